From an optimization exercise on the open Yosys and OpenROAD flow, aimed at small area; shortcuts taken in it are not production practice.
The RTL was checked by simulation tests, not by an equivalence proof against the original design.
Order is by start time. A run may have started before the one above it ended, and the first run may already hold edits.
Not every run is shown, and edits may drop behaviour that the tests do not exercise.
Power figures rest on the tool's default switching activity, not on a simulated workload.

[flow/run.sh]
#!/bin/bash
# synth_recipe.tcl (not shown) runs the flow's synth.tcl, then flattens the netlist and writes it again
# the make line also repeats each setting of config.mk as NAME=value (left out here)
make -C /OpenROAD-flow-scripts/flow DESIGN_CONFIG=/design/flow/config.mk WORK_HOME=/design/flow/orfs CLKGATE_MAP_FILE= SYNTH_SCRIPT=/design/flow/synth_recipe.tcl finish
[flow/config.mk]
export PLATFORM = sky130hd
export DESIGN_NAME = dct_top
export DESIGN_NICKNAME = dct_top
export VERILOG_FILES = /design/flow/design.v
export SDC_FILE = /design/flow/constraint.sdc
export NUM_CORES = 4
export LEC_CHECK = 0
export CAP_MARGIN = 20
export CORE_MARGIN = 2
export CORE_UTILIZATION = 40
export SLEW_MARGIN = 20
[flow/constraint.sdc]
create_clock -name core_clock -period 12.0 [get_ports {clk}]
set_input_delay 2.4000 -clock core_clock [delete_from_list [all_inputs] [get_ports {clk}]]
set_output_delay 2.4000 -clock core_clock [all_outputs]
set_load 0.01 [all_outputs]
[flow/design.v]
module dct_1d
#(  parameter BWo = 10,
    parameter BWi = 8)
(
    output [BWo-1:0] dct_out,
    output tp_mem_enb,
    input  [BWi-1:0] dct_in,  
    input  clk, rst, enb
);
reg signed [BWi-1:0] data_8bx8 [0:7];
reg signed [BWo-1:0] data_outs [0:7];
reg [2:0] cnt_data, cnt_data_out;
reg tp_enb, tp_enb_delayed;
wire signed [8:0] v0, v1, v2, v3, v4, v5, v6, v7;
wire signed [9:0] v8, v9, v10, v11, v12, vv13, v14;
wire signed [10:0] v15, v16, vv17, vv18;
wire signed [11:0] v13;
wire signed [11:0] v17, v18, v19, v20, v21, v22, v23, v24;
wire signed [11:0] v25, v26, v27, v28;
wire signed [11:0] out1, out2, out3, out4, out5, out6, out7;
assign v0 = (|cnt_data) ?  9'b0 : ({data_8bx8[0][BWi-1], data_8bx8[0]} + {data_8bx8[7][BWi-1], data_8bx8[7]});  
assign v1 = (|cnt_data) ?  9'b0 : ({data_8bx8[1][BWi-1], data_8bx8[1]} + {data_8bx8[6][BWi-1], data_8bx8[6]});  
assign v2 = (|cnt_data) ?  9'b0 : ({data_8bx8[2][BWi-1], data_8bx8[2]} + {data_8bx8[5][BWi-1], data_8bx8[5]});  
assign v3 = (|cnt_data) ?  9'b0 : ({data_8bx8[3][BWi-1], data_8bx8[3]} + {data_8bx8[4][BWi-1], data_8bx8[4]});  
assign v4 = (|cnt_data) ?  9'b0 : ({data_8bx8[3][BWi-1], data_8bx8[3]} - {data_8bx8[4][BWi-1], data_8bx8[4]});  
assign v5 = (|cnt_data) ?  9'b0 : ({data_8bx8[2][BWi-1], data_8bx8[2]} - {data_8bx8[5][BWi-1], data_8bx8[5]});  
assign v6 = (|cnt_data) ?  9'b0 : ({data_8bx8[1][BWi-1], data_8bx8[1]} - {data_8bx8[6][BWi-1], data_8bx8[6]});  
assign v7 = (|cnt_data) ?  9'b0 : ({data_8bx8[0][BWi-1], data_8bx8[0]} - {data_8bx8[7][BWi-1], data_8bx8[7]});  
assign v8 = v0 + v3;
assign v9 = v1 + v2;
assign v10 = v1 - v2;
assign v11 = v0 - v3;
assign v12 = -v4 - v5;
assign vv13 = v5 + v6;
assign v13 = ((vv13 <<< 1) + vv13) >>> 2;
assign v14 = v6 + v7;
assign v15 = v8 + v9;
assign v16 = v8 - v9;
assign vv17 = v10 + v11;
assign vv18 = v12 + v14;
assign v17 = ((vv17 <<< 1) + vv17) >>> 2;
assign v18 = ((vv18 <<< 1) + vv18) >>> 3;
assign v19 = ((-v12) >>> 1) - v18;
assign v20 = (((v14 <<< 2) + v14) - (v18 <<< 2)) >>> 2;
assign v21 = v17 + v11;
assign v22 = v11 - v17;
assign v23 = v13 + v7; 
assign v24 = v7 - v13; 
assign v25 = v19 + v24;
assign v26 = v23 + v20;
assign v27 = v23 - v20;
assign v28 = v24 - v19;
assign out1 = v26 >>> 1;
assign out2 = v21 >>> 1;
assign out3 = ((v28 <<< 2) + v28) >>> 3;
assign out4 = ((v16 <<< 1) + v16) >>> 2;
assign out5 = ((v25 <<< 3) - v25) >>> 3;
assign out6 = (v22 + (v22 <<< 2)) >>> 2;
assign out7 = ((v27 <<< 2) + v27) >>> 1;
assign dct_out = data_outs[cnt_data_out];
assign tp_mem_enb = tp_enb_delayed;
always @ (posedge clk) begin
    if (rst) begin
        data_8bx8[0] <= 8'b0;
        data_8bx8[1] <= 8'b0;
        data_8bx8[2] <= 8'b0;
        data_8bx8[3] <= 8'b0;
        data_8bx8[4] <= 8'b0;
        data_8bx8[5] <= 8'b0;
        data_8bx8[6] <= 8'b0;
        data_8bx8[7] <= 8'b0;
        data_outs[0] <= 8'b0;
        data_outs[1] <= 8'b0;
        data_outs[2] <= 8'b0;
        data_outs[3] <= 8'b0;
        data_outs[4] <= 8'b0;
        data_outs[5] <= 8'b0;
        data_outs[6] <= 8'b0;
        data_outs[7] <= 8'b0;
        cnt_data <= 3'b0;
        cnt_data_out <= 3'b0;
        tp_enb <= 1'b0;
        tp_enb_delayed <= 1'b0;
    end
    else if (enb) begin
        if (cnt_data == 3'd7) begin
            cnt_data <= 3'b0;
            tp_enb <= 1'b1;
        end
        else if (cnt_data == 3'b0) begin
            data_outs[0] <=  v15[10 -: BWo];
            data_outs[1] <= {out1[11], out1[0 +: BWo - 1]};
            data_outs[2] <= {out2[11], out2[0 +: BWo - 1]};
            data_outs[3] <= {out3[11], out3[0 +: BWo - 1]};
            data_outs[4] <= {out4[11], out4[0 +: BWo - 1]};
            data_outs[5] <= {out5[11], out5[0 +: BWo - 1]};
            data_outs[6] <= {out6[11], out6[0 +: BWo - 1]};
            data_outs[7] <= {out7[11], out7[0 +: BWo - 1]};
            cnt_data <= cnt_data + 3'b1;
        end
        else begin
            cnt_data <= cnt_data + 3'b1;
        end
        cnt_data_out <= cnt_data;
        tp_enb_delayed <= tp_enb;
        data_8bx8[cnt_data] <= dct_in;
    end
end
endmodule
module dct_2d
#(  parameter BWo = 12,
    parameter BWi = 10)
(
    output [BWo-1:0] dct_out,
    output tp_mem_enb,
    input  [BWi-1:0] dct_in,  
    input  clk, rst, enb
);
reg signed [BWi-1:0] data_10bx8 [0:7];
reg signed [BWo-1:0] data_outs [0:7];
reg [2:0] cnt_data, cnt_data_out;
reg tp_enb, tp_enb_delayed;
wire signed [BWi:0] v0, v1, v2, v3, v4, v5, v6, v7;
wire signed [BWi+1:0] v8, v9, v10, v11, v12, vv13, v14;
wire signed [BWi+2:0] v15, v16, vv17, vv18;
wire signed [BWi+3:0] v13;
wire signed [BWi+3:0] v17, v18, v19, v20, v21, v22, v23, v24;
wire signed [BWi+3:0] v25, v26, v27, v28;
wire signed [BWi+3:0] out1, out2, out3, out4, out5, out6, out7;
assign v0 = (|cnt_data) ?  10'b0 : ({data_10bx8[0][BWi-1], data_10bx8[0]} + {data_10bx8[7][BWi-1], data_10bx8[7]});  
assign v1 = (|cnt_data) ?  10'b0 : ({data_10bx8[1][BWi-1], data_10bx8[1]} + {data_10bx8[6][BWi-1], data_10bx8[6]});  
assign v2 = (|cnt_data) ?  10'b0 : ({data_10bx8[2][BWi-1], data_10bx8[2]} + {data_10bx8[5][BWi-1], data_10bx8[5]});  
assign v3 = (|cnt_data) ?  10'b0 : ({data_10bx8[3][BWi-1], data_10bx8[3]} + {data_10bx8[4][BWi-1], data_10bx8[4]});  
assign v4 = (|cnt_data) ?  10'b0 : ({data_10bx8[3][BWi-1], data_10bx8[3]} - {data_10bx8[4][BWi-1], data_10bx8[4]});  
assign v5 = (|cnt_data) ?  10'b0 : ({data_10bx8[2][BWi-1], data_10bx8[2]} - {data_10bx8[5][BWi-1], data_10bx8[5]});  
assign v6 = (|cnt_data) ?  10'b0 : ({data_10bx8[1][BWi-1], data_10bx8[1]} - {data_10bx8[6][BWi-1], data_10bx8[6]});  
assign v7 = (|cnt_data) ?  10'b0 : ({data_10bx8[0][BWi-1], data_10bx8[0]} - {data_10bx8[7][BWi-1], data_10bx8[7]});  
assign v8 = v0 + v3;
assign v9 = v1 + v2;
assign v10 = v1 - v2;
assign v11 = v0 - v3;
assign v12 = -v4 - v5;
assign vv13 = v5 + v6;
assign v13 = ((vv13 <<< 1) + vv13) >>> 2;
assign v14 = v6 + v7;
assign v15 = v8 + v9;
assign v16 = v8 - v9;
assign vv17 = v10 + v11;
assign vv18 = v12 + v14;
assign v17 = ((vv17 <<< 1) + vv17) >>> 2;
assign v18 = ((vv18 <<< 1) + vv18) >>> 3;
assign v19 = ((-v12) >>> 1) - v18;
assign v20 = (((v14 <<< 2) + v14) - (v18 <<< 2)) >>> 2;
assign v21 = v17 + v11;
assign v22 = v11 - v17;
assign v23 = v13 + v7; 
assign v24 = v7 - v13; 
assign v25 = v19 + v24;
assign v26 = v23 + v20;
assign v27 = v23 - v20;
assign v28 = v24 - v19;
assign out1 = v26 >>> 1;
assign out2 = v21 >>> 1;
assign out3 = ((v28 <<< 2) + v28) >>> 3;
assign out4 = ((v16 <<< 1) + v16) >>> 2;
assign out5 = ((v25 <<< 3) - v25) >>> 3;
assign out6 = (v22 + (v22 <<< 2)) >>> 2;
assign out7 = ((v27 <<< 2) + v27) >>> 1;
assign dct_out = data_outs[cnt_data_out];
assign tp_mem_enb = tp_enb_delayed;
always @ (posedge clk) begin
    if (rst) begin
        data_10bx8[0] <= 10'b0;
        data_10bx8[1] <= 10'b0;
        data_10bx8[2] <= 10'b0;
        data_10bx8[3] <= 10'b0;
        data_10bx8[4] <= 10'b0;
        data_10bx8[5] <= 10'b0;
        data_10bx8[6] <= 10'b0;
        data_10bx8[7] <= 10'b0;
        data_outs[0] <= 12'b0;
        data_outs[1] <= 12'b0;
        data_outs[2] <= 12'b0;
        data_outs[3] <= 12'b0;
        data_outs[4] <= 12'b0;
        data_outs[5] <= 12'b0;
        data_outs[6] <= 12'b0;
        data_outs[7] <= 12'b0;
        cnt_data <= 3'b0;
        cnt_data_out <= 3'b0;
        tp_enb <= 1'b0;
        tp_enb_delayed <= 1'b0;
    end
    else if (enb) begin
        if (cnt_data == 3'd7) begin
            cnt_data <= 3'b0;
            tp_enb <= 1'b1;
        end
        else if (cnt_data == 3'b0) begin
            data_outs[0] <=  v15[BWi+2 -: BWo];
            data_outs[1] <= {out1[BWi+3], out1[0 +: BWo - 1]};
            data_outs[2] <= {out2[BWi+3], out2[0 +: BWo - 1]};
            data_outs[3] <= {out3[BWi+3], out3[0 +: BWo - 1]};
            data_outs[4] <= {out4[BWi+3], out4[0 +: BWo - 1]};
            data_outs[5] <= {out5[BWi+3], out5[0 +: BWo - 1]};
            data_outs[6] <= {out6[BWi+3], out6[0 +: BWo - 1]};
            data_outs[7] <= {out7[BWi+3], out7[0 +: BWo - 1]};
            cnt_data <= cnt_data + 3'b1;
        end
        else begin
            cnt_data <= cnt_data + 3'b1;
        end
        cnt_data_out <= cnt_data;
        tp_enb_delayed <= tp_enb;
        data_10bx8[cnt_data] <= dct_in;
    end
end
endmodule
module tp_mem
#(parameter BW = 8)
(
    output [BW-1:0] mem_out,
    output reg enb_out,
    input  [BW-1:0] mem_in,
    input  clk, rst, enb
);
reg [BW-1:0] data [0:7][0:7];
reg odd;
reg [2:0] cnt_row, cnt_col;
assign mem_out = odd ? data[cnt_row][cnt_col] : data[cnt_col][cnt_row];
always @ (posedge clk) begin
    if (rst) begin
        odd        <= 1'b0;
        cnt_row    <= 3'b0;
        cnt_col    <= 3'b0;
        enb_out    <= 1'b0;
    end
    else if (enb) begin
        if (cnt_col == 3'd7) begin
            cnt_col <= 3'b0;
            if (cnt_row == 3'd7) begin
                cnt_row <= 3'b0;
                enb_out <= 1'b1;
                odd <= ~odd;
            end
            else begin
                cnt_row <= cnt_row + 3'b1;
            end
        end
        else begin
            cnt_col <= cnt_col + 3'b1;
        end
    end
end
integer i, j;    
always @ (posedge clk) begin
    if (rst) begin
        for (i=0;i<8;i=i+1) begin
            for (j=0;j<8;j=j+1) begin
                data[j][i] <= 0;
            end
        end
    end
    else if (odd) begin
        data[cnt_row][cnt_col] <= mem_in;
    end
    else begin
        data[cnt_col][cnt_row] <= mem_in;
    end
end
endmodule
module dct_top(
    output [11:0] dct_data_out,
    input  [7:0]  dct_data_in,
    input  clk, rst, enb
);
parameter BWo1d = 10;
parameter BWo2d = 12;
reg [7:0] dct_data_in_reg;
wire [BWo1d-1:0] dct_1d_out, tp_1d_out;
wire [BWo2d-1:0] dct_2d_out, tp_2d_out;
wire tp_1d_enb, tp_2d_enb;
wire dct_2d_enb, dct_fin_enb;
dct_1d DCT1D(dct_1d_out, tp_1d_enb, dct_data_in_reg, clk, rst, enb);
tp_mem #(.BW(10)) TP1D(tp_1d_out, dct_2d_enb, dct_1d_out, clk, rst, tp_1d_enb);
dct_2d DCT2D(dct_2d_out, tp_2d_enb, tp_1d_out, clk, rst, dct_2d_enb);
tp_mem #(.BW(12)) TP2D(tp_2d_out, dct_fin_enb, dct_2d_out, clk, rst, tp_2d_enb);
assign dct_data_out = tp_2d_out;
always @ (posedge clk) begin
    if (rst) begin
        dct_data_in_reg <= 8'b0;
    end
    else begin
        dct_data_in_reg <= dct_data_in;
    end
end
endmodule
==> reports/metrics.csv, run 1 <==
stage,metric,value,unit
run_status,status,no timing/DRC/antenna violations,
clock_network,H-tree Lvls,4,
grt,antenna violations before repair,25,
clock_network,Num CTS Buffers,200,
routing,metal2 WL,165000,microns
sta,minimum clock period after layout,9800,ps
worst_setup_path,Reg2Reg Depth,36,
synth,Synth Flop Type,edfxtp_1,
synth,cell taking the most area after synthesis,edfxtp_1,
floorplanning,Die Y,546,microns
hold_path,Hold Path Class,flip-flop to flip-flop,
placed_design,Detail Placement HPWL,245000,microns
clock_network,clock root cell,clkbuf_16,
placed_design,number of port buffers,22,
clock_network,worst-skew pair later-pin latency,960,ps
grt,total gr overflow,0,
routing,Iteration-0 DRC Markers,8805,
worst_setup_path,delay of the slowest critical-path stage,740,ps
sta,measured slew at the worst slew-check pin,1280,ps
cells_and_area,max FFs per register,768,
floorplanning,total core area,291000,sq um
floorplanning,Die W,546,microns
synth,Yosys Warn Count,7,
routing,DR WL/cell,24.9,microns
routing,post-DR vias/cell,5.84,
sta,final clock period utilization by the worst path,81.6,%
clock_network,clock transition at the registers of the reported paths,60,ps
sta,final setup vio count,0,
clock_network,postcts setup bufs,0,
routing,Routed Antenna Nets,0,
placed_design,Cell Count Post-Placement,13600,
worst_setup_path,CP arrival,10540,ps
worst_setup_path,Crit. End Element,flip-flop,
clock_network,CTS tree,built,
floorplanning,row count,198,
synth,Synth cell types,85,
cells_and_area,Largest regs,"TP2D.data x768, TP1D.data x640, DCT2D.data_outs x94",
sta,setup ws final,2200,ps
worst_setup_path,crit path kind,flip-flop to flip-flop,
floorplanning,Starting Density,40.3,%
hold_path,hold path cells,2,
clock_network,cts hold-fix bufs,0,
floorplanning,# IOs,23,
synth,asr flop ratio synth,0,%
sta,Max Freq,0.102,GHz
grt,first-pass GRT wire length,521000,microns
routing,Initial DRT Pass Iterations,8,
routing,DR top layer,met5,
synth,Syn Inst Count,10300,
worst_setup_path,Setup crit start kind,flip-flop,
synth,synth top area cells,"edfxtp_1 40%, mux4_2 18%, ha_1 8.2%, nor2_1 6.2%, dfxtp_1 3.6%",
cells_and_area,share of cells above drive strength 1,14.3,%
routing,drc violations,0,
synth,post-synthesis sequential area ratio,43.3,%
grt,largest net degree at the start of global routing,154,
cells_and_area,Final Non-Filler Cells,14000,
cells_and_area,Layout area overhead,8.45,%
sta,Slew HR,14.9,%
routing,DRT Wirelength,349000,microns
grt,total track usage,22.9,%
run,max_cap viols,0,
clock_network,post-CTS sizing,0,
cells_and_area,Largest Register,TP2D.data,
sta,Fin Setup TNS,0,ps
clock_network,Max Buffers Root-to-Sink,4,
synth,top cell type's share of synthesized area,39.7,%
worst_setup_path,critical path data required time,12750,ps
sta,WHS,448,ps
routing,vias post-DR,81700,
synth,"flops & latches, synth",1763,
clock_network,CTS sink cnt,1763,
worst_setup_path,Reg2Reg Setup Slack,2200,ps
placed_design,Setup WS pre-CTS,2300,ps
grt,vias in the first global route,80800,
routing,met1 WL,139000,microns
worst_setup_path,critical-path maximum fanout,22,
synth,Post-synth EDFFs,1552,
cells_and_area,layout net count,10800,
synth,Mapped Area,117000,sq um
placed_design,routability cong.,0.910,
sta,Max Slew Vio Count,0,
worst_setup_path,"Slowest-stage cell, CP",a2111oi_0,
routing,routed wl met3,30200,microns
synth,syn nets,11200,
worst_setup_path,CP dominant cell by count,ha_1,
sta,RSZ-0062 raised after global routing,no,
synth,Mapped Avg Cell Area,11.4,sq um
sta,Fin. Hold Viols,0,
floorplanning,DIE AREA,298000,sq um
sta,Worst Skew,148,ps
==> synthesized netlist by cell type (38+ instances only) <==
cell         n
o21bai_1   151
fa_1       106
a31oi_1     50
nor2b_1    102
clkbuf_1   518
a21oi_1    545
dfxtp_1    211
nand3_1     82
nand2b_1   117
or3_1       42
inv_1      674
nor3_1     137
xnor2_1    385
xor2_1     128
and2_1      97
edfxtp_1  1552
a21boi_0    38
nand2_1    646
a21o_1      96
mux4_2     929
buf_2       84
mux2i_1     52
nor2_1    1938
o21ai_0    269
ha_1       770
buf_1       50
==> worst paths after layout <==
path                         start               endpoint
min          DCT2D.data_outs[7][6]  DCT2D.data_outs[7][6]
min reg2reg  DCT2D.data_outs[7][6]  DCT2D.data_outs[7][6]
max reg2reg      DCT1D.cnt_data[0]  DCT1D.data_outs[3][8]
max              DCT1D.cnt_data[0]  DCT1D.data_outs[3][8]
==> metrics by stage <==
| stage | instance area [sq um] | util, % |
|---|---|---|
| 2_1_floorplan | 117000 | - |
| 3_3_place_gp | 121000 | 41.5 |
| 3_5_place_dp | 121000 | 41.5 |
| 4_1_cts | 127000 | 43.7 |
| 5_1_grt | 127000 | 43.7 |
| 6_report | 127000 | 43.7 |
==> area by class of cell <==
type	instances	area (sq um)
fill	26800	164000
antenna	10	25.0
multi-input combinational	7164	61700
sequential	1763	50900
tap	3900	4880
timing repair buffer	108	955
inverter	675	2540
clock inverter	124	1150
clock buffer	242	5210
==> cell families (layout without fill, tap and decap cells) <==
| kind of cell | after synthesis | in the layout | synth area share [%] |
|---|---|---|---|
| AND/OR/NAND/NOR | 3333 | 3333 | 12.1 |
| flip-flops | 1763 | 1763 | 43.3 |
| AO/OA/AOI/OAI | 1420 | 1420 | 7.47 |
| buffers and inverters | 1343 | 1149 | 4.45 |
| multiplexers | 1019 | 1019 | 18.7 |
| adder cells (fa/ha/maj) | 876 | 876 | 10.0 |
| XOR/XNOR | 516 | 516 | 3.89 |
| other | 0 | 10 | 0 |
==> layer usage <==
metal / GRT usage, % / vias up
li1: - / 36400
met1: 30.9 / 41200
met2: 37.5 / 3471
met3: 3.71 / 627
met4: 8.06 / 10
met5: 0.192 / -
==> placed cells by master (no fill, tap or decap), types with 38 or more instances in the layout <==
| master | instances |
|---|---|
| nor2b_1 | 100 |
| a31oi_1 | 50 |
| dfxtp_1 | 198 |
| clkbuf_1 | 38 |
| nand3_1 | 82 |
| nor2_1 | 1932 |
| a21o_1 | 96 |
| ha_1 | 770 |
| edfxtp_1 | 1552 |
| xnor2_1 | 385 |
| a21boi_0 | 38 |
| nor3_1 | 135 |
| xor2_1 | 128 |
| o21ai_0 | 268 |
| buf_4 | 78 |
| fa_1 | 106 |
| a21oi_1 | 544 |
| or3_1 | 41 |
| and2_1 | 97 |
| inv_1 | 673 |
| mux4_2 | 929 |
| clkinv_2 | 40 |
| clkinv_1 | 49 |
| clkbuf_16 | 201 |
| nand2_1 | 645 |
| o21bai_1 | 151 |
| nand2b_1 | 116 |
| mux2i_1 | 52 |
==> worst max-delay path: cells and delay by family (launching register included) <==
| family | cells | cell delay (ps) |
|---|---|---|
| DFF | 1 | 410 |
| adders and majority gates | 8 | 2660 |
| AOI/OAI and AO/OA | 13 | 3430 |
| buffers and inverters | 3 | 620 |
| xor gates and xnor gates | 4 | 680 |
| and+or+nand+nor | 8 | 1910 |
Power of run 1 is not shown: default switching activity piles up to over one toggle a cycle in this logic, so the estimate is an artifact.
==> run 2, diff against run 1 <==
==> flow/design.v (replaced) <==
module dct_1d
#(  parameter BWi = 8,
    parameter BWo = BWi + 2)
(
    input  [BWi-1:0] x0, x1, x2, x3, x4, x5, x6, x7,
    output [BWo-1:0] y0, y1, y2, y3, y4, y5, y6, y7
);
wire signed [BWi-1:0] d0 = x0, d1 = x1, d2 = x2, d3 = x3, d4 = x4, d5 = x5, d6 = x6, d7 = x7;
wire signed [BWi:0] v0, v1, v2, v3, v4, v5, v6, v7;
wire signed [BWi+1:0] v8, v9, v10, v11, v12, vv13, v14;
wire signed [BWi+2:0] v15, v16, vv17, vv18;
wire signed [BWi+3:0] v13;
wire signed [BWi+3:0] v17, v18, v19, v20, v21, v22, v23, v24;
wire signed [BWi+3:0] v25, v26, v27, v28;
wire signed [BWi+3:0] out1, out2, out3, out4, out5, out6, out7;
assign v0 = {d0[BWi-1], d0} + {d7[BWi-1], d7};
assign v1 = {d1[BWi-1], d1} + {d6[BWi-1], d6};
assign v2 = {d2[BWi-1], d2} + {d5[BWi-1], d5};
assign v3 = {d3[BWi-1], d3} + {d4[BWi-1], d4};
assign v4 = {d3[BWi-1], d3} - {d4[BWi-1], d4};
assign v5 = {d2[BWi-1], d2} - {d5[BWi-1], d5};
assign v6 = {d1[BWi-1], d1} - {d6[BWi-1], d6};
assign v7 = {d0[BWi-1], d0} - {d7[BWi-1], d7};
assign v8 = v0 + v3;
assign v9 = v1 + v2;
assign v10 = v1 - v2;
assign v11 = v0 - v3;
assign v12 = -v4 - v5;
assign vv13 = v5 + v6;
assign v13 = ((vv13 <<< 1) + vv13) >>> 2;
assign v14 = v6 + v7;
assign v15 = v8 + v9;
assign v16 = v8 - v9;
assign vv17 = v10 + v11;
assign vv18 = v12 + v14;
assign v17 = ((vv17 <<< 1) + vv17) >>> 2;
assign v18 = ((vv18 <<< 1) + vv18) >>> 3;
assign v19 = ((-v12) >>> 1) - v18;
assign v20 = (((v14 <<< 2) + v14) - (v18 <<< 2)) >>> 2;
assign v21 = v17 + v11;
assign v22 = v11 - v17;
assign v23 = v13 + v7;
assign v24 = v7 - v13;
assign v25 = v19 + v24;
assign v26 = v23 + v20;
assign v27 = v23 - v20;
assign v28 = v24 - v19;
assign out1 = v26 >>> 1;
assign out2 = v21 >>> 1;
assign out3 = ((v28 <<< 2) + v28) >>> 3;
assign out4 = ((v16 <<< 1) + v16) >>> 2;
assign out5 = ((v25 <<< 3) - v25) >>> 3;
assign out6 = (v22 + (v22 <<< 2)) >>> 2;
assign out7 = ((v27 <<< 2) + v27) >>> 1;
assign y0 = v15[BWi+2 -: BWo];
assign y1 = {out1[BWi+3], out1[0 +: BWo - 1]};
assign y2 = {out2[BWi+3], out2[0 +: BWo - 1]};
assign y3 = {out3[BWi+3], out3[0 +: BWo - 1]};
assign y4 = {out4[BWi+3], out4[0 +: BWo - 1]};
assign y5 = {out5[BWi+3], out5[0 +: BWo - 1]};
assign y6 = {out6[BWi+3], out6[0 +: BWo - 1]};
assign y7 = {out7[BWi+3], out7[0 +: BWo - 1]};
endmodule
module dct_top(
    output [11:0] dct_data_out,
    input  [7:0]  dct_data_in,
    input  clk, rst, enb
);
localparam NP = 90;             
reg  [7:0]  P [0:NP-1];
reg  [11:0] B [0:55];           
reg  [9:0]  T [56:63];          
reg  [5:0]  ph;                 
wire row_ins = (ph[2:0] == 3'd1);           
wire conv    = (ph >= 6'd18) && (ph <= 6'd25);   
wire [9:0] r0, r1, r2, r3, r4, r5, r6, r7;
wire [11:0] c0, c1, c2, c3, c4, c5, c6, c7;
dct_1d #(.BWi(8)) ROW (
    .x0(P[89]), .x1(P[88]), .x2(P[87]), .x3(P[86]),
    .x4(P[85]), .x5(P[84]), .x6(P[83]), .x7(P[82]),
    .y0(r0), .y1(r1), .y2(r2), .y3(r3), .y4(r4), .y5(r5), .y6(r6), .y7(r7));
dct_1d #(.BWi(10)) COL (
    .x0(B[0][9:0]),  .x1(B[8][9:0]),  .x2(B[16][9:0]), .x3(B[24][9:0]),
    .x4(B[32][9:0]), .x5(B[40][9:0]), .x6(B[48][9:0]), .x7(T[56]),
    .y0(c0), .y1(c1), .y2(c2), .y3(c3), .y4(c4), .y5(c5), .y6(c6), .y7(c7));
assign dct_data_out = conv ? c0 : B[0];
integer i;
always @(posedge clk) begin
    if (rst) ph <= 6'd0;
    else if (enb) ph <= ph + 6'd1;
    if (rst) P[0] <= 8'd0;
    else P[0] <= dct_data_in;
    for (i = 1; i < NP; i = i + 1) P[i] <= P[i-1];
    for (i = 0; i < 55; i = i + 1) B[i] <= B[i+1];
    B[55] <= {2'b00, T[56]};
    for (i = 56; i < 63; i = i + 1) T[i] <= T[i+1];
    if (conv) begin
        B[7]  <= c1;
        B[15] <= c2;
        B[23] <= c3;
        B[31] <= c4;
        B[39] <= c5;
        B[47] <= c6;
        B[55] <= c7;
    end
    if (row_ins) begin
        T[56] <= r0; T[57] <= r1; T[58] <= r2; T[59] <= r3;
        T[60] <= r4; T[61] <= r5; T[62] <= r6;
    end
    T[63] <= r7;
end
endmodule
==> run 2 against run 1 <==
Still clean on timing, DRC and antenna; register-to-register slack got worse by 640 ps; first-iteration DRC count down 80%; worst setup slack worse by 640 ps; via count is 56% lower; sequential share of layout area rose by 3.7 points; non-clock buffer count is 83 lower; die area decreased by 48%; critical endpoint is now B[39][10].
==> reports/metrics.csv, run 2 <==
stage,metric,value,unit
synth,top cell type's share of synthesized area,49.1,%
synth,Yosys Warn Count,7,
grt,antenna violations before repair,8,
cells_and_area,ant diodes,0,
cells_and_area,Layout area overhead,12.6,%
sta,Max Freq,0.0958,GHz
synth,Mapped Area,60200,sq um
cells_and_area,"leading cell types in the layout, fill and taps excluded","1478 x dfxtp_1, 730 x ha_1, 665 x inv_1",
cells_and_area,Largest regs,"P x720, B x672, T x80",
placed_design,Detail Placement HPWL,94800,microns
worst_setup_path,delay of the slowest critical-path stage,610,ps
cells_and_area,fillcell total,14000,
grt,first-pass GRT wire length,191000,microns
routing,Initial DRT Pass Iterations,5,
clock_network,CTS tree,built,
clock_network,CTS sink cnt,1478,
run,max_cap viols,0,
clock_network,post-CTS sizing,0,
cells_and_area,"commonest non-fill, non-tap cell in the layout",dfxtp_1,
sta,Slew HR,36.2,%
floorplanning,total core area,150000,sq um
synth,synth top area cells,"dfxtp_1 49%, ha_1 15%, xnor2_1 6.2%, inv_1 4.1%, fa_1 4.0%",
grt,vias in the first global route,34700,
sta,RSZ-0062 raised after global routing,no,
placed_design,routability cong.,0.885,
synth,Syn Inst Count,5608,
sta,Fin. Hold Viols,0,
sta,Max Slew Vio Count,0,
routing,vias post-DR,35700,
placed_design,Setup WS pre-CTS,1530,ps
routing,drc violations,0,
clock_network,cts hold-fix bufs,0,
floorplanning,# IOs,23,
synth,cell taking the most area after synthesis,dfxtp_1,
routing,Iteration-0 DRC Markers,1768,
routing,post-DR vias/cell,4.55,
worst_setup_path,crit path kind,flip-flop to flip-flop,
worst_setup_path,critical-path maximum fanout,9,
floorplanning,Starting Density,40.3,%
floorplanning,Die Y,392,microns
sta,Fin Setup TNS,0,ps
floorplanning,Die W,392,microns
worst_setup_path,critical path data required time,12640,ps
synth,Synth Flop Type,dfxtp_1,
synth,Post-synth EDFFs,0,
routing,DRT Wirelength,121000,microns
cells_and_area,Largest Register,P,
cells_and_area,Seq. cell area,29600,sq um
sta,minimum clock period after layout,10440,ps
clock_network,Num CTS Buffers,145,
synth,"flops & latches, synth",1478,
synth,Synth cell types,80,
synth,Mapped Avg Cell Area,10.7,sq um
synth,most frequent cell after synthesis,dfxtp_1,
worst_setup_path,Crit. End Element,flip-flop,
worst_setup_path,CP dominant cell by count,ha_1,
cells_and_area,share of cells above drive strength 1,5.19,%
clock_network,worst-skew pair later-pin latency,780,ps
run_status,status,no timing/DRC/antenna violations,
synth,asr flop ratio synth,0,%
grt,largest net degree at the start of global routing,174,
clock_network,Max Buffers Root-to-Sink,3,
sta,measured slew at the worst slew-check pin,933,ps
hold_path,Hold Path Class,flip-flop to flip-flop,
synth,post-synthesis sequential area ratio,49.1,%
synth,Post-synth top cells,"1478 x dfxtp_1, 730 x ha_1, 665 x inv_1",
sta,Worst Skew,34.6,ps
clock_network,postcts setup bufs,0,
floorplanning,row count,142,
cells_and_area,max FFs per register,720,
worst_setup_path,Setup crit start kind,flip-flop,
clock_network,clock root cell,clkbuf_16,
floorplanning,DIE AREA,154000,sq um
sta,final clock period utilization by the worst path,87.0,%
sta,setup ws final,1560,ps
placed_design,number of port buffers,22,
clock_network,clock transition at the registers of the reported paths,70,ps
cells_and_area,layout net count,6566,
worst_setup_path,CP arrival,11080,ps
clock_network,H-tree Lvls,4,
routing,DR WL/cell,15.4,microns
grt,total track usage,15.9,%
routing,Routed Antenna Nets,0,
grt,total gr overflow,0,
sta,final setup vio count,0,
worst_setup_path,"Slowest-stage cell, CP",a211oi_1,
synth,syn nets,6469,
cells_and_area,multi-input combinational cell area,27800,sq um
-- run 2: changes by cell type after synthesis, moves of 56 or more --
cell,previous run,this run
a21oi_1,545,430
and2_1,97,8
buf_2,84,3
clkbuf_1,518,64
dfxtp_1,211,1478
edfxtp_1,1552,0
mux4_2,929,0
nand2_1,646,232
nand2b_1,117,39
nand3_1,82,13
nor2_1,1938,251
nor3_1,137,52
o21bai_1,151,233
xor2_1,128,184
-- run 2: logic make-up (layout without fill, tap and decap cells) --
kind of cell	Yosys count	after routing	synth area share, %
AO/OA/AOI/OAI	1185	1185	12.1
XOR/XNOR	616	616	9.13
adder cells (fa/ha/maj)	853	853	19.2
buffers and inverters	740	952	4.67
flip-flops	1478	1478	49.1
multiplexers	18	18	0.322
AND/OR/NAND/NOR	718	718	5.48
-- run 2: final timing paths --
check,cells past startpoint,slack (ps),endpoint,startpoint
setup / recovery,46,1560,B[39][10],B[16][0]
hold / removal,0,300,P[19][0],P[18][0]
setup reg to reg,46,1560,B[39][10],B[16][0]
hold reg to reg,0,300,P[19][0],P[18][0]
-- run 2: final cells by class --
| type | count | area share, % |
|---|---|---|
| sequential | 1478 | 43.6 |
| multi-input combinational | 3390 | 41.1 |
| clock buffer | 183 | 5.93 |
| tap | 2016 | 3.72 |
| inverter | 665 | 3.68 |
| clock inverter | 79 | 1.60 |
| timing repair buffer | 25 | 0.376 |
-- run 2: stage by stage --
step	hold slack, ps	utilization [%]	area (sq um)	std cells
final	300	45.3	67800	7836
after global routing	306	45.3	67800	7836
after CTS	297	45.3	67800	7836
after detailed placement	312	41.9	62700	7574
after global placement	310	41.9	62700	7574
after floorplan	310	-	60200	5608
-- run 2: worst max-delay path: cells and delay by family, from the launching register on --
| kind | cells | cell delay, ps |
|---|---|---|
| buffers and inverters | 4 | 260 |
| and+or+nand+nor | 3 | 210 |
| adders and majority gates | 9 | 3100 |
| AOI/OAI and AO/OA | 22 | 4420 |
| xor gates and xnor gates | 8 | 1940 |
| DFF | 1 | 330 |
-- run 2: layer usage --
layer  share of wire [%]  wire (microns)  GRT usage (%)  vias to the layer above
met5               0.022              27              0                        -
met4                 2.5            3070           5.11                        4
met3                 3.8            4640           2.79                      167
li1                    -               -              -                    18600
met2                  43           51500           24.2                      494
met1                  51           61700           22.9                    16400
Power of run 2 is left out for the same reason.
==> run 3, diff against run 2 <==
==> flow/design.v (replaced) <==
module rca #(parameter W = 8) (
    input  [W-1:0] a, b,
    input          ci,
    output [W-1:0] s
);
wire [W:0] c;
assign c[0] = ci;
genvar i;
generate for (i = 0; i < W; i = i + 1) begin : g
    assign s[i]   = a[i] ^ b[i] ^ c[i];
    assign c[i+1] = (a[i] & b[i]) | (c[i] & (a[i] ^ b[i]));
end endgenerate
endmodule
module dct_1d
#(  parameter BWi = 8,
    parameter BWo = BWi + 2)
(
    input  [BWi-1:0] x0, x1, x2, x3, x4, x5, x6, x7,
    output [BWo-1:0] y0, y1, y2, y3, y4, y5, y6, y7
);
localparam N = BWi;
localparam W = BWi + 4;
wire [N:0] v0, v1, v2, v3, v4, v5, v6, v7;
rca #(N+1) a0 ({x0[N-1], x0}, { x7[N-1],  x7}, 1'b0, v0);
rca #(N+1) a1 ({x1[N-1], x1}, { x6[N-1],  x6}, 1'b0, v1);
rca #(N+1) a2 ({x2[N-1], x2}, { x5[N-1],  x5}, 1'b0, v2);
rca #(N+1) a3 ({x3[N-1], x3}, { x4[N-1],  x4}, 1'b0, v3);
rca #(N+1) a4 ({x3[N-1], x3}, ~{x4[N-1], x4}, 1'b1, v4);
rca #(N+1) a5 ({x2[N-1], x2}, ~{x5[N-1], x5}, 1'b1, v5);
rca #(N+1) a6 ({x1[N-1], x1}, ~{x6[N-1], x6}, 1'b1, v6);
rca #(N+1) a7 ({x0[N-1], x0}, ~{x7[N-1], x7}, 1'b1, v7);
wire [N+1:0] v8, v9, v10, v11, t, vv13, v14;
rca #(N+2) b8  ({v0[N], v0}, { v3[N], v3}, 1'b0, v8);
rca #(N+2) b9  ({v1[N], v1}, { v2[N], v2}, 1'b0, v9);
rca #(N+2) b10 ({v1[N], v1}, ~{v2[N], v2}, 1'b1, v10);
rca #(N+2) b11 ({v0[N], v0}, ~{v3[N], v3}, 1'b1, v11);
rca #(N+2) b12 ({v4[N], v4}, { v5[N], v5}, 1'b0, t);
rca #(N+2) b13 ({v5[N], v5}, { v6[N], v6}, 1'b0, vv13);
rca #(N+2) b14 ({v6[N], v6}, { v7[N], v7}, 1'b0, v14);
wire [N+2:0] v15, v16, vv17, vv18;
rca #(N+3) c15 ({v8[N+1],  v8},  { v9[N+1], v9},  1'b0, v15);
rca #(N+3) c16 ({v8[N+1],  v8},  ~{v9[N+1], v9},  1'b1, v16);
rca #(N+3) c17 ({v10[N+1], v10}, { v11[N+1], v11}, 1'b0, vv17);
rca #(N+3) c18 ({v14[N+1], v14}, ~{t[N+1], t},    1'b1, vv18);
wire [N+2:0] s13;
rca #(N+3) d13 ({vv13[N+1], vv13}, {{2{vv13[N+1]}}, vv13[N+1:1]}, 1'b0, s13);
wire [W-1:0] v13 = {{2{s13[N+2]}}, s13[N+2:1]};
wire [W-1:0] e17 = {vv17[N+2], vv17};
wire [W-1:0] m17;
rca #(W-1) d17 (e17[W-1:1], e17[W-2:0], 1'b0, m17[W-1:1]);
assign m17[0] = e17[0];
wire [W-1:0] v17 = {{2{m17[W-1]}}, m17[W-1:2]};
wire [W-1:0] e18 = {vv18[N+2], vv18};
wire [W-1:0] m18;
rca #(W-1) d18 (e18[W-1:1], e18[W-2:0], 1'b0, m18[W-1:1]);
assign m18[0] = e18[0];
wire [W-1:0] v18 = {{3{m18[W-1]}}, m18[W-1:3]};
wire [W-1:0] th = {{3{t[N+1]}}, t[N+1:1]};
wire [W-1:0] v19;
rca #(W) d19 (th, ~v18, 1'b1, v19);
wire [W-1:0] e14 = {{2{v14[N+1]}}, v14};
wire [W-3:0] p20, q20;
rca #(W-2) d20a (e14[W-3:0], ~v18[W-3:0], 1'b1, p20);
rca #(W-2) d20b (p20, e14[W-1:2], 1'b0, q20);
wire [W-1:0] v20 = {{2{q20[W-3]}}, q20};
wire [W-1:0] e11 = {{2{v11[N+1]}}, v11};
wire [W-1:0] e7  = {{3{v7[N]}}, v7};
wire [W-1:0] v21, v22, v23, v24;
rca #(W) f21 (v17, e11, 1'b0, v21);
rca #(W) f22 (e11, ~v17, 1'b1, v22);
rca #(W) f23 (v13, e7, 1'b0, v23);
rca #(W) f24 (e7, ~v13, 1'b1, v24);
wire [W-1:0] v25, v26, v27, v28;
rca #(W) g25 (v19, v24, 1'b0, v25);
rca #(W) g26 (v23, v20, 1'b0, v26);
rca #(W) g27 (v23, ~v20, 1'b1, v27);
rca #(W) g28 (v24, ~v19, 1'b1, v28);
assign y1 = {v26[W-1], v26[BWo-1:1]};
assign y2 = {v21[W-1], v21[BWo-1:1]};
wire [W-1:0] m3;
rca #(W-2) h3 (v28[W-1:2], v28[W-3:0], 1'b0, m3[W-1:2]);
assign m3[1:0] = v28[1:0];
assign y3 = {m3[W-1], m3[BWo+1:3]};
wire [W-1:0] e16 = {v16[N+2], v16};
wire [W-1:0] m4;
rca #(W-1) h4 (e16[W-1:1], e16[W-2:0], 1'b0, m4[W-1:1]);
assign m4[0] = e16[0];
assign y4 = {m4[W-1], m4[BWo:2]};
wire [W-1:0] m5;
rca #(W) h5 ({v25[W-4:0], 3'b000}, ~v25, 1'b1, m5);
assign y5 = {m5[W-1], m5[BWo+1:3]};
wire [W-1:0] m6;
rca #(W-2) h6 (v22[W-1:2], v22[W-3:0], 1'b0, m6[W-1:2]);
assign m6[1:0] = v22[1:0];
assign y6 = {m6[W-1], m6[BWo:2]};
wire [W-1:0] m7;
rca #(W-2) h7 (v27[W-1:2], v27[W-3:0], 1'b0, m7[W-1:2]);
assign m7[1:0] = v27[1:0];
assign y7 = {m7[W-1], m7[BWo-1:1]};
assign y0 = v15[N+2:1];
endmodule
module dct_top(
    output [11:0] dct_data_out,
    input  [7:0]  dct_data_in,
    input  clk, rst, enb
);
localparam NP = 90;             
reg  [7:0]  P [0:NP-1];
reg  [11:0] B [0:55];           
reg  [9:0]  T [56:63];          
reg  [5:0]  ph;                 
wire row_ins = (ph[2:0] == 3'd1);           
wire conv    = (ph >= 6'd18) && (ph <= 6'd25);   
wire [9:0] r0, r1, r2, r3, r4, r5, r6, r7;
wire [11:0] c0, c1, c2, c3, c4, c5, c6, c7;
dct_1d #(.BWi(8)) ROW (
    .x0(P[89]), .x1(P[88]), .x2(P[87]), .x3(P[86]),
    .x4(P[85]), .x5(P[84]), .x6(P[83]), .x7(P[82]),
    .y0(r0), .y1(r1), .y2(r2), .y3(r3), .y4(r4), .y5(r5), .y6(r6), .y7(r7));
dct_1d #(.BWi(10)) COL (
    .x0(B[0][9:0]),  .x1(B[8][9:0]),  .x2(B[16][9:0]), .x3(B[24][9:0]),
    .x4(B[32][9:0]), .x5(B[40][9:0]), .x6(B[48][9:0]), .x7(T[56]),
    .y0(c0), .y1(c1), .y2(c2), .y3(c3), .y4(c4), .y5(c5), .y6(c6), .y7(c7));
assign dct_data_out = conv ? c0 : B[0];
integer i;
always @(posedge clk) begin
    if (rst) ph <= 6'd0;
    else if (enb) ph <= ph + 6'd1;
    if (rst) P[0] <= 8'd0;
    else P[0] <= dct_data_in;
    for (i = 1; i < NP; i = i + 1) P[i] <= P[i-1];
    for (i = 0; i < 55; i = i + 1) B[i] <= B[i+1];
    B[55] <= {2'b00, T[56]};
    for (i = 56; i < 63; i = i + 1) T[i] <= T[i+1];
    if (conv) begin
        B[7]  <= c1;
        B[15] <= c2;
        B[23] <= c3;
        B[31] <= c4;
        B[39] <= c5;
        B[47] <= c6;
        B[55] <= c7;
    end
    if (row_ins) begin
        T[56] <= r0; T[57] <= r1; T[58] <= r2; T[59] <= r3;
        T[60] <= r4; T[61] <= r5; T[62] <= r6;
    end
    T[63] <= r7;
end
endmodule
==> run 3 against run 2 <==
Still clean on timing, DRC and antenna; count of clock-buffer cells in the layout up 13; first-iteration DRC count down 59%; non-clock buffer count up 2; fmax down 7.2%; final area down 15%; synthesized cell count down 36%; routed wire length down 38%; worst setup slack worse by 810 ps; global-route usage down 3.3 points; critical path depth down 4; worst hold slack better by 8.0 ps; sequential share of layout area up 7.9 points.
==> reports/metrics.csv, run 3 <==
stage,metric,value,unit
clock_network,CTS sink cnt,1478,
worst_setup_path,Reg2Reg Launch Point,B[0][0],
clock_network,postcts setup bufs,0,
grt,total gr overflow,0,
grt,total track usage,12.7,%
synth,asr flop ratio synth,0,%
worst_setup_path,Reg2Reg Setup Slack,750,ps
worst_setup_path,CP arrival,11840,ps
synth,cell taking the most area after synthesis,dfxtp_1,
placed_design,routability cong.,0.833,
clock_network,CTS tree,built,
worst_setup_path,Setup crit start kind,flip-flop,
sta,Fin. Hold Viols,0,
worst_setup_path,Crit. End Element,flip-flop,
grt,first-pass GRT wire length,127000,microns
worst_setup_path,"Slowest-stage cell, CP",fa_1,
placed_design,Detail Placement HPWL,58600,microns
clock_network,worst-skew pair later-pin latency,750,ps
cells_and_area,Layout area overhead,13.9,%
synth,syn nets,4389,
clock_network,H-tree Lvls,4,
sta,Slew HR,42.1,%
routing,Routed Antenna Nets,0,
worst_setup_path,Reg2Reg Depth,42,
sta,minimum clock period after layout,11250,ps
run,max_cap viols,0,
grt,grt met1 use,16.2,%
clock_network,cts hold-fix bufs,0,
synth,top cell type's share of synthesized area,58.7,%
cells_and_area,max FFs per register,720,
sta,measured slew at the worst slew-check pin,869,ps
synth,Mapped Avg Cell Area,14.1,sq um
cells_and_area,Final Non-Filler Cells,5469,
synth,post-synthesis sequential area ratio,58.7,%
cells_and_area,fillcell total,11100,
floorplanning,# IOs,23,
grt,met2 usage,21.3,%
sta,final setup vio count,0,
grt,largest net degree at the start of global routing,79,
run_status,status,no timing/DRC/antenna violations,
sta,Fin Setup TNS,0,ps
sta,RSZ-0062 raised after global routing,no,
routing,vias post-DR,21700,
cells_and_area,share of cells above drive strength 1,6.08,%
placed_design,number of port buffers,22,
synth,Synth Flop Type,dfxtp_1,
synth,Yosys Warn Count,7,
worst_setup_path,critical-path maximum fanout,5,
worst_setup_path,crit path launch,B[0][0],
synth,Post-synth EDFFs,0,
synth,"flops & latches, synth",1478,
cells_and_area,"commonest non-fill, non-tap cell in the layout",dfxtp_1,
floorplanning,Starting Density,40.2,%
floorplanning,DIE AREA,129000,sq um
sta,Worst Skew,26.2,ps
grt,met3 Track Usage GR,2.53,%
routing,Initial DRT Pass Iterations,5,
floorplanning,Die Y,359,microns
floorplanning,Die W,359,microns
placed_design,Cell Count Post-Placement,5214,
grt,GRT Max-Usage Layer,met2,
hold_path,Hold Path Class,flip-flop to flip-flop,
clock_network,clock transition at the registers of the reported paths,60,ps
cells_and_area,Largest regs,"P x720, B x672, T x80",
hold_path,worst hold endpoint,B[25][0],
worst_setup_path,CP dominant cell by count,fa_1,
routing,post-DR vias/cell,3.97,
clock_network,Max Buffers Root-to-Sink,3,
cells_and_area,layout net count,4521,
synth,most frequent cell after synthesis,dfxtp_1,
hold_path,hold path cells,0,
clock_network,clock root cell,clkbuf_16,
clock_network,post-CTS sizing,0,
sta,Max Freq,0.0889,GHz
synth,synth top area cells,"dfxtp_1 59%, fa_1 28%, inv_1 5.3%, ha_1 2.7%, nand2_1 2.1%",
routing,DRT Wirelength,75500,microns
grt,antenna violations before repair,1,
worst_setup_path,critical path data required time,12590,ps
synth,Post-synth top cells,"1478 x dfxtp_1, 714 x inv_1, 695 x fa_1",
sta,Max Slew Vio Count,0,
routing,DR WL/cell,13.8,microns
cells_and_area,Largest Register,P,
floorplanning,row count,130,
synth,Mapped Area,50400,sq um
routing,drc violations,0,
worst_setup_path,RR Endpoint,B[55][11],
cells_and_area,"leading cell types in the layout, fill and taps excluded","1478 x dfxtp_1, 714 x inv_1, 695 x fa_1",
grt,vias in the first global route,24100,
synth,Syn Inst Count,3573,
floorplanning,total core area,125000,sq um
clock_network,Num CTS Buffers,139,
worst_setup_path,delay of the slowest critical-path stage,550,ps
synth,Synth cell types,32,
worst_setup_path,crit path kind,flip-flop to flip-flop,
hold_path,HP Start,B[26][0],
routing,Iteration-0 DRC Markers,718,
sta,final clock period utilization by the worst path,93.7,%
[run 3: worst max path at each step]
stage                end  slack, ps  depth (start not counted)
2_1_floorplan  B[39][10]       1410                         37
3_3_place_gp   B[55][11]        770                         42
3_5_place_dp   B[55][11]        670                         42
4_1_cts        B[55][11]        640                         42
5_1_grt        B[55][11]        100                         42
6_report       B[55][11]        750                         42
[run 3: cell type report]
cell class	instances	area [sq um]	area share, %
clock buffers	196	3950	6.88
clock inverters	58	876	1.52
diodes	1	2.50	0.00436
multi-input cells	1345	18000	31.4
well taps	1650	2060	3.59
inverters	714	2680	4.67
flip-flops and latches	1478	29600	51.5
repair buffers	27	258	0.449
[run 3: worst max-delay path: cells and delay by family, from the launching register on]
| kind | cells | cell delay, ps |
|---|---|---|
| DFF | 1 | 330 |
| buffers and inverters | 6 | 460 |
| and+or+nand+nor | 1 | 60 |
| xor gates and xnor gates | 6 | 990 |
| AOI/OAI and AO/OA | 6 | 1030 |
| adders and majority gates | 23 | 8260 |
[run 3: layer usage]
metal | vias up | wire length [microns]
met5 | - | 11
met4 | 2 | 2060
met3 | 122 | 2390
met2 | 230 | 36800
met1 | 10700 | 34200
li1 | 10600 | -
[run 3: cells by family after synthesis]
kind of cell / share of synthesized area [%]
mux: 0.0198
compound gates: 1.58
buf+inv: 5.65
flops: 58.7
simple gates: 2.58
xor+xnor: 1.20
fa+ha+maj: 30.3
[run 3: through the flow]
step / util, % / hold WS, ps / area (sq um) / worst slack, ps
global placement: 41.9 / 310 / 52600 / 765
detailed placement: 41.9 / 312 / 52600 / 674
CTS: 45.8 / 311 / 57400 / 640
floorplan: - / 310 / 50400 / 1410
finish: 45.8 / 308 / 57400 / 750
global route: 45.8 / 316 / 57400 / 105
Power of run 3 is left out for the same reason.
==> run 4, diff against run 3 <==
--- a/flow/design.v
+++ b/flow/design.v
@@ -13,11 +13,10 @@
 endmodule
-module dct_1d
-#(  parameter BWi = 8,
-    parameter BWo = BWi + 2)
-(
-    input  [BWi-1:0] x0, x1, x2, x3, x4, x5, x6, x7,
-    output [BWo-1:0] y0, y1, y2, y3, y4, y5, y6, y7
+module dct_1d (
+    input  [9:0]  x0, x1, x2, x3, x4, x5, x6, x7,
+    input         row,
+    output [11:0] yc0, yc1, yc2, yc3, yc4, yc5, yc6, yc7,
+    output [9:0]  yr0, yr1, yr2, yr3, yr4, yr5, yr6, yr7
 );
-localparam N = BWi;
-localparam W = BWi + 4;
+localparam N = 10;
+localparam W = 14;
 wire [N:0] v0, v1, v2, v3, v4, v5, v6, v7;
@@ -51,3 +50,5 @@
 assign m17[0] = e17[0];
-wire [W-1:0] v17 = {{2{m17[W-1]}}, m17[W-1:2]};
+wire s17 = row ? m17[W-3] : m17[W-1];
+wire t17 = row ? m17[W-3] : m17[W-2];
+wire [W-1:0] v17 = {{3{s17}}, t17, m17[W-3:2]};
 wire [W-1:0] e18 = {vv18[N+2], vv18};
@@ -56,3 +57,5 @@
 assign m18[0] = e18[0];
-wire [W-1:0] v18 = {{3{m18[W-1]}}, m18[W-1:3]};
+wire s18 = row ? m18[W-3] : m18[W-1];
+wire t18 = row ? m18[W-3] : m18[W-2];
+wire [W-1:0] v18 = {{4{s18}}, t18, m18[W-3:3]};
 wire [W-1:0] th = {{3{t[N+1]}}, t[N+1:1]};
@@ -62,5 +65,7 @@
 wire [W-3:0] p20, q20;
-rca #(W-2) d20a (e14[W-3:0], ~v18[W-3:0], 1'b1, p20);
-rca #(W-2) d20b (p20, e14[W-1:2], 1'b0, q20);
-wire [W-1:0] v20 = {{2{q20[W-3]}}, q20};
+rca #(W-2) d20a (e14[W-3:0], e14[W-1:2], 1'b0, p20);
+rca #(W-2) d20b (p20, ~v18[W-3:0], 1'b1, q20);
+wire s20 = row ? q20[W-5] : q20[W-3];
+wire t20 = row ? q20[W-5] : q20[W-4];
+wire [W-1:0] v20 = {{3{s20}}, t20, q20[W-5:0]};
 wire [W-1:0] e11 = {{2{v11[N+1]}}, v11};
@@ -77,25 +82,29 @@
 rca #(W) g28 (v24, ~v19, 1'b1, v28);
-assign y1 = {v26[W-1], v26[BWo-1:1]};
-assign y2 = {v21[W-1], v21[BWo-1:1]};
-wire [W-1:0] m3;
+wire [W-1:0] m3, m4, m5, m6, m7;
 rca #(W-2) h3 (v28[W-1:2], v28[W-3:0], 1'b0, m3[W-1:2]);
 assign m3[1:0] = v28[1:0];
-assign y3 = {m3[W-1], m3[BWo+1:3]};
 wire [W-1:0] e16 = {v16[N+2], v16};
-wire [W-1:0] m4;
 rca #(W-1) h4 (e16[W-1:1], e16[W-2:0], 1'b0, m4[W-1:1]);
 assign m4[0] = e16[0];
-assign y4 = {m4[W-1], m4[BWo:2]};
-wire [W-1:0] m5;
 rca #(W) h5 ({v25[W-4:0], 3'b000}, ~v25, 1'b1, m5);
-assign y5 = {m5[W-1], m5[BWo+1:3]};
-wire [W-1:0] m6;
 rca #(W-2) h6 (v22[W-1:2], v22[W-3:0], 1'b0, m6[W-1:2]);
 assign m6[1:0] = v22[1:0];
-assign y6 = {m6[W-1], m6[BWo:2]};
-wire [W-1:0] m7;
 rca #(W-2) h7 (v27[W-1:2], v27[W-3:0], 1'b0, m7[W-1:2]);
 assign m7[1:0] = v27[1:0];
-assign y7 = {m7[W-1], m7[BWo-1:1]};
-assign y0 = v15[N+2:1];
+assign yc0 = v15[12:1];
+assign yc1 = {v26[13], v26[11:1]};
+assign yc2 = {v21[13], v21[11:1]};
+assign yc3 = {m3[13], m3[13:3]};
+assign yc4 = {m4[13], m4[12:2]};
+assign yc5 = {m5[13], m5[13:3]};
+assign yc6 = {m6[13], m6[12:2]};
+assign yc7 = {m7[13], m7[11:1]};
+assign yr0 = v15[10:1];
+assign yr1 = {v26[11], v26[9:1]};
+assign yr2 = {v21[11], v21[9:1]};
+assign yr3 = {m3[11], m3[11:3]};
+assign yr4 = {m4[11], m4[10:2]};
+assign yr5 = {m5[11], m5[11:3]};
+assign yr6 = {m6[11], m6[10:2]};
+assign yr7 = {m7[11], m7[9:1]};
 endmodule
@@ -106,3 +115,3 @@
 );
-localparam NP = 90;             
+localparam NP = 91;             
 reg  [7:0]  P [0:NP-1];
@@ -110,15 +119,27 @@
 reg  [9:0]  T [56:63];          
-reg  [5:0]  ph;                 
-wire row_ins = (ph[2:0] == 3'd1);           
-wire conv    = (ph >= 6'd18) && (ph <= 6'd25);   
-wire [9:0] r0, r1, r2, r3, r4, r5, r6, r7;
+reg  [5:0]  ph;
+reg conv;       
+reg row_ins;    
+reg row0;       
+reg late;       
+wire [5:0] phn = rst ? 6'd0 : enb ? ph + 6'd1 : ph;
+wire convn = (phn >= 6'd18) && (phn <= 6'd25);
+function [9:0] px(input [7:0] p);
+    px = {{2{p[7]}}, p};
+endfunction
+wire [9:0] x0 = conv ? B[0][9:0]  : px(late ? P[90] : P[89]);
+wire [9:0] x1 = conv ? B[8][9:0]  : px(late ? P[89] : P[88]);
+wire [9:0] x2 = conv ? B[16][9:0] : px(late ? P[88] : P[87]);
+wire [9:0] x3 = conv ? B[24][9:0] : px(late ? P[87] : P[86]);
+wire [9:0] x4 = conv ? B[32][9:0] : px(late ? P[86] : P[85]);
+wire [9:0] x5 = conv ? B[40][9:0] : px(late ? P[85] : P[84]);
+wire [9:0] x6 = conv ? B[48][9:0] : px(late ? P[84] : P[83]);
+wire [9:0] x7 = conv ? T[56]      : px(late ? P[83] : P[82]);
 wire [11:0] c0, c1, c2, c3, c4, c5, c6, c7;
-dct_1d #(.BWi(8)) ROW (
-    .x0(P[89]), .x1(P[88]), .x2(P[87]), .x3(P[86]),
-    .x4(P[85]), .x5(P[84]), .x6(P[83]), .x7(P[82]),
-    .y0(r0), .y1(r1), .y2(r2), .y3(r3), .y4(r4), .y5(r5), .y6(r6), .y7(r7));
-dct_1d #(.BWi(10)) COL (
-    .x0(B[0][9:0]),  .x1(B[8][9:0]),  .x2(B[16][9:0]), .x3(B[24][9:0]),
-    .x4(B[32][9:0]), .x5(B[40][9:0]), .x6(B[48][9:0]), .x7(T[56]),
-    .y0(c0), .y1(c1), .y2(c2), .y3(c3), .y4(c4), .y5(c5), .y6(c6), .y7(c7));
+wire [9:0]  r0, r1, r2, r3, r4, r5, r6, r7;
+dct_1d BF (
+    .x0(x0), .x1(x1), .x2(x2), .x3(x3), .x4(x4), .x5(x5), .x6(x6), .x7(x7),
+    .row(!conv),
+    .yc0(c0), .yc1(c1), .yc2(c2), .yc3(c3), .yc4(c4), .yc5(c5), .yc6(c6), .yc7(c7),
+    .yr0(r0), .yr1(r1), .yr2(r2), .yr3(r3), .yr4(r4), .yr5(r5), .yr6(r6), .yr7(r7));
 assign dct_data_out = conv ? c0 : B[0];
@@ -126,4 +147,7 @@
 always @(posedge clk) begin
-    if (rst) ph <= 6'd0;
-    else if (enb) ph <= ph + 6'd1;
+    ph      <= phn;
+    conv    <= convn;
+    row_ins <= (phn[2:0] == 3'd1) && !convn;
+    row0    <= (phn == 6'd26);
+    late    <= phn[1];
     if (rst) P[0] <= 8'd0;
@@ -134,2 +158,3 @@
     for (i = 56; i < 63; i = i + 1) T[i] <= T[i+1];
+    T[63] <= r7;
     if (conv) begin
@@ -147,3 +172,7 @@
     end
-    T[63] <= r7;
+    if (row0) begin
+        B[55] <= {2'b00, r0};
+        T[56] <= r1; T[57] <= r2; T[58] <= r3; T[59] <= r4;
+        T[60] <= r5; T[61] <= r6; T[62] <= r7;
+    end
 end
--- a/flow/config.mk
+++ b/flow/config.mk
@@ -10,2 +10,4 @@
 export CORE_UTILIZATION = 40
+export CTS_CLUSTER_DIAMETER = 100
+export CTS_CLUSTER_SIZE = 28
 export SLEW_MARGIN = 20
==> run 4 against run 3 <==
Register-to-register slack got worse by 360 ps; worst hold slack got worse by 5.1 ps; critical path depth fell by 6; largest cell class unchanged; routed wire length down 5.5%; critical path type unchanged; worst setup slack worse by 360 ps.
==> reports/metrics.csv, run 4 <==
stage,metric,value,unit
worst_setup_path,delay of the slowest critical-path stage,580,ps
power_and_ir_drop,Comb pwr share,0.9,%
clock_network,Max Buffers Root-to-Sink,3,
routing,DRT Wirelength,71400,microns
sta,Fin Setup TNS,0,ps
floorplanning,# IOs,23,
synth,Mapped Avg Cell Area,14.6,sq um
power_and_ir_drop,Max IR drop VDD,0.124,mV
run,max_cap viols,0,
worst_setup_path,Setup crit start kind,flip-flop,
clock_network,cts hold-fix bufs,0,
grt,total gr overflow,0,
worst_setup_path,Reg2Reg Launch Point,ph[1],
synth,top cell type's share of synthesized area,67.2,%
floorplanning,Die Y,337,microns
grt,met2 usage,20.9,%
cells_and_area,Largest regs,"P x728, B x672, T x80",
floorplanning,DIE AREA,114000,sq um
worst_setup_path,Crit. End Element,flip-flop,
routing,Initial DRT Pass Iterations,4,
clock_network,CTS sink cnt,1489,
worst_setup_path,RR Endpoint,B[39][11],
sta,measured slew at the worst slew-check pin,1060,ps
routing,DR WL/cell,15.5,microns
floorplanning,Starting Density,40.2,%
synth,Post-synth EDFFs,0,
grt,antenna violations before repair,1,
synth,most frequent cell after synthesis,dfxtp_1,
cells_and_area,Largest Register,P,
worst_setup_path,CP dominant cell by count,fa_1,
synth,cell taking the most area after synthesis,dfxtp_1,
grt,grt met1 use,17.3,%
routing,vias post-DR,19100,
synth,Yosys Warn Count,4,
cells_and_area,share of cells above drive strength 1,6.58,%
grt,met3 Track Usage GR,2.62,%
power_and_ir_drop,sw power,1.60,mW
routing,Routed Antenna Nets,0,
cells_and_area,"commonest non-fill, non-tap cell in the layout",dfxtp_1,
hold_path,worst hold endpoint,B[33][5],
sta,Worst Skew,57.6,ps
synth,Syn Inst Count,3042,
sta,minimum clock period after layout,11610,ps
cells_and_area,layout net count,3549,
placed_design,Cell Count Post-Placement,4507,
placed_design,Setup WS pre-CTS,203,ps
worst_setup_path,critical-path maximum fanout,7,
synth,synth top area cells,"dfxtp_1 67%, fa_1 18%, inv_1 3.0%, mux2i_1 2.5%, ha_1 1.4%",
sta,Fin. Hold Viols,0,
floorplanning,row count,122,
power_and_ir_drop,Clk pwr share,33.0,%
grt,first-pass GRT wire length,112000,microns
sta,Max Freq,0.0861,GHz
placed_design,Placed Area,46300,sq um
clock_network,clock root cell,clkbuf_16,
routing,post-DR vias/cell,4.15,
synth,post-synthesis sequential area ratio,67.2,%
power_and_ir_drop,P_int,6.22,mW
worst_setup_path,critical path data required time,12590,ps
worst_setup_path,Reg2Reg Setup Slack,390,ps
synth,syn nets,3492,
worst_setup_path,"Slowest-stage cell, CP",fa_2,
sta,final setup vio count,0,
synth,Synth cell types,46,
routing,Iteration-0 DRC Markers,952,
power_and_ir_drop,Sw Ratio,20.5,%
clock_network,clock transition at the registers of the reported paths,100,ps
clock_network,CTS tree,built,
cells_and_area,Finished Cell Area,48500,sq um
sta,setup ws final,388,ps
cells_and_area,Final Non-Filler Cells,4604,
hold_path,Hold Path Class,flip-flop to flip-flop,
worst_setup_path,CP arrival,12200,ps
clock_network,Num CTS Buffers,66,
cells_and_area,max FFs per register,728,
grt,largest net degree at the start of global routing,111,
run_status,status,no timing/DRC/antenna violations,
routing,drc violations,0,
clock_network,worst-skew pair later-pin latency,700,ps
synth,Mapped Area,44400,sq um
synth,Post-synth top cells,"1489 x dfxtp_1, 389 x fa_1, 359 x inv_1",
power_and_ir_drop,sequential share of power,66.1,%
cells_and_area,Layout area overhead,9.26,%
clock_network,H-tree Lvls,3,
sta,Slew HR,29.6,%
grt,total track usage,13.1,%
grt,vias in the first global route,19500,
sta,final clock period utilization by the worst path,96.8,%
placed_design,routability cong.,0.861,
grt,GRT Max-Usage Layer,met2,
worst_setup_path,Reg2Reg Depth,36,
cells_and_area,"leading cell types in the layout, fill and taps excluded","1485 x dfxtp_1, 373 x fa_1, 358 x inv_1",
power_and_ir_drop,Pwr Total,7.82,mW
hold_path,hold path cells,0,
synth,Synth Flop Type,dfxtp_1,
cells_and_area,fin util,43.9,%
floorplanning,Die W,337,microns
sta,Max Slew Vio Count,0,
cells_and_area,ant diodes,0,
worst_setup_path,crit path kind,flip-flop to flip-flop,
placed_design,Detail Placement HPWL,53400,microns
sta,WHS,303,ps
floorplanning,total core area,110000,sq um
power_and_ir_drop,Leakage,20.1,nW
placed_design,number of port buffers,22,
power_and_ir_drop,pwr dens,161,nW/um^2
synth,"flops & latches, synth",1489,
hold_path,HP Start,B[34][5],
synth,asr flop ratio synth,0,%
[run 4: cell count changes in the layout (fill, tap and decap cells not counted), sizes merged, moves of 21 or more]
cell / delta
xnor2: -45
o21a: +33
mux2i: +109
nand2: -165
a21o: -21
fa: -306
ha: -60
buf: +31
nor2: +55
clkbuf: -127
inv: -361
a211oi: +22
mux2: +51
a21oi: +71
[run 4: cell families (layout without fill, tap and decap cells)]
| logic type | count (synthesis) | in the layout | synth area share (%) |
|---|---|---|---|
| and+or+nand+nor | 244 | 244 | 2.45 |
| muxes | 161 | 161 | 3.77 |
| AOI/OAI and AO/OA | 253 | 253 | 3.26 |
| DFF | 1489 | 1489 | 67.2 |
| xor gates and xnor gates | 26 | 26 | 0.626 |
| buffers and inverters | 430 | 504 | 3.77 |
| adders and majority gates | 439 | 439 | 19.0 |
[run 4: critical path, delay by kind of cell (launching register included)]
family	cells	cell delay [ps]
xor gates and xnor gates	3	690
adders and majority gates	22	9100
buffers and inverters	5	440
AOI/OAI and AO/OA	3	410
and+or+nand+nor	2	390
muxes	1	110
DFF	1	390
[run 4: power by group through the flow]
stage               Clock (mW)  Sequential, mW  Combinational, mW
floorplan                    0            5.26             0.0513
global placement             0            5.29             0.0660
detailed placement           0            5.29             0.0666
CTS                       2.70            5.18             0.0667
global route              2.87            5.19             0.0743
finish                    2.58            5.17             0.0693
[run 4: timing repair]
item,4_1_cts,5_1_grt
setup buffers,0,12
gates resized for setup,0,24
setup endpoints to repair,0,8
[run 4: worst max path at each step]
| stage | slack, ps | from | endpoint |
|---|---|---|---|
| detailed placement | 200 | ph[1] | B[55][11] |
| CTS | 190 | ph[1] | B[39][11] |
| global route | -9 | ph[1] | B[39][11] |
| floorplan | 340 | ph[1] | B[39][10] |
| global placement | 280 | ph[1] | B[39][11] |
| finish | 390 | ph[1] | B[39][11] |
[run 4: area by class of cell]
type | instances | area, sq um
repair buffers | 58 | 502
flip-flops and latches | 1489 | 29800
well taps | 1488 | 1860
multi-input cells | 1123 | 12900
clock inverters | 16 | 343
inverters | 361 | 1360
fillers | 9936 | 61900
clock buffers | 69 | 1660
[run 4: metal layers]
metal,share of wire (%),wire length (microns)
met2,45,32400
met4,4.3,3060
met5,0.014,10
met3,4.0,2830
met1,46,33000
==> run 5, diff against run 4 <==
==> flow/flow/run.sh (new file) <==
#!/bin/bash
cp standard.sh standard_sh.log
cp config.mk config_mk.log
export CTS_ARGS="-sink_clustering_enable -repair_clock_nets -dont_use_dummy_load -sink_clustering_size 28 -sink_clustering_max_diameter 100"
bash standard.sh > standard_run.log 2>&1
==> flow/standard.sh (new file) <==
#!/bin/bash
# synth_recipe.tcl (not shown) runs the flow's synth.tcl, then flattens the netlist and writes it again
# the make line also repeats each setting of config.mk as NAME=value (left out here)
make -C /OpenROAD-flow-scripts/flow DESIGN_CONFIG=/design/flow/config.mk WORK_HOME=/design/flow/orfs CLKGATE_MAP_FILE= SYNTH_SCRIPT=/design/flow/synth_recipe.tcl "${@:-finish}"
removed: flow/run.sh
==> run 5 against run 4 <==
Clock power decreased by 8.1%; highest routed layer unchanged; non-clock buffer count decreased by 5; fmax about the same; final cell count decreased by 0.52%; synthesized cell count unchanged; count of clock-buffer cells in the layout decreased by 3; critical path depth decreased by 3; still clean on timing, DRC and antenna; worst setup slack got worse by 8.3 ps; die area unchanged.
==> reports/metrics.csv, run 5 <==
stage,metric,value,unit
cells_and_area,Finished Cell Area,48100,sq um
routing,Routed Antenna Nets,0,
sta,final clock period utilization by the worst path,96.8,%
worst_setup_path,Crit. End Element,flip-flop,
power_and_ir_drop,Clk pwr share,31.1,%
synth,Synth Flop Type,dfxtp_1,
grt,total track usage,13.0,%
synth,most frequent cell after synthesis,dfxtp_1,
grt,total gr overflow,0,
synth,Syn Inst Count,3042,
placed_design,number of port buffers,22,
sta,Max Slew Vio Count,0,
synth,Post-synth EDFFs,0,
worst_setup_path,Reg2Reg Setup Slack,380,ps
synth,asr flop ratio synth,0,%
sta,Worst Skew,100,ps
synth,syn nets,3492,
sta,minimum clock period after layout,11620,ps
worst_setup_path,delay of the slowest critical-path stage,680,ps
cells_and_area,"commonest non-fill, non-tap cell in the layout",dfxtp_1,
floorplanning,Die W,337,microns
clock_network,clock root cell,clkbuf_16,
routing,DRT Wirelength,71100,microns
cells_and_area,Largest regs,"P x728, B x672, T x80",
sta,Max Freq,0.0861,GHz
synth,Mapped Area,44400,sq um
sta,WHS,260,ps
worst_setup_path,Setup crit start kind,flip-flop,
hold_path,Hold Path Class,flip-flop to flip-flop,
run_status,status,no timing/DRC/antenna violations,
synth,"flops & latches, synth",1489,
grt,largest net degree at the start of global routing,111,
worst_setup_path,CP dominant cell by count,fa_1,
floorplanning,DIE AREA,114000,sq um
grt,met2 usage,20.9,%
routing,vias post-DR,19000,
routing,post-DR vias/cell,4.15,
clock_network,Num CTS Buffers,66,
clock_network,Max Buffers Root-to-Sink,3,
worst_setup_path,crit path launch,ph[1],
sta,final setup vio count,0,
grt,first-pass GRT wire length,112000,microns
power_and_ir_drop,Comb pwr share,0.9,%
worst_setup_path,RR Endpoint,B[39][11],
cells_and_area,Layout area overhead,8.35,%
cells_and_area,ant diodes,0,
cells_and_area,layout net count,3544,
cells_and_area,Largest Register,P,
grt,GRT Max-Usage Layer,met2,
floorplanning,total core area,110000,sq um
clock_network,CTS sink cnt,1489,
placed_design,routability cong.,0.861,
grt,grt met1 use,17.2,%
clock_network,H-tree Lvls,3,
hold_path,worst hold endpoint,B[33][5],
floorplanning,# IOs,23,
power_and_ir_drop,Sw Ratio,19.3,%
hold_path,HP Start,B[34][5],
power_and_ir_drop,Max IR drop VDD,0.124,mV
floorplanning,row count,122,
routing,Iteration-0 DRC Markers,925,
worst_setup_path,Reg2Reg Depth,33,
synth,cell taking the most area after synthesis,dfxtp_1,
synth,synth top area cells,"dfxtp_1 67%, fa_1 18%, inv_1 3.0%, mux2i_1 2.5%, ha_1 1.4%",
clock_network,clock transition at the registers of the reported paths,100,ps
power_and_ir_drop,Pwr Total,7.61,mW
worst_setup_path,Reg2Reg Launch Point,ph[1],
power_and_ir_drop,pwr dens,158,nW/um^2
cells_and_area,"leading cell types in the layout, fill and taps excluded","1485 x dfxtp_1, 380 x fa_1, 358 x inv_1",
grt,vias in the first global route,19500,
cells_and_area,max FFs per register,728,
clock_network,worst-skew pair later-pin latency,690,ps
clock_network,CTS tree,built,
worst_setup_path,WP buf/inv,2,
grt,met3 Track Usage GR,2.47,%
floorplanning,Starting Density,40.2,%
placed_design,Detail Placement HPWL,53400,microns
power_and_ir_drop,Leakage,19.9,nW
synth,Mapped Avg Cell Area,14.6,sq um
synth,Synth cell types,46,
synth,top cell type's share of synthesized area,67.2,%
sta,Fin. Hold Viols,0,
cells_and_area,share of cells above drive strength 1,5.76,%
routing,Initial DRT Pass Iterations,5,
routing,DR WL/cell,15.5,microns
worst_setup_path,CP top delay family,adder cells,
power_and_ir_drop,sw power,1.47,mW
worst_setup_path,crit path kind,flip-flop to flip-flop,
synth,post-synthesis sequential area ratio,67.2,%
grt,antenna violations before repair,1,
synth,Post-synth top cells,"1489 x dfxtp_1, 389 x fa_1, 359 x inv_1",
run,max_cap viols,0,
power_and_ir_drop,P_int,6.14,mW
power_and_ir_drop,sequential share of power,68.0,%
placed_design,Placed Area,46300,sq um
worst_setup_path,"Slowest-stage cell, CP",fa_1,
hold_path,hold path cells,0,
worst_setup_path,critical-path maximum fanout,11,
worst_setup_path,CP arrival,12170,ps
sta,measured slew at the worst slew-check pin,1050,ps
floorplanning,Die Y,337,microns
synth,Yosys Warn Count,4,
routing,drc violations,0,
sta,Slew HR,30.1,%
cells_and_area,fillcell total,9963,
worst_setup_path,critical path data required time,12550,ps
## run 5: cell counts after synthesis
Identical to the previous run, type by type.
## run 5: what timing repair did
action	4_1_cts	5_1_grt
hold buffers	0	0
buffers inserted	0	7
gates resized for setup	0	15
endpoints found under the setup margin	0	7
## run 5: worst max-delay path by stage
stage / cells after the start / slack (ps) / to
detailed placement: 40 / 200 / B[55][11]
finish: 33 / 380 / B[39][11]
global placement: 35 / 280 / B[39][11]
global route: 36 / -0.8 / B[39][11]
floorplan: 36 / 340 / B[39][10]
CTS: 33 / 210 / B[39][11]
## run 5: layout make-up
type | instances | area, sq um | area share [%]
sequential | 1489 | 29800 | 62.0
inverter | 361 | 1360 | 2.82
timing repair buffer | 53 | 464 | 0.965
multi-input combinational | 1123 | 12900 | 26.9
tap | 1488 | 1860 | 3.87
clock buffer | 66 | 1650 | 3.43
## run 5: metrics by stage
step	setup WS [ps]	TNS, ps	instances	utilization [%]
finish	380	0	4580	43.6
detailed placement	203	0	4507	42.0
CTS	206	0	4573	43.5
floorplan	336	0	3042	-
global route	-0.759	-0.759	4580	43.6
global placement	278	0	4507	42.0
## run 5: layer usage
metal  vias to the layer above  wire length (microns)
li1                       9373                      -
met3                       127                   2610
met2                       232                  32200
met4                         2                   3180
met5                         -                     10
met1                      9276                  33100
## run 5: power groups by stage
stage,Clock [mW],Sequential (mW),Combinational [mW]
floorplan,0,5.26,0.0513
global placement,0,5.29,0.0660
detailed placement,0,5.29,0.0666
CTS,2.49,5.18,0.0667
global route,2.65,5.19,0.0732
finish,2.37,5.17,0.0680
## run 5: logic make-up (layout without fill, tap and decap cells)
| family | count (synthesis) | after routing | share of synthesized area (%) |
|---|---|---|---|
| DFF | 1489 | 1489 | 67.2 |
| xor gates and xnor gates | 26 | 26 | 0.626 |
| adders and majority gates | 439 | 439 | 19.0 |
| AOI/OAI and AO/OA | 253 | 253 | 3.26 |
| muxes | 161 | 161 | 3.77 |
| and+or+nand+nor | 244 | 244 | 2.45 |
| buffers and inverters | 430 | 480 | 3.77 |
==> run 6, diff against run 5 <==
--- a/flow/design.v
+++ b/flow/design.v
@@ -123,5 +123,10 @@
 reg row0;       
-reg late;       
+reg t_shift;    
+reg b_shift;    
+reg sel_a;      
+reg sel_b;      
 wire [5:0] phn = rst ? 6'd0 : enb ? ph + 6'd1 : ph;
 wire convn = (phn >= 6'd18) && (phn <= 6'd25);
+wire row_insn = (phn[2:0] == 3'd1) && !convn;
+wire row0n = (phn == 6'd26);
 function [9:0] px(input [7:0] p);
@@ -129,10 +134,13 @@
 endfunction
-wire [9:0] x0 = conv ? B[0][9:0]  : px(late ? P[90] : P[89]);
-wire [9:0] x1 = conv ? B[8][9:0]  : px(late ? P[89] : P[88]);
-wire [9:0] x2 = conv ? B[16][9:0] : px(late ? P[88] : P[87]);
-wire [9:0] x3 = conv ? B[24][9:0] : px(late ? P[87] : P[86]);
-wire [9:0] x4 = conv ? B[32][9:0] : px(late ? P[86] : P[85]);
-wire [9:0] x5 = conv ? B[40][9:0] : px(late ? P[85] : P[84]);
-wire [9:0] x6 = conv ? B[48][9:0] : px(late ? P[84] : P[83]);
-wire [9:0] x7 = conv ? T[56]      : px(late ? P[83] : P[82]);
+function [9:0] sel3(input [9:0] b, input [7:0] pa, input [7:0] pb, input sb, input sa, input sp);
+    sel3 = ({10{sb}} & b) | ({10{sa}} & px(pa)) | ({10{sp}} & px(pb));
+endfunction
+wire [9:0] x0 = sel3(B[0][9:0],  P[89], P[90], conv, sel_a, sel_b);
+wire [9:0] x1 = sel3(B[8][9:0],  P[88], P[89], conv, sel_a, sel_b);
+wire [9:0] x2 = sel3(B[16][9:0], P[87], P[88], conv, sel_a, sel_b);
+wire [9:0] x3 = sel3(B[24][9:0], P[86], P[87], conv, sel_a, sel_b);
+wire [9:0] x4 = sel3(B[32][9:0], P[85], P[86], conv, sel_a, sel_b);
+wire [9:0] x5 = sel3(B[40][9:0], P[84], P[85], conv, sel_a, sel_b);
+wire [9:0] x6 = sel3(B[48][9:0], P[83], P[84], conv, sel_a, sel_b);
+wire [9:0] x7 = sel3(T[56],      P[82], P[83], conv, sel_a, sel_b);
 wire [11:0] c0, c1, c2, c3, c4, c5, c6, c7;
@@ -149,5 +157,8 @@
     conv    <= convn;
-    row_ins <= (phn[2:0] == 3'd1) && !convn;
-    row0    <= (phn == 6'd26);
-    late    <= phn[1];
+    row_ins <= row_insn;
+    row0    <= row0n;
+    t_shift <= !(row_insn || row0n);
+    b_shift <= !(convn || row0n);
+    sel_a   <= !convn && !phn[1];
+    sel_b   <= !convn && phn[1];
     if (rst) P[0] <= 8'd0;
@@ -156,5 +167,2 @@
     for (i = 0; i < 55; i = i + 1) B[i] <= B[i+1];
-    B[55] <= {2'b00, T[56]};
-    for (i = 56; i < 63; i = i + 1) T[i] <= T[i+1];
-    T[63] <= r7;
     if (conv) begin
@@ -166,13 +174,12 @@
         B[47] <= c6;
-        B[55] <= c7;
     end
-    if (row_ins) begin
-        T[56] <= r0; T[57] <= r1; T[58] <= r2; T[59] <= r3;
-        T[60] <= r4; T[61] <= r5; T[62] <= r6;
-    end
-    if (row0) begin
-        B[55] <= {2'b00, r0};
-        T[56] <= r1; T[57] <= r2; T[58] <= r3; T[59] <= r4;
-        T[60] <= r5; T[61] <= r6; T[62] <= r7;
-    end
+    B[55] <= ({12{conv}} & c7) | ({12{row0}} & {2'b00, r0}) | ({12{b_shift}} & {2'b00, T[56]});
+    T[56] <= ({10{row_ins}} & r0) | ({10{row0}} & r1) | ({10{t_shift}} & T[57]);
+    T[57] <= ({10{row_ins}} & r1) | ({10{row0}} & r2) | ({10{t_shift}} & T[58]);
+    T[58] <= ({10{row_ins}} & r2) | ({10{row0}} & r3) | ({10{t_shift}} & T[59]);
+    T[59] <= ({10{row_ins}} & r3) | ({10{row0}} & r4) | ({10{t_shift}} & T[60]);
+    T[60] <= ({10{row_ins}} & r4) | ({10{row0}} & r5) | ({10{t_shift}} & T[61]);
+    T[61] <= ({10{row_ins}} & r5) | ({10{row0}} & r6) | ({10{t_shift}} & T[62]);
+    T[62] <= ({10{row_ins}} & r6) | ({10{row0}} & r7) | ({10{t_shift}} & T[63]);
+    T[63] <= r7;
 end
==> flow/run.sh (new file) <==
#!/bin/bash
# synth_recipe.tcl (not shown) runs the flow's synth.tcl, then flattens the netlist and writes it again
# the make line also repeats each setting of config.mk as NAME=value (left out here)
make -C /OpenROAD-flow-scripts/flow DESIGN_CONFIG=/design/flow/config.mk WORK_HOME=/design/flow/orfs CLKGATE_MAP_FILE= SYNTH_SCRIPT=/design/flow/synth_recipe.tcl finish
removed: flow/flow/run.sh
removed: flow/standard.sh
==> run 6 against run 5 <==
Via count fell by 1.2%; highest routed layer is now met4; power shrank 2.0%; count of clock-buffer cells in the layout is 4 lower; critical endpoint is now B[39][10]; largest cell class unchanged; non-clock buffer count grew 3; synthesized cell count decreased by 4.6%; still clean on timing, DRC and antenna.
==> reports/metrics.csv, run 6 <==
stage,metric,value,unit
sta,Fin Setup TNS,0,ps
routing,Routed Antenna Nets,0,
synth,Synth cell types,43,
sta,Slew HR,29.7,%
grt,antenna violations before repair,0,
clock_network,Num CTS Buffers,61,
grt,total track usage,13.3,%
floorplanning,# IOs,23,
worst_setup_path,WP buf/inv,4,
floorplanning,Die Y,334,microns
placed_design,Cell Count Post-Placement,4288,
clock_network,clock root cell,clkbuf_16,
cells_and_area,ant diodes,0,
worst_setup_path,"Slowest-stage cell, CP",fa_1,
routing,Iteration-0 DRC Markers,1409,
worst_setup_path,Reg2Reg Setup Slack,490,ps
worst_setup_path,delay of the slowest critical-path stage,620,ps
synth,Yosys Warn Count,4,
routing,drc violations,0,
worst_setup_path,CP arrival,12130,ps
grt,total gr overflow,0,
worst_setup_path,Crit. End Element,flip-flop,
routing,vias post-DR,18800,
synth,top cell type's share of synthesized area,68.8,%
synth,Post-synth EDFFs,0,
run,max_cap viols,0,
synth,Mapped Area,43400,sq um
synth,Syn Inst Count,2902,
routing,DRT Wirelength,72000,microns
cells_and_area,max FFs per register,728,
grt,largest net degree at the start of global routing,72,
synth,cell taking the most area after synthesis,dfxtp_1,
clock_network,H-tree Lvls,2,
sta,final clock period utilization by the worst path,95.9,%
synth,asr flop ratio synth,0,%
cells_and_area,"commonest non-fill, non-tap cell in the layout",dfxtp_1,
worst_setup_path,CP top delay family,adder cells,
placed_design,Detail Placement HPWL,53700,microns
cells_and_area,share of cells above drive strength 1,5.47,%
grt,vias in the first global route,19500,
clock_network,CTS tree,built,
clock_network,Max Buffers Root-to-Sink,3,
hold_path,Hold Path Class,flip-flop to flip-flop,
synth,synth top area cells,"dfxtp_1 69%, fa_1 18%, inv_1 3.5%, a222oi_1 1.6%, ha_1 1.3%",
floorplanning,DIE AREA,111000,sq um
worst_setup_path,critical path data required time,12610,ps
floorplanning,Die W,334,microns
clock_network,CTS sink cnt,1493,
placed_design,Setup WS pre-CTS,147,ps
synth,Mapped Avg Cell Area,15.0,sq um
run_status,status,no timing/DRC/antenna violations,
sta,Max Freq,0.0869,GHz
cells_and_area,layout net count,3407,
cells_and_area,"leading cell types in the layout, fill and taps excluded","1489 x dfxtp_1, 402 x inv_1, 382 x fa_1",
worst_setup_path,CP dominant cell by count,fa_1,
sta,WHS,303,ps
synth,Synth Flop Type,dfxtp_1,
grt,first-pass GRT wire length,113000,microns
sta,final setup vio count,0,
synth,syn nets,3353,
cells_and_area,Layout area overhead,8.62,%
worst_setup_path,Setup crit start kind,flip-flop,
sta,setup ws final,486,ps
worst_setup_path,crit path kind,flip-flop to flip-flop,
routing,post-DR vias/cell,4.30,
hold_path,hold path cells,0,
clock_network,worst-skew pair later-pin latency,730,ps
floorplanning,Starting Density,40.5,%
power_and_ir_drop,pwr dens,158,nW/um^2
placed_design,routability cong.,0.859,
synth,"flops & latches, synth",1493,
cells_and_area,Final Non-Filler Cells,4367,
worst_setup_path,Reg2Reg Depth,35,
synth,post-synthesis sequential area ratio,68.8,%
power_and_ir_drop,Leakage,19.5,nW
floorplanning,row count,120,
sta,minimum clock period after layout,11510,ps
cells_and_area,Largest regs,"P x728, B x672, T x80",
worst_setup_path,Stages on worst setup path,35,
sta,Max Slew Vio Count,0,
worst_setup_path,critical-path maximum fanout,15,
sta,measured slew at the worst slew-check pin,1050,ps
cells_and_area,Largest Register,P,
routing,DR WL/cell,16.5,microns
sta,Worst Skew,66.1,ps
placed_design,number of port buffers,22,
synth,Post-synth top cells,"1493 x dfxtp_1, 404 x inv_1, 395 x fa_1",
synth,most frequent cell after synthesis,dfxtp_1,
clock_network,clock transition at the registers of the reported paths,100,ps
power_and_ir_drop,Max IR drop VDD,0.143,mV
routing,Initial DRT Pass Iterations,7,
cells_and_area,fillcell total,9658,
floorplanning,total core area,107000,sq um
sta,Fin. Hold Viols,0,
[run 6: changes by cell type after synthesis, moves of 31 or more]
cell / before / now
o221ai_1: 0 / 33
o21ai_0: 103 / 51
inv_1: 359 / 404
o21a_1: 35 / 2
nor2_1: 70 / 39
mux2i_1: 110 / 9
a222oi_1: 0 / 68
a21oi_1: 80 / 34
[run 6: logic make-up after synthesis]
family	count (synthesis)	synth area share (%)
AND/OR/NAND/NOR	189	1.87
buffers and inverters	470	4.10
AO/OA/AOI/OAI	244	4.22
adder cells (fa/ha/maj)	440	19.5
multiplexers	38	0.959
XOR/XNOR	28	0.564
flip-flops	1493	68.8
[run 6: worst register-to-register path: cells and delay by family (launching register included)]
kind	cells	cell delay (ps)
compound gates	3	560
flops	1	410
buf+inv	4	350
fa+ha+maj	22	9100
xor+xnor	4	630
simple gates	2	390
[run 6: per-stage QoR]
step                      cell area, sq um  utilization [%]  total power [mW]
final                                47200             44.0              7.46
after global routing                 47200             44.0              7.74
after CTS                            47100             43.8              7.56
after detailed placement             45400             42.3              5.20
after global placement               45400             42.3              5.20
after floorplan                      43400                -              5.18
[run 6: layout make-up]
cell class | instances | area (sq um) | share of cell area, %
Clock buffer | 62 | 1530 | 3.24
Sequential cell | 1493 | 29900 | 63.4
Multi-Input combinational cell | 939 | 11800 | 25.1
Inverter | 405 | 1520 | 3.22
Clock inverter | 9 | 179 | 0.379
Tap cell | 1403 | 1760 | 3.72
Timing Repair Buffer | 56 | 475 | 1.01
[run 6: repair_timing]
action,in CTS,in global routing
hold buffers,0,0
setup buffers,0,8
endpoints found under the setup margin,0,15
resized for setup,0,20
[run 6: metal layers]
metal	GRT usage [%]	vias to the layer above	routed length [microns]
met5	0	-	0
met4	5.33	0	2680
met3	2.17	118	3240
met2	21.5	364	32900
met1	17.9	9270	33100
li1	-	9039	-
[run 6: worst paths after layout]
path	start	end
setup reg to reg	sel_a	B[39][10]
hold reg to reg	P[60][4]	P[61][4]
setup / recovery	sel_a	B[39][10]
hold / removal	P[60][4]	P[61][4]
[run 6: report_power, final]
group          switching, mW  internal (mW)  total [mW]
sequential            0.0174           5.02        5.04
clock                   1.43          0.942        2.37
combinational         0.0367        0.00967      0.0463
total                   1.48           5.98        7.46
==> run 7, diff against run 6 <==
==> flow/flow/run.sh (new file) <==
#!/bin/bash
# The standard layout (standard.sh, unchanged synthesis), with two
# settings passed to ORFS through the environment:
#  - clock tree: clusters of at most 18 flip-flops within 60 um, each driven
#    by a clkbuf_8, and no dummy loads added for level balancing;
#  - port buffers: the smallest buffer, buf_1, on every input and output.
# Each tool's output is in the ORFS logs under orfs/logs; the make output is
# in standard_run.log.
set -euo pipefail
export CTS_ARGS="-sink_clustering_enable -repair_clock_nets -dont_use_dummy_load -sink_clustering_size 18 -sink_clustering_max_diameter 60 -buf_list sky130_fd_sc_hd__clkbuf_8"
export BUFFER_PORTS_ARGS="-buffer_cell sky130_fd_sc_hd__buf_1"
bash standard.sh > standard_run.log 2>&1
==> flow/standard.sh (new file) <==
#!/bin/bash
# synth_recipe.tcl (not shown) runs the flow's synth.tcl, then flattens the netlist and writes it again
# the make line also repeats each setting of config.mk as NAME=value (left out here)
make -C /OpenROAD-flow-scripts/flow DESIGN_CONFIG=/design/flow/config.mk WORK_HOME=/design/flow/orfs CLKGATE_MAP_FILE= SYNTH_SCRIPT=/design/flow/synth_recipe.tcl "${@:-finish}"
--- a/flow/config.mk
+++ b/flow/config.mk
@@ -9,5 +9,3 @@
 export CORE_MARGIN = 2
-export CORE_UTILIZATION = 40
-export CTS_CLUSTER_DIAMETER = 100
-export CTS_CLUSTER_SIZE = 28
+export CORE_UTILIZATION = 60
 export SLEW_MARGIN = 20
removed: flow/run.sh
==> run 7 against run 6 <==
Final area is 2.3% lower; worst setup slack worse by 120 ps; area after synthesis stayed put; critical path depth stayed put; fmax is 1.0% lower; sequential share of layout area is 1.5 points higher; via count is 2.6% higher; worst hold slack worse by 64 ps; power is 3.8% lower; critical path type unchanged; non-clock buffer count is 7 lower; still clean; register-to-register slack worse by 120 ps; largest cell class unchanged; critical endpoint unchanged.
==> reports/metrics.csv, run 7 <==
stage,metric,value,unit
sta,minimum clock period after layout,11630,ps
synth,Mapped Area,43400,sq um
synth,Post-synth EDFFs,0,
clock_network,cts hold-fix bufs,0,
sta,Slew HR,22.0,%
worst_setup_path,delay of the slowest critical-path stage,600,ps
synth,Synth Flop Type,dfxtp_1,
worst_setup_path,Reg2Reg Setup Slack,370,ps
cells_and_area,max FFs per register,728,
synth,Syn Inst Count,2902,
power_and_ir_drop,Max IR drop VDD,0.151,mV
grt,total gr overflow,0,
worst_setup_path,crit path kind,flip-flop to flip-flop,
hold_path,worst hold endpoint,B[26][10],
synth,post-synthesis sequential area ratio,68.8,%
clock_network,CTS sink cnt,1493,
cells_and_area,share of cells above drive strength 1,6.40,%
routing,Initial DRT Pass Iterations,9,
routing,drc violations,0,
grt,antenna violations before repair,1,
synth,main combinational cell family by area after synthesis,adder cells,
sta,Max Slew Vio Count,0,
synth,compound-cell area share of the yosys netlist,4.22,%
floorplanning,row count,98,
cells_and_area,"commonest non-fill, non-tap cell in the layout",dfxtp_1,
synth,most frequent cell after synthesis,dfxtp_1,
synth,Post-Synth XOR/XNOR Area,0.564,%
grt,total track usage,21.6,%
worst_setup_path,critical-path maximum fanout,14,
synth,synth top area cells,"dfxtp_1 69%, fa_1 18%, inv_1 3.5%, a222oi_1 1.6%, ha_1 1.3%",
floorplanning,Starting Density,60.7,%
routing,DRT Wirelength,77300,microns
synth,asr flop ratio synth,0,%
sta,final setup vio count,0,
placed_design,number of port buffers,22,
worst_setup_path,"Slowest-stage cell, CP",fa_1,
cells_and_area,Layout area overhead,6.16,%
grt,vias in the first global route,20700,
routing,Iteration-0 DRC Markers,1375,
worst_setup_path,Crit. End Element,flip-flop,
sta,setup ws final,370,ps
clock_network,Max Buffers Root-to-Sink,3,
hold_path,HP Start,B[27][10],
power_and_ir_drop,pwr dens,156,nW/um^2
cells_and_area,Seq. cell area,29900,sq um
synth,Post-synth top cells,"1493 x dfxtp_1, 404 x inv_1, 395 x fa_1",
power_and_ir_drop,Leakage,19.3,nW
cells_and_area,Largest regs,"P x728, B x672, T x80",
synth,Synth Area in Simple Gates,1.87,%
sta,final clock period utilization by the worst path,96.9,%
floorplanning,# IOs,23,
routing,DR WL/cell,19.6,microns
sta,Fin Setup TNS,0,ps
cells_and_area,multi-input combinational cell area,11900,sq um
routing,Routed Antenna Nets,0,
sta,measured slew at the worst slew-check pin,1170,ps
synth,post-synthesis mux area share,0.959,%
worst_setup_path,CP arrival,12220,ps
clock_network,H-tree Lvls,3,
worst_setup_path,critical path data required time,12590,ps
clock_network,worst-skew pair later-pin latency,730,ps
grt,largest net degree at the start of global routing,72,
worst_setup_path,Reg2Reg Launch Point,conv,
floorplanning,Die Y,273,microns
placed_design,routability cong.,0.918,
worst_setup_path,RR Endpoint,B[39][10],
sta,Worst Skew,125,ps
routing,vias post-DR,19300,
worst_setup_path,Setup crit start kind,flip-flop,
synth,cell taking the most area after synthesis,dfxtp_1,
synth,top cell type's share of synthesized area,68.8,%
clock_network,CTS tree,built,
floorplanning,total core area,71600,sq um
synth,"flops & latches, synth",1493,
clock_network,Num CTS Buffers,99,
sta,Fin. Hold Viols,0,
synth,syn nets,3353,
cells_and_area,layout net count,3438,
placed_design,Detail Placement HPWL,58000,microns
worst_setup_path,Reg2Reg Depth,35,
clock_network,clock transition at the registers of the reported paths,110,ps
synth,Synth cell types,43,
grt,first-pass GRT wire length,120000,microns
routing,post-DR vias/cell,4.90,
clock_network,clock root cell,clkbuf_8,
hold_path,hold path cells,0,
synth,Yosys Warn Count,4,
cells_and_area,Largest Register,P,
hold_path,Hold Path Class,flip-flop to flip-flop,
floorplanning,Die W,273,microns
floorplanning,DIE AREA,74600,sq um
cells_and_area,fillcell total,5257,
sta,Max Freq,0.0860,GHz
cells_and_area,"leading cell types in the layout, fill and taps excluded","1489 x dfxtp_1, 403 x inv_1, 376 x fa_1",
synth,adder-cell share of the synthesized area,19.5,%
worst_setup_path,CP dominant cell by count,fa_1,
run,max_cap viols,0,
placed_design,Setup WS pre-CTS,118,ps
run_status,status,no timing/DRC/antenna violations,
synth,Mapped Avg Cell Area,15.0,sq um
-- run 7: layout make-up --
| type | count | share of cell area [%] |
|---|---|---|
| diodes | 1 | 0.00543 |
| clock buffers | 99 | 2.95 |
| inverters | 405 | 3.30 |
| multi-input cells | 939 | 25.7 |
| flip-flops and latches | 1493 | 64.8 |
| well taps | 950 | 2.58 |
| repair buffers | 49 | 0.643 |
-- run 7: cells by family (layout without fill, tap and decap cells) --
group,count (synthesis),count (layout)
simple gates,189,189
xor+xnor,28,28
buf+inv,470,553
mux,38,38
compound gates,244,244
flops,1493,1493
other cells,0,1
fa+ha+maj,440,440
-- run 7: layer usage --
| layer | vias up | track usage (%) | wire, microns |
|---|---|---|---|
| met3 | 139 | 3.03 | 2950 |
| met5 | - | 0 | 0 |
| li1 | 9072 | - | - |
| met2 | 443 | 37.6 | 38900 |
| met4 | 0 | 8.58 | 3240 |
| met1 | 9627 | 27.4 | 32200 |
-- run 7: per-stage QoR --
| step | cells | utilization, % | area, sq um | hold WS, ps | power, mW |
|---|---|---|---|---|---|
| CTS | 3928 | 64.2 | 46000 | 241 | 7.25 |
| detailed placement | 3829 | 62.3 | 44600 | 312 | 5.20 |
| global route | 3936 | 64.4 | 46100 | 244 | 7.45 |
| finish | 3936 | 64.4 | 46100 | 239 | 7.17 |
| floorplan | 2902 | - | 43400 | 310 | 5.18 |
| global placement | 3829 | 62.3 | 44600 | 309 | 5.20 |
-- run 7: how the worst max path moves through the flow --
stage	startpoint	to	slack, ps	depth (start not counted)
floorplan	sel_b	B[39][10]	510	37
global placement	sel_a	B[39][10]	200	35
detailed placement	sel_a	B[55][11]	120	39
CTS	sel_b	B[55][11]	100	39
global route	sel_b	B[39][10]	-7	36
finish	conv	B[39][10]	370	35
-- run 7: worst max-delay path: cells and delay by family, from the launching register on --
family | cells | cell delay (ps)
fa+ha+maj | 22 | 9250
xor+xnor | 4 | 640
simple gates | 2 | 400
flops | 1 | 410
buf+inv | 4 | 300
compound gates | 3 | 560
-- run 7: power breakdown --
part	switching, mW	total, mW	internal [mW]
Combinational	0.0271	0.0349	0.00774
Sequential	0.0289	5.05	5.02
Clock	1.35	2.09	0.739
Total	1.40	7.17	5.77
-- run 7: repair_timing --
item,4_1_cts,5_1_grt
resized for setup,0,28
buffers inserted,0,7
endpoints found under the setup margin,0,5
==> run 8, diff against run 7 <==
==> flow/flow/run.sh (replaced) <==
#!/bin/bash
# The standard layout (standard.sh), with:
#  - the standard synthesis, unchanged; its netlist then goes through
#    flow/bubble.py, which moves inverters across full-adder cells (a full
#    adder with all inputs and outputs complemented is the same cell) so
#    that fewer inverters are needed; registers are not touched;
#  - clock tree: clusters of at most 18 flip-flops within 60 um, each driven
#    by a clkbuf_8, and no dummy loads added for level balancing;
#  - port buffers: the smallest buffer, buf_1, on every input and output.
# Logs: synth_run.log (synthesis), bubble.log (netlist pass),
# standard_run.log (floorplan to finish); ORFS's own logs are under orfs/logs.
set -euo pipefail
export CTS_ARGS="-sink_clustering_enable -repair_clock_nets -dont_use_dummy_load -sink_clustering_size 18 -sink_clustering_max_diameter 60 -buf_list sky130_fd_sc_hd__clkbuf_8"
export BUFFER_PORTS_ARGS="-buffer_cell sky130_fd_sc_hd__buf_1"
bash standard.sh synth > synth_run.log 2>&1
R="$PWD/orfs/results/sky130hd/dct_top/base"
cp "$R/1_2_yosys.v" "$PWD/standard_netlist.v"
python3 flow/bubble.py "$PWD/standard_netlist.v" "$R/1_2_yosys.v" bubble.log > bubble_stdout.log 2>&1
rm -f "$R/1_synth.odb" "$R/1_synth.sdc"
bash standard.sh > standard_run.log 2>&1
==> flow/flow/bubble.py (new file) <==
#!/usr/bin/env python3
"""Inverter bubble-pushing through full adders in a mapped netlist.

A full adder is self-dual: FA(~a, ~b, ~c) = (~sum, ~cout).  Synthesis leaves
inverters on many full-adder inputs and outputs (subtractions).  This script
reads the flat netlist written by the standard synthesis, removes its
inverters, chooses for every full-adder cell whether it computes its outputs
in true or in complemented form (local search that minimises the number of
signals that must be available in both forms), and rebuilds the inverters:
one per signal that some input pin needs in the polarity it is not produced
in.  The logic function at every register and port is unchanged; registers
and their names are untouched.

usage: bubble.py IN.v OUT.v [LOG]
"""
import re, sys, random
from collections import defaultdict

src = open(sys.argv[1]).read()
log = open(sys.argv[3], 'w') if len(sys.argv) > 3 else sys.stdout

inst_re = re.compile(r'^(\s*)(sky130_fd_sc_hd__\w+)\s+(\\\S+ |\S+)\s*\(\n(.*?)\n\s*\);\n', re.S | re.M)
pin_re = re.compile(r'\.(\w+)\(([^()]*)\)')
OUTP = {'X', 'Y', 'Q', 'Q_N', 'SUM', 'COUT', 'HI', 'LO'}

matches = list(inst_re.finditer(src))
assert matches, 'no instances found'
head = src[:matches[0].start()]
tail = src[matches[-1].end():]
# everything between instances must be whitespace only
for a, b in zip(matches, matches[1:]):
    assert src[a.end():b.start()].strip() == '', 'unexpected text between instances'
assert tail.strip() == 'endmodule', 'unexpected tail: %r' % tail[:200]
assert 'assign' not in head

cells = []
for m in matches:
    typ, name = m.group(2), m.group(3)
    pins = [(p, e.strip()) for p, e in pin_re.findall(m.group(4))]
    cells.append([typ, name, pins])

# output port nets
outnets = set()
for m in re.finditer(r'^\s*output\s+(?:\[(\d+):(\d+)\]\s*)?(\w+)\s*;', head, re.M):
    if m.group(1) is not None:
        hi, lo = int(m.group(1)), int(m.group(2))
        for i in range(min(hi, lo), max(hi, lo) + 1):
            outnets.add('%s[%d]' % (m.group(3), i))
    else:
        outnets.add(m.group(3))

is_inv = lambda t: re.match(r'sky130_fd_sc_hd__inv_\d+$', t) is not None
is_fa = lambda t: re.match(r'sky130_fd_sc_hd__fa_\d+$', t) is not None

drv = {}
for i, (t, n, pins) in enumerate(cells):
    for p, e in pins:
        if p in OUTP:
            drv[e] = i

inv_in = {}      # output net -> input net, for removable inverters
removed = set()
for i, (t, n, pins) in enumerate(cells):
    if is_inv(t):
        d = dict(pins)
        if d['Y'] not in outnets:
            inv_in[d['Y']] = d['A']
            removed.add(i)

def base(net):
    c = 0
    seen = 0
    while net in inv_in:
        net = inv_in[net]
        c ^= 1
        seen += 1
        assert seen < 100
    return net, c

fas = [i for i, (t, n, p) in enumerate(cells) if is_fa(t)]
fa_k = {c: k for k, c in enumerate(fas)}
fixed = set()
for i in fas:
    for p, e in cells[i][1 + 1]:
        if p in OUTP and e in outnets:
            fixed.add(fa_k[i])

reqs = defaultdict(list)      # base net -> list of (c, consumer fa k or None)
for i, (t, n, pins) in enumerate(cells):
    if i in removed:
        continue
    for p, e in pins:
        if p in OUTP:
            continue
        b, c = base(e)
        reqs[b].append((c, fa_k.get(i)))
for e in outnets:
    b, c = base(e)
    if b != e:
        reqs[b].append((c, None))

def drv_k(b):
    i = drv.get(b)
    return fa_k.get(i) if i is not None else None
bdrv = {b: drv_k(b) for b in reqs}
users = defaultdict(set)
for b, lst in reqs.items():
    for c, k in lst:
        if k is not None:
            users[k].add(b)
    if bdrv[b] is not None:
        users[bdrv[b]].add(b)

def bad(f, b):
    dk = bdrv[b]
    dp = f[dk] if dk is not None else 0
    for c, k in reqs[b]:
        if (c ^ (f[k] if k is not None else 0)) != dp:
            return 1
    return 0

def total(f):
    return sum(bad(f, b) for b in reqs)

def local(f, k):
    return sum(bad(f, b) for b in users[k])

random.seed(12345)
nfa = len(fas)
best_f = [0] * nfa
best = total(best_f)
print('inverters before: %d (removable %d), full adders: %d, model cost: %d'
      % (sum(1 for t, n, p in cells if is_inv(t)), len(removed), nfa, best), file=log)
for restart in range(40):
    f = [0] * nfa if restart == 0 else [random.randint(0, 1) if k not in fixed else 0 for k in range(nfa)]
    improved = True
    while improved:
        improved = False
        order = list(range(nfa))
        random.shuffle(order)
        for k in order:
            if k in fixed:
                continue
            a = local(f, k)
            f[k] ^= 1
            if local(f, k) < a:
                improved = True
            else:
                f[k] ^= 1
    c = total(f)
    if c < best:
        best, best_f = c, f[:]
f = best_f
print('inverters after: %d, full adders flipped: %d' % (best, sum(f)), file=log)

# rebuild connections
phys = {}
def physpol(b):
    dk = bdrv.get(b, drv_k(b))
    return f[dk] if dk is not None else 0
comp = {}
newwires = []
newcells = []
def get_comp(b):
    if b not in comp:
        w = '_bub%d_' % len(comp)
        comp[b] = w
        newwires.append(w)
        newcells.append(['sky130_fd_sc_hd__inv_1', '_bubinv%d_' % len(newcells), [('A', b), ('Y', w)]])
    return comp[b]

for i, cell in enumerate(cells):
    if i in removed:
        continue
    t, n, pins = cell
    fk = f[fa_k[i]] if i in fa_k else 0
    newpins = []
    for p, e in pins:
        if p in OUTP:
            newpins.append((p, e))
            continue
        b, c = base(e)
        want = c ^ fk
        newpins.append((p, b if want == physpol(b) else get_comp(b)))
    cell[2] = newpins
# output ports fed through removed inverters cannot happen (kept), but ports
# driven directly by a flipped adder are excluded by 'fixed'.
for e in outnets:
    b, c = base(e)
    assert b == e

def fmt(e):
    return e + ' ' if e.startswith('\\') else e

out = [head.rstrip('\n') + '\n']
for w in newwires:
    out.append('  wire %s;\n' % w)
for i, (t, n, pins) in enumerate(cells + newcells):
    if i < len(cells) and i in removed:
        continue
    out.append('  %s %s (\n' % (t, n.rstrip() + (' ' if n.startswith('\\') else '')))
    out.append(',\n'.join('    .%s(%s)' % (p, fmt(e)) for p, e in pins))
    out.append('\n  );\n')
out.append('endmodule\n')
open(sys.argv[2], 'w').write(''.join(out))
print('wrote %s: %d inverters' % (sys.argv[2], sum(1 for t, n, p in cells + newcells if is_inv(t)) - len(removed)), file=log)
==> run 8 against run 7 <==
Area after synthesis fell by 0.83%; largest cell class unchanged; via count shrank 2.7%; critical endpoint unchanged; flip-flop and latch count did not move; non-clock buffer count is 9 higher.
==> reports/metrics.csv, run 8 <==
stage,metric,value,unit
run_status,status,no timing/DRC/antenna violations,
clock_network,cts hold-fix bufs,0,
sta,WHS,256,ps
worst_setup_path,Setup crit start kind,flip-flop,
power_and_ir_drop,P_int,5.77,mW
floorplanning,total core area,71200,sq um
worst_setup_path,"Slowest-stage cell, CP",fa_2,
grt,total track usage,21.7,%
power_and_ir_drop,Sw Ratio,19.6,%
placed_design,Detail Placement HPWL,58300,microns
worst_setup_path,CP dominant cell by count,fa_1,
clock_network,Num CTS Buffers,99,
worst_setup_path,delay of the slowest critical-path stage,570,ps
synth,Syn Inst Count,2806,
hold_path,Hold Path Class,flip-flop to flip-flop,
routing,drc violations,0,
floorplanning,Starting Density,60.5,%
routing,Routed Antenna Nets,0,
cells_and_area,fillcell total,5175,
cells_and_area,"leading cell types in the layout, fill and taps excluded","1489 x dfxtp_1, 383 x fa_1, 306 x inv_1",
power_and_ir_drop,Comb pwr share,0.6,%
worst_setup_path,Crit. End Element,flip-flop,
power_and_ir_drop,sequential share of power,70.3,%
sta,Slew HR,20.4,%
grt,first-pass GRT wire length,119000,microns
grt,antenna violations before repair,4,
synth,Mapped Avg Cell Area,15.4,sq um
sta,Fin Setup TNS,0,ps
power_and_ir_drop,Leakage,19.1,nW
power_and_ir_drop,sw power,1.41,mW
routing,DR WL/cell,20.1,microns
sta,Worst Skew,137,ps
floorplanning,DIE AREA,74000,sq um
cells_and_area,max FFs per register,728,
cells_and_area,Largest Register,P,
clock_network,clock root cell,clkbuf_8,
power_and_ir_drop,pwr dens,157,nW/um^2
hold_path,HP Start,B[53][1],
clock_network,clock transition at the registers of the reported paths,100,ps
grt,vias in the first global route,20300,
sta,Fin. Hold Viols,0,
cells_and_area,Layout area overhead,6.34,%
clock_network,worst-skew pair later-pin latency,770,ps
worst_setup_path,CP arrival,12160,ps
routing,vias post-DR,18800,
worst_setup_path,critical-path maximum fanout,13,
floorplanning,row count,98,
floorplanning,Die W,272,microns
cells_and_area,share of cells above drive strength 1,6.59,%
worst_setup_path,crit path kind,flip-flop to flip-flop,
clock_network,H-tree Lvls,3,
floorplanning,Die Y,272,microns
routing,DRT Wirelength,77200,microns
synth,Mapped Area,43100,sq um
worst_setup_path,Reg2Reg Launch Point,sel_b,
sta,minimum clock period after layout,11580,ps
grt,largest net degree at the start of global routing,71,
sta,Max Freq,0.0864,GHz
run,max_cap viols,0,
clock_network,CTS tree,built,
sta,final clock period utilization by the worst path,96.5,%
floorplanning,# IOs,23,
sta,measured slew at the worst slew-check pin,1190,ps
routing,Iteration-0 DRC Markers,1430,
grt,total gr overflow,0,
cells_and_area,layout net count,3351,
sta,Max Slew Vio Count,0,
sta,final setup vio count,0,
routing,Initial DRT Pass Iterations,8,
clock_network,Max Buffers Root-to-Sink,3,
placed_design,routability cong.,0.904,
cells_and_area,"commonest non-fill, non-tap cell in the layout",dfxtp_1,
clock_network,CTS sink cnt,1493,
cells_and_area,Largest regs,"P x728, B x672, T x80",
placed_design,number of port buffers,22,
synth,Yosys Warn Count,4,
routing,post-DR vias/cell,4.87,
worst_setup_path,critical path data required time,12590,ps
power_and_ir_drop,Clk pwr share,29.1,%
worst_setup_path,crit path launch,sel_b,
power_and_ir_drop,Max IR drop VDD,0.154,mV
synth,syn nets,3257,
## run 8: cell count changes in the layout (fill, tap and decap cells not counted), sizes merged
cell and change:
clkinv +1, inv -97, buf +9
## run 8: power by group through the flow
stage | Sequential (mW) | Clock, mW | Combinational, mW
after detailed placement | 5.16 | 0 | 0.0443
after CTS | 5.05 | 2.17 | 0.0444
after global routing | 5.06 | 2.35 | 0.0482
after global placement | 5.16 | 0 | 0.0429
after floorplan | 5.15 | 0 | 0.0290
final | 5.05 | 2.09 | 0.0455
## run 8: final timing paths
check / endpoint / slack (ps) / depth (start not counted)
worst min-delay path: B[52][1] / 260 / 0
worst min register to register: B[52][1] / 260 / 0
worst max register to register: B[39][10] / 420 / 35
worst max-delay path: B[39][10] / 420 / 35
## run 8: worst max-delay path, delay by kind of cell, from the launching register on
kind	cells	cell delay, ps
compound gates	3	790
xor+xnor	4	570
fa+ha+maj	22	9040
buf+inv	4	320
flops	1	390
simple gates	2	400
## run 8: cell type report
cell class	count	area, sq um	area share (%)
Tap cell	950	1190	2.59
Multi-Input combinational cell	939	11800	25.8
Timing Repair Buffer	58	382	0.833
Sequential cell	1493	29900	65.3
Clock buffer	99	1360	2.97
Inverter	309	1160	2.53
Antenna cell	1	2.50	0.00546
## run 8: per-stage QoR
stage	cells	power [mW]	util (%)	instance area, sq um	setup WS [ps]
global placement	3745	5.20	62.3	44400	196
detailed placement	3745	5.21	62.3	44400	64.4
CTS	3844	7.26	64.2	45700	69.7
floorplan	2806	5.18	-	43100	335
global route	3849	7.45	64.3	45800	-20.8
finish	3849	7.18	64.3	45800	421
## run 8: what timing repair did
| item | CTS | global route |
|---|---|---|
| hold endpoints to repair | 0 | 0 |
| endpoints found under the setup margin | 0 | 6 |
| buffers inserted | 0 | 4 |
| gates resized for setup | 0 | 18 |
## run 8: layer usage
layer | part of all wire (%) | vias to the layer above | global-route usage [%]
met4 | 4.2 | 2 | 9.33
met5 | 0.017 | - | 0
met3 | 4.8 | 143 | 3.64
met1 | 43 | 9266 | 28.5
met2 | 48 | 442 | 36.0
li1 | - | 8902 | -
==> run 9, diff against run 8 <==
==> flow/flow/bubble.py (replaced) <==
#!/usr/bin/env python3
"""Inverter bubble-pushing through full adders and XOR gates in a mapped netlist.

A full adder is self-dual: FA(~a, ~b, ~c) = (~sum, ~cout).  An XOR gate absorbs
an inverted input by becoming an XNOR (and back).  Synthesis leaves inverters
on many full-adder inputs and outputs (subtractions).  This script reads the
flat netlist written by the standard synthesis, removes its inverters, chooses
for every full-adder and XOR/XNOR cell whether its output is produced in true
or in complemented form (simulated annealing, then a greedy pass, minimising
the number of signals that must be available in both forms), swaps XOR and
XNOR cells where needed, and rebuilds the inverters: one inverter per signal
that some input pin needs in the form it is not produced in.  The function at
every register and port is unchanged; registers and their names are untouched.

usage: bubble.py IN.v OUT.v [LOG]
"""
import re, sys, random, math
from collections import defaultdict

src = open(sys.argv[1]).read()
log = open(sys.argv[3], 'w') if len(sys.argv) > 3 else sys.stdout

inst_re = re.compile(r'^(\s*)(sky130_fd_sc_hd__\w+)\s+(\\\S+ |\S+)\s*\(\n(.*?)\n\s*\);\n', re.S | re.M)
pin_re = re.compile(r'\.(\w+)\(([^()]*)\)')
OUTP = {'X', 'Y', 'Q', 'Q_N', 'SUM', 'COUT', 'HI', 'LO'}

matches = list(inst_re.finditer(src))
assert matches, 'no instances found'
head = src[:matches[0].start()]
tail = src[matches[-1].end():]
for a, b in zip(matches, matches[1:]):
    assert src[a.end():b.start()].strip() == '', 'unexpected text between instances'
assert tail.strip() == 'endmodule', 'unexpected tail'
assert 'assign' not in head

cells = []
for m in matches:
    pins = [(p, e.strip()) for p, e in pin_re.findall(m.group(4))]
    cells.append([m.group(2), m.group(3), pins])

outnets = set()
for m in re.finditer(r'^\s*output\s+(?:\[(\d+):(\d+)\]\s*)?(\w+)\s*;', head, re.M):
    if m.group(1) is not None:
        hi, lo = int(m.group(1)), int(m.group(2))
        for i in range(min(hi, lo), max(hi, lo) + 1):
            outnets.add('%s[%d]' % (m.group(3), i))
    else:
        outnets.add(m.group(3))

def kind(t):
    if re.match(r'sky130_fd_sc_hd__inv_\d+$', t): return 'inv'
    if re.match(r'sky130_fd_sc_hd__fa_\d+$', t): return 'fa'
    if re.match(r'sky130_fd_sc_hd__x(n?)or[23]_\d+$', t): return 'xor'
    return 'other'

# XOR/XNOR swap table: type -> (swapped type, output pin of each)
def xswap(t):
    m = re.match(r'sky130_fd_sc_hd__(xor|xnor)([23])_(\d+)$', t)
    other = 'xnor' if m.group(1) == 'xor' else 'xor'
    return 'sky130_fd_sc_hd__%s%s_%s' % (other, m.group(2), m.group(3))
def xout(t):
    return 'Y' if re.match(r'sky130_fd_sc_hd__xnor2_', t) else 'X'

drv = {}
for i, (t, n, pins) in enumerate(cells):
    for p, e in pins:
        if p in OUTP:
            drv[e] = i

inv_in = {}
removed = set()
for i, (t, n, pins) in enumerate(cells):
    if kind(t) == 'inv':
        d = dict(pins)
        if d['Y'] not in outnets:
            inv_in[d['Y']] = d['A']
            removed.add(i)

def base(net):
    c = 0
    for _ in range(1000):
        if net not in inv_in:
            return net, c
        net = inv_in[net]
        c ^= 1
    raise RuntimeError('inverter loop')

var = [i for i, (t, n, p) in enumerate(cells) if kind(t) in ('fa', 'xor')]
vk = {c: k for k, c in enumerate(var)}
nv = len(var)
fixed = set()
for i in var:
    for p, e in cells[i][2]:
        if p in OUTP and e in outnets:
            fixed.add(vk[i])

# requirements: base net -> list of (c, consumer variable or None)
reqs = defaultdict(list)
for i, (t, n, pins) in enumerate(cells):
    if i in removed or kind(t) == 'xor':
        continue          # XOR inputs accept either form
    for p, e in pins:
        if p in OUTP:
            continue
        b, c = base(e)
        reqs[b].append((c, vk.get(i)))
for e in outnets:
    b, c = base(e)
    assert b == e

def drv_k(b):
    i = drv.get(b)
    return vk.get(i) if i is not None else None
bdrv = {b: drv_k(b) for b in reqs}
users = defaultdict(set)
for b, lst in reqs.items():
    for c, k in lst:
        if k is not None:
            users[k].add(b)
    if bdrv[b] is not None:
        users[bdrv[b]].add(b)

def bad(f, b):
    dk = bdrv[b]
    dp = f[dk] if dk is not None else 0
    for c, k in reqs[b]:
        if (c ^ (f[k] if k is not None else 0)) != dp:
            return 1
    return 0
def total(f):
    return sum(bad(f, b) for b in reqs)
def local(f, k):
    return sum(bad(f, b) for b in users[k])

random.seed(12345)
f = [0] * nv
start = total(f)
print('inverters before: %d (removable %d), full adders and xor gates: %d, model cost at start: %d'
      % (sum(1 for t, n, p in cells if kind(t) == 'inv'), len(removed), nv, start), file=log)
best_f, best = f[:], start
cur = start
N = 400000
free = [k for k in range(nv) if k not in fixed]
for it in range(N):
    k = random.choice(free)
    a = local(f, k); f[k] ^= 1; d = local(f, k) - a
    T = max(0.05, 2.0 * (1 - it / N))
    if d <= 0 or random.random() < math.exp(-d / T):
        cur += d
        if cur < best:
            best, best_f = cur, f[:]
    else:
        f[k] ^= 1
f = best_f
improved = True
while improved:
    improved = False
    for k in free:
        a = local(f, k); f[k] ^= 1
        if local(f, k) < a:
            improved = True
        else:
            f[k] ^= 1
best = total(f)
print('inverters after: %d, cells with complemented output: %d' % (best, sum(f)), file=log)

def physpol(b):
    dk = drv_k(b)
    return f[dk] if dk is not None else 0
comp = {}
newwires, newcells = [], []
def get_comp(b):
    if b not in comp:
        w = '_bub%d_' % len(comp)
        comp[b] = w
        newwires.append(w)
        newcells.append(['sky130_fd_sc_hd__inv_1', '_bubinv%d_' % len(newcells), [('A', b), ('Y', w)]])
    return comp[b]

swapped = 0
for i, cell in enumerate(cells):
    if i in removed:
        continue
    t, n, pins = cell
    kd = kind(t)
    fk = f[vk[i]] if i in vk else 0
    newpins = []
    if kd == 'xor':
        par = fk
        for p, e in pins:
            if p in OUTP:
                continue
            b, c = base(e)
            newpins.append((p, b))
            par ^= c ^ physpol(b)
        outp = [(p, e) for p, e in pins if p in OUTP]
        assert len(outp) == 1
        if par:
            t2 = xswap(t)
            newpins.append((xout(t2), outp[0][1]))
            cell[0] = t2
            swapped += 1
        else:
            newpins.append(outp[0])
        cell[2] = newpins
        continue
    for p, e in pins:
        if p in OUTP:
            newpins.append((p, e))
            continue
        b, c = base(e)
        want = c ^ fk
        newpins.append((p, b if want == physpol(b) else get_comp(b)))
    cell[2] = newpins
print('xor/xnor cells swapped: %d' % swapped, file=log)

def fmt(e):
    return e + ' ' if e.startswith('\\') else e
out = [head.rstrip('\n') + '\n']
for w in newwires:
    out.append('  wire %s;\n' % w)
allc = [c for i, c in enumerate(cells) if i not in removed] + newcells
for t, n, pins in allc:
    out.append('  %s %s (\n' % (t, n.rstrip() + (' ' if n.startswith('\\') else '')))
    out.append(',\n'.join('    .%s(%s)' % (p, fmt(e)) for p, e in pins))
    out.append('\n  );\n')
out.append('endmodule\n')
open(sys.argv[2], 'w').write(''.join(out))
print('wrote %s: %d inverters' % (sys.argv[2], sum(1 for t, n, p in allc if kind(t) == 'inv')), file=log)
==> run 9 against run 8 <==
Synthesized cell count fell by 1.7%; flip-flop and latch count did not move; non-clock buffer count rose by 30; count of clock-buffer cells in the layout fell by 2; final cell count fell by 0.36%; critical path type unchanged; highest routed layer is now met4.
==> reports/metrics.csv, run 9 <==
stage,metric,value,unit
run_status,status,no timing/DRC/antenna violations,
grt,total track usage,21.1,%
clock_network,clock root cell,clkbuf_8,
sta,Fin. Hold Viols,0,
sta,Max Slew Vio Count,0,
cells_and_area,layout net count,3332,
grt,largest net degree at the start of global routing,71,
clock_network,Num CTS Buffers,97,
cells_and_area,Largest regs,"P x728, B x672, T x80",
routing,Routed Antenna Nets,0,
sta,Max Freq,0.0863,GHz
placed_design,number of port buffers,22,
clock_network,H-tree Lvls,3,
routing,DR WL/cell,19.5,microns
sta,final clock period utilization by the worst path,96.5,%
worst_setup_path,critical-path maximum fanout,31,
worst_setup_path,CP dominant cell by count,fa_1,
worst_setup_path,"Slowest-stage cell, CP",a222oi_1,
routing,Initial DRT Pass Iterations,8,
sta,Worst Skew,109,ps
power_and_ir_drop,Max IR drop VDD,0.143,mV
routing,post-DR vias/cell,4.90,
grt,antenna violations before repair,4,
synth,Syn Inst Count,2759,
clock_network,clock transition at the registers of the reported paths,100,ps
routing,vias post-DR,18800,
power_and_ir_drop,Comb pwr share,0.7,%
synth,Mapped Avg Cell Area,15.6,sq um
routing,DRT Wirelength,74900,microns
clock_network,worst-skew pair later-pin latency,740,ps
grt,vias in the first global route,20200,
floorplanning,row count,98,
cells_and_area,Largest Register,P,
placed_design,Detail Placement HPWL,56000,microns
sta,final setup vio count,0,
placed_design,Cell Count Post-Placement,3711,
run,max_cap viols,0,
power_and_ir_drop,sw power,1.40,mW
power_and_ir_drop,P_int,5.76,mW
floorplanning,Starting Density,60.3,%
synth,Mapped Area,42900,sq um
hold_path,Hold Path Class,flip-flop to flip-flop,
synth,syn nets,3210,
worst_setup_path,CP arrival,12150,ps
placed_design,routability cong.,0.909,
worst_setup_path,WP buf/inv,8,
worst_setup_path,CP top delay family,adder cells,
clock_network,CTS sink cnt,1493,
power_and_ir_drop,pwr dens,156,nW/um^2
floorplanning,Die Y,271,microns
sta,Fin Setup TNS,0,ps
floorplanning,Die W,271,microns
cells_and_area,fin util,64.5,%
clock_network,Max Buffers Root-to-Sink,3,
grt,total gr overflow,0,
routing,drc violations,0,
cells_and_area,"leading cell types in the layout, fill and taps excluded","1488 x dfxtp_1, 356 x fa_1, 259 x inv_1",
worst_setup_path,delay of the slowest critical-path stage,950,ps
floorplanning,DIE AREA,73700,sq um
power_and_ir_drop,Leakage,19.1,nW
floorplanning,# IOs,23,
power_and_ir_drop,Clk pwr share,28.9,%
clock_network,CTS tree,built,
worst_setup_path,Crit. End Element,flip-flop,
worst_setup_path,Setup crit start kind,flip-flop,
cells_and_area,max FFs per register,728,
grt,first-pass GRT wire length,116000,microns
cells_and_area,Layout area overhead,6.96,%
cells_and_area,share of cells above drive strength 1,8.68,%
worst_setup_path,crit path kind,flip-flop to flip-flop,
worst_setup_path,critical path data required time,12570,ps
sta,measured slew at the worst slew-check pin,1170,ps
floorplanning,total core area,71100,sq um
power_and_ir_drop,Sw Ratio,19.6,%
synth,Yosys Warn Count,4,
cells_and_area,"commonest non-fill, non-tap cell in the layout",dfxtp_1,
power_and_ir_drop,sequential share of power,70.4,%
sta,Slew HR,22.1,%
sta,minimum clock period after layout,11590,ps
routing,Iteration-0 DRC Markers,1079,
cells_and_area,Final Non-Filler Cells,3835,
## run 9: routing by layer
metal / global-route usage [%] / part of all wire (%)
met1: 27.0 / 42
met2: 35.5 / 49
met3: 3.54 / 4.5
met4: 9.37 / 4.4
met5: 0 / 0
## run 9: area by class of cell
type / count / area, sq um
flip-flops and latches: 1493 / 29900
multi-input cells: 939 / 11900
well taps: 950 / 1190
repair buffers: 88 / 578
fillers: 5254 / 25200
clock buffers: 97 / 1340
diodes: 6 / 15.0
inverters: 262 / 983
## run 9: timing repair
item,CTS,global route
endpoints found under the setup margin,2,5
hold buffers,0,0
pin swaps,1,25
buffers inserted,1,20
gates resized for setup,1,46
## run 9: final timing paths
path | start | depth (start not counted) | slack (ps) | endpoint
worst max register to register | conv | 35 | 410 | B[39][10]
worst max-delay path | conv | 35 | 410 | B[39][10]
worst min register to register | B[36][8] | 0 | 270 | B[35][8]
worst min-delay path | B[36][8] | 0 | 270 | B[35][8]
## run 9: stage by stage
step           area (sq um)  worst slack [ps]  total power [mW]  hold WS, ps
2_1_floorplan         42900               291              5.18          310
4_1_cts               45600              3.22              7.24          264
3_3_place_gp          44300               211              5.20          309
6_report              45900               414              7.16          268
5_1_grt               45900             -61.1              7.42          270
3_5_place_dp          44300              9.93              5.20          312
## run 9: power groups by stage
stage          registers [mW]  logic, mW  clock network (mW)
2_1_floorplan            5.15     0.0290                   0
3_3_place_gp             5.16     0.0423                   0
3_5_place_dp             5.16     0.0435                   0
4_1_cts                  5.05     0.0435                2.15
5_1_grt                  5.05     0.0497                2.32
6_report                 5.04     0.0472                2.07
==> run 10, diff against run 9 <==
--- a/flow/design.v
+++ b/flow/design.v
@@ -88,3 +88,4 @@
 assign m4[0] = e16[0];
-rca #(W) h5 ({v25[W-4:0], 3'b000}, ~v25, 1'b1, m5);
+rca #(W-3) h5 (v25[W-4:0], ~v25[W-1:3], ~|v25[2:0], m5[W-1:3]);
+assign m5[2:0] = 3'b000;
 rca #(W-2) h6 (v22[W-1:2], v22[W-3:0], 1'b0, m6[W-1:2]);
==> flow/flow/bubble.py: back to that of run 8 <==
==> run 10 against run 9 <==
Die area is 0.35% higher; non-clock buffer count is 33 lower; worst setup slack improved by 120 ps; flip-flop and latch count is the same; clock power about the same; count of clock-buffer cells in the layout is the same; global-route usage grew 1.3 points; sequential share of layout area increased by 0.20 points; sequential power about the same; highest routed layer unchanged.
==> reports/metrics.csv, run 10 <==
stage,metric,value,unit
run_status,status,no timing/DRC/antenna violations,
cells_and_area,fillcell total,5114,
cells_and_area,share of cells above drive strength 1,6.46,%
synth,Yosys Warn Count,4,
hold_path,Hold Path Class,flip-flop to flip-flop,
worst_setup_path,critical-path maximum fanout,10,
worst_setup_path,Reg2Reg Launch Point,sel_a,
clock_network,clock root cell,clkbuf_8,
cells_and_area,fin util,64.2,%
cells_and_area,"commonest non-fill, non-tap cell in the layout",dfxtp_1,
cells_and_area,Layout area overhead,6.26,%
synth,Mapped Area,43100,sq um
worst_setup_path,delay of the slowest critical-path stage,580,ps
cells_and_area,Largest Register,P,
grt,total gr overflow,0,
power_and_ir_drop,sw power,1.41,mW
routing,DRT Wirelength,79500,microns
floorplanning,Starting Density,60.4,%
clock_network,Max Buffers Root-to-Sink,3,
placed_design,routability cong.,0.888,
sta,Worst Skew,97.5,ps
sta,Slew HR,23.8,%
worst_setup_path,CP arrival,12070,ps
clock_network,H-tree Lvls,3,
floorplanning,# IOs,23,
clock_network,clock transition at the registers of the reported paths,110,ps
grt,antenna violations before repair,7,
sta,Fin. Hold Viols,0,
power_and_ir_drop,Sw Ratio,19.7,%
sta,WHS,293,ps
power_and_ir_drop,P_int,5.76,mW
clock_network,worst-skew pair later-pin latency,750,ps
worst_setup_path,Reg2Reg Setup Slack,540,ps
sta,final setup vio count,0,
power_and_ir_drop,Clk pwr share,29.0,%
sta,final clock period utilization by the worst path,95.5,%
grt,first-pass GRT wire length,122000,microns
floorplanning,Die W,272,microns
floorplanning,Die Y,272,microns
routing,drc violations,0,
worst_setup_path,Crit. End Element,flip-flop,
cells_and_area,Largest regs,"P x728, B x672, T x80",
worst_setup_path,Setup crit start kind,flip-flop,
cells_and_area,"leading cell types in the layout, fill and taps excluded","1489 x dfxtp_1, 382 x fa_1, 302 x inv_1",
routing,DR WL/cell,20.7,microns
placed_design,Detail Placement HPWL,60000,microns
grt,total track usage,22.4,%
power_and_ir_drop,pwr dens,157,nW/um^2
placed_design,number of port buffers,22,
sta,minimum clock period after layout,11460,ps
worst_setup_path,CP dominant cell by count,fa_1,
routing,post-DR vias/cell,4.90,
cells_and_area,layout net count,3346,
power_and_ir_drop,Comb pwr share,0.6,%
worst_setup_path,Reg2Reg Depth,33,
power_and_ir_drop,Pwr Total,7.17,mW
floorplanning,DIE AREA,73900,sq um
routing,Iteration-0 DRC Markers,1338,
routing,Routed Antenna Nets,0,
sta,Max Freq,0.0873,GHz
grt,largest net degree at the start of global routing,139,
floorplanning,row count,98,
clock_network,Num CTS Buffers,97,
routing,vias post-DR,18800,
power_and_ir_drop,Leakage,19.0,nW
worst_setup_path,"Slowest-stage cell, CP",fa_2,
worst_setup_path,Worst Setup EP,B[39][10],
sta,measured slew at the worst slew-check pin,1140,ps
run,max_cap viols,0,
sta,Max Slew Vio Count,0,
worst_setup_path,crit path launch,sel_a,
synth,Syn Inst Count,2806,
power_and_ir_drop,sequential share of power,70.4,%
placed_design,Cell Count Post-Placement,3734,
routing,Initial DRT Pass Iterations,8,
floorplanning,total core area,71200,sq um
clock_network,CTS tree,built,
worst_setup_path,crit path kind,flip-flop to flip-flop,
clock_network,CTS sink cnt,1493,
synth,Mapped Avg Cell Area,15.3,sq um
cells_and_area,Final Non-Filler Cells,3847,
cells_and_area,max FFs per register,728,
power_and_ir_drop,Max IR drop VDD,0.149,mV
synth,syn nets,3257,
worst_setup_path,RR Endpoint,B[39][10],
worst_setup_path,critical path data required time,12610,ps
grt,vias in the first global route,20200,
## run 10: layout make-up
cell class / count / area (sq um) / share of cell area [%]
flip-flops and latches: 1493 / 29900 / 65.4
diodes: 4 / 10.0 / 0.0219
inverters: 305 / 1140 / 2.50
clock buffers: 97 / 1340 / 2.92
multi-input cells: 943 / 11800 / 25.8
well taps: 950 / 1190 / 2.60
repair buffers: 55 / 350 / 0.766
## run 10: what timing repair did
| action | 4_1_cts | 5_1_grt |
|---|---|---|
| hold buffers | 0 | 0 |
| setup endpoints to repair | 0 | 19 |
| resized for setup | 0 | 20 |
| buffers inserted | 0 | 12 |
| endpoints found under the hold margin | 0 | 0 |
## run 10: critical path, delay by kind of cell (launching register included)
kind	cells	cell delay [ps]
and+or+nand+nor	2	390
xor gates and xnor gates	2	250
buffers and inverters	4	410
AOI/OAI and AO/OA	3	740
adders and majority gates	22	9150
DFF	1	410
## run 10: power groups by stage
stage                     Combinational, mW  Clock (mW)  Sequential, mW
after CTS                            0.0431        2.15            5.05
after detailed placement             0.0430           0            5.16
after global routing                 0.0478        2.33            5.05
after global placement               0.0422           0            5.16
after floorplan                      0.0283           0            5.15
final                                0.0452        2.08            5.04
## run 10: worst min path at each step
stage,start,slack [ps],cells after the start,to
CTS,P[41][7],290,0,P[42][7]
floorplan,B[1][0],310,0,B[0][0]
detailed placement,B[55][10],310,0,B[54][10]
global route,B[42][2],290,0,B[41][2]
global placement,B[3][5],310,0,B[2][5]
finish,P[41][7],290,0,P[42][7]
## run 10: metal layers
metal	GRT usage, %	part of all wire, %	routed length (microns)	vias up
met4	9.40	4.2	3350	0
met3	3.61	4.3	3450	143
li1	-	-	-	8899
met5	0	0	0	-
met1	29.5	43	34000	9390
met2	37.2	49	38700	415
## run 10: stage by stage
stage / worst slack, ps / instance area, sq um / setup TNS (ps)
detailed placement: 143 / 44300 / 0
finish: 539 / 45800 / 0
global route: -50.7 / 45700 / -78.3
global placement: 311 / 44300 / 0
CTS: 145 / 45600 / 0
floorplan: 620 / 43100 / 0
==> run 11, diff against run 10 <==
==> flow/flow/bubble.py (replaced) <==
#!/usr/bin/env python3
"""Inverter bubble-pushing through full adders and XOR gates in a mapped netlist.

A full adder is self-dual: FA(~a, ~b, ~c) = (~sum, ~cout).  An XOR gate absorbs
an inverted input by becoming an XNOR (and back).  Synthesis leaves inverters
on many full-adder inputs and outputs (subtractions).  This script reads the
flat netlist written by the standard synthesis, removes its inverters, chooses
for every full-adder and XOR/XNOR cell whether its output is produced in true
or in complemented form (simulated annealing, then a greedy pass, minimising
the number of signals that must be available in both forms), swaps XOR and
XNOR cells where needed, and rebuilds the inverters: one inverter per signal
that some input pin needs in the form it is not produced in.  Inverters
after other gates are left in place.  The function at every register and port
is unchanged; registers and their names are untouched.

usage: bubble.py IN.v OUT.v [LOG]
"""
import re, sys, random, math
from collections import defaultdict

src = open(sys.argv[1]).read()
log = open(sys.argv[3], 'w') if len(sys.argv) > 3 else sys.stdout

inst_re = re.compile(r'^(\s*)(sky130_fd_sc_hd__\w+)\s+(\\\S+ |\S+)\s*\(\n(.*?)\n\s*\);\n', re.S | re.M)
pin_re = re.compile(r'\.(\w+)\(([^()]*)\)')
OUTP = {'X', 'Y', 'Q', 'Q_N', 'SUM', 'COUT', 'HI', 'LO'}

matches = list(inst_re.finditer(src))
assert matches, 'no instances found'
head = src[:matches[0].start()]
tail = src[matches[-1].end():]
for a, b in zip(matches, matches[1:]):
    assert src[a.end():b.start()].strip() == '', 'unexpected text between instances'
assert tail.strip() == 'endmodule', 'unexpected tail'
assert 'assign' not in head

cells = []
for m in matches:
    pins = [(p, e.strip()) for p, e in pin_re.findall(m.group(4))]
    cells.append([m.group(2), m.group(3), pins])

outnets = set()
for m in re.finditer(r'^\s*output\s+(?:\[(\d+):(\d+)\]\s*)?(\w+)\s*;', head, re.M):
    if m.group(1) is not None:
        hi, lo = int(m.group(1)), int(m.group(2))
        for i in range(min(hi, lo), max(hi, lo) + 1):
            outnets.add('%s[%d]' % (m.group(3), i))
    else:
        outnets.add(m.group(3))

def kind(t):
    if re.match(r'sky130_fd_sc_hd__inv_\d+$', t): return 'inv'
    if re.match(r'sky130_fd_sc_hd__fa_\d+$', t): return 'fa'
    if re.match(r'sky130_fd_sc_hd__x(n?)or[23]_\d+$', t): return 'xor'
    return 'other'

# XOR/XNOR swap table: type -> (swapped type, output pin of each)
def xswap(t):
    m = re.match(r'sky130_fd_sc_hd__(xor|xnor)([23])_(\d+)$', t)
    other = 'xnor' if m.group(1) == 'xor' else 'xor'
    return 'sky130_fd_sc_hd__%s%s_%s' % (other, m.group(2), m.group(3))
def xout(t):
    return 'Y' if re.match(r'sky130_fd_sc_hd__xnor2_', t) else 'X'

drv = {}
for i, (t, n, pins) in enumerate(cells):
    for p, e in pins:
        if p in OUTP:
            drv[e] = i

# Only inverters fed by a full adder, an XOR gate or another such inverter are
# taken out; an inverter after any other gate also buffers that gate's output
# and stays.
def removable_src(net, depth=0):
    i = drv.get(net)
    if i is None or depth > 20:
        return False
    k = kind(cells[i][0])
    if k in ('fa', 'xor'):
        return True
    if k == 'inv':
        return removable_src(dict(cells[i][2])['A'], depth + 1)
    return False

inv_in = {}
removed = set()
for i, (t, n, pins) in enumerate(cells):
    if kind(t) == 'inv':
        d = dict(pins)
        if d['Y'] not in outnets and removable_src(d['A']):
            inv_in[d['Y']] = d['A']
            removed.add(i)

def base(net):
    c = 0
    for _ in range(1000):
        if net not in inv_in:
            return net, c
        net = inv_in[net]
        c ^= 1
    raise RuntimeError('inverter loop')

var = [i for i, (t, n, p) in enumerate(cells) if kind(t) in ('fa', 'xor')]
vk = {c: k for k, c in enumerate(var)}
nv = len(var)
fixed = set()
for i in var:
    for p, e in cells[i][2]:
        if p in OUTP and e in outnets:
            fixed.add(vk[i])

# requirements: base net -> list of (c, consumer variable or None)
reqs = defaultdict(list)
for i, (t, n, pins) in enumerate(cells):
    if i in removed or kind(t) == 'xor':
        continue          # XOR inputs accept either form
    for p, e in pins:
        if p in OUTP:
            continue
        b, c = base(e)
        reqs[b].append((c, vk.get(i)))
for e in outnets:
    b, c = base(e)
    assert b == e

def drv_k(b):
    i = drv.get(b)
    return vk.get(i) if i is not None else None
bdrv = {b: drv_k(b) for b in reqs}
users = defaultdict(set)
for b, lst in reqs.items():
    for c, k in lst:
        if k is not None:
            users[k].add(b)
    if bdrv[b] is not None:
        users[bdrv[b]].add(b)

def bad(f, b):
    dk = bdrv[b]
    dp = f[dk] if dk is not None else 0
    for c, k in reqs[b]:
        if (c ^ (f[k] if k is not None else 0)) != dp:
            return 1
    return 0
def total(f):
    return sum(bad(f, b) for b in reqs)
def local(f, k):
    return sum(bad(f, b) for b in users[k])

random.seed(12345)
f = [0] * nv
start = total(f)
print('inverters before: %d (removable %d), full adders and xor gates: %d, model cost at start: %d'
      % (sum(1 for t, n, p in cells if kind(t) == 'inv'), len(removed), nv, start), file=log)
best_f, best = f[:], start
cur = start
N = 400000
free = [k for k in range(nv) if k not in fixed]
for it in range(N):
    k = random.choice(free)
    a = local(f, k); f[k] ^= 1; d = local(f, k) - a
    T = max(0.05, 2.0 * (1 - it / N))
    if d <= 0 or random.random() < math.exp(-d / T):
        cur += d
        if cur < best:
            best, best_f = cur, f[:]
    else:
        f[k] ^= 1
f = best_f
improved = True
while improved:
    improved = False
    for k in free:
        a = local(f, k); f[k] ^= 1
        if local(f, k) < a:
            improved = True
        else:
            f[k] ^= 1
best = total(f)
print('inverters after: %d, cells with complemented output: %d' % (best, sum(f)), file=log)

def physpol(b):
    dk = drv_k(b)
    return f[dk] if dk is not None else 0
comp = {}
newwires, newcells = [], []
def get_comp(b):
    if b not in comp:
        w = '_bub%d_' % len(comp)
        comp[b] = w
        newwires.append(w)
        newcells.append(['sky130_fd_sc_hd__inv_1', '_bubinv%d_' % len(newcells), [('A', b), ('Y', w)]])
    return comp[b]

swapped = 0
for i, cell in enumerate(cells):
    if i in removed:
        continue
    t, n, pins = cell
    kd = kind(t)
    fk = f[vk[i]] if i in vk else 0
    newpins = []
    if kd == 'xor':
        par = fk
        for p, e in pins:
            if p in OUTP:
                continue
            b, c = base(e)
            newpins.append((p, b))
            par ^= c ^ physpol(b)
        outp = [(p, e) for p, e in pins if p in OUTP]
        assert len(outp) == 1
        if par:
            t2 = xswap(t)
            newpins.append((xout(t2), outp[0][1]))
            cell[0] = t2
            swapped += 1
        else:
            newpins.append(outp[0])
        cell[2] = newpins
        continue
    for p, e in pins:
        if p in OUTP:
            newpins.append((p, e))
            continue
        b, c = base(e)
        want = c ^ fk
        newpins.append((p, b if want == physpol(b) else get_comp(b)))
    cell[2] = newpins
print('xor/xnor cells swapped: %d' % swapped, file=log)

def fmt(e):
    return e + ' ' if e.startswith('\\') else e
out = [head.rstrip('\n') + '\n']
for w in newwires:
    out.append('  wire %s;\n' % w)
allc = [c for i, c in enumerate(cells) if i not in removed] + newcells
for t, n, pins in allc:
    out.append('  %s %s (\n' % (t, n.rstrip() + (' ' if n.startswith('\\') else '')))
    out.append(',\n'.join('    .%s(%s)' % (p, fmt(e)) for p, e in pins))
    out.append('\n  );\n')
out.append('endmodule\n')
open(sys.argv[2], 'w').write(''.join(out))
print('wrote %s: %d inverters' % (sys.argv[2], sum(1 for t, n, p in allc if kind(t) == 'inv')), file=log)
==> run 11 against run 10 <==
Via count is 0.39% lower; sequential power hardly changed; register-to-register slack got worse by 180 ps; routed wire length shrank 4.4%; still clean; critical endpoint unchanged; first-iteration DRC count increased by 13%; fmax shrank 1.5%; non-clock buffer count decreased by 3; global-route usage down 0.83 points; count of clock-buffer cells in the layout rose by 1; critical path depth fell by 2; sequential share of layout area is 0.15 points higher.
==> reports/metrics.csv, run 11 <==
stage,metric,value,unit
run_status,status,no timing/DRC/antenna violations,
worst_setup_path,CP dominant cell by count,fa_1,
placed_design,number of port buffers,22,
worst_setup_path,critical path data required time,12540,ps
routing,DRT Wirelength,76000,microns
cells_and_area,Layout area overhead,6.19,%
floorplanning,DIE AREA,73800,sq um
hold_path,Hold Path Class,flip-flop to flip-flop,
run,max_cap viols,0,
grt,vias in the first global route,19900,
cells_and_area,layout net count,3324,
grt,largest net degree at the start of global routing,74,
floorplanning,# IOs,23,
floorplanning,row count,98,
synth,syn nets,3237,
sta,RSZ-0062 raised after global routing,no,
cells_and_area,share of cells above drive strength 1,6.55,%
clock_network,worst-skew pair later-pin latency,740,ps
routing,post-DR vias/cell,4.91,
routing,Iteration-0 DRC Markers,1510,
cells_and_area,Largest Register,P,
synth,Syn Inst Count,2786,
floorplanning,total core area,71200,sq um
clock_network,Num CTS Buffers,98,
floorplanning,Starting Density,60.3,%
cells_and_area,fillcell total,5185,
grt,antenna violations before repair,2,
routing,Initial DRT Pass Iterations,9,
power_and_ir_drop,Pwr Total,7.16,mW
clock_network,CTS sink cnt,1493,
sta,Fin. Hold Viols,0,
clock_network,clock transition at the registers of the reported paths,110,ps
worst_setup_path,CP arrival,12180,ps
power_and_ir_drop,Leakage,18.9,nW
sta,measured slew at the worst slew-check pin,1090,ps
worst_setup_path,"Slowest-stage cell, CP",fa_2,
floorplanning,Die Y,272,microns
clock_network,Max Buffers Root-to-Sink,3,
clock_network,CTS tree,built,
clock_network,H-tree Lvls,3,
sta,Max Slew Vio Count,0,
grt,first-pass GRT wire length,119000,microns
sta,Slew HR,27.5,%
cells_and_area,"leading cell types in the layout, fill and taps excluded","1489 x dfxtp_1, 377 x fa_1, 283 x inv_1",
worst_setup_path,Setup crit start kind,flip-flop,
sta,Max Freq,0.0859,GHz
routing,vias post-DR,18800,
sta,final clock period utilization by the worst path,97.0,%
synth,Yosys Warn Count,4,
routing,drc violations,0,
power_and_ir_drop,pwr dens,157,nW/um^2
placed_design,Setup WS pre-CTS,76.9,ps
cells_and_area,"commonest non-fill, non-tap cell in the layout",dfxtp_1,
power_and_ir_drop,Max IR drop VDD,0.146,mV
floorplanning,Die W,272,microns
sta,Worst Skew,124,ps
routing,Routed Antenna Nets,0,
synth,Mapped Avg Cell Area,15.4,sq um
sta,Fin Setup TNS,0,ps
worst_setup_path,delay of the slowest critical-path stage,590,ps
placed_design,routability cong.,0.927,
routing,DR WL/cell,19.9,microns
worst_setup_path,critical-path maximum fanout,4,
placed_design,Detail Placement HPWL,57600,microns
synth,Mapped Area,43000,sq um
sta,final setup vio count,0,
sta,setup ws final,362,ps
cells_and_area,Largest regs,"P x728, B x672, T x80",
cells_and_area,max FFs per register,728,
worst_setup_path,crit path kind,flip-flop to flip-flop,
grt,total gr overflow,0,
worst_setup_path,Crit. End Element,flip-flop,
sta,minimum clock period after layout,11640,ps
cells_and_area,fin util,64.1,%
clock_network,clock root cell,clkbuf_8,
grt,total track usage,21.6,%
## run 11: cell count changes in the layout (fill, tap and decap cells not counted), sizes merged
cell	previous run	this run
inv	304	285
clkinv	1	0
buf	54	52
diode	4	1
xor2	6	13
xnor2	23	16
## run 11: worst paths after layout
check / startpoint / end / slack (ps) / depth (start not counted)
worst min register to register: B[21][8] / B[20][8] / 280 / 0
worst max register to register: B[32][0] / B[39][10] / 360 / 31
worst min-delay path: B[21][8] / B[20][8] / 280 / 0
worst max-delay path: B[32][0] / B[39][10] / 360 / 31
## run 11: report_power, final
part           total (mW)  switching [mW]  internal (mW)
registers            5.04          0.0201           5.02
logic              0.0425          0.0357        0.00682
clock network        2.07            1.34          0.732
total                7.16            1.39           5.76
## run 11: timing repair
| item | CTS | global route |
|---|---|---|
| gates cloned | 0 | 0 |
| endpoints found under the setup margin | 2 | 12 |
| hold buffers | 0 | 0 |
| gates resized for setup | 1 | 21 |
| pin swaps | 1 | 8 |
| setup buffers | 0 | 6 |
## run 11: through the flow
step	hold slack (ps)	cell area, sq um	instances
after global routing	266	45600	3822
after global placement	309	44200	3716
after detailed placement	312	44200	3717
final	275	45600	3822
after CTS	254	45500	3815
after floorplan	310	43000	2786
## run 11: cell type report
class	count	area, sq um	share of cell area [%]
Sequential cell	1493	29900	65.5
Timing Repair Buffer	52	309	0.677
Multi-Input combinational cell	943	11800	25.9
Inverter	285	1070	2.34
Tap cell	950	1190	2.60
Clock buffer	98	1350	2.95
Antenna cell	1	2.50	0.00548
## run 11: worst max-delay path: cells and delay by family, from the launching register on
kind | cells | cell delay [ps]
compound gates | 3 | 890
fa+ha+maj | 22 | 9340
buf+inv | 2 | 210
simple gates | 2 | 380
flops | 1 | 360
xor+xnor | 2 | 270
## run 11: routing by layer
metal  routed length, microns  part of all wire (%)  GRT usage [%]  vias to the layer above
li1                         -                     -              -                     8851
met1                    33300                    44           29.1                     9421
met2                    37400                    49           36.3                      389
met3                     2970                   3.9           3.22                      112
met4                     2330                   3.1           6.67                        0
met5                        0                     0              0                        -

## separate check: timing with driven ports
The flow's constraints put no driver on any port. The routed layouts listed below were extracted and timed again, unchanged, in two steps.
Step 1, drivers: a clkbuf_16 drives clk and a buf_2 each remaining input, both assumed.
Step 2 moves the port delays by t, midway between the first and last clock arrival at a register: inputs arrive t later, outputs are due t later. That takes back most of the time a late clock gives input paths.
Slacks: ideal ports / drivers / drivers and shift; pairs: ideal ports / drivers.
| run | t (ns) | setup WS [ns] | clock arrival spread, ns | pins driven straight from the clock port |
|---|---|---|---|---|
| run 1 | 0.980 | 2.205 / 2.205 / 2.205 | 0.149 / 0.149 | 1 |
| run 2 | 0.833 | 1.564 / 1.564 / 1.564 | 0.036 / 0.036 | 1 |
| run 3 | 0.808 | 0.750 / 0.750 / 0.750 | 0.035 / 0.035 | 1 |
| run 4 | 0.734 | 0.388 / 0.388 / 0.388 | 0.065 / 0.065 | 1 |
| run 5 | 0.703 | 0.380 / 0.380 / 0.380 | 0.115 / 0.115 | 1 |
| run 6 | 0.758 | 0.486 / 0.486 / 0.486 | 0.067 / 0.067 | 1 |
| run 7 | 0.740 | 0.370 / 0.370 / 0.370 | 0.125 / 0.125 | 1 |
| run 8 | 0.765 | 0.421 / 0.421 / 0.421 | 0.140 / 0.140 | 1 |
| run 9 | 0.751 | 0.414 / 0.414 / 0.414 | 0.110 / 0.110 | 1 |
| run 10 | 0.764 | 0.539 / 0.539 / 0.539 | 0.105 / 0.105 | 1 |
| run 11 | 0.736 | 0.362 / 0.362 / 0.362 | 0.125 / 0.124 | 1 |
After both steps setup and hold are still met in every run listed.
